What follows belongs to an exercise in optimizing a design on an open flow for small area and a short achievable clock period; a production flow would make more cautious choices. Only simulation tests tie the RTL to the original design; equivalence was not proved. Runs are listed by start time; runs that overlapped did not see each other's results, and the first one shown may already differ from the original design. Not every run is shown, and edits may drop behaviour that the tests do not exercise.

`flow/design.v`:
```
module riscv_core
(
	input  wire        clk,
	input  wire        rst,
	output wire [31:0] ib_addr,
	input  wire [31:0] ib_data,
	output wire        ib_valid,
	input  wire        ib_ready,
	output wire [31:0] db_addr,
	output wire [ 3:0] db_lanes,
	input  wire [31:0] db_din,
	output wire [31:0] db_dout,
	output wire        db_wr,
	output wire        db_valid,
	input  wire        db_ready
);
localparam P1 = 20;
localparam P2 = 9;
reg  [31:1] pc;
reg  [31:0] fi0, fi1;
reg  [31:1] fa0, fa1;
reg         rp, wp;
reg  [ 1:0] cnt;
reg         skip;
wire        jmp;
wire [31:1] jmp_addr;
wire        hazard;
wire        ready = !hazard;
wire        f_full  = cnt[1];
wire        f_valid = cnt != 2'b00;
wire [31:0] f_instr = rp ? fi1 : fi0;
wire [31:1] f_addr  = rp ? fa1 : fa0;
assign ib_addr  = {pc, 1'b0};
assign ib_valid = !f_full;
wire [31:1] bp_jimm = {{12{ib_data[31]}}, ib_data[19:12], ib_data[20], ib_data[30:21]};
wire [31:1] bp_bimm = {{20{ib_data[31]}}, ib_data[7], ib_data[30:25], ib_data[11:8]};
wire        bp_jal  = ib_data[6:0] == 7'h6F;
wire        bp_br   = ib_data[6:0] == 7'h63 && ib_data[31];
wire [31:1] bp_next = pc + (bp_jal ? bp_jimm : bp_br ? bp_bimm : 31'd2);
wire        f_take  = ib_valid && ib_ready && !skip;
always @(posedge clk or posedge rst)
begin
	if (rst)
	begin
		pc   <= 31'd0;
		rp   <= 1'b0;
		wp   <= 1'b0;
		cnt  <= 2'd0;
		skip <= 1'b0;
	end
	else if (jmp)
	begin
		pc   <= jmp_addr;
		wp   <= rp;
		cnt  <= 2'd0;
		skip <= !f_full;
	end
	else
	begin
		if (ib_valid && ib_ready)
		begin
			skip <= 1'b0;
			if (!skip)
			begin
				pc <= bp_next;
				wp <= !wp;
				if (!ready || !f_valid)
					cnt <= cnt + 2'd1;
			end
		end
		if (f_valid && ready)
		begin
			rp <= !rp;
			if (!ib_ready || !ib_valid || skip)
				cnt <= cnt - 2'd1;
		end
	end
end
always @(posedge clk)
begin
	if (f_take && !jmp && !rst)
	begin
		if (wp) fa1 <= pc;
		else    fa0 <= pc;
	end
	if (f_take && !jmp)
	begin
		if (wp) fi1 <= ib_data;
		else    fi0 <= ib_data;
	end
end
reg         d_valid;
reg  [ 4:0] d_rd, d_rs1, d_rs2;
reg  [31:0] d_a, d_b, d_sd;
reg  [ 3:0] d_lanes;
reg         d_wr, d_isjal, d_isbr, d_mem, d_st;
reg  [31:1] d_jaddr, d_addr4;
reg         c_add, c_sub, c_and, c_or, c_xor, c_sll, c_srl;
reg         c_lt, c_ge, c_eq, c_ne, c_sgn, c_mul;
reg         c_div, c_rem, c_negq, c_negr;
reg         e_valid;
reg         w1_we;
reg  [ 4:0] w1_rd;
reg         w2_we;
reg  [ 4:0] w2_rd;
wire [31:0] w2_val;
wire [ 6:0] op  = f_instr[6:0];
wire [ 2:0] f3  = f_instr[14:12];
wire [ 4:0] rd  = f_instr[11:7];
wire [ 4:0] rs1 = f_instr[19:15];
wire [ 4:0] rs2 = f_instr[24:20];
wire [31:0] i_imm = {{20{f_instr[31]}}, f_instr[31:20]};
wire [31:0] s_imm = {{20{f_instr[31]}}, f_instr[31:25], f_instr[11:7]};
wire [31:0] u_imm = {f_instr[31:12], 12'h000};
wire [31:1] j_imm = {{12{f_instr[31]}}, f_instr[19:12], f_instr[20], f_instr[30:21]};
wire [31:1] b_imm = {{20{f_instr[31]}}, f_instr[7], f_instr[30:25], f_instr[11:8]};
reg  [31:0] rf [1:31];
always @(posedge clk)
	if (w2_we)
		rf[w2_rd] <= w2_val;
wire [31:0] rv1 = rs1 == 5'd0 ? 32'h0 : rf[rs1];
wire [31:0] rv2 = rs2 == 5'd0 ? 32'h0 : rf[rs2];
wire [31:0] fw1 = (w2_we && w2_rd == rs1) ? w2_val : rv1;
wire [31:0] fw2 = (w2_we && w2_rd == rs2) ? w2_val : rv2;
reg [4:0] alu_op;
always @*
begin
	casex ({f_instr[30], f_instr[25], f_instr[14:12], f_instr[6:0]})
		12'bxx_000_0010011: alu_op = 5'h00;
		12'bxx_xxx_0000011: alu_op = 5'h00;
		12'bxx_010_0010011: alu_op = 5'h0D;
		12'bxx_011_0010011: alu_op = 5'h0E;
		12'bxx_100_0010011: alu_op = 5'h04;
		12'bxx_110_0010011: alu_op = 5'h03;
		12'bxx_111_0010011: alu_op = 5'h02;
		12'bxx_001_0010011: alu_op = 5'h05;
		12'b0x_101_0010011: alu_op = 5'h06;
		12'b1x_101_0010011: alu_op = 5'h07;
		12'b00_000_0110011: alu_op = 5'h00;
		12'b10_000_0110011: alu_op = 5'h01;
		12'bx0_010_0110011: alu_op = 5'h0D;
		12'bx0_011_0110011: alu_op = 5'h0E;
		12'bx0_100_0110011: alu_op = 5'h04;
		12'bx0_110_0110011: alu_op = 5'h03;
		12'bx0_111_0110011: alu_op = 5'h02;
		12'bx0_001_0110011: alu_op = 5'h05;
		12'b00_101_0110011: alu_op = 5'h06;
		12'b10_101_0110011: alu_op = 5'h07;
		12'bxx_xxx_0110111: alu_op = 5'h08;
		12'bxx_xxx_0010111: alu_op = 5'h09;
		12'bxx_xxx_110x111: alu_op = 5'h0A;
		12'bxx_000_1100011: alu_op = 5'h0B;
		12'bxx_001_1100011: alu_op = 5'h0C;
		12'bxx_100_1100011: alu_op = 5'h0D;
		12'bxx_101_1100011: alu_op = 5'h0F;
		12'bxx_110_1100011: alu_op = 5'h0E;
		12'bxx_111_1100011: alu_op = 5'h10;
		12'b01_000_0110011: alu_op = 5'h18;
		12'b01_001_0110011: alu_op = 5'h19;
		12'b01_010_0110011: alu_op = 5'h1A;
		12'b01_011_0110011: alu_op = 5'h1B;
		12'b01_100_0110011: alu_op = 5'h1C;
		12'b01_101_0110011: alu_op = 5'h1D;
		12'b01_110_0110011: alu_op = 5'h1E;
		12'b01_111_0110011: alu_op = 5'h1F;
		12'bxx_xxx_0100011: alu_op = 5'h11;
		default:            alu_op = 5'h00;
	endcase
end
wire o_lui   = alu_op == 5'h08;
wire o_auipc = alu_op == 5'h09;
wire o_jal   = alu_op == 5'h0A;
wire o_mulh  = alu_op == 5'h19 || alu_op == 5'h1A || alu_op == 5'h1B;
wire o_saddr = alu_op == 5'h11;
wire o_div   = alu_op == 5'h1C || alu_op == 5'h1D || alu_op == 5'h1E || alu_op == 5'h1F;
wire o_sdiv  = alu_op == 5'h1C || alu_op == 5'h1E;
wire o_rem   = alu_op == 5'h1E || alu_op == 5'h1F;
wire        neg1 = o_sdiv && fw1[31];
wire        neg2 = o_sdiv && fw2[31];
wire [31:0] mag1 = neg1 ? -fw1 : fw1;
wire [31:0] mag2 = neg2 ? -fw2 : fw2;
wire [31:0] addr32 = {f_addr, 1'b0};
wire [31:0] opa =
	(o_lui || o_mulh)   ? 32'h0 :
	(o_auipc || o_jal)  ? addr32 :
	o_div               ? mag1 :
	fw1;
wire [31:0] opb =
	(o_lui || o_auipc)  ? u_imm :
	(o_jal || o_mulh)   ? 32'h0 :
	o_saddr             ? s_imm :
	o_div               ? mag2 :
	f_instr[5]          ? fw2 : i_imm;
wire        is_lw = {f3, op} == 10'b010_0000011;
wire        is_sb = {f3, op} == 10'b000_0100011;
wire        is_sh = {f3, op} == 10'b001_0100011;
wire        is_sw = {f3, op} == 10'b010_0100011;
wire [ 1:0] sa    = fw1[1:0] + s_imm[1:0];
wire [31:0] sdat  = is_sb ? {4{fw2[7:0]}} : is_sh ? {2{fw2[15:0]}} : fw2;
wire [31:0] sdrot =
	sa == 2'd0 ? sdat :
	sa == 2'd1 ? {sdat[23:0], sdat[31:24]} :
	sa == 2'd2 ? {sdat[15:0], sdat[31:16]} :
	             {sdat[ 7:0], sdat[31: 8]};
reg  [ 3:0] lanes;
always @*
begin
	if (is_sb)
		lanes = 4'b0001 << sa;
	else if (is_sh)
		lanes = sa == 2'd0 ? 4'b0011 : sa == 2'd1 ? 4'b0110 : sa == 2'd2 ? 4'b1100 : 4'b1000;
	else if (is_sw)
		lanes = sa == 2'd0 ? 4'b1111 : sa == 2'd1 ? 4'b1110 : sa == 2'd2 ? 4'b1100 : 4'b1000;
	else
		lanes = 4'b1111;
end
wire d_acc = f_valid && !jmp && !hazard;
always @(posedge clk or posedge rst)
begin
	if (rst)
		d_valid <= 1'b0;
	else
		d_valid <= d_acc;
end
always @(posedge clk)
begin
	d_rd    <= rd;
	d_rs1   <= rs1;
	d_rs2   <= rs2;
	d_a     <= opa;
	d_b     <= opb;
	d_sd    <= sdrot;
	d_lanes <= lanes;
	d_wr    <= rd != 5'd0 && op != 7'h63 && op != 7'h23 && op != 7'h0F;
	d_isjal <= op == 7'h6F;
	d_isbr  <= op == 7'h63;
	d_mem   <= is_lw || is_sb || is_sh || is_sw;
	d_st    <= is_sb || is_sh || is_sw;
	d_jaddr <= f_addr + (op == 7'h63 ? b_imm : j_imm);
	d_addr4 <= f_addr + 31'd2;
	c_add <= alu_op == 5'h00 || o_lui || o_auipc || o_jal || o_mulh || o_saddr;
	c_sub <= alu_op == 5'h01;
	c_and <= alu_op == 5'h02;
	c_or  <= alu_op == 5'h03;
	c_xor <= alu_op == 5'h04;
	c_sll <= alu_op == 5'h05;
	c_srl <= alu_op == 5'h06 || alu_op == 5'h07;
	c_lt  <= alu_op == 5'h0D || alu_op == 5'h0E;
	c_ge  <= alu_op == 5'h0F || alu_op == 5'h10;
	c_sgn <= alu_op == 5'h0D || alu_op == 5'h0F;
	c_eq  <= alu_op == 5'h0B;
	c_ne  <= alu_op == 5'h0C;
	c_mul <= alu_op == 5'h18;
	c_div <= o_div;
	c_rem <= o_rem;
	c_negq <= o_sdiv && (fw1[31] ^ fw2[31]) && fw2 != 32'h0;
	c_negr <= o_sdiv && fw1[31];
end
wire h_d = d_rd != 5'd0 && d_valid && (d_rd == rs1 || d_rd == rs2) && f_valid;
wire h_e = w1_rd != 5'd0 && e_valid &&
	(((w1_rd == rs1 || w1_rd == rs2) && f_valid) ||
	 ((w1_rd == d_rs1 || w1_rd == d_rs2) && d_valid));
assign hazard = h_d || h_e;
reg         q_jmp;
reg  [31:1] q_jaddr;
assign jmp      = q_jmp;
assign jmp_addr = q_jaddr;
wire        e_go = d_valid && !q_jmp;
wire        sub   = c_sub || c_lt || c_ge;
wire [32:0] sum   = {c_sgn & d_a[31], d_a} + ({c_sgn & d_b[31], d_b} ^ {33{sub}}) + {32'h0, sub};
wire        lt    = sum[32];
wire        eq    = d_a == d_b;
wire [31:0] prod  = d_a * d_b;
wire [31:0] res_e =
	({32{c_add | c_sub}} & sum[31:0]) |
	({32{c_and}} & (d_a & d_b)) |
	({32{c_or }} & (d_a | d_b)) |
	({32{c_xor}} & (d_a ^ d_b)) |
	({32{c_sll}} & (d_a << d_b[4:0])) |
	({32{c_srl}} & (d_a >> d_b[4:0])) |
	({32{c_mul}} & prod) |
	{31'h0, (c_lt & lt) | (c_ge & ~lt) | (c_eq & eq) | (c_ne & ~eq)};
wire        cond = res_e[0];
always @(posedge clk or posedge rst)
begin
	if (rst)
	begin
		q_jmp   <= 1'b0;
		w1_we   <= 1'b0;
		e_valid <= 1'b0;
	end
	else
	begin
		q_jmp   <= e_go && ((d_isjal && d_jaddr != f_addr) ||
		                    (d_isbr && (d_jaddr != f_addr || !cond)));
		w1_we   <= e_go && d_wr;
		e_valid <= e_go;
	end
end
always @(posedge clk)
begin
	q_jaddr <= (d_isbr && !cond) ? d_addr4 : d_jaddr;
	w1_rd   <= d_rd;
	w2_rd   <= w1_rd;
	w2_we   <= w1_we;    
end
reg         bus_valid;
reg  [31:0] bus_addr, bus_dout;
reg  [ 3:0] bus_lanes;
reg         bus_wr;
always @(posedge clk or posedge rst)
begin
	if (rst)
		bus_valid <= 1'b0;
	else if (!bus_valid)
		bus_valid <= d_valid && d_mem;
	else if (db_ready)
		bus_valid <= 1'b0;
end
always @(posedge clk)
begin
	if (!bus_valid)
	begin
		bus_addr  <= sum[31:0];
		bus_dout  <= d_sd;
		bus_lanes <= d_lanes;
		bus_wr    <= d_st;
	end
end
assign db_addr  = bus_addr;
assign db_dout  = bus_dout;
assign db_lanes = bus_lanes;
assign db_wr    = bus_wr;
assign db_valid = bus_valid;
reg  [31-P1:0] s1_r;
reg  [P1-1:0]  s1_a;
reg  [31:P1]   s1_q;
reg  [31:0]    s1_b;
reg            s1_div, s1_rem, s1_negq, s1_negr;
reg  [31-P2:0] s2_r;
reg  [P2-1:0]  s2_a;
reg  [31:P2]   s2_q;
reg  [31:0]    s2_b;
reg            s2_div, s2_rem, s2_negq, s2_negr;
wire [32:0] hz0, hz1, hz2;    
assign hz0[32] = 1'b1;
assign hz1[32] = 1'b1;
assign hz2[32] = 1'b1;
genvar k;
generate
	for (k = 31; k >= 0; k = k - 1)
	begin : hzg
		assign hz0[k] = hz0[k+1] & ~d_b[k];
		assign hz1[k] = hz1[k+1] & ~s1_b[k];
		assign hz2[k] = hz2[k+1] & ~s2_b[k];
	end
endgenerate
wire [31:0] qv;    
genvar i;
generate
	for (i = 31; i >= 0; i = i - 1)
	begin : row
		localparam W = 32 - i;
		wire [W-1:0] x;
		wire [W-1:0] b;
		wire         hz;
		wire [W-1:0] r;
		wire         q;
		if (i == 31)
		begin : s
			assign x = d_a[31];
			assign b = d_b[0];
			assign hz = hz0[32-i];
		end
		else if (i >= P1)
		begin : s
			assign x = {row[i+1].r, d_a[i]};
			assign b = d_b[W-1:0];
			assign hz = hz0[32-i];
		end
		else if (i == P1 - 1)
		begin : s
			assign x = {s1_r, s1_a[i]};
			assign b = s1_b[W-1:0];
			assign hz = hz1[32-i];
		end
		else if (i >= P2)
		begin : s
			assign x = {row[i+1].r, s1_a[i]};
			assign b = s1_b[W-1:0];
			assign hz = hz1[32-i];
		end
		else if (i == P2 - 1)
		begin : s
			assign x = {s2_r, s2_a[i]};
			assign b = s2_b[W-1:0];
			assign hz = hz2[32-i];
		end
		else
		begin : s
			assign x = {row[i+1].r, s2_a[i]};
			assign b = s2_b[W-1:0];
			assign hz = hz2[32-i];
		end
		wire [W:0] t = {1'b0, x} - {1'b0, b};
		assign q = hz & ~t[W];
		assign r = q ? t[W-1:0] : x;
		assign qv[i] = q;
	end
endgenerate
wire [31:0] res1 = {s1_r, s1_a};    
wire [31:0] res2 = {s2_r, s2_a};    
always @(posedge clk)
begin
	if (c_div)
	begin
		s1_r <= row[P1].r;
		s1_a <= d_a[P1-1:0];
	end
	else
		{s1_r, s1_a} <= res_e;
	s1_q    <= qv[31:P1];
	s1_b    <= d_b;
	s1_div  <= c_div;
	s1_rem  <= c_rem;
	s1_negq <= c_negq;
	s1_negr <= c_negr;
	if (s1_div)
	begin
		s2_r <= row[P2].r;
		s2_a <= s1_a[P2-1:0];
	end
	else
		{s2_r, s2_a} <= res1;
	s2_q    <= {s1_q, qv[P1-1:P2]};
	s2_b    <= s1_b;
	s2_div  <= s1_div;
	s2_rem  <= s1_rem;
	s2_negq <= s1_negq;
	s2_negr <= s1_negr;
end
wire [31:0] quo  = {s2_q, qv[P2-1:0]};
wire [31:0] rmd  = row[0].r;
wire [31:0] dres = s2_rem ? (s2_negr ? -rmd : rmd) : (s2_negq ? -quo : quo);
assign w2_val = s2_div ? dres : res2;
endmodule
```
`flow/run.sh`:
```
#!/bin/bash
# synth_recipe.tcl (not shown) runs the flow's synth.tcl, then flattens the netlist and writes it again
# the make line also repeats each setting of config.mk as NAME=value (left out here)
make -C /OpenROAD-flow-scripts/flow DESIGN_CONFIG=/design/flow/config.mk WORK_HOME=/design/flow/orfs CLKGATE_MAP_FILE= SYNTH_SCRIPT=/design/flow/synth_recipe.tcl finish
```
`flow/config.mk`:
```
export PLATFORM = sky130hd
export DESIGN_NAME = riscv_core
export DESIGN_NICKNAME = riscv_core
export VERILOG_FILES = /design/flow/design.v
export SDC_FILE = /design/flow/constraint.sdc
export NUM_CORES = 4
export LEC_CHECK = 0
export ABC_CLOCK_PERIOD_IN_PS = 25000
export CAP_MARGIN = 20
export CELL_PAD_IN_SITES_DETAIL_PLACEMENT = 1
export CELL_PAD_IN_SITES_GLOBAL_PLACEMENT = 2
export CORE_MARGIN = 2
export CORE_UTILIZATION = 30
export PLACE_DENSITY = 0.5
export SLEW_MARGIN = 20
```
`flow/constraint.sdc`:
```
create_clock -name core_clock -period 110.0 [get_ports {clk}]
set_input_delay 22.0000 -clock core_clock [delete_from_list [all_inputs] [get_ports {clk}]]
set_output_delay 22.0000 -clock core_clock [all_outputs]
set_load 0.01 [all_outputs]
```
==> qor.csv, run 1 <==
stage;metric;value;unit
clock_network;postCtsHoldBufs;0;
critical_path;critPathSlowestCell;o41ai_1;
flow_run;cap_violations;0;
global_routing;grt_usage;0.305;
critical_path;cp-start-kind;flop;
die;initial_core_util;0.301;
global_routing;overflow;0;
detailed_routing;drtIter0Drc;8916;
logic_synthesis;yosysWarnings;1;
global_routing;grt_max_degree;113;
critical_path;crit_path_max_incr_delay;0.66;ns
cells_and_area;syn_to_final_growth;12.3;%
clock_network;htreeDepth;4;
logic_synthesis;synth_area;130000;um2
critical_path;critPathRequiredTime;110.72;ns
hold_path;hold_path_class;reg -> reg;
logic_synthesis;ys_types;121;
sta;tightest_slew;1.35;ns
detailed_routing;detail_route.vias_per_cell;5.70;
detailed_routing;ant_nets;0;
logic_synthesis;synth_edf_count;1187;
clock_network;clk_pin_slew;0.06;ns
logic_synthesis;synth_top_area_frac;0.274;
clock_network;postCtsSetupBuffers;0;
detailed_routing;drt_wl_total;682000;um
sta;min_period;44.74;ns
logic_synthesis;synthTopCellsByArea;edfxtp_1 27%, nand2_1 9.0%, ha_1 8.0%, fa_1 6.8%, dfxtp_1 6.4%;
sta;fin_skew;0.0996;ns
sta;period_share;0.407;
global_routing;met2_usage;0.515;
cells_and_area;final_cells;21000;
die;num_rows;241;
clock_network;clkSinkCount;1640;
logic_synthesis;synthArstFlopShare;0.0250;
sta;slew_headroom;0.102;
placement;dp_cells;20600;
placement;place_hpwl;490000;um
critical_path;worstSetupPathType;reg -> reg;
sta;tns;0;ns
sta;hold_viol_final;0;
global_routing;antenna_found_initial;49;
die;die_area;438000;um2
placement;place_congestion;0.923;
cells_and_area;fin_nets;16500;
logic_synthesis;syn-num-nets;16500;
detailed_routing;routedWlPerCell;32.5;um
global_routing;grt.busiest_layer;met2;
global_routing;first_global_vias;125000;
logic_synthesis;ys_seq_area_frac;0.346;
logic_synthesis;post-synth-top-area-cell;edfxtp_1;
logic_synthesis;synthFlopType;edfxtp_1;
clock_network;cts_tree;done;
sta;finalSetupViolations;0;
detailed_routing;vias;120000;
cells_and_area;final_common_cell;nand2_1;
logic_synthesis;synthCells;15200;
status;outcome;finished clean;
global_routing;met3_usage;0.0343;
detailed_routing;route.detailed.drc;0;
die;die_h;662;um
critical_path;crit_fanout;27;
sta;finalMaxSlewViolations;0;
die;coreArea;431000;um2
critical_path;cpMostUsedCell;o21ai_0;
placement;portBuffers;137;
sta;fmax;22.4;MHz
die;num_io_pins;171;
critical_path;endpoint_kind;flop;
cells_and_area;layout_common_cells;3107 x nand2_1, 1187 x edfxtp_1, 1068 x nand3_1, 1025 x inv_1, 879 x nor2_1;
sta;rsz0062_at_grt;no;
critical_path;critical_path_arrival;45.45;ns
clock_network;ctsResizeCount;0;
logic_synthesis;avgSynthCellArea;8.54;um2
clock_network;cts_root_buf;clkbuf_16;
detailed_routing;first_pass_iters;6;
global_routing;grt_pass1_wl;957000;um
die;die_w;662;um
cells_and_area;layout-drive-gt1-share;0.0749;
clock_network;clk_latency;0.96;ns
clock_network;cts_inserted_buffers;203;
global_routing;grt_util_met1;0.397;
cells_and_area;top_register;rf;
cells_and_area;largest_reg_flops;992;
cells_and_area;fillers;49900;
logic_synthesis;ys_seq_elements;1640;
clock_network;clockBufferDepth;4;
[path summary, 6_finish.rpt]
kind                       slack (ns)      from  cells after the start       end
max                             65.27  s1_b[30]                    189  s2_r[12]
min                              0.33     c_rem                      0    s1_rem
max reg2reg                     65.27  s1_b[30]                    189  s2_r[12]
min reg2reg                      0.33     c_rem                      0    s1_rem
max in group asynchronous       87.81       rst                      3     q_jmp
min in group asynchronous       21.63       rst                      3        wp
[cells by family (layout without fill, tap and decap cells)]
family,Yosys count,after routing,synth area share
buf+inv,1908,1994,0.0556
fa+ha+maj,1274,1274,0.148
simple gates,6089,6089,0.206
xor+xnor,667,667,0.0450
mux,365,365,0.0299
compound gates,3258,3258,0.170
flops,1640,1640,0.346
other cells,1,24,0.0000289
[worst max-delay path: cells and delay by family, from the launching register on]
| kind | cells | cell delay (ns) |
|---|---|---|
| flops | 1 | 0.31 |
| compound gates | 134 | 29.15 |
| buf+inv | 12 | 3.24 |
| simple gates | 29 | 7.01 |
| mux | 4 | 1.36 |
| fa+ha+maj | 10 | 3.28 |
[final cells by class]
cell class / count / area [um2] / share of cell area
Multi-Input combinational cell: 11700 / 78500 / 0.538
Sequential cell: 1640 / 44900 / 0.308
Tap cell: 5710 / 7140 / 0.0490
Clock buffer: 266 / 5570 / 0.0382
Timing Repair Buffer: 566 / 4790 / 0.0329
Inverter: 1061 / 4030 / 0.0277
Clock inverter: 101 / 847 / 0.00581
Antenna cell: 23 / 57.6 / 0.000395
[through the flow]
stage	hold slack, ns	setup slack [ns]	utilization	instance area [um2]
after floorplan	0.310	73.94	-	130000
after CTS	0.322	64.89	0.338	146000
final	0.329	65.27	0.338	146000
after detailed placement	0.314	65.29	0.323	139000
after global placement	0.310	65.77	0.323	139000
after global routing	0.322	60.43	0.338	146000
[synthesized netlist by cell type, drive strengths merged (104+ instances only)]
master,n
ha,831
a31oi,129
mux2i,211
dfxtp,412
a311oi,361
a21oi,695
nand2,3110
o21ai,720
mux2,151
xor2,213
nor3,175
a21o,237
and3,195
edfxtp,1187
nand3,1073
nor2,921
o21a,126
clkbuf,611
o211ai,155
nand2b,104
fa,442
xnor2,454
inv,1042
buf,236
[layer usage]
layer,share of wire,up-vias
li1,-,53600
met1,0.44,62000
met2,0.47,3289
met3,0.047,894
met4,0.043,6
met5,0.000056,-
Power of run 1 is not shown: default switching activity piles up to over one toggle a cycle in this logic, so the estimate is an artifact.
==> inputs of run 2 (changes only) <==
==> flow/flow/run.sh (new file) <==
#!/bin/bash
# Standard synthesis and layout (standard.sh), with ORFS's repair_timing asked for
# extra setup margin and free to resize cells across footprints. The SDC is the design's.
set -euo pipefail
bash standard.sh SETUP_SLACK_MARGIN=75 MATCH_CELL_FOOTPRINT=0 finish > make.log 2>&1
==> flow/standard.sh (new file) <==
#!/bin/bash
# synth_recipe.tcl (not shown) runs the flow's synth.tcl, then flattens the netlist and writes it again
# the make line also repeats each setting of config.mk as NAME=value (left out here)
make -C /OpenROAD-flow-scripts/flow DESIGN_CONFIG=/design/flow/config.mk WORK_HOME=/design/flow/orfs CLKGATE_MAP_FILE= SYNTH_SCRIPT=/design/flow/synth_recipe.tcl "${@:-finish}"
removed: flow/run.sh
==> run 2 against run 1 <==
Worst hold slack worse by 0.0067 ns. Register-to-register slack better by 11 ns. Global-route usage is 0.31 points higher. Critical path type unchanged. Critical endpoint is now d_a[29]. Highest routed layer unchanged.
==> qor.csv, run 2 <==
stage;metric;value;unit;change
placement;place_congestion;0.935;;was 0.923
die;num_io_pins;171;;unchanged
logic_synthesis;synthFlopType;edfxtp_1;;unchanged
hold_path;hp-start;s1_q[28];;was c_rem
clock_network;htreeDepth;4;;unchanged
status;outcome;finished clean;;unchanged
die;initial_core_util;0.301;;unchanged
clock_network;clk_pin_slew;0.07;ns;was 0.06 ns
die;coreArea;431000;um2;unchanged
die;die_w;662;um;unchanged
critical_path;reg2reg_depth;113;;was 189
logic_synthesis;ys_types;121;;unchanged
critical_path;r2r_start;s2_b[0];;was s1_b[30]
critical_path;cpMostUsedCell;buf_4;;was o21ai_0
critical_path;r2r_end;d_a[29];;was s2_r[12]
die;num_rows;241;;unchanged
logic_synthesis;post-synth-top-area-cell;edfxtp_1;;unchanged
logic_synthesis;synth_edf_count;1187;;unchanged
sta;tightest_slew;1.43;ns;was 1.35 ns
cells_and_area;largest_reg_flops;992;;unchanged
sta;finalSetupViolations;0;;unchanged
logic_synthesis;ys_seq_elements;1640;;unchanged
global_routing;first_global_vias;125000;;about the same
cells_and_area;fillers;49600;;was 49900
detailed_routing;drt_wl_total;690000;um;was 682000 um
critical_path;path_buf_inv;16;;was 12
cells_and_area;final_common_cell;nand2_1;;unchanged
global_routing;antenna_found_initial;56;;was 49
critical_path;crit_path_max_incr_delay;0.75;ns;was 0.66 ns
critical_path;r2r_setup_slack;76.46;ns;was 65.27 ns
critical_path;critical_path_arrival;34.23;ns;was 45.45 ns
detailed_routing;routedWlPerCell;32.6;um;was 32.5 um
placement;place_hpwl;492000;um;was 490000 um
global_routing;overflow;0;;unchanged
logic_synthesis;synth_top_area_frac;0.274;;unchanged
sta;slew_headroom;0.0431;;was 0.102
logic_synthesis;yosysMostFrequentCell;nand2_1;;unchanged
clock_network;postCtsHoldBufs;0;;unchanged
detailed_routing;ant_nets;0;;unchanged
critical_path;critPathRequiredTime;110.69;ns;was 110.72 ns
placement;portBuffers;137;;unchanged
sta;period_share;0.305;;was 0.407
hold_path;hold_path_class;reg -> reg;;unchanged
sta;hold_viol_final;0;;unchanged
critical_path;endpoint_kind;flop;;unchanged
sta;tns;0;ns;unchanged
sta;hold_ws;0.322;ns;was 0.329 ns
sta;finalMaxSlewViolations;0;;unchanged
detailed_routing;detail_route.vias_per_cell;5.69;;was 5.70
cells_and_area;fin_nets;16600;;was 16500
die;die_area;438000;um2;unchanged
critical_path;critPathSlowestCell;a211oi_2;;was o41ai_1
critical_path;cp-start-kind;flop;;unchanged
cells_and_area;layout-drive-gt1-share;0.0938;;was 0.0749
global_routing;grt_pass1_wl;966000;um;was 957000 um
global_routing;grt_usage;0.308;;was 0.305
critical_path;crit_fanout;44;;was 27
clock_network;cts_inserted_buffers;206;;was 203
cells_and_area;layout_common_cells;3105 x nand2_1, 1187 x edfxtp_1, 1066 x nand3_1, 1025 x inv_1, 872 x nor2_1;;was 3107 x nand2_1, 1187 x edfxtp_1, 1068 x nand3_1, 1025 x inv_1, 879 x nor2_1
clock_network;clockBufferDepth;4;;unchanged
logic_synthesis;synthCells;15200;;unchanged
logic_synthesis;synthTopCellsByArea;edfxtp_1 27%, nand2_1 9.0%, ha_1 8.0%, fa_1 6.8%, dfxtp_1 6.4%;;unchanged
clock_network;cts_tree;done;;unchanged
logic_synthesis;ys_seq_area_frac;0.346;;unchanged
critical_path;crit_family;compound AO/OA/AOI/OAI gates;;unchanged
logic_synthesis;synth_area;130000;um2;unchanged
global_routing;grt_max_degree;99;;was 113
flow_run;cap_violations;0;;unchanged
cells_and_area;top_register;rf;;unchanged
critical_path;worstSetupPathType;reg -> reg;;unchanged
detailed_routing;drtIter0Drc;9279;;was 8916
hold_path;hold_depth;0;;unchanged
sta;fmax;29.8;MHz;was 22.4 MHz
sta;rsz0062_at_grt;no;;unchanged
detailed_routing;route.detailed.drc;0;;unchanged
clock_network;cts_root_buf;clkbuf_16;;unchanged
cells_and_area;syn_to_final_growth;14.1;%;was 12.3%
logic_synthesis;yosysWarnings;1;;unchanged
logic_synthesis;syn-num-nets;16500;;unchanged
sta;fin_skew;0.113;ns;was 0.0996 ns
sta;min_period;33.54;ns;was 44.74 ns
hold_path;hold_end;s2_q[28];;was s1_rem
die;die_h;662;um;unchanged
logic_synthesis;synthArstFlopShare;0.0250;;unchanged
detailed_routing;vias;120000;;about the same
logic_synthesis;avgSynthCellArea;8.54;um2;unchanged
logic_synthesis;synth_common_cells;3107 x nand2_1, 1187 x edfxtp_1, 1070 x nand3_1;;unchanged
detailed_routing;first_pass_iters;6;;unchanged
clock_network;clkSinkCount;1640;;unchanged
clock_network;clk_latency;0.94;ns;was 0.96 ns
==> run 2: cell counts after synthesis <==
No cell type changed its count.
==> run 2: metal layers <==
layer | vias to the layer above | share of wire | global-route usage
li1 | 53800 | - | -
met4 | 16 | 0.049 | 0.126
met5 | - | 0.00015 | 0
met1 | 62200 | 0.43 | 0.396
met3 | 972 | 0.052 | 0.0410
met2 | 3254 | 0.47 | 0.519
==> run 2: per-stage QoR <==
| step | cells | cell area [um2] | utilization | setup slack, ns |
|---|---|---|---|---|
| 5_1_grt | 21100 | 148000 | 0.344 | 74.92 |
| 6_report | 21100 | 148000 | 0.344 | 76.46 |
| 2_1_floorplan | 15200 | 130000 | - | 75.00 |
| 3_3_place_gp | 20600 | 139000 | 0.323 | 64.98 |
| 3_5_place_dp | 20600 | 139000 | 0.323 | 64.54 |
| 4_1_cts | 21100 | 147000 | 0.342 | 75.00 |
==> run 2: final cells by class <==
| class | instances | area (um2) | share of cell area |
|---|---|---|---|
| multi-input combinational | 11700 | 79400 | 0.536 |
| sequential | 1640 | 44900 | 0.303 |
| tap | 5710 | 7140 | 0.0482 |
| timing repair buffer | 682 | 5800 | 0.0392 |
| clock buffer | 270 | 5650 | 0.0382 |
| inverter | 1061 | 4040 | 0.0273 |
| clock inverter | 110 | 1150 | 0.00776 |
| antenna | 11 | 27.5 | 0.000186 |
==> run 2: kinds of logic (layout without fill, tap and decap cells) <==
| group | Yosys count | in the layout | synth area share |
|---|---|---|---|
| flip-flops | 1640 | 1640 | 0.346 |
| AO/OA/AOI/OAI | 3258 | 3258 | 0.170 |
| buffers and inverters | 1908 | 2123 | 0.0556 |
| AND/OR/NAND/NOR | 6089 | 6089 | 0.206 |
| other | 1 | 12 | 0.0000289 |
| XOR/XNOR | 667 | 667 | 0.0450 |
| adder cells (fa/ha/maj) | 1274 | 1274 | 0.148 |
| multiplexers | 365 | 365 | 0.0299 |
==> run 2: worst max-delay path by stage <==
stage / start / end / cells past startpoint
after floorplan: s1_b[1] / s2_r[21] / 195
final: s2_b[0] / d_a[29] / 113
after global routing: s1_b[25] / s2_r[5] / 195
after CTS: s1_b[28] / s2_r[5] / 194
after global placement: s1_b[30] / s2_r[10] / 190
after detailed placement: s1_b[30] / s2_r[10] / 191
==> run 2: repair_timing <==
| item | CTS | global route |
|---|---|---|
| pin swaps | 54 | 79 |
| gates cloned | 2 | 2 |
| setup buffers | 68 | 40 |
| setup endpoints to repair | 61 | 119 |
| resized for setup | 183 | 123 |
Power of run 2 is left out for the same reason.
==> inputs of run 3 (changes only) <==
--- a/flow/design.v
+++ b/flow/design.v
@@ -16,4 +16,2 @@
 );
-localparam P1 = 20;
-localparam P2 = 9;
 reg  [31:1] pc;
@@ -34,7 +32,15 @@
 assign ib_valid = !f_full;
-wire [31:1] bp_jimm = {{12{ib_data[31]}}, ib_data[19:12], ib_data[20], ib_data[30:21]};
-wire [31:1] bp_bimm = {{20{ib_data[31]}}, ib_data[7], ib_data[30:25], ib_data[11:8]};
+wire [19:1] bp_jlo  = {ib_data[19:12], ib_data[20], ib_data[30:21]};
+wire [11:1] bp_blo  = {ib_data[7], ib_data[30:25], ib_data[11:8]};
+wire [19:0] bp_sj   = {1'b0, pc[19:1]} + {1'b0, bp_jlo};
+wire [11:0] bp_sb   = {1'b0, pc[11:1]} + {1'b0, bp_blo};
+wire [31:20] pc_jp  = pc[31:20] + 12'd1;
+wire [31:20] pc_jm  = pc[31:20] - 12'd1;
+wire [31:12] pc_bm  = pc[31:12] - 20'd1;
+wire [31:1]  pc_p4  = pc + 31'd2;
+wire [31:20] bp_jhi = ib_data[31] ? (bp_sj[19] ? pc[31:20] : pc_jm) : (bp_sj[19] ? pc_jp : pc[31:20]);
+wire [31:12] bp_bhi = bp_sb[11] ? pc[31:12] : pc_bm;
 wire        bp_jal  = ib_data[6:0] == 7'h6F;
 wire        bp_br   = ib_data[6:0] == 7'h63 && ib_data[31];
-wire [31:1] bp_next = pc + (bp_jal ? bp_jimm : bp_br ? bp_bimm : 31'd2);
+wire [31:1] bp_next = bp_jal ? {bp_jhi, bp_sj[18:0]} : bp_br ? {bp_bhi, bp_sb[10:0]} : pc_p4;
 wire        f_take  = ib_valid && ib_ready && !skip;
@@ -80,3 +86,3 @@
 begin
-	if (f_take && !jmp && !rst)
+	if (f_take && !jmp)
 	begin
@@ -85,3 +91,3 @@
 	end
-	if (f_take && !jmp)
+	if (!f_full)
 	begin
@@ -120,6 +126,18 @@
 		rf[w2_rd] <= w2_val;
-wire [31:0] rv1 = rs1 == 5'd0 ? 32'h0 : rf[rs1];
-wire [31:0] rv2 = rs2 == 5'd0 ? 32'h0 : rf[rs2];
-wire [31:0] fw1 = (w2_we && w2_rd == rs1) ? w2_val : rv1;
-wire [31:0] fw2 = (w2_we && w2_rd == rs2) ? w2_val : rv2;
+wire        hit1 = w2_we && w2_rd == rs1;
+wire        hit2 = w2_we && w2_rd == rs2;
+wire [31:0] oh1  = 32'h1 << rs1;
+wire [31:0] oh2  = 32'h1 << rs2;
+reg  [31:0] fw1, fw2;
+integer n;
+always @*
+begin
+	fw1 = {32{hit1}} & w2_val;
+	fw2 = {32{hit2}} & w2_val;
+	for (n = 1; n < 32; n = n + 1)
+	begin
+		fw1 = fw1 | ({32{oh1[n] & !hit1}} & rf[n]);
+		fw2 = fw2 | ({32{oh2[n] & !hit2}} & rf[n]);
+	end
+end
 reg [4:0] alu_op;
@@ -334,78 +352,197 @@
 assign db_valid = bus_valid;
-reg  [31-P1:0] s1_r;
-reg  [P1-1:0]  s1_a;
-reg  [31:P1]   s1_q;
-reg  [31:0]    s1_b;
-reg            s1_div, s1_rem, s1_negq, s1_negr;
-reg  [31-P2:0] s2_r;
-reg  [P2-1:0]  s2_a;
-reg  [31:P2]   s2_q;
-reg  [31:0]    s2_b;
-reg            s2_div, s2_rem, s2_negq, s2_negr;
-wire [32:0] hz0, hz1, hz2;    
+reg  [13:0] s1_r;
+reg  [17:0] s1_a;
+reg  [31:18] s1_q;
+reg  [31:0] s1_b;
+reg  [33:0] s1_b3;
+reg         s1_div, s1_rem, s1_negq, s1_negr;
+reg  [23:0] s2_r;
+reg  [7:0] s2_a;
+reg  [31:8] s2_q;
+reg  [31:0] s2_b;
+reg  [33:0] s2_b3;
+reg         s2_div, s2_rem, s2_negq, s2_negr;
+wire [32:0] hz0;
 assign hz0[32] = 1'b1;
+genvar k0;
+generate for (k0 = 31; k0 >= 0; k0 = k0 - 1) begin : ghz0 assign hz0[k0] = hz0[k0+1] & ~d_b[k0]; end endgenerate
+wire [34:0] h30;
+assign h30[34] = 1'b1;
+generate for (k0 = 33; k0 >= 0; k0 = k0 - 1) begin : gh30 assign h30[k0] = h30[k0+1] & ~d_b3[k0]; end endgenerate
+wire [32:0] hz1;
 assign hz1[32] = 1'b1;
+genvar k1;
+generate for (k1 = 31; k1 >= 0; k1 = k1 - 1) begin : ghz1 assign hz1[k1] = hz1[k1+1] & ~s1_b[k1]; end endgenerate
+wire [34:0] h31;
+assign h31[34] = 1'b1;
+generate for (k1 = 33; k1 >= 0; k1 = k1 - 1) begin : gh31 assign h31[k1] = h31[k1+1] & ~s1_b3[k1]; end endgenerate
+wire [32:0] hz2;
 assign hz2[32] = 1'b1;
-genvar k;
-generate
-	for (k = 31; k >= 0; k = k - 1)
-	begin : hzg
-		assign hz0[k] = hz0[k+1] & ~d_b[k];
-		assign hz1[k] = hz1[k+1] & ~s1_b[k];
-		assign hz2[k] = hz2[k+1] & ~s2_b[k];
-	end
-endgenerate
-wire [31:0] qv;    
-genvar i;
-generate
-	for (i = 31; i >= 0; i = i - 1)
-	begin : row
-		localparam W = 32 - i;
-		wire [W-1:0] x;
-		wire [W-1:0] b;
-		wire         hz;
-		wire [W-1:0] r;
-		wire         q;
-		if (i == 31)
-		begin : s
-			assign x = d_a[31];
-			assign b = d_b[0];
-			assign hz = hz0[32-i];
-		end
-		else if (i >= P1)
-		begin : s
-			assign x = {row[i+1].r, d_a[i]};
-			assign b = d_b[W-1:0];
-			assign hz = hz0[32-i];
-		end
-		else if (i == P1 - 1)
-		begin : s
-			assign x = {s1_r, s1_a[i]};
-			assign b = s1_b[W-1:0];
-			assign hz = hz1[32-i];
-		end
-		else if (i >= P2)
-		begin : s
-			assign x = {row[i+1].r, s1_a[i]};
-			assign b = s1_b[W-1:0];
-			assign hz = hz1[32-i];
-		end
-		else if (i == P2 - 1)
-		begin : s
-			assign x = {s2_r, s2_a[i]};
-			assign b = s2_b[W-1:0];
-			assign hz = hz2[32-i];
-		end
-		else
-		begin : s
-			assign x = {row[i+1].r, s2_a[i]};
-			assign b = s2_b[W-1:0];
-			assign hz = hz2[32-i];
-		end
-		wire [W:0] t = {1'b0, x} - {1'b0, b};
-		assign q = hz & ~t[W];
-		assign r = q ? t[W-1:0] : x;
-		assign qv[i] = q;
-	end
-endgenerate
+genvar k2;
+generate for (k2 = 31; k2 >= 0; k2 = k2 - 1) begin : ghz2 assign hz2[k2] = hz2[k2+1] & ~s2_b[k2]; end endgenerate
+wire [34:0] h32;
+assign h32[34] = 1'b1;
+generate for (k2 = 33; k2 >= 0; k2 = k2 - 1) begin : gh32 assign h32[k2] = h32[k2+1] & ~s2_b3[k2]; end endgenerate
+wire [33:0] d_b3 = {2'b00, d_b} + {1'b0, d_b, 1'b0};    
+wire [31:0] qv;
+wire [0:0] x31 = d_a[31:31];
+wire [1:0] t1_31 = {1'b0, x31} - {1'b0, d_b[0:0]};
+wire g1_31 = hz0[1] & ~t1_31[1];
+wire [0:0] r31 = g1_31 ? t1_31[0:0] : x31;
+assign qv[31] = g1_31;
+wire [1:0] x30 = {r31, d_a[30:30]};
+wire [2:0] t1_30 = {1'b0, x30} - {1'b0, d_b[1:0]};
+wire g1_30 = hz0[2] & ~t1_30[2];
+wire [1:0] r30 = g1_30 ? t1_30[1:0] : x30;
+assign qv[30] = g1_30;
+wire [2:0] x29 = {r30, d_a[29:29]};
+wire [3:0] t1_29 = {1'b0, x29} - {1'b0, d_b[2:0]};
+wire g1_29 = hz0[3] & ~t1_29[3];
+wire [2:0] r29 = g1_29 ? t1_29[2:0] : x29;
+assign qv[29] = g1_29;
+wire [3:0] x28 = {r29, d_a[28:28]};
+wire [4:0] t1_28 = {1'b0, x28} - {1'b0, d_b[3:0]};
+wire g1_28 = hz0[4] & ~t1_28[4];
+wire [3:0] r28 = g1_28 ? t1_28[3:0] : x28;
+assign qv[28] = g1_28;
+wire [5:0] x26 = {r28, d_a[27:26]};
+wire [6:0] t1_26 = {1'b0, x26} - {1'b0, d_b[5:0]};
+wire g1_26 = hz0[6] & ~t1_26[6];
+wire [6:0] t2_26 = {1'b0, x26} - {1'b0, d_b[4:0], 1'b0};
+wire [6:0] t3_26 = {1'b0, x26} - {1'b0, d_b3[5:0]};
+wire g2_26 = hz0[5] & ~t2_26[6];
+wire g3_26 = h30[6] & ~t3_26[6];
+wire [5:0] r26 = g3_26 ? t3_26[5:0] : g2_26 ? t2_26[5:0] : g1_26 ? t1_26[5:0] : x26;
+assign qv[27] = g2_26;
+assign qv[26] = g3_26 | (g1_26 & ~g2_26);
+wire [7:0] x24 = {r26, d_a[25:24]};
+wire [8:0] t1_24 = {1'b0, x24} - {1'b0, d_b[7:0]};
+wire g1_24 = hz0[8] & ~t1_24[8];
+wire [8:0] t2_24 = {1'b0, x24} - {1'b0, d_b[6:0], 1'b0};
+wire [8:0] t3_24 = {1'b0, x24} - {1'b0, d_b3[7:0]};
+wire g2_24 = hz0[7] & ~t2_24[8];
+wire g3_24 = h30[8] & ~t3_24[8];
+wire [7:0] r24 = g3_24 ? t3_24[7:0] : g2_24 ? t2_24[7:0] : g1_24 ? t1_24[7:0] : x24;
+assign qv[25] = g2_24;
+assign qv[24] = g3_24 | (g1_24 & ~g2_24);
+wire [9:0] x22 = {r24, d_a[23:22]};
+wire [10:0] t1_22 = {1'b0, x22} - {1'b0, d_b[9:0]};
+wire g1_22 = hz0[10] & ~t1_22[10];
+wire [10:0] t2_22 = {1'b0, x22} - {1'b0, d_b[8:0], 1'b0};
+wire [10:0] t3_22 = {1'b0, x22} - {1'b0, d_b3[9:0]};
+wire g2_22 = hz0[9] & ~t2_22[10];
+wire g3_22 = h30[10] & ~t3_22[10];
+wire [9:0] r22 = g3_22 ? t3_22[9:0] : g2_22 ? t2_22[9:0] : g1_22 ? t1_22[9:0] : x22;
+assign qv[23] = g2_22;
+assign qv[22] = g3_22 | (g1_22 & ~g2_22);
+wire [11:0] x20 = {r22, d_a[21:20]};
+wire [12:0] t1_20 = {1'b0, x20} - {1'b0, d_b[11:0]};
+wire g1_20 = hz0[12] & ~t1_20[12];
+wire [12:0] t2_20 = {1'b0, x20} - {1'b0, d_b[10:0], 1'b0};
+wire [12:0] t3_20 = {1'b0, x20} - {1'b0, d_b3[11:0]};
+wire g2_20 = hz0[11] & ~t2_20[12];
+wire g3_20 = h30[12] & ~t3_20[12];
+wire [11:0] r20 = g3_20 ? t3_20[11:0] : g2_20 ? t2_20[11:0] : g1_20 ? t1_20[11:0] : x20;
+assign qv[21] = g2_20;
+assign qv[20] = g3_20 | (g1_20 & ~g2_20);
+wire [13:0] x18 = {r20, d_a[19:18]};
+wire [14:0] t1_18 = {1'b0, x18} - {1'b0, d_b[13:0]};
+wire g1_18 = hz0[14] & ~t1_18[14];
+wire [14:0] t2_18 = {1'b0, x18} - {1'b0, d_b[12:0], 1'b0};
+wire [14:0] t3_18 = {1'b0, x18} - {1'b0, d_b3[13:0]};
+wire g2_18 = hz0[13] & ~t2_18[14];
+wire g3_18 = h30[14] & ~t3_18[14];
+wire [13:0] r18 = g3_18 ? t3_18[13:0] : g2_18 ? t2_18[13:0] : g1_18 ? t1_18[13:0] : x18;
+assign qv[19] = g2_18;
+assign qv[18] = g3_18 | (g1_18 & ~g2_18);
+wire [15:0] x16 = {s1_r, s1_a[17:16]};
+wire [16:0] t1_16 = {1'b0, x16} - {1'b0, s1_b[15:0]};
+wire g1_16 = hz1[16] & ~t1_16[16];
+wire [16:0] t2_16 = {1'b0, x16} - {1'b0, s1_b[14:0], 1'b0};
+wire [16:0] t3_16 = {1'b0, x16} - {1'b0, s1_b3[15:0]};
+wire g2_16 = hz1[15] & ~t2_16[16];
+wire g3_16 = h31[16] & ~t3_16[16];
+wire [15:0] r16 = g3_16 ? t3_16[15:0] : g2_16 ? t2_16[15:0] : g1_16 ? t1_16[15:0] : x16;
+assign qv[17] = g2_16;
+assign qv[16] = g3_16 | (g1_16 & ~g2_16);
+wire [17:0] x14 = {r16, s1_a[15:14]};
+wire [18:0] t1_14 = {1'b0, x14} - {1'b0, s1_b[17:0]};
+wire g1_14 = hz1[18] & ~t1_14[18];
+wire [18:0] t2_14 = {1'b0, x14} - {1'b0, s1_b[16:0], 1'b0};
+wire [18:0] t3_14 = {1'b0, x14} - {1'b0, s1_b3[17:0]};
+wire g2_14 = hz1[17] & ~t2_14[18];
+wire g3_14 = h31[18] & ~t3_14[18];
+wire [17:0] r14 = g3_14 ? t3_14[17:0] : g2_14 ? t2_14[17:0] : g1_14 ? t1_14[17:0] : x14;
+assign qv[15] = g2_14;
+assign qv[14] = g3_14 | (g1_14 & ~g2_14);
+wire [19:0] x12 = {r14, s1_a[13:12]};
+wire [20:0] t1_12 = {1'b0, x12} - {1'b0, s1_b[19:0]};
+wire g1_12 = hz1[20] & ~t1_12[20];
+wire [20:0] t2_12 = {1'b0, x12} - {1'b0, s1_b[18:0], 1'b0};
+wire [20:0] t3_12 = {1'b0, x12} - {1'b0, s1_b3[19:0]};
+wire g2_12 = hz1[19] & ~t2_12[20];
+wire g3_12 = h31[20] & ~t3_12[20];
+wire [19:0] r12 = g3_12 ? t3_12[19:0] : g2_12 ? t2_12[19:0] : g1_12 ? t1_12[19:0] : x12;
+assign qv[13] = g2_12;
+assign qv[12] = g3_12 | (g1_12 & ~g2_12);
+wire [20:0] x11 = {r12, s1_a[11:11]};
+wire [21:0] t1_11 = {1'b0, x11} - {1'b0, s1_b[20:0]};
+wire g1_11 = hz1[21] & ~t1_11[21];
+wire [20:0] r11 = g1_11 ? t1_11[20:0] : x11;
+assign qv[11] = g1_11;
+wire [21:0] x10 = {r11, s1_a[10:10]};
+wire [22:0] t1_10 = {1'b0, x10} - {1'b0, s1_b[21:0]};
+wire g1_10 = hz1[22] & ~t1_10[22];
+wire [21:0] r10 = g1_10 ? t1_10[21:0] : x10;
+assign qv[10] = g1_10;
+wire [22:0] x9 = {r10, s1_a[9:9]};
+wire [23:0] t1_9 = {1'b0, x9} - {1'b0, s1_b[22:0]};
+wire g1_9 = hz1[23] & ~t1_9[23];
+wire [22:0] r9 = g1_9 ? t1_9[22:0] : x9;
+assign qv[9] = g1_9;
+wire [23:0] x8 = {r9, s1_a[8:8]};
+wire [24:0] t1_8 = {1'b0, x8} - {1'b0, s1_b[23:0]};
+wire g1_8 = hz1[24] & ~t1_8[24];
+wire [23:0] r8 = g1_8 ? t1_8[23:0] : x8;
+assign qv[8] = g1_8;
+wire [25:0] x6 = {s2_r, s2_a[7:6]};
+wire [26:0] t1_6 = {1'b0, x6} - {1'b0, s2_b[25:0]};
+wire g1_6 = hz2[26] & ~t1_6[26];
+wire [26:0] t2_6 = {1'b0, x6} - {1'b0, s2_b[24:0], 1'b0};
+wire [26:0] t3_6 = {1'b0, x6} - {1'b0, s2_b3[25:0]};
+wire g2_6 = hz2[25] & ~t2_6[26];
+wire g3_6 = h32[26] & ~t3_6[26];
+wire [25:0] r6 = g3_6 ? t3_6[25:0] : g2_6 ? t2_6[25:0] : g1_6 ? t1_6[25:0] : x6;
+assign qv[7] = g2_6;
+assign qv[6] = g3_6 | (g1_6 & ~g2_6);
+wire [27:0] x4 = {r6, s2_a[5:4]};
+wire [28:0] t1_4 = {1'b0, x4} - {1'b0, s2_b[27:0]};
+wire g1_4 = hz2[28] & ~t1_4[28];
+wire [28:0] t2_4 = {1'b0, x4} - {1'b0, s2_b[26:0], 1'b0};
+wire [28:0] t3_4 = {1'b0, x4} - {1'b0, s2_b3[27:0]};
+wire g2_4 = hz2[27] & ~t2_4[28];
+wire g3_4 = h32[28] & ~t3_4[28];
+wire [27:0] r4 = g3_4 ? t3_4[27:0] : g2_4 ? t2_4[27:0] : g1_4 ? t1_4[27:0] : x4;
+assign qv[5] = g2_4;
+assign qv[4] = g3_4 | (g1_4 & ~g2_4);
+wire [28:0] x3 = {r4, s2_a[3:3]};
+wire [29:0] t1_3 = {1'b0, x3} - {1'b0, s2_b[28:0]};
+wire g1_3 = hz2[29] & ~t1_3[29];
+wire [28:0] r3 = g1_3 ? t1_3[28:0] : x3;
+assign qv[3] = g1_3;
+wire [29:0] x2 = {r3, s2_a[2:2]};
+wire [30:0] t1_2 = {1'b0, x2} - {1'b0, s2_b[29:0]};
+wire g1_2 = hz2[30] & ~t1_2[30];
+wire [29:0] r2 = g1_2 ? t1_2[29:0] : x2;
+assign qv[2] = g1_2;
+wire [30:0] x1 = {r2, s2_a[1:1]};
+wire [31:0] t1_1 = {1'b0, x1} - {1'b0, s2_b[30:0]};
+wire g1_1 = hz2[31] & ~t1_1[31];
+wire [30:0] r1 = g1_1 ? t1_1[30:0] : x1;
+assign qv[1] = g1_1;
+wire [31:0] x0 = {r1, s2_a[0:0]};
+wire [32:0] t1_0 = {1'b0, x0} - {1'b0, s2_b[31:0]};
+wire g1_0 = hz2[32] & ~t1_0[32];
+wire [31:0] r0 = g1_0 ? t1_0[31:0] : x0;
+assign qv[0] = g1_0;
 wire [31:0] res1 = {s1_r, s1_a};    
@@ -416,4 +553,4 @@
 	begin
-		s1_r <= row[P1].r;
-		s1_a <= d_a[P1-1:0];
+		s1_r <= r18;
+		s1_a <= d_a[17:0];
 	end
@@ -421,6 +558,7 @@
 		{s1_r, s1_a} <= res_e;
-	s1_q    <= qv[31:P1];
+	s1_q    <= qv[31:18];
 	s1_b    <= d_b;
-	s1_div  <= c_div;
-	s1_rem  <= c_rem;
+	s1_b3   <= d_b3;
+	s1_div <= c_div;
+	s1_rem <= c_rem;
 	s1_negq <= c_negq;
@@ -429,4 +567,4 @@
 	begin
-		s2_r <= row[P2].r;
-		s2_a <= s1_a[P2-1:0];
+		s2_r <= r8;
+		s2_a <= s1_a[7:0];
 	end
@@ -434,6 +572,7 @@
 		{s2_r, s2_a} <= res1;
-	s2_q    <= {s1_q, qv[P1-1:P2]};
+	s2_q    <= {s1_q, qv[17:8]};
 	s2_b    <= s1_b;
-	s2_div  <= s1_div;
-	s2_rem  <= s1_rem;
+	s2_b3   <= s1_b3;
+	s2_div <= s1_div;
+	s2_rem <= s1_rem;
 	s2_negq <= s1_negq;
@@ -441,4 +580,4 @@
 end
-wire [31:0] quo  = {s2_q, qv[P2-1:0]};
-wire [31:0] rmd  = row[0].r;
+wire [31:0] quo  = {s2_q, qv[7:0]};
+wire [31:0] rmd  = r0;
 wire [31:0] dres = s2_rem ? (s2_negr ? -rmd : rmd) : (s2_negq ? -quo : quo);
--- a/flow/flow/run.sh
+++ b/flow/flow/run.sh
@@ -4,2 +4,2 @@
 set -euo pipefail
-bash standard.sh SETUP_SLACK_MARGIN=75 MATCH_CELL_FOOTPRINT=0 finish > make.log 2>&1
+bash standard.sh SETUP_SLACK_MARGIN=85 MATCH_CELL_FOOTPRINT=0 finish > make.log 2>&1
==> run 3 against run 2 <==
Global-route usage rose by 3.3 points. Utilization increased by 0.57 points. First-iteration DRC count grew 53%. Non-clock buffer count increased by 151. Final area is 6.6% higher. Final cell count up 1.2%. Worst hold slack worse by 0.025 ns. Wire length grew 18%. Sequential cell count rose by 69. Still clean. Count of clock-buffer cells in the layout fell by 4. Sequential share of layout area down 0.98 points. Synthesized cell count shrank 3.0%.
==> qor.csv, run 3 <==
stage;metric;value;unit;change
cells_and_area;fillers;51100;;was 49600
hold_path;hold_path_class;reg -> reg;;unchanged
detailed_routing;first_pass_iters;7;;was 6
global_routing;met3_usage;0.0571;;was 0.0410
sta;tightest_slew;1.32;ns;was 1.43 ns
sta;finalSetupViolations;0;;unchanged
clock_network;clkSinkCount;1709;;was 1640
logic_synthesis;synth_edf_count;1187;;unchanged
logic_synthesis;synth_top_family_by_area;compound AO/OA/AOI/OAI gates;;was simple AND/OR/NAND/NOR gates
logic_synthesis;ys_seq_elements;1709;;was 1640
global_routing;grt_max_degree;60;;was 99
die;num_io_pins;171;;unchanged
critical_path;worstSetupPathType;in -> reg;;was reg -> reg
logic_synthesis;yosysWarnings;1;;unchanged
critical_path;endpoint_kind;flop;;unchanged
logic_synthesis;avgSynthCellArea;9.22;um2;was 8.54 um2
detailed_routing;vias;130000;;was 120000
global_routing;met2_usage;0.542;;was 0.519
logic_synthesis;synthArstFlopShare;0.0240;;was 0.0250
clock_network;htreeDepth;4;;unchanged
global_routing;first_global_vias;131000;;was 125000
global_routing;grt.busiest_layer;met2;;unchanged
cells_and_area;largest_reg_flops;992;;unchanged
sta;hold_ws;0.297;ns;was 0.322 ns
critical_path;critPathRequiredTime;110.77;ns;was 110.69 ns
clock_network;cts_inserted_buffers;206;;unchanged
sta;rsz0062_at_grt;yes;;was no
clock_network;clk_pin_slew;0.06;ns;was 0.07 ns
die;die_h;677;um;was 662 um
sta;fin_skew;0.172;ns;was 0.113 ns
logic_synthesis;synthFlopType;edfxtp_1;;unchanged
logic_synthesis;ys_types;117;;was 121
sta;min_period;24.94;ns;was 33.54 ns
placement;place_hpwl;588000;um;was 492000 um
sta;period_share;0.227;;was 0.305
sta;slew_headroom;0.112;;was 0.0431
logic_synthesis;synth_xor_area_frac;0.0524;;was 0.0450
global_routing;grt_usage;0.341;;was 0.308
clock_network;cts_tree;done;;unchanged
detailed_routing;drt_wl_total;811000;um;was 690000 um
sta;fmax;40.1;MHz;was 29.8 MHz
detailed_routing;route.detailed.drc;0;;unchanged
logic_synthesis;yosysMostFrequentCell;nand2_1;;unchanged
detailed_routing;detail_route.vias_per_cell;6.06;;was 5.69
critical_path;critical_path_arrival;25.71;ns;was 34.23 ns
logic_synthesis;synth_top_area_frac;0.262;;was 0.274
detailed_routing;ant_nets;0;;unchanged
logic_synthesis;synthTopCellsByArea;edfxtp_1 26%, ha_1 9.5%, dfxtp_1 7.1%, fa_1 6.7%, nand2_1 3.7%;;was edfxtp_1 27%, nand2_1 9.0%, ha_1 8.0%, fa_1 6.8%, dfxtp_1 6.4%
cells_and_area;syn_to_final_growth;16.3;%;was 14.1%
sta;finalMaxSlewViolations;0;;unchanged
clock_network;cts_root_buf;clkbuf_16;;unchanged
cells_and_area;layout_common_cells;1331 x nand2_1, 1187 x edfxtp_1, 1160 x inv_1, 1060 x nor2_1, 1020 x ha_1;;was 3105 x nand2_1, 1187 x edfxtp_1, 1066 x nand3_1, 1025 x inv_1, 872 x nor2_1
die;die_area;458000;um2;was 438000 um2
detailed_routing;drtIter0Drc;14200;;was 9279
placement;portBuffers;137;;unchanged
logic_synthesis;ys_seq_area_frac;0.341;;was 0.346
die;die_w;677;um;was 662 um
detailed_routing;routedWlPerCell;37.9;um;was 32.6 um
logic_synthesis;post-synth-top-area-cell;edfxtp_1;;unchanged
logic_synthesis;synth_area;136000;um2;was 130000 um2
cells_and_area;final_util;0.349;;was 0.344
global_routing;antenna_found_initial;79;;was 56
cells_and_area;reg_top3;rf (992), s1_b3 (34), s2_b3 (34);;
global_routing;grt_pass1_wl;1100000;um;was 966000 um
die;initial_core_util;0.301;;about the same
die;num_rows;247;;was 241
status;outcome;finished clean;;unchanged
logic_synthesis;synth_common_cells;1337 x nand2_1, 1187 x edfxtp_1, 1172 x inv_1;;was 3107 x nand2_1, 1187 x edfxtp_1, 1070 x nand3_1
logic_synthesis;synth_fa_ha_area_frac;0.162;;was 0.148
clock_network;clk_latency;1.05;ns;was 0.94 ns
die;coreArea;452000;um2;was 431000 um2
critical_path;crit_fanout;7;;was 44
global_routing;overflow;0;;unchanged
clock_network;clockBufferDepth;4;;unchanged
placement;place_congestion;0.985;;was 0.935
cells_and_area;top_register;rf;;unchanged
logic_synthesis;syn-num-nets;16300;;was 16500
cells_and_area;fin_nets;16600;;about the same
logic_synthesis;synth-simple-area-share;0.142;;was 0.206
critical_path;cp-start-kind;input port;;was flop
cells_and_area;layout-drive-gt1-share;0.113;;was 0.0938
logic_synthesis;synthMuxAreaShare;0.0286;;was 0.0299
cells_and_area;final_common_cell;nand2_1;;unchanged
logic_synthesis;synth_compound_area_frac;0.222;;was 0.170
sta;hold_viol_final;0;;unchanged
logic_synthesis;synthCells;14700;;was 15200
global_routing;grt_util_met1;0.444;;was 0.396
sta;tns;0;ns;unchanged
flow_run;cap_violations;0;;unchanged
run 3: cell count changes after synthesis, moves of 149 or more:
| cell | before | now |
|---|---|---|
| a22oi_1 | 29 | 389 |
| a311oi_1 | 360 | 24 |
| a221oi_1 | 41 | 315 |
| ha_1 | 831 | 1027 |
| a22o_1 | 5 | 244 |
| a21oi_1 | 691 | 840 |
| nand3_1 | 1070 | 321 |
| nor3_1 | 173 | 334 |
| nand2_1 | 3107 | 1337 |
| nor2_1 | 921 | 1156 |
run 3: metal layers:
layer  wire (um)  share of wire
met1      343000           0.42
met2      364000           0.45
met3       56400          0.069
met4       47800          0.059
met5         331        0.00041
run 3: cell families (layout without fill, tap and decap cells):
kind of cell | Yosys count | after routing
AO/OA/AOI/OAI | 4319 | 4319
AND/OR/NAND/NOR | 4173 | 4175
buffers and inverters | 1878 | 2408
flip-flops | 1709 | 1709
adder cells (fa/ha/maj) | 1482 | 1482
XOR/XNOR | 813 | 813
multiplexers | 364 | 364
other | 1 | 139
run 3: worst max-delay path, cell delays in order:
cell	delay (ns)
buf_8	0.11
ha_4	0.20
a21o_1	0.18
a21o_1	0.19
a21o_1	0.20
a21oi_2	0.16
o21a_1	0.16
o21bai_1	0.08
a21o_1	0.19
a21oi_4	0.16
o21a_1	0.15
o21bai_2	0.07
a21o_1	0.18
a21o_1	0.20
a21oi_2	0.19
o21ai_2	0.10
a211oi_2	0.26
xnor2_1	0.17
a21oi_2	0.11
or2_4	0.33
mux2_4	0.30
run 3: timing repair:
| action | in CTS | in global routing |
|---|---|---|
| setup endpoints to repair | 886 | 244 |
| setup buffers | 52 | 60 |
| gates resized for setup | 201 | 236 |
| pin swaps | 47 | 74 |
| hold buffers | 0 | 0 |
| gates cloned | 4 | 2 |
run 3: layout make-up:
type,count,area [um2],area share
repair buffers,833,6980,0.0442
diodes,138,345,0.00219
inverters,1194,4520,0.0286
repair inverters,1,5.00,0.0000317
clock inverters,114,1500,0.00947
clock buffers,266,5570,0.0353
well taps,5976,7480,0.0474
multi-input cells,11200,85100,0.539
flip-flops and latches,1709,46400,0.294
run 3: metrics by stage:
stage                     setup slack, ns  area [um2]  std cells
final                               85.06      158000      21400
after global routing                84.85      158000      21400
after floorplan                     84.66      136000      14700
after detailed placement            76.79      148000      20700
after global placement              77.11      148000      20700
after CTS                           84.94      156000      21200
run 3: path summary, 6_finish.rpt:
| check | startpoint | to | slack [ns] | cells after the start |
|---|---|---|---|---|
| max in group asynchronous | rst | rp | 87.96 | 3 |
| worst max-delay path | ib_data[22] | pc[26] | 85.06 | 21 |
| min in group asynchronous | rst | pc[27] | 21.55 | 3 |
| worst min-delay path | s1_a[3] | s2_a[3] | 0.30 | 0 |
| worst max register to register | s2_b3[0] | d_sd[24] | 85.76 | 82 |
| worst min register to register | s1_a[3] | s2_a[3] | 0.30 | 0 |
Power of run 3 is left out for the same reason.
==> inputs of run 4 (changes only) <==
--- a/flow/design.v
+++ b/flow/design.v
@@ -356,9 +356,7 @@
 reg  [31:0] s1_b;
-reg  [33:0] s1_b3;
 reg         s1_div, s1_rem, s1_negq, s1_negr;
-reg  [23:0] s2_r;
-reg  [7:0] s2_a;
-reg  [31:8] s2_q;
+reg  [22:0] s2_r;
+reg  [8:0] s2_a;
+reg  [31:9] s2_q;
 reg  [31:0] s2_b;
-reg  [33:0] s2_b3;
 reg         s2_div, s2_rem, s2_negq, s2_negr;
@@ -368,5 +366,2 @@
 generate for (k0 = 31; k0 >= 0; k0 = k0 - 1) begin : ghz0 assign hz0[k0] = hz0[k0+1] & ~d_b[k0]; end endgenerate
-wire [34:0] h30;
-assign h30[34] = 1'b1;
-generate for (k0 = 33; k0 >= 0; k0 = k0 - 1) begin : gh30 assign h30[k0] = h30[k0+1] & ~d_b3[k0]; end endgenerate
 wire [32:0] hz1;
@@ -375,5 +370,2 @@
 generate for (k1 = 31; k1 >= 0; k1 = k1 - 1) begin : ghz1 assign hz1[k1] = hz1[k1+1] & ~s1_b[k1]; end endgenerate
-wire [34:0] h31;
-assign h31[34] = 1'b1;
-generate for (k1 = 33; k1 >= 0; k1 = k1 - 1) begin : gh31 assign h31[k1] = h31[k1+1] & ~s1_b3[k1]; end endgenerate
 wire [32:0] hz2;
@@ -382,5 +374,2 @@
 generate for (k2 = 31; k2 >= 0; k2 = k2 - 1) begin : ghz2 assign hz2[k2] = hz2[k2+1] & ~s2_b[k2]; end endgenerate
-wire [34:0] h32;
-assign h32[34] = 1'b1;
-generate for (k2 = 33; k2 >= 0; k2 = k2 - 1) begin : gh32 assign h32[k2] = h32[k2+1] & ~s2_b3[k2]; end endgenerate
 wire [33:0] d_b3 = {2'b00, d_b} + {1'b0, d_b, 1'b0};    
@@ -407,82 +396,82 @@
 assign qv[28] = g1_28;
-wire [5:0] x26 = {r28, d_a[27:26]};
+wire [4:0] x27 = {r28, d_a[27:27]};
+wire [5:0] t1_27 = {1'b0, x27} - {1'b0, d_b[4:0]};
+wire g1_27 = hz0[5] & ~t1_27[5];
+wire [4:0] r27 = g1_27 ? t1_27[4:0] : x27;
+assign qv[27] = g1_27;
+wire [5:0] x26 = {r27, d_a[26:26]};
 wire [6:0] t1_26 = {1'b0, x26} - {1'b0, d_b[5:0]};
 wire g1_26 = hz0[6] & ~t1_26[6];
-wire [6:0] t2_26 = {1'b0, x26} - {1'b0, d_b[4:0], 1'b0};
-wire [6:0] t3_26 = {1'b0, x26} - {1'b0, d_b3[5:0]};
-wire g2_26 = hz0[5] & ~t2_26[6];
-wire g3_26 = h30[6] & ~t3_26[6];
-wire [5:0] r26 = g3_26 ? t3_26[5:0] : g2_26 ? t2_26[5:0] : g1_26 ? t1_26[5:0] : x26;
-assign qv[27] = g2_26;
-assign qv[26] = g3_26 | (g1_26 & ~g2_26);
-wire [7:0] x24 = {r26, d_a[25:24]};
+wire [5:0] r26 = g1_26 ? t1_26[5:0] : x26;
+assign qv[26] = g1_26;
+wire [6:0] x25 = {r26, d_a[25:25]};
+wire [7:0] t1_25 = {1'b0, x25} - {1'b0, d_b[6:0]};
+wire g1_25 = hz0[7] & ~t1_25[7];
+wire [6:0] r25 = g1_25 ? t1_25[6:0] : x25;
+assign qv[25] = g1_25;
+wire [7:0] x24 = {r25, d_a[24:24]};
 wire [8:0] t1_24 = {1'b0, x24} - {1'b0, d_b[7:0]};
 wire g1_24 = hz0[8] & ~t1_24[8];
-wire [8:0] t2_24 = {1'b0, x24} - {1'b0, d_b[6:0], 1'b0};
-wire [8:0] t3_24 = {1'b0, x24} - {1'b0, d_b3[7:0]};
-wire g2_24 = hz0[7] & ~t2_24[8];
-wire g3_24 = h30[8] & ~t3_24[8];
-wire [7:0] r24 = g3_24 ? t3_24[7:0] : g2_24 ? t2_24[7:0] : g1_24 ? t1_24[7:0] : x24;
-assign qv[25] = g2_24;
-assign qv[24] = g3_24 | (g1_24 & ~g2_24);
-wire [9:0] x22 = {r24, d_a[23:22]};
+wire [7:0] r24 = g1_24 ? t1_24[7:0] : x24;
+assign qv[24] = g1_24;
+wire [8:0] x23 = {r24, d_a[23:23]};
+wire [9:0] t1_23 = {1'b0, x23} - {1'b0, d_b[8:0]};
+wire g1_23 = hz0[9] & ~t1_23[9];
+wire [8:0] r23 = g1_23 ? t1_23[8:0] : x23;
+assign qv[23] = g1_23;
+wire [9:0] x22 = {r23, d_a[22:22]};
 wire [10:0] t1_22 = {1'b0, x22} - {1'b0, d_b[9:0]};
 wire g1_22 = hz0[10] & ~t1_22[10];
-wire [10:0] t2_22 = {1'b0, x22} - {1'b0, d_b[8:0], 1'b0};
-wire [10:0] t3_22 = {1'b0, x22} - {1'b0, d_b3[9:0]};
-wire g2_22 = hz0[9] & ~t2_22[10];
-wire g3_22 = h30[10] & ~t3_22[10];
-wire [9:0] r22 = g3_22 ? t3_22[9:0] : g2_22 ? t2_22[9:0] : g1_22 ? t1_22[9:0] : x22;
-assign qv[23] = g2_22;
-assign qv[22] = g3_22 | (g1_22 & ~g2_22);
-wire [11:0] x20 = {r22, d_a[21:20]};
+wire [9:0] r22 = g1_22 ? t1_22[9:0] : x22;
+assign qv[22] = g1_22;
+wire [10:0] x21 = {r22, d_a[21:21]};
+wire [11:0] t1_21 = {1'b0, x21} - {1'b0, d_b[10:0]};
+wire g1_21 = hz0[11] & ~t1_21[11];
+wire [10:0] r21 = g1_21 ? t1_21[10:0] : x21;
+assign qv[21] = g1_21;
+wire [11:0] x20 = {r21, d_a[20:20]};
 wire [12:0] t1_20 = {1'b0, x20} - {1'b0, d_b[11:0]};
 wire g1_20 = hz0[12] & ~t1_20[12];
-wire [12:0] t2_20 = {1'b0, x20} - {1'b0, d_b[10:0], 1'b0};
-wire [12:0] t3_20 = {1'b0, x20} - {1'b0, d_b3[11:0]};
-wire g2_20 = hz0[11] & ~t2_20[12];
-wire g3_20 = h30[12] & ~t3_20[12];
-wire [11:0] r20 = g3_20 ? t3_20[11:0] : g2_20 ? t2_20[11:0] : g1_20 ? t1_20[11:0] : x20;
-assign qv[21] = g2_20;
-assign qv[20] = g3_20 | (g1_20 & ~g2_20);
-wire [13:0] x18 = {r20, d_a[19:18]};
+wire [11:0] r20 = g1_20 ? t1_20[11:0] : x20;
+assign qv[20] = g1_20;
+wire [12:0] x19 = {r20, d_a[19:19]};
+wire [13:0] t1_19 = {1'b0, x19} - {1'b0, d_b[12:0]};
+wire g1_19 = hz0[13] & ~t1_19[13];
+wire [12:0] r19 = g1_19 ? t1_19[12:0] : x19;
+assign qv[19] = g1_19;
+wire [13:0] x18 = {r19, d_a[18:18]};
 wire [14:0] t1_18 = {1'b0, x18} - {1'b0, d_b[13:0]};
 wire g1_18 = hz0[14] & ~t1_18[14];
-wire [14:0] t2_18 = {1'b0, x18} - {1'b0, d_b[12:0], 1'b0};
-wire [14:0] t3_18 = {1'b0, x18} - {1'b0, d_b3[13:0]};
-wire g2_18 = hz0[13] & ~t2_18[14];
-wire g3_18 = h30[14] & ~t3_18[14];
-wire [13:0] r18 = g3_18 ? t3_18[13:0] : g2_18 ? t2_18[13:0] : g1_18 ? t1_18[13:0] : x18;
-assign qv[19] = g2_18;
-assign qv[18] = g3_18 | (g1_18 & ~g2_18);
-wire [15:0] x16 = {s1_r, s1_a[17:16]};
+wire [13:0] r18 = g1_18 ? t1_18[13:0] : x18;
+assign qv[18] = g1_18;
+wire [14:0] x17 = {s1_r, s1_a[17:17]};
+wire [15:0] t1_17 = {1'b0, x17} - {1'b0, s1_b[14:0]};
+wire g1_17 = hz1[15] & ~t1_17[15];
+wire [14:0] r17 = g1_17 ? t1_17[14:0] : x17;
+assign qv[17] = g1_17;
+wire [15:0] x16 = {r17, s1_a[16:16]};
 wire [16:0] t1_16 = {1'b0, x16} - {1'b0, s1_b[15:0]};
 wire g1_16 = hz1[16] & ~t1_16[16];
-wire [16:0] t2_16 = {1'b0, x16} - {1'b0, s1_b[14:0], 1'b0};
-wire [16:0] t3_16 = {1'b0, x16} - {1'b0, s1_b3[15:0]};
-wire g2_16 = hz1[15] & ~t2_16[16];
-wire g3_16 = h31[16] & ~t3_16[16];
-wire [15:0] r16 = g3_16 ? t3_16[15:0] : g2_16 ? t2_16[15:0] : g1_16 ? t1_16[15:0] : x16;
-assign qv[17] = g2_16;
-assign qv[16] = g3_16 | (g1_16 & ~g2_16);
-wire [17:0] x14 = {r16, s1_a[15:14]};
+wire [15:0] r16 = g1_16 ? t1_16[15:0] : x16;
+assign qv[16] = g1_16;
+wire [16:0] x15 = {r16, s1_a[15:15]};
+wire [17:0] t1_15 = {1'b0, x15} - {1'b0, s1_b[16:0]};
+wire g1_15 = hz1[17] & ~t1_15[17];
+wire [16:0] r15 = g1_15 ? t1_15[16:0] : x15;
+assign qv[15] = g1_15;
+wire [17:0] x14 = {r15, s1_a[14:14]};
 wire [18:0] t1_14 = {1'b0, x14} - {1'b0, s1_b[17:0]};
 wire g1_14 = hz1[18] & ~t1_14[18];
-wire [18:0] t2_14 = {1'b0, x14} - {1'b0, s1_b[16:0], 1'b0};
-wire [18:0] t3_14 = {1'b0, x14} - {1'b0, s1_b3[17:0]};
-wire g2_14 = hz1[17] & ~t2_14[18];
-wire g3_14 = h31[18] & ~t3_14[18];
-wire [17:0] r14 = g3_14 ? t3_14[17:0] : g2_14 ? t2_14[17:0] : g1_14 ? t1_14[17:0] : x14;
-assign qv[15] = g2_14;
-assign qv[14] = g3_14 | (g1_14 & ~g2_14);
-wire [19:0] x12 = {r14, s1_a[13:12]};
+wire [17:0] r14 = g1_14 ? t1_14[17:0] : x14;
+assign qv[14] = g1_14;
+wire [18:0] x13 = {r14, s1_a[13:13]};
+wire [19:0] t1_13 = {1'b0, x13} - {1'b0, s1_b[18:0]};
+wire g1_13 = hz1[19] & ~t1_13[19];
+wire [18:0] r13 = g1_13 ? t1_13[18:0] : x13;
+assign qv[13] = g1_13;
+wire [19:0] x12 = {r13, s1_a[12:12]};
 wire [20:0] t1_12 = {1'b0, x12} - {1'b0, s1_b[19:0]};
 wire g1_12 = hz1[20] & ~t1_12[20];
-wire [20:0] t2_12 = {1'b0, x12} - {1'b0, s1_b[18:0], 1'b0};
-wire [20:0] t3_12 = {1'b0, x12} - {1'b0, s1_b3[19:0]};
-wire g2_12 = hz1[19] & ~t2_12[20];
-wire g3_12 = h31[20] & ~t3_12[20];
-wire [19:0] r12 = g3_12 ? t3_12[19:0] : g2_12 ? t2_12[19:0] : g1_12 ? t1_12[19:0] : x12;
-assign qv[13] = g2_12;
-assign qv[12] = g3_12 | (g1_12 & ~g2_12);
+wire [19:0] r12 = g1_12 ? t1_12[19:0] : x12;
+assign qv[12] = g1_12;
 wire [20:0] x11 = {r12, s1_a[11:11]};
@@ -502,27 +491,27 @@
 assign qv[9] = g1_9;
-wire [23:0] x8 = {r9, s1_a[8:8]};
-wire [24:0] t1_8 = {1'b0, x8} - {1'b0, s1_b[23:0]};
-wire g1_8 = hz1[24] & ~t1_8[24];
+wire [23:0] x8 = {s2_r, s2_a[8:8]};
+wire [24:0] t1_8 = {1'b0, x8} - {1'b0, s2_b[23:0]};
+wire g1_8 = hz2[24] & ~t1_8[24];
 wire [23:0] r8 = g1_8 ? t1_8[23:0] : x8;
 assign qv[8] = g1_8;
-wire [25:0] x6 = {s2_r, s2_a[7:6]};
+wire [24:0] x7 = {r8, s2_a[7:7]};
+wire [25:0] t1_7 = {1'b0, x7} - {1'b0, s2_b[24:0]};
+wire g1_7 = hz2[25] & ~t1_7[25];
+wire [24:0] r7 = g1_7 ? t1_7[24:0] : x7;
+assign qv[7] = g1_7;
+wire [25:0] x6 = {r7, s2_a[6:6]};
 wire [26:0] t1_6 = {1'b0, x6} - {1'b0, s2_b[25:0]};
 wire g1_6 = hz2[26] & ~t1_6[26];
-wire [26:0] t2_6 = {1'b0, x6} - {1'b0, s2_b[24:0], 1'b0};
-wire [26:0] t3_6 = {1'b0, x6} - {1'b0, s2_b3[25:0]};
-wire g2_6 = hz2[25] & ~t2_6[26];
-wire g3_6 = h32[26] & ~t3_6[26];
-wire [25:0] r6 = g3_6 ? t3_6[25:0] : g2_6 ? t2_6[25:0] : g1_6 ? t1_6[25:0] : x6;
-assign qv[7] = g2_6;
-assign qv[6] = g3_6 | (g1_6 & ~g2_6);
-wire [27:0] x4 = {r6, s2_a[5:4]};
+wire [25:0] r6 = g1_6 ? t1_6[25:0] : x6;
+assign qv[6] = g1_6;
+wire [26:0] x5 = {r6, s2_a[5:5]};
+wire [27:0] t1_5 = {1'b0, x5} - {1'b0, s2_b[26:0]};
+wire g1_5 = hz2[27] & ~t1_5[27];
+wire [26:0] r5 = g1_5 ? t1_5[26:0] : x5;
+assign qv[5] = g1_5;
+wire [27:0] x4 = {r5, s2_a[4:4]};
 wire [28:0] t1_4 = {1'b0, x4} - {1'b0, s2_b[27:0]};
 wire g1_4 = hz2[28] & ~t1_4[28];
-wire [28:0] t2_4 = {1'b0, x4} - {1'b0, s2_b[26:0], 1'b0};
-wire [28:0] t3_4 = {1'b0, x4} - {1'b0, s2_b3[27:0]};
-wire g2_4 = hz2[27] & ~t2_4[28];
-wire g3_4 = h32[28] & ~t3_4[28];
-wire [27:0] r4 = g3_4 ? t3_4[27:0] : g2_4 ? t2_4[27:0] : g1_4 ? t1_4[27:0] : x4;
-assign qv[5] = g2_4;
-assign qv[4] = g3_4 | (g1_4 & ~g2_4);
+wire [27:0] r4 = g1_4 ? t1_4[27:0] : x4;
+assign qv[4] = g1_4;
 wire [28:0] x3 = {r4, s2_a[3:3]};
@@ -560,3 +549,2 @@
 	s1_b    <= d_b;
-	s1_b3   <= d_b3;
 	s1_div <= c_div;
@@ -567,4 +555,4 @@
 	begin
-		s2_r <= r8;
-		s2_a <= s1_a[7:0];
+		s2_r <= r9;
+		s2_a <= s1_a[8:0];
 	end
@@ -572,5 +560,4 @@
 		{s2_r, s2_a} <= res1;
-	s2_q    <= {s1_q, qv[17:8]};
+	s2_q    <= {s1_q, qv[17:9]};
 	s2_b    <= s1_b;
-	s2_b3   <= s1_b3;
 	s2_div <= s1_div;
@@ -580,3 +567,3 @@
 end
-wire [31:0] quo  = {s2_q, qv[7:0]};
+wire [31:0] quo  = {s2_q, qv[8:0]};
 wire [31:0] rmd  = r0;
--- a/flow/flow/run.sh
+++ b/flow/flow/run.sh
@@ -4,2 +4,2 @@
 set -euo pipefail
-bash standard.sh SETUP_SLACK_MARGIN=85 MATCH_CELL_FOOTPRINT=0 finish > make.log 2>&1
+bash standard.sh SETUP_SLACK_MARGIN=80 MATCH_CELL_FOOTPRINT=0 finish > make.log 2>&1
==> run 4 against run 3 <==
Still clean. First-iteration DRC count decreased by 4.0%. Critical path depth increased by 83. Synthesized cell count decreased by 9.4%. Die area decreased by 7.5%. Synthesized area decreased by 7.6%. Fmax decreased by 14%. Largest cell class unchanged.
==> qor.csv, run 4 <==
stage;metric;value;unit;change
logic_synthesis;synth_common_cells;1192 x nand2_1, 1187 x edfxtp_1, 1087 x nor2_1;;was 1337 x nand2_1, 1187 x edfxtp_1, 1172 x inv_1
hold_path;hold_end;s2_a[0];;was s2_a[3]
clock_network;htreeDepth;4;;unchanged
clock_network;cts_inserted_buffers;197;;was 206
logic_synthesis;synth_edf_count;1187;;unchanged
sta;tns;0;ns;unchanged
sta;fmax;34.4;MHz;was 40.1 MHz
critical_path;critPathRequiredTime;110.79;ns;was 110.77 ns
global_routing;met3_usage;0.0568;;was 0.0571
sta;fin_skew;0.119;ns;was 0.172 ns
die;die_w;651;um;was 677 um
critical_path;reg2reg_depth;104;;was 82
hold_path;hold_depth;0;;unchanged
global_routing;grt_pass1_wl;1010000;um;was 1100000 um
logic_synthesis;synthFlopType;edfxtp_1;;unchanged
cells_and_area;syn_to_final_growth;16.7;%;was 16.3%
global_routing;antenna_found_initial;72;;was 79
sta;finalMaxSlewViolations;0;;unchanged
clock_network;clkSinkCount;1642;;was 1709
die;initial_core_util;0.301;;about the same
logic_synthesis;yosysWarnings;1;;unchanged
cells_and_area;top_register;rf;;unchanged
sta;rsz0062_at_grt;yes;;unchanged
detailed_routing;drtIter0Drc;13700;;was 14200
logic_synthesis;post-synth-top-area-cell;edfxtp_1;;unchanged
global_routing;grt.busiest_layer;met2;;unchanged
critical_path;worstSetupPathType;reg -> reg;;was in -> reg
clock_network;cts_tree;done;;unchanged
sta;hold_viol_final;0;;unchanged
critical_path;r2r_start;s2_b[15];;was s2_b3[0]
cells_and_area;largest_reg_flops;992;;unchanged
logic_synthesis;ys_seq_area_frac;0.358;;was 0.341
global_routing;met2_usage;0.537;;was 0.542
logic_synthesis;syn-num-nets;14700;;was 16300
cells_and_area;final_common_cell;edfxtp_1;;was nand2_1
die;die_area;424000;um2;was 458000 um2
global_routing;grt_usage;0.339;;was 0.341
critical_path;critical_path_arrival;29.82;ns;was 25.71 ns
logic_synthesis;avgSynthCellArea;9.41;um2;was 9.22 um2
critical_path;endpoint_kind;flop;;unchanged
detailed_routing;vias;118000;;was 130000
cells_and_area;fin_nets;15100;;was 16600
placement;place_hpwl;537000;um;was 588000 um
logic_synthesis;synth_area;126000;um2;was 136000 um2
clock_network;clk_pin_slew;0.06;ns;about the same
flow_run;cap_violations;0;;unchanged
global_routing;overflow;0;;unchanged
cells_and_area;layout_common_cells;1187 x edfxtp_1, 1183 x nand2_1, 1047 x inv_1, 970 x nor2_1, 835 x ha_1;;was 1331 x nand2_1, 1187 x edfxtp_1, 1160 x inv_1, 1060 x nor2_1, 1020 x ha_1
hold_path;hold_path_class;reg -> reg;;unchanged
critical_path;cpMostUsedCell;buf_4;;was a21o_1
sta;period_share;0.264;;was 0.227
detailed_routing;drt_wl_total;745000;um;was 811000 um
global_routing;grt_util_met1;0.441;;was 0.444
logic_synthesis;ys_seq_elements;1642;;was 1709
global_routing;first_global_vias;119000;;was 131000
placement;place_congestion;0.960;;was 0.985
global_routing;grt_max_degree;106;;was 60
clock_network;clockBufferDepth;4;;unchanged
logic_synthesis;ys_types;117;;unchanged
detailed_routing;first_pass_iters;10;;was 7
sta;min_period;29.04;ns;was 24.94 ns
hold_path;hp-start;s1_a[0];;was s1_a[3]
critical_path;crit_fanout;45;;was 7
critical_path;crit_path_max_incr_delay;0.61;ns;was 0.33 ns
status;outcome;finished clean;;unchanged
critical_path;critPathSlowestCell;or4_1;;was or2_4
sta;finalSetupViolations;0;;unchanged
logic_synthesis;synth_top_area_frac;0.284;;was 0.262
placement;portBuffers;137;;unchanged
die;num_rows;237;;was 247
logic_synthesis;synthArstFlopShare;0.0250;;was 0.0240
cells_and_area;final_util;0.352;;was 0.349
critical_path;r2r_end;d_b[30];;was d_sd[24]
detailed_routing;route.detailed.drc;0;;unchanged
cells_and_area;layout-drive-gt1-share;0.125;;was 0.113
detailed_routing;routedWlPerCell;38.3;um;was 37.9 um
clock_network;postCtsHoldBufs;0;;unchanged
die;die_h;651;um;was 677 um
clock_network;clk_latency;1.00;ns;was 1.05 ns
die;num_io_pins;171;;unchanged
logic_synthesis;yosysMostFrequentCell;nand2_1;;unchanged
logic_synthesis;synthCells;13300;;was 14700
clock_network;cts_root_buf;clkbuf_16;;unchanged
detailed_routing;ant_nets;0;;unchanged
detailed_routing;detail_route.vias_per_cell;6.09;;was 6.06
logic_synthesis;synthTopCellsByArea;edfxtp_1 28%, ha_1 8.4%, fa_1 7.1%, dfxtp_1 6.6%, a22oi_1 3.6%;;was edfxtp_1 26%, ha_1 9.5%, dfxtp_1 7.1%, fa_1 6.7%, nand2_1 3.7%
sta;tightest_slew;1.27;ns;was 1.32 ns
sta;slew_headroom;0.151;;was 0.112
critical_path;cp-start-kind;flop;;was input port
die;coreArea;417000;um2;was 452000 um2
critical_path;r2r_setup_slack;80.96;ns;was 85.76 ns
-- run 4: worst max-delay path: cells and delay by family, from the launching register on --
kind	cells	cell delay (ns)
xor gates and xnor gates	1	0.22
muxes	4	1.65
AOI/OAI and AO/OA	45	11.90
buffers and inverters	17	3.67
DFF	1	0.32
and+or+nand+nor	28	7.26
adders and majority gates	9	3.45
-- run 4: cells by family (layout without fill, tap and decap cells) --
kind of cell,Yosys count,in the layout,share of synthesized area
mux,388,388,0.0334
simple gates,3736,3741,0.138
fa+ha+maj,1284,1284,0.154
flops,1642,1642,0.358
compound gates,3871,3872,0.215
xor+xnor,695,695,0.0485
other cells,1,76,0.0000299
buf+inv,1732,2263,0.0525
-- run 4: how the worst max path moves through the flow --
stage / startpoint / to / slack (ns) / cells after the start
2_1_floorplan: s2_b[1] / d_b[25] / 80.28 / 132
3_3_place_gp: s2_b[1] / d_a[28] / 72.30 / 103
3_5_place_dp: s2_b[1] / d_a[28] / 72.07 / 103
4_1_cts: s2_b[15] / d_a[28] / 80.01 / 106
5_1_grt: s1_b[1] / s2_r[22] / 79.86 / 156
6_report: s2_b[15] / d_b[30] / 80.96 / 104
-- run 4: metal layers --
layer | wire, um | share of wire
met1 | 311000 | 0.42
met2 | 333000 | 0.45
met3 | 53700 | 0.072
met4 | 47600 | 0.064
met5 | 131 | 0.00018
-- run 4: what timing repair did --
action	in CTS	in global routing
buffers inserted	61	65
cloned	3	6
pin swaps	42	84
resized for setup	265	200
setup endpoints to repair	1134	728
-- run 4: stage by stage --
stage	setup WS [ns]	area, um2	hold WS, ns	instances
6_report	80.96	147000	0.328	19500
5_1_grt	79.86	147000	0.331	19400
4_1_cts	80.01	145000	0.330	19300
3_5_place_dp	72.07	137000	0.314	18900
3_3_place_gp	72.30	137000	0.315	18900
2_1_floorplan	80.28	126000	0.310	13300
-- run 4: cell type report --
| class | count | area, um2 |
|---|---|---|
| repair buffers | 822 | 7000 |
| well taps | 5497 | 6880 |
| multi-input cells | 9981 | 76800 |
| flip-flops and latches | 1642 | 45000 |
| clock inverters | 119 | 1350 |
| clock buffers | 239 | 5230 |
| diodes | 75 | 188 |
| fillers | 46800 | 270000 |
| inverters | 1083 | 4100 |
Power of run 4 is left out for the same reason.
==> inputs of run 5 (changes only) <==
--- a/flow/design.v
+++ b/flow/design.v
@@ -16,3 +16,3 @@
 );
-reg  [31:1] pc;
+reg  [31:1] pc;    
 reg  [31:0] fi0, fi1;
@@ -32,16 +32,52 @@
 assign ib_valid = !f_full;
-wire [19:1] bp_jlo  = {ib_data[19:12], ib_data[20], ib_data[30:21]};
-wire [11:1] bp_blo  = {ib_data[7], ib_data[30:25], ib_data[11:8]};
-wire [19:0] bp_sj   = {1'b0, pc[19:1]} + {1'b0, bp_jlo};
-wire [11:0] bp_sb   = {1'b0, pc[11:1]} + {1'b0, bp_blo};
-wire [31:20] pc_jp  = pc[31:20] + 12'd1;
-wire [31:20] pc_jm  = pc[31:20] - 12'd1;
-wire [31:12] pc_bm  = pc[31:12] - 20'd1;
-wire [31:1]  pc_p4  = pc + 31'd2;
-wire [31:20] bp_jhi = ib_data[31] ? (bp_sj[19] ? pc[31:20] : pc_jm) : (bp_sj[19] ? pc_jp : pc[31:20]);
-wire [31:12] bp_bhi = bp_sb[11] ? pc[31:12] : pc_bm;
+localparam NPB = 4;
+reg  [31:1]    ps0, ps1;
+reg  [NPB-1:0] pg, pp;
+wire [NPB:0]   pcc;
+assign pcc[0] = 1'b0;
+wire [31:1] bp_jimm = {{12{ib_data[31]}}, ib_data[19:12], ib_data[20], ib_data[30:21]};
+wire [31:1] bp_bimm = {{20{ib_data[31]}}, ib_data[7], ib_data[30:25], ib_data[11:8]};
 wire        bp_jal  = ib_data[6:0] == 7'h6F;
 wire        bp_br   = ib_data[6:0] == 7'h63 && ib_data[31];
-wire [31:1] bp_next = bp_jal ? {bp_jhi, bp_sj[18:0]} : bp_br ? {bp_bhi, bp_sb[10:0]} : pc_p4;
 wire        f_take  = ib_valid && ib_ready && !skip;
+wire [31:1] pn_base = jmp ? jmp_addr : pc;
+wire [31:1] pn_inc  = jmp ? 31'd0 : bp_jal ? bp_jimm : bp_br ? bp_bimm : 31'd2;
+wire        pn_load = jmp || f_take;
+wire [31:1] pn_s0, pn_s1;
+wire [NPB-1:0] pn_g, pn_p;
+genvar pb;
+generate
+	for (pb = 0; pb < NPB; pb = pb + 1)
+	begin : pcb
+		localparam LO = 1 + 8 * pb;
+		localparam HI = (8 * pb + 8 < 31) ? 8 * pb + 8 : 31;
+		localparam N  = HI - LO + 1;
+		wire [N:0] s0 = {1'b0, pn_base[HI:LO]} + {1'b0, pn_inc[HI:LO]};
+		wire [N:0] s1 = {1'b0, pn_base[HI:LO]} + {1'b0, pn_inc[HI:LO]} + {{N{1'b0}}, 1'b1};
+		assign pn_s0[HI:LO] = s0[N-1:0];
+		assign pn_s1[HI:LO] = s1[N-1:0];
+		assign pn_g[pb] = s0[N];
+		assign pn_p[pb] = s1[N];
+		assign pcc[pb+1] = pcc[pb] ? pp[pb] : pg[pb];
+		always @*
+			pc[HI:LO] = pcc[pb] ? ps1[HI:LO] : ps0[HI:LO];
+	end
+endgenerate
+always @(posedge clk or posedge rst)
+begin
+	if (rst)
+	begin
+		ps0 <= 31'd0;
+		ps1 <= 31'd0;
+		pg  <= {NPB{1'b0}};
+		pp  <= {NPB{1'b0}};
+	end
+	else if (pn_load)
+	begin
+		ps0 <= pn_s0;
+		ps1 <= pn_s1;
+		pg  <= pn_g;
+		pp  <= pn_p;
+	end
+end
 always @(posedge clk or posedge rst)
@@ -50,3 +86,2 @@
 	begin
-		pc   <= 31'd0;
 		rp   <= 1'b0;
@@ -58,3 +93,2 @@
 	begin
-		pc   <= jmp_addr;
 		wp   <= rp;
@@ -70,3 +104,2 @@
 			begin
-				pc <= bp_next;
 				wp <= !wp;
@@ -357,5 +390,5 @@
 reg         s1_div, s1_rem, s1_negq, s1_negr;
-reg  [22:0] s2_r;
-reg  [8:0] s2_a;
-reg  [31:9] s2_q;
+reg  [21:0] s2_r;
+reg  [9:0] s2_a;
+reg  [31:10] s2_q;
 reg  [31:0] s2_b;
@@ -486,8 +519,8 @@
 assign qv[10] = g1_10;
-wire [22:0] x9 = {r10, s1_a[9:9]};
-wire [23:0] t1_9 = {1'b0, x9} - {1'b0, s1_b[22:0]};
-wire g1_9 = hz1[23] & ~t1_9[23];
+wire [22:0] x9 = {s2_r, s2_a[9:9]};
+wire [23:0] t1_9 = {1'b0, x9} - {1'b0, s2_b[22:0]};
+wire g1_9 = hz2[23] & ~t1_9[23];
 wire [22:0] r9 = g1_9 ? t1_9[22:0] : x9;
 assign qv[9] = g1_9;
-wire [23:0] x8 = {s2_r, s2_a[8:8]};
+wire [23:0] x8 = {r9, s2_a[8:8]};
 wire [24:0] t1_8 = {1'b0, x8} - {1'b0, s2_b[23:0]};
@@ -555,4 +588,4 @@
 	begin
-		s2_r <= r9;
-		s2_a <= s1_a[8:0];
+		s2_r <= r10;
+		s2_a <= s1_a[9:0];
 	end
@@ -560,3 +593,3 @@
 		{s2_r, s2_a} <= res1;
-	s2_q    <= {s1_q, qv[17:9]};
+	s2_q    <= {s1_q, qv[17:10]};
 	s2_b    <= s1_b;
@@ -567,3 +600,3 @@
 end
-wire [31:0] quo  = {s2_q, qv[8:0]};
+wire [31:0] quo  = {s2_q, qv[9:0]};
 wire [31:0] rmd  = r0;
--- a/flow/flow/run.sh
+++ b/flow/flow/run.sh
@@ -4,2 +4,2 @@
 set -euo pipefail
-bash standard.sh SETUP_SLACK_MARGIN=80 MATCH_CELL_FOOTPRINT=0 finish > make.log 2>&1
+bash standard.sh SETUP_SLACK_MARGIN=85 MATCH_CELL_FOOTPRINT=0 finish > make.log 2>&1
--- a/flow/config.mk
+++ b/flow/config.mk
@@ -7,3 +7,3 @@
 export LEC_CHECK = 0
-export ABC_CLOCK_PERIOD_IN_PS = 25000
+export ABC_AREA = 1
 export CAP_MARGIN = 20
==> run 5 against run 4 <==
Still clean on timing, DRC and antenna. Clock skew up 0.062 ns. Synthesized cell count up 18%. Wire length down 8.0%. First-iteration DRC count down 20%. Critical path type is now reg -> out. Critical endpoint is now ib_addr[27].
==> qor.csv, run 5 <==
stage;metric;value;unit;change
status;outcome;finished clean;;unchanged
critical_path;worstSetupPathType;reg -> out;;was reg -> reg
placement;dpl-instance-area;137000;um2;about the same
logic_synthesis;ys_seq_elements;1669;;was 1642
global_routing;overflow;0;;unchanged
logic_synthesis;synth_top_family_by_area;simple AND/OR/NAND/NOR gates;;was compound AO/OA/AOI/OAI gates
hold_path;hp-start;s1_a[0];;unchanged
die;num_rows;239;;was 237
flow_run;cap_violations;0;;unchanged
clock_network;postCtsHoldBufs;0;;unchanged
die;die_area;432000;um2;was 424000 um2
logic_synthesis;ys_seq_area_frac;0.357;;was 0.358
detailed_routing;ant_nets;0;;unchanged
critical_path;r2r_start;d_b[17];;was s2_b[15]
logic_synthesis;synth_fa_ha_area_frac;0.151;;was 0.154
global_routing;antenna_found_initial;55;;was 72
critical_path;crit_family;buffers and inverters;;was compound AO/OA/AOI/OAI gates
global_routing;first_global_vias;123000;;was 119000
sta;tns;0;ns;unchanged
critical_path;critPathSlowestCell;dfrtp_2;;was or4_1
critical_path;crit_fanout;7;;was 45
hold_path;hold_end;s2_a[0];;unchanged
die;coreArea;424000;um2;was 417000 um2
critical_path;critPathRequiredTime;88.00;ns;was 110.79 ns
die;die_h;657;um;was 651 um
cells_and_area;final_common_cell;nand2_1;;was edfxtp_1
cells_and_area;layout_common_cells;3592 x nand2_1, 2287 x inv_1, 1187 x edfxtp_1, 778 x nor2_1, 758 x a21oi_1;;was 1187 x edfxtp_1, 1183 x nand2_1, 1047 x inv_1, 970 x nor2_1, 835 x ha_1
critical_path;r2r_end;s1_r[0];;was d_b[30]
critical_path;crit_path_max_incr_delay;0.45;ns;was 0.61 ns
die;num_io_pins;171;;unchanged
critical_path;critical_path_arrival;2.86;ns;was 29.82 ns
hold_path;hold_path_class;reg -> reg;;unchanged
placement;portBuffers;137;;unchanged
critical_path;r2r_setup_slack;85.97;ns;was 80.96 ns
die;initial_core_util;0.302;;was 0.301
detailed_routing;detail_route.vias_per_cell;5.40;;was 6.09
cells_and_area;largest_reg_flops;992;;unchanged
clock_network;clk_latency;1.02;ns;was 1.00 ns
critical_path;endpoint_kind;output port;;was flop
logic_synthesis;avgSynthCellArea;8.10;um2;was 9.41 um2
sta;final.setup.worst_slack;85.14;ns;was 80.96 ns
sta;hold_viol_final;0;;unchanged
logic_synthesis;synth_area;128000;um2;was 126000 um2
clock_network;cts_root_buf;clkbuf_16;;unchanged
logic_synthesis;synth_common_cells;3736 x nand2_1, 2335 x inv_1, 1187 x edfxtp_1;;was 1192 x nand2_1, 1187 x edfxtp_1, 1087 x nor2_1
placement;place_hpwl;499000;um;was 537000 um
critical_path;path_cells;or2_4 > nand2_8 > buf_4 > clkinvlp_4 > o21ai_4 > buf_6 > mux2_4 > clkbuf_2;;
detailed_routing;route.detailed.drc;0;;unchanged
sta;finalMaxSlewViolations;0;;unchanged
cells_and_area;fillers;49900;;was 46800
logic_synthesis;synth_compound_area_frac;0.152;;was 0.215
logic_synthesis;synth_xor_area_frac;0.0466;;was 0.0485
sta;min_period;24.86;ns;was 29.04 ns
sta;rsz0062_at_grt;yes;;unchanged
clock_network;htreeDepth;4;;unchanged
sta;finalSetupViolations;0;;unchanged
logic_synthesis;synthMuxAreaShare;0.00177;;was 0.0334
logic_synthesis;post-synth-top-area-cell;edfxtp_1;;unchanged
logic_synthesis;synthArstFlopShare;0.0413;;was 0.0250
clock_network;clkSinkCount;1669;;was 1642
logic_synthesis;synthFlopType;edfxtp_1;;unchanged
logic_synthesis;synthCells;15800;;was 13300
critical_path;reg2reg_depth;174;;was 104
detailed_routing;routedWlPerCell;30.8;um;was 38.3 um
detailed_routing;drtIter0Drc;11000;;was 13700
sta;fin_skew;0.181;ns;was 0.119 ns
logic_synthesis;synthTopCellsByArea;edfxtp_1 28%, nand2_1 11%, ha_1 8.2%, fa_1 7.0%, inv_1 6.9%;;was edfxtp_1 28%, ha_1 8.4%, fa_1 7.1%, dfxtp_1 6.6%, a22oi_1 3.6%
die;die_w;657;um;was 651 um
logic_synthesis;synth_top_area_frac;0.279;;was 0.284
clock_network;clk_pin_slew;0.06;ns;about the same
sta;tightest_slew;1.34;ns;was 1.27 ns
global_routing;grt_max_degree;67;;was 106
logic_synthesis;syn-num-nets;17100;;was 14700
detailed_routing;vias;120000;;was 118000
sta;fmax;40.2;MHz;was 34.4 MHz
cells_and_area;top_register;rf;;unchanged
clock_network;cts_inserted_buffers;203;;was 197
sta;slew_headroom;0.102;;was 0.151
placement;place_congestion;0.958;;was 0.960
sta;hold_ws;0.275;ns;was 0.328 ns
detailed_routing;drt_wl_total;686000;um;was 745000 um
clock_network;cts_tree;done;;unchanged
logic_synthesis;yosysMostFrequentCell;nand2_1;;unchanged
logic_synthesis;ys_types;104;;was 117
logic_synthesis;synth-simple-area-share;0.198;;was 0.138
logic_synthesis;yosysWarnings;1;;unchanged
critical_path;path_buf_inv;4;;was 17
hold_path;hold_depth;0;;unchanged
detailed_routing;first_pass_iters;6;;was 10
cells_and_area;final_area;152000;um2;was 147000 um2
cells_and_area;syn_to_final_growth;19.2;%;was 16.7%
critical_path;cp-start-kind;flop;;unchanged
cells_and_area;layout-drive-gt1-share;0.142;;was 0.125
sta;period_share;0.226;;was 0.264
global_routing;grt_usage;0.305;;was 0.339
global_routing;grt_pass1_wl;942000;um;was 1010000 um
clock_network;clockBufferDepth;4;;unchanged
logic_synthesis;synth_edf_count;1187;;unchanged
cells_and_area;fin_nets;17700;;was 15100
placement;dp_slack;77.57;ns;was 72.07 ns
-- run 5: cell count changes after synthesis, moves of 189 or more --
| cell | change |
|---|---|
| a21o_1 | -191 |
| a21oi_1 | +189 |
| a22oi_1 | -591 |
| inv_1 | +1278 |
| mux2i_1 | -190 |
| nand2_1 | +2544 |
| nand3_1 | +401 |
| nor2_1 | -235 |
| o21ai_0 | +251 |
| o22ai_1 | +260 |
| xnor2_1 | -263 |
| xor2_1 | +248 |
-- run 5: how the worst max path moves through the flow --
stage,startpoint,end,slack (ns),depth (start not counted)
6_report,pg[0],ib_addr[27],85.14,8
5_1_grt,d_b[24],s1_r[0],84.47,177
4_1_cts,pg[0],ib_addr[27],84.89,8
3_5_place_dp,d_b[17],s1_r[1],77.57,167
3_3_place_gp,d_b[17],s1_r[1],78.05,168
2_1_floorplan,ib_ready,fa0[10],85.06,4
-- run 5: stage by stage --
stage,instances,utilization
6_report,22300,0.360
5_1_grt,22200,0.359
4_1_cts,22000,0.347
3_5_place_dp,21400,0.324
3_3_place_gp,21400,0.324
2_1_floorplan,15800,-
-- run 5: layout make-up --
type,instances,area [um2],area share
Antenna cell,73,183,0.00120
Multi-Input combinational cell,11100,75200,0.493
Clock inverter,99,1010,0.00663
Tap cell,5663,7090,0.0465
Inverter,2422,9310,0.0610
Timing Repair inverter,6,48.8,0.000320
Timing Repair Buffer,919,8370,0.0549
Sequential cell,1669,45700,0.300
Clock buffer,272,5630,0.0369
-- run 5: cells by family after synthesis --
family,Yosys count
compound gates,3167
fa+ha+maj,1281
simple gates,5973
flops,1669
xor+xnor,680
buf+inv,3006
mux,22
other cells,1
-- run 5: repair_timing --
| action | in CTS | in global routing |
|---|---|---|
| setup endpoints to repair | 1168 | 849 |
| cloned | 24 | 21 |
| setup buffers | 123 | 217 |
| endpoints found under the hold margin | 0 | 0 |
| resized for setup | 501 | 710 |
| pin swaps | 96 | 314 |
-- run 5: metal layers --
metal	global-route usage	share of wire	wire length (um)
met5	0	0.000086	59
met1	0.421	0.45	309000
met4	0.112	0.041	28000
met2	0.488	0.45	308000
met3	0.0388	0.060	41200
Power of run 5 is left out for the same reason.
==> inputs of run 6 (changes only) <==
--- a/flow/design.v
+++ b/flow/design.v
@@ -136,3 +136,3 @@
 reg  [31:1] d_jaddr, d_addr4;
-reg         c_add, c_sub, c_and, c_or, c_xor, c_sll, c_srl;
+reg         c_add, c_sub, c_and, c_or, c_xor, c_srl;
 reg         c_lt, c_ge, c_eq, c_ne, c_sgn, c_mul;
@@ -233,2 +233,13 @@
 wire [31:0] addr32 = {f_addr, 1'b0};
+wire        o_sll = alu_op == 5'h05;
+wire        o_srl = alu_op == 5'h06 || alu_op == 5'h07;
+wire [31:0] rop2  = f_instr[5] ? fw2 : i_imm;
+wire [31:0] fw1r;
+genvar rv;
+generate
+	for (rv = 0; rv < 32; rv = rv + 1)
+	begin : rev1
+		assign fw1r[rv] = fw1[31-rv];
+	end
+endgenerate
 wire [31:0] opa =
@@ -237,2 +248,3 @@
 	o_div               ? mag1 :
+	o_srl               ? fw1r :
 	fw1;
@@ -243,3 +255,4 @@
 	o_div               ? mag2 :
-	f_instr[5]          ? fw2 : i_imm;
+	(o_sll || o_srl)    ? 32'h1 << rop2[4:0] :
+	rop2;
 wire        is_lw = {f3, op} == 10'b010_0000011;
@@ -296,4 +309,3 @@
 	c_xor <= alu_op == 5'h04;
-	c_sll <= alu_op == 5'h05;
-	c_srl <= alu_op == 5'h06 || alu_op == 5'h07;
+	c_srl <= o_srl;
 	c_lt  <= alu_op == 5'h0D || alu_op == 5'h0E;
@@ -303,3 +315,3 @@
 	c_ne  <= alu_op == 5'h0C;
-	c_mul <= alu_op == 5'h18;
+	c_mul <= alu_op == 5'h18 || o_sll;
 	c_div <= o_div;
@@ -324,2 +336,10 @@
 wire [31:0] prod  = d_a * d_b;
+wire [31:0] prod_r;
+genvar rp2;
+generate
+	for (rp2 = 0; rp2 < 32; rp2 = rp2 + 1)
+	begin : rev2
+		assign prod_r[rp2] = prod[31-rp2];
+	end
+endgenerate
 wire [31:0] res_e =
@@ -329,5 +349,4 @@
 	({32{c_xor}} & (d_a ^ d_b)) |
-	({32{c_sll}} & (d_a << d_b[4:0])) |
-	({32{c_srl}} & (d_a >> d_b[4:0])) |
 	({32{c_mul}} & prod) |
+	({32{c_srl}} & prod_r) |
 	{31'h0, (c_lt & lt) | (c_ge & ~lt) | (c_eq & eq) | (c_ne & ~eq)};
--- a/flow/flow/run.sh
+++ b/flow/flow/run.sh
@@ -4,2 +4,2 @@
 set -euo pipefail
-bash standard.sh SETUP_SLACK_MARGIN=85 MATCH_CELL_FOOTPRINT=0 finish > make.log 2>&1
+bash standard.sh SETUP_SLACK_MARGIN=86 MATCH_CELL_FOOTPRINT=0 finish > make.log 2>&1
--- a/flow/config.mk
+++ b/flow/config.mk
@@ -12,4 +12,4 @@
 export CORE_MARGIN = 2
-export CORE_UTILIZATION = 30
-export PLACE_DENSITY = 0.5
+export CORE_UTILIZATION = 45
+export PLACE_DENSITY = 0.6
 export SLEW_MARGIN = 20
==> run 6 against run 5 <==
First-iteration DRC count grew 22%. Die area shrank 34%. Register-to-register slack lost 0.10 ns. Critical path type unchanged.
==> qor.csv, run 6 <==
stage;metric;value;unit;change
status;outcome;finished clean;;unchanged
sta;fmax;40.3;MHz;was 40.2 MHz
detailed_routing;first_pass_iters;7;;was 6
critical_path;critPathRequiredTime;88.00;ns;about the same
sta;finalMaxSlewViolations;0;;unchanged
clock_network;cts_root_buf;clkbuf_16;;unchanged
flow_run;cap_violations;0;;unchanged
critical_path;crit_fanout;5;;was 7
die;initial_core_util;0.453;;was 0.302
logic_synthesis;synthMuxAreaShare;0.000692;;was 0.00177
critical_path;worstSetupPathType;reg -> out;;unchanged
critical_path;reg2reg_depth;178;;was 174
critical_path;cp-start-kind;flop;;unchanged
clock_network;cts_inserted_buffers;189;;was 203
detailed_routing;vias;124000;;was 120000
cells_and_area;fillers;32800;;was 49900
clock_network;htreeDepth;4;;unchanged
detailed_routing;routedWlPerCell;29.8;um;was 30.8 um
detailed_routing;drt_wl_total;603000;um;was 686000 um
cells_and_area;largest_reg_flops;992;;unchanged
logic_synthesis;synthCells;15600;;was 15800
die;die_area;286000;um2;was 432000 um2
cells_and_area;layout-drive-gt1-share;0.161;;was 0.142
critical_path;r2r_end;s1_r[4];;was s1_r[0]
logic_synthesis;ys_seq_area_frac;0.360;;was 0.357
placement;portBuffers;137;;unchanged
placement;place_congestion;0.982;;was 0.958
logic_synthesis;synthTopCellsByArea;edfxtp_1 28%, nand2_1 11%, ha_1 8.2%, inv_1 7.4%, fa_1 7.0%;;was edfxtp_1 28%, nand2_1 11%, ha_1 8.2%, fa_1 7.0%, inv_1 6.9%
logic_synthesis;avgSynthCellArea;8.09;um2;was 8.10 um2
critical_path;critical_path_arrival;2.79;ns;was 2.86 ns
sta;slew_headroom;0.104;;was 0.102
die;coreArea;280000;um2;was 424000 um2
logic_synthesis;synthFlopType;edfxtp_1;;unchanged
hold_path;hold_path_class;reg -> reg;;unchanged
placement;place_hpwl;411000;um;was 499000 um
global_routing;grt_max_degree;70;;was 67
logic_synthesis;ys_seq_elements;1668;;was 1669
global_routing;first_global_vias;125000;;was 123000
clock_network;clk_latency;0.92;ns;was 1.02 ns
logic_synthesis;synth_fa_ha_area_frac;0.153;;was 0.151
detailed_routing;detail_route.vias_per_cell;6.11;;was 5.40
logic_synthesis;ys_types;94;;was 104
logic_synthesis;yosysWarnings;1;;unchanged
clock_network;clk_pin_slew;0.07;ns;was 0.06 ns
critical_path;crit_end;ib_addr[28];;was ib_addr[27]
detailed_routing;drtIter0Drc;13400;;was 11000
detailed_routing;route.detailed.drc;0;;unchanged
sta;tightest_slew;1.34;ns;about the same
logic_synthesis;synth_compound_area_frac;0.145;;was 0.152
sta;finalSetupViolations;0;;unchanged
sta;min_period;24.79;ns;was 24.86 ns
cells_and_area;seq_area;45700;um2;about the same
critical_path;r2r_start;d_b[27];;was d_b[17]
logic_synthesis;synth_xor_area_frac;0.0488;;was 0.0466
logic_synthesis;synth_top_family_by_area;simple AND/OR/NAND/NOR gates;;unchanged
sta;fin_skew;0.0970;ns;was 0.181 ns
cells_and_area;top_register;rf;;unchanged
sta;period_share;0.225;;was 0.226
logic_synthesis;synth-simple-area-share;0.195;;was 0.198
cells_and_area;layout_common_cells;3472 x nand2_1, 2415 x inv_1, 1187 x edfxtp_1, 774 x buf_4, 713 x nor2_1;;was 3592 x nand2_1, 2287 x inv_1, 1187 x edfxtp_1, 778 x nor2_1, 758 x a21oi_1
critical_path;crit_start;pg[0];;unchanged
die;num_io_pins;171;;unchanged
die;num_rows;194;;was 239
global_routing;antenna_found_initial;31;;was 55
die;die_w;534;um;was 657 um
sta;tns;0;ns;unchanged
global_routing;grt_pass1_wl;847000;um;was 942000 um
logic_synthesis;post-synth-top-area-cell;edfxtp_1;;unchanged
logic_synthesis;synth_common_cells;3692 x nand2_1, 2497 x inv_1, 1187 x edfxtp_1;;was 3736 x nand2_1, 2335 x inv_1, 1187 x edfxtp_1
detailed_routing;ant_nets;0;;unchanged
logic_synthesis;synth_top_area_frac;0.282;;was 0.279
logic_synthesis;synth_edf_count;1187;;unchanged
sta;hold_viol_final;0;;unchanged
clock_network;clockBufferDepth;4;;unchanged
logic_synthesis;yosysMostFrequentCell;nand2_1;;unchanged
critical_path;endpoint_kind;output port;;unchanged
die;die_h;534;um;was 657 um
global_routing;overflow;0;;unchanged
logic_synthesis;syn-num-nets;17000;;was 17100
critical_path;r2r_setup_slack;85.87;ns;was 85.97 ns
cells_and_area;fin_nets;17700;;about the same
logic_synthesis;synthArstFlopShare;0.0414;;was 0.0413
global_routing;grt_usage;0.401;;was 0.305
clock_network;cts_tree;done;;unchanged
sta;rsz0062_at_grt;yes;;unchanged
cells_and_area;final_common_cell;nand2_1;;unchanged
logic_synthesis;synth_area;127000;um2;was 128000 um2
cells_and_area;syn_to_final_growth;19.4;%;was 19.2%
clock_network;clkSinkCount;1668;;was 1669
cells_and_area;multi_input_area;75000;um2;was 75200 um2
run 6: cell count changes in the layout (fill, tap and decap cells not counted), moves of 49 or more:
cell / delta
o22ai_1: -49
o21ai_0: -135
diode_2: -60
nor2_1: -65
inv_1: +128
buf_4: +107
a21oi_1: -107
nand2_1: -120
run 6: worst max-delay path, stage by stage (launching register included):
cell and delay, ns:
dfrtp_4 0.50, or2_4 0.27, nand2_8 0.09, clkinvlp_4 0.15
o21ai_2 0.17, buf_6 0.13, buf_6 0.11, mux2_4 0.32
buf_6 0.13
run 6: through the flow:
step                instance area [um2]  setup slack [ns]   util  hold WS (ns)  instances
floorplan                        127000             85.23      -         0.310      15600
global placement                 133000             79.36  0.477         0.317      19300
detailed placement               133000             78.70  0.477         0.314      19300
CTS                              145000             85.22  0.519         0.327      20000
global route                     151000             84.68  0.540         0.333      20200
finish                           151000             85.21  0.541         0.326      20200
run 6: how the worst min path moves through the flow:
stage / startpoint / end / cells after the start
2_1_floorplan: c_negq / s1_negq / 0
5_1_grt: c_rem / s1_rem / 0
3_3_place_gp: s1_a[0] / s2_a[0] / 0
6_report: s1_a[0] / s2_a[0] / 0
3_5_place_dp: s1_negr / s2_negr / 0
4_1_cts: s1_negr / s2_negr / 0
run 6: area by class of cell:
class                           instances  area share
Antenna cell                           13    0.000215
Clock inverter                        102     0.00773
Tap cell                             3724      0.0308
Clock buffer                          245      0.0340
Timing Repair Buffer                 1045      0.0623
Timing Repair inverter                  7    0.000389
Multi-Input combinational cell      10900       0.496
Sequential cell                      1668       0.302
Inverter                             2582      0.0662
run 6: logic make-up (layout without fill, tap and decap cells):
| kind of cell | after synthesis | after routing |
|---|---|---|
| buf+inv | 3141 | 3981 |
| fa+ha+maj | 1279 | 1279 |
| flops | 1668 | 1668 |
| other cells | 1 | 14 |
| compound gates | 2974 | 2976 |
| xor+xnor | 705 | 705 |
| mux | 8 | 8 |
| simple gates | 5871 | 5886 |
run 6: what timing repair did:
action | CTS | global route
setup buffers | 297 | 251
hold buffers | 0 | 0
gates cloned | 31 | 18
endpoints found under the hold margin | 0 | 0
pin swaps | 253 | 464
endpoints found under the setup margin | 1209 | 975
resized for setup | 893 | 840
run 6: per-layer routing:
layer  up-vias  GRT usage  part of all wire
met4        10      0.211             0.064
met1     61900      0.512              0.39
met2      6404      0.626              0.44
met3      1784      0.102              0.10
li1      53500          -                 -
met5         -          0           0.00010
Power of run 6 is left out for the same reason.
==> inputs of run 7 (changes only) <==
--- a/flow/config.mk
+++ b/flow/config.mk
@@ -8,3 +8,3 @@
 export ABC_AREA = 1
-export CAP_MARGIN = 20
+export CAP_MARGIN = 10
 export CELL_PAD_IN_SITES_DETAIL_PLACEMENT = 1
@@ -13,3 +13,5 @@
 export CORE_UTILIZATION = 45
+export CTS_BUF_LIST = sky130_fd_sc_hd__clkbuf_4 sky130_fd_sc_hd__clkbuf_8
+export CTS_CLUSTER_SIZE = 30
 export PLACE_DENSITY = 0.6
-export SLEW_MARGIN = 20
+export SLEW_MARGIN = 10
==> run 7 against run 6 <==
Now fails the layout checks on slew limit. Synthesized area is the same. Register-to-register slack lost 0.47 ns. First-iteration DRC count grew 2.8%. Global-route usage shrank 0.17 points. Via count grew 0.58%. Sequential share of layout area is essentially flat. Sequential cell count is the same. Non-clock buffer count grew 9. Synthesized cell count is the same. Clock skew grew 0.055 ns. Wire length grew 0.14%. Critical endpoint is now ib_addr[26].
==> qor.csv, run 7 <==
stage;metric;value;unit;change
status;outcome;finished with violations;;was finished clean
status;violatedChecks;slew limit;;
critical_path;r2r_start;d_b[27];;unchanged
sta;tns;0;ns;unchanged
cells_and_area;fillers;33100;;was 32800
sta;finalSetupViolations;0;;unchanged
logic_synthesis;synthFlopType;edfxtp_1;;unchanged
clock_network;cts_root_buf;clkbuf_8;;was clkbuf_16
clock_network;cts_tree;done;;unchanged
cells_and_area;layout_common_cells;3471 x nand2_1, 2417 x inv_1, 1187 x edfxtp_1, 781 x buf_4, 726 x nor2_1;;was 3472 x nand2_1, 2415 x inv_1, 1187 x edfxtp_1, 774 x buf_4, 713 x nor2_1
clock_network;clkSinkCount;1668;;unchanged
critical_path;critical_path_arrival;2.82;ns;was 2.79 ns
detailed_routing;drtIter0Drc;13800;;was 13400
logic_synthesis;avgSynthCellArea;8.09;um2;unchanged
logic_synthesis;yosysMostFrequentCell;nand2_1;;unchanged
sta;period_share;0.226;;was 0.225
die;num_io_pins;171;;unchanged
sta;slew_headroom;-0.00565;;was 0.104
critical_path;critPathRequiredTime;88.00;ns;about the same
flow_run;cap_violations;0;;unchanged
global_routing;grt_util_met1;0.508;;was 0.512
logic_synthesis;synth_top_area_frac;0.282;;unchanged
critical_path;cp-start-kind;flop;;unchanged
global_routing;grt_max_degree;70;;unchanged
placement;dp_slack;78.12;ns;was 78.70 ns
placement;dpl-instance-area;133000;um2;unchanged
placement;place_hpwl;411000;um;about the same
cells_and_area;layout-drive-gt1-share;0.171;;was 0.161
logic_synthesis;post-synth-top-area-cell;edfxtp_1;;unchanged
global_routing;met2_usage;0.619;;was 0.626
detailed_routing;detail_route.vias_per_cell;6.08;;was 6.11
cells_and_area;syn_to_final_growth;19.3;%;was 19.4%
sta;fin_skew;0.152;ns;was 0.0970 ns
die;die_h;534;um;unchanged
sta;min_period;24.82;ns;was 24.79 ns
clock_network;clockBufferDepth;4;;unchanged
global_routing;first_global_vias;126000;;was 125000
cells_and_area;fin_nets;17800;;was 17700
die;num_rows;194;;unchanged
sta;finalMaxSlewViolations;1;;was 0
die;die_area;286000;um2;unchanged
global_routing;overflow;0;;unchanged
logic_synthesis;synth_common_cells;3692 x nand2_1, 2497 x inv_1, 1187 x edfxtp_1;;unchanged
sta;final.setup.worst_slack;85.18;ns;was 85.21 ns
die;die_w;534;um;unchanged
cells_and_area;final_area;151000;um2;about the same
cells_and_area;largest_reg_flops;992;;unchanged
sta;rsz0062_at_grt;yes;;unchanged
hold_path;hp-start;s1_a[2];;was s1_a[0]
global_routing;grt.busiest_layer;met2;;unchanged
die;initial_core_util;0.453;;unchanged
sta;hold_viol_final;0;;unchanged
critical_path;crit_fanout;5;;unchanged
detailed_routing;routedWlPerCell;29.5;um;was 29.8 um
logic_synthesis;ys_seq_elements;1668;;unchanged
global_routing;grt_pass1_wl;843000;um;was 847000 um
logic_synthesis;yosysWarnings;1;;unchanged
clock_network;cts_inserted_buffers;300;;was 189
logic_synthesis;ys_seq_area_frac;0.360;;unchanged
cells_and_area;top_register;rf;;unchanged
die;coreArea;280000;um2;unchanged
critical_path;worstSetupPathType;reg -> out;;unchanged
clock_network;htreeDepth;5;;was 4
hold_path;hold_path_class;reg -> reg;;unchanged
sta;tightest_slew;1.51;ns;was 1.34 ns
detailed_routing;ant_nets;0;;unchanged
logic_synthesis;synthArstFlopShare;0.0414;;unchanged
critical_path;endpoint_kind;output port;;unchanged
cells_and_area;final_common_cell;nand2_1;;unchanged
logic_synthesis;syn-num-nets;17000;;unchanged
placement;place_congestion;0.982;;unchanged
logic_synthesis;synth_area;127000;um2;unchanged
logic_synthesis;synthCells;15600;;unchanged
placement;portBuffers;137;;unchanged
sta;fmax;40.3;MHz;about the same
clock_network;clk_pin_slew;0.06;ns;was 0.07 ns
logic_synthesis;synthTopCellsByArea;edfxtp_1 28%, nand2_1 11%, ha_1 8.2%, inv_1 7.4%, fa_1 7.0%;;unchanged
critical_path;crit_start;pg[0];;unchanged
global_routing;met3_usage;0.109;;was 0.102
detailed_routing;vias;124000;;about the same
global_routing;grt_usage;0.400;;was 0.401
clock_network;clk_latency;1.13;ns;was 0.92 ns
logic_synthesis;synth_edf_count;1187;;unchanged
detailed_routing;first_pass_iters;6;;was 7
global_routing;antenna_found_initial;51;;was 31
detailed_routing;drt_wl_total;604000;um;was 603000 um
detailed_routing;route.detailed.drc;0;;unchanged
clock_network;postCtsHoldBufs;0;;unchanged
logic_synthesis;ys_types;94;;unchanged
## run 7: cell counts after synthesis
No cell type changed its count.
## run 7: stage by stage
step                      hold slack (ns)  utilization  instances
after floorplan                     0.310            -      15600
after global placement              0.317        0.477      19300
after detailed placement            0.314        0.477      19300
after CTS                           0.288        0.517      20100
after global routing                0.304        0.540      20400
final                               0.289        0.540      20500
## run 7: cells by family (layout without fill, tap and decap cells)
group                      after synthesis  after routing  share of synthesized area
and+or+nand+nor                       5871           5885                      0.195
buffers and inverters                 3141           4183                     0.0966
AOI/OAI and AO/OA                     2974           2975                      0.145
DFF                                   1668           1668                      0.360
adders and majority gates             1279           1279                      0.153
xor gates and xnor gates               705            705                     0.0488
muxes                                    8              8                   0.000692
other                                    1             24                  0.0000296
## run 7: final timing paths
path	end	slack (ns)	depth (start not counted)
worst max-delay path	ib_addr[26]	85.18	10
worst min register to register	s2_a[2]	0.29	0
worst max register to register	s1_r[5]	85.40	178
max in group asynchronous	q_jmp	87.58	3
worst min-delay path	s2_a[2]	0.29	0
min in group asynchronous	ps0[13]	21.63	3
## run 7: routing by layer
layer,part of all wire,up-vias
li1,-,53900
met1,0.39,61900
met2,0.44,6635
met3,0.11,1880
met4,0.065,28
met5,0.00060,-
## run 7: critical path: stages, from the launching register on
cell,delay [ns]
dfrtp_2,0.44
or2_4,0.27
nand2_8,0.09
clkinvlp_4,0.14
nand2_2,0.11
o21ai_2,0.06
buf_6,0.13
buf_6,0.12
buf_4,0.14
o21ai_4,0.18
buf_6,0.15
## run 7: final cells by class
| class | instances | area (um2) | area share |
|---|---|---|---|
| Clock inverter | 124 | 1010 | 0.00669 |
| Sequential cell | 1668 | 45700 | 0.302 |
| Multi-Input combinational cell | 10900 | 74900 | 0.496 |
| Inverter | 2582 | 10000 | 0.0662 |
| Clock buffer | 417 | 5180 | 0.0343 |
| Timing Repair inverter | 6 | 48.8 | 0.000323 |
| Tap cell | 3724 | 4660 | 0.0309 |
| Timing Repair Buffer | 1054 | 9520 | 0.0631 |
| Antenna cell | 23 | 57.6 | 0.000381 |
## run 7: repair_timing
action / CTS / global route
pin swaps: 205 / 477
endpoints found under the setup margin: 1238 / 965
gates resized for setup: 833 / 905
gates cloned: 27 / 18
setup buffers: 286 / 270
Power of run 7 is left out for the same reason.
==> inputs of run 8 (changes only) <==
--- a/flow/design.v
+++ b/flow/design.v
@@ -34,5 +34,5 @@
 reg  [31:1]    ps0, ps1;
-reg  [NPB-1:0] pg, pp;
-wire [NPB:0]   pcc;
-assign pcc[0] = 1'b0;
+reg  [NPB-1:0] pcc;
+wire [NPB:0]   pn_c;
+assign pn_c[0] = 1'b0;
 wire [31:1] bp_jimm = {{12{ib_data[31]}}, ib_data[19:12], ib_data[20], ib_data[30:21]};
@@ -60,3 +60,3 @@
 		assign pn_p[pb] = s1[N];
-		assign pcc[pb+1] = pcc[pb] ? pp[pb] : pg[pb];
+		assign pn_c[pb+1] = pn_g[pb] | (pn_p[pb] & pn_c[pb]);
 		always @*
@@ -71,4 +71,3 @@
 		ps1 <= 31'd0;
-		pg  <= {NPB{1'b0}};
-		pp  <= {NPB{1'b0}};
+		pcc <= {NPB{1'b0}};
 	end
@@ -78,4 +77,3 @@
 		ps1 <= pn_s1;
-		pg  <= pn_g;
-		pp  <= pn_p;
+		pcc <= pn_c[NPB-1:0];
 	end
@@ -335,3 +333,27 @@
 wire        eq    = d_a == d_b;
-wire [31:0] prod  = d_a * d_b;
+reg  [31:0] prod;
+reg  [31:0] bpp [0:15];
+reg  [31:0] bneg;
+reg  [31:0] bsel;
+reg  [ 2:0] bdig;
+integer bi;
+always @*
+begin
+	bneg = 32'h0;
+	for (bi = 0; bi < 16; bi = bi + 1)
+	begin
+		bdig = {d_b[2*bi+1], d_b[2*bi], (bi == 0) ? 1'b0 : d_b[2*bi-1]};
+		case (bdig)
+			3'b001, 3'b010: bsel = d_a;
+			3'b011:         bsel = {d_a[30:0], 1'b0};
+			3'b100:         bsel = ~{d_a[30:0], 1'b0};
+			3'b101, 3'b110: bsel = ~d_a;
+			default:        bsel = 32'h0;
+		endcase
+		bpp[bi] = bsel << (2 * bi);
+		bneg[2*bi] = bdig[2] & ~(bdig[1] & bdig[0]);
+	end
+	prod = bpp[0] + bpp[1] + bpp[2] + bpp[3] + bpp[4] + bpp[5] + bpp[6] + bpp[7] +
+	       bpp[8] + bpp[9] + bpp[10] + bpp[11] + bpp[12] + bpp[13] + bpp[14] + bpp[15] + bneg;
+end
 wire [31:0] prod_r;
--- a/flow/flow/run.sh
+++ b/flow/flow/run.sh
@@ -4,2 +4,2 @@
 set -euo pipefail
-bash standard.sh SETUP_SLACK_MARGIN=86 MATCH_CELL_FOOTPRINT=0 finish > make.log 2>&1
+bash standard.sh SETUP_SLACK_MARGIN=85 MATCH_CELL_FOOTPRINT=0 finish > make.log 2>&1
==> flow/config.mk (replaced) <==
export PLATFORM = sky130hd
export DESIGN_NAME = riscv_core
export DESIGN_NICKNAME = riscv_core
export VERILOG_FILES = /design/flow/design.v
export SDC_FILE = /design/flow/constraint.sdc
export NUM_CORES = 4
export LEC_CHECK = 0
export ABC_AREA = 1
export CAP_MARGIN = 20
export CELL_PAD_IN_SITES_DETAIL_PLACEMENT = 1
export CELL_PAD_IN_SITES_GLOBAL_PLACEMENT = 2
export CORE_MARGIN = 2
export CORE_UTILIZATION = 30
export PLACE_DENSITY = 0.5
export SLEW_MARGIN = 20
==> run 8 against run 7 <==
The run now finishes clean. Worst hold slack got worse by 0.024 ns. Via count decreased by 5.9%. Fmax is essentially flat. Critical path depth down 8. Wire length increased by 9.1%. Highest routed layer unchanged. Die area is 45% higher. Critical path type unchanged. Count of clock-buffer cells in the layout decreased by 154. Synthesized cell count shrank 4.0%. Sequential share of layout area grew 1.3 points. Sequential cell count shrank 2. Clock skew up 0.0095 ns.
==> qor.csv, run 8 <==
stage;metric;value;unit;change
logic_synthesis;synthMuxAreaShare;0.000972;;was 0.000692
global_routing;grt_pass1_wl;908000;um;was 843000 um
logic_synthesis;syn-num-nets;16100;;was 17000
hold_path;hp-start;s1_q[27];;was s1_a[2]
logic_synthesis;synth_compound_area_frac;0.171;;was 0.145
logic_synthesis;synthFlopType;edfxtp_1;;unchanged
cells_and_area;syn_to_final_growth;18.3;%;was 19.3%
sta;finalSetupViolations;0;;unchanged
clock_network;cts_tree;done;;unchanged
cells_and_area;largest_reg_flops;992;;unchanged
placement;place_congestion;0.907;;was 0.982
detailed_routing;routedWlPerCell;31.3;um;was 29.5 um
global_routing;antenna_found_initial;40;;was 51
global_routing;grt_max_degree;68;;was 70
logic_synthesis;avgSynthCellArea;8.14;um2;was 8.09 um2
critical_path;path_cells;o21ai_1 > clkdlybuf4s50_1;;was or2_4 > nand2_8 > clkinvlp_4 > nand2_2 > o21ai_2 > buf_6 > buf_6 > buf_4 > o21ai_4 > buf_6
logic_synthesis;synth_edf_count;1187;;unchanged
placement;dpl-instance-area;131000;um2;was 133000 um2
logic_synthesis;ys_seq_area_frac;0.373;;was 0.360
clock_network;cts_inserted_buffers;205;;was 300
logic_synthesis;synth_top_area_frac;0.291;;was 0.282
logic_synthesis;post-synth-top-area-cell;edfxtp_1;;unchanged
critical_path;cp-start-kind;flop;;unchanged
logic_synthesis;ys_seq_elements;1666;;was 1668
critical_path;critical_path_arrival;2.84;ns;was 2.82 ns
logic_synthesis;synth_common_cells;3635 x nand2_1, 1694 x inv_1, 1187 x edfxtp_1;;was 3692 x nand2_1, 2497 x inv_1, 1187 x edfxtp_1
sta;min_period;24.84;ns;was 24.82 ns
die;num_io_pins;171;;unchanged
sta;fin_skew;0.161;ns;was 0.152 ns
detailed_routing;vias;117000;;was 124000
critical_path;r2r_setup_slack;86.39;ns;was 85.40 ns
sta;finalMaxSlewViolations;0;;was 1
cells_and_area;layout-drive-gt1-share;0.139;;was 0.171
logic_synthesis;synthTopCellsByArea;edfxtp_1 29%, nand2_1 11%, ha_1 8.2%, dfxtp_1 6.7%, inv_1 5.2%;;was edfxtp_1 28%, nand2_1 11%, ha_1 8.2%, inv_1 7.4%, fa_1 7.0%
critical_path;critPathRequiredTime;88.00;ns;about the same
cells_and_area;layout_common_cells;3521 x nand2_1, 1632 x inv_1, 1187 x edfxtp_1, 798 x nor2_1, 710 x ha_1;;was 3471 x nand2_1, 2417 x inv_1, 1187 x edfxtp_1, 781 x buf_4, 726 x nor2_1
logic_synthesis;synth_xor_area_frac;0.0474;;was 0.0488
die;num_rows;234;;was 194
logic_synthesis;yosysMostFrequentCell;nand2_1;;unchanged
die;initial_core_util;0.301;;was 0.453
cells_and_area;final_area;145000;um2;was 151000 um2
hold_path;hold_path_class;reg -> reg;;unchanged
die;die_h;642;um;was 534 um
clock_network;postCtsHoldBufs;0;;unchanged
sta;period_share;0.226;;about the same
clock_network;clockBufferDepth;4;;unchanged
detailed_routing;drt_wl_total;659000;um;was 604000 um
critical_path;reg2reg_depth;171;;was 178
logic_synthesis;ys_types;96;;was 94
status;outcome;finished clean;;was finished with violations
clock_network;clk_latency;1.00;ns;was 1.13 ns
logic_synthesis;synth_area;122000;um2;was 127000 um2
die;coreArea;406000;um2;was 280000 um2
critical_path;r2r_end;s1_r[7];;was s1_r[5]
sta;fmax;40.3;MHz;about the same
critical_path;crit_fanout;14;;was 5
critical_path;endpoint_kind;output port;;unchanged
global_routing;overflow;0;;unchanged
hold_path;hold_end;s2_q[27];;was s2_a[2]
detailed_routing;first_pass_iters;5;;was 6
global_routing;first_global_vias;118000;;was 126000
clock_network;cts_root_buf;clkbuf_16;;was clkbuf_8
clock_network;clk_pin_slew;0.06;ns;about the same
critical_path;worstSetupPathType;reg -> out;;unchanged
sta;hold_viol_final;0;;unchanged
logic_synthesis;synthArstFlopShare;0.0402;;was 0.0414
placement;portBuffers;137;;unchanged
clock_network;htreeDepth;4;;was 5
detailed_routing;drtIter0Drc;10400;;was 13800
die;die_area;413000;um2;was 286000 um2
cells_and_area;fin_nets;16500;;was 17800
detailed_routing;detail_route.vias_per_cell;5.56;;was 6.08
critical_path;critPathSlowestCell;o21ai_1;;was dfrtp_2
critical_path;r2r_start;d_b[15];;was d_b[27]
sta;tns;0;ns;unchanged
placement;place_hpwl;469000;um;was 411000 um
logic_synthesis;synth-simple-area-share;0.208;;was 0.195
detailed_routing;route.detailed.drc;0;;unchanged
hold_path;hold_depth;0;;unchanged
global_routing;grt_usage;0.305;;was 0.400
sta;tightest_slew;1.30;ns;was 1.51 ns
sta;rsz0062_at_grt;no;;was yes
logic_synthesis;yosysWarnings;2;;was 1
detailed_routing;ant_nets;0;;unchanged
die;die_w;642;um;was 534 um
sta;slew_headroom;0.131;;was -0.00565
clock_network;clkSinkCount;1666;;was 1668
flow_run;cap_violations;0;;unchanged
logic_synthesis;synth_fa_ha_area_frac;0.121;;was 0.153
logic_synthesis;synth_top_family_by_area;simple AND/OR/NAND/NOR gates;;unchanged
cells_and_area;top_register;rf;;unchanged
critical_path;crit_path_max_incr_delay;0.68;ns;was 0.44 ns
cells_and_area;final_common_cell;nand2_1;;unchanged
logic_synthesis;synthCells;15000;;was 15600
## run 8: cell count changes after synthesis, moves of 37 or more
cell       change
o22ai_1       +86
nor2_1        +78
nand3_1       -44
fa_1         -206
o2111ai_1     +77
ha_1          -37
inv_1        -803
a221oi_1     +157
nand2_1       -57
## run 8: cells by family (layout without fill, tap and decap cells)
family                   Yosys count  count (layout)
AND/OR/NAND/NOR                 5956            5971
adder cells (fa/ha/maj)         1036            1036
other                              1              20
buffers and inverters           2412            2961
multiplexers                      11              11
XOR/XNOR                         662             662
AO/OA/AOI/OAI                   3283            3283
flip-flops                      1666            1666
## run 8: through the flow
stage	hold WS, ns	utilization	std cells	setup WS [ns]
6_report	0.266	0.356	21000	85.16
3_5_place_dp	0.313	0.322	20400	77.93
4_1_cts	0.270	0.345	20900	84.85
3_3_place_gp	0.314	0.322	20300	78.27
2_1_floorplan	0.310	-	15000	84.91
5_1_grt	0.284	0.356	21000	84.68
## run 8: worst max path at each step
stage,from,endpoint,slack (ns),cells past startpoint
after floorplan,ib_data[5],pcc[3],84.91,27
after global placement,s2_b[1],d_b[4],78.27,152
after detailed placement,s2_b[1],d_b[4],77.93,153
after CTS,pcc[2],ib_addr[24],84.85,2
after global routing,d_b[15],s1_r[8],84.68,172
final,pcc[2],ib_addr[23],85.16,2
## run 8: worst max-delay path: cells and delay by family, from the launching register on
kind	cells	cell delay (ns)
DFF	1	0.57
buffers and inverters	1	0.67
AOI/OAI and AO/OA	1	0.68
## run 8: per-layer routing
layer	share of wire	GRT usage	up-vias
met5	0.000077	0	-
met4	0.049	0.125	8
met3	0.063	0.0434	985
met2	0.45	0.495	4056
met1	0.44	0.408	59300
li1	-	-	52700
## run 8: final cells by class
| cell class | count | area (um2) |
|---|---|---|
| inverters | 1799 | 7030 |
| flip-flops and latches | 1666 | 45700 |
| clock inverters | 112 | 1110 |
| repair inverters | 4 | 33.8 |
| clock buffers | 263 | 5610 |
| fillers | 47400 | 261000 |
| diodes | 19 | 47.5 |
| repair buffers | 783 | 7070 |
| well taps | 5428 | 6790 |
| multi-input cells | 11000 | 71300 |
## run 8: repair_timing
item                                    4_1_cts  5_1_grt
pin swaps                                    69      211
resized for setup                           436      718
setup buffers                               113      142
endpoints found under the setup margin     1178      894
cloned                                       15       22
Power of run 8 is left out for the same reason.
==> inputs of run 9 (changes only) <==
--- a/flow/config.mk
+++ b/flow/config.mk
@@ -12,4 +12,4 @@
 export CORE_MARGIN = 2
-export CORE_UTILIZATION = 30
-export PLACE_DENSITY = 0.5
+export CORE_UTILIZATION = 45
+export PLACE_DENSITY = 0.6
 export SLEW_MARGIN = 20
==> run 9 against run 8 <==
Largest cell class unchanged. Critical path depth unchanged. Wire length decreased by 12%. Non-clock buffer count decreased by 93. Critical path type unchanged. Sequential cell count stayed put. Count of clock-buffer cells in the layout is 26 lower. Fmax fell by 0.22%. First-iteration DRC count rose by 28%. Final area fell by 3.5%. Clock skew shrank 0.039 ns. Worst hold slack better by 0.034 ns. Global-route usage up 9.5 points. Sequential share of layout area up 1.1 points. Critical endpoint is now ib_addr[15].
==> qor.csv, run 9 <==
stage;metric;value;unit;change
status;outcome;finished clean;;unchanged
cells_and_area;largest_reg_flops;992;;unchanged
critical_path;endpoint_kind;output port;;unchanged
global_routing;grt_max_degree;68;;unchanged
detailed_routing;route.detailed.drc;0;;unchanged
detailed_routing;first_pass_iters;7;;was 5
clock_network;cts_inserted_buffers;188;;was 205
logic_synthesis;ys_seq_area_frac;0.373;;unchanged
logic_synthesis;synth_edf_count;1187;;unchanged
critical_path;cp-start-kind;flop;;unchanged
logic_synthesis;synth_common_cells;3635 x nand2_1, 1694 x inv_1, 1187 x edfxtp_1;;unchanged
placement;portBuffers;137;;unchanged
logic_synthesis;ys_seq_elements;1666;;unchanged
cells_and_area;fillers;32000;;was 47400
cells_and_area;final_common_cell;nand2_1;;unchanged
global_routing;grt_usage;0.400;;was 0.305
sta;hold_ws;0.299;ns;was 0.266 ns
clock_network;postCtsHoldBufs;0;;unchanged
logic_synthesis;synthCells;15000;;unchanged
critical_path;critical_path_arrival;2.89;ns;was 2.84 ns
logic_synthesis;synthArstFlopShare;0.0402;;unchanged
die;die_area;276000;um2;was 413000 um2
critical_path;crit_path_max_incr_delay;0.75;ns;was 0.68 ns
cells_and_area;top_register;rf;;unchanged
critical_path;path_cells;o21ai_0 > clkdlybuf4s50_1;;was o21ai_1 > clkdlybuf4s50_1
sta;period_share;0.226;;about the same
global_routing;grt_pass1_wl;819000;um;was 908000 um
logic_synthesis;synth_area;122000;um2;unchanged
logic_synthesis;synth_top_area_frac;0.291;;unchanged
clock_network;clkSinkCount;1666;;unchanged
logic_synthesis;synthMuxAreaShare;0.000972;;unchanged
clock_network;clk_pin_slew;0.06;ns;about the same
sta;min_period;24.89;ns;was 24.84 ns
cells_and_area;fin_nets;16400;;was 16500
detailed_routing;routedWlPerCell;30.4;um;was 31.3 um
global_routing;antenna_found_initial;33;;was 40
sta;finalSetupViolations;0;;unchanged
die;num_rows;191;;was 234
logic_synthesis;synth_fa_ha_area_frac;0.121;;unchanged
logic_synthesis;ys_types;96;;unchanged
clock_network;clk_latency;0.94;ns;was 1.00 ns
cells_and_area;layout-drive-gt1-share;0.120;;was 0.139
sta;final.setup.worst_slack;85.11;ns;was 85.16 ns
placement;place_congestion;1.00;;was 0.907
cells_and_area;layout_common_cells;3560 x nand2_1, 1637 x inv_1, 1187 x edfxtp_1, 829 x nor2_1, 734 x ha_1;;was 3521 x nand2_1, 1632 x inv_1, 1187 x edfxtp_1, 798 x nor2_1, 710 x ha_1
placement;place_hpwl;406000;um;was 469000 um
detailed_routing;drt_wl_total;579000;um;was 659000 um
logic_synthesis;synthTopCellsByArea;edfxtp_1 29%, nand2_1 11%, ha_1 8.2%, dfxtp_1 6.7%, inv_1 5.2%;;unchanged
global_routing;overflow;0;;unchanged
hold_path;hold_path_class;reg -> reg;;unchanged
global_routing;first_global_vias;121000;;was 118000
logic_synthesis;synth_top_family_by_area;simple AND/OR/NAND/NOR gates;;unchanged
sta;fin_skew;0.123;ns;was 0.161 ns
sta;tightest_slew;1.38;ns;was 1.30 ns
critical_path;critPathRequiredTime;88.00;ns;about the same
sta;tns;0;ns;unchanged
sta;fmax;40.2;MHz;was 40.3 MHz
clock_network;cts_root_buf;clkbuf_16;;unchanged
sta;slew_headroom;0.0788;;was 0.131
clock_network;cts_tree;done;;unchanged
critical_path;worstSetupPathType;reg -> out;;unchanged
sta;hold_viol_final;0;;unchanged
logic_synthesis;synth_xor_area_frac;0.0474;;unchanged
die;coreArea;271000;um2;was 406000 um2
logic_synthesis;yosysMostFrequentCell;nand2_1;;unchanged
logic_synthesis;avgSynthCellArea;8.14;um2;unchanged
detailed_routing;vias;120000;;was 117000
flow_run;cap_violations;0;;unchanged
die;die_h;525;um;was 642 um
placement;dp_slack;79.69;ns;was 77.93 ns
detailed_routing;ant_nets;0;;unchanged
clock_network;htreeDepth;4;;unchanged
critical_path;crit_fanout;14;;unchanged
critical_path;critPathSlowestCell;o21ai_0;;was o21ai_1
logic_synthesis;synth_compound_area_frac;0.171;;unchanged
clock_network;clockBufferDepth;4;;unchanged
logic_synthesis;synth-simple-area-share;0.208;;unchanged
die;die_w;525;um;was 642 um
detailed_routing;drtIter0Drc;13400;;was 10400
logic_synthesis;syn-num-nets;16100;;unchanged
cells_and_area;syn_to_final_growth;14.2;%;was 18.3%
cells_and_area;seq_area;45600;um2;was 45700 um2
logic_synthesis;post-synth-top-area-cell;edfxtp_1;;unchanged
detailed_routing;detail_route.vias_per_cell;6.31;;was 5.56
logic_synthesis;synthFlopType;edfxtp_1;;unchanged
critical_path;path_buf_inv;1;;unchanged
sta;rsz0062_at_grt;no;;unchanged
die;initial_core_util;0.452;;was 0.301
sta;finalMaxSlewViolations;0;;unchanged
logic_synthesis;yosysWarnings;2;;unchanged
critical_path;crit_family;compound AO/OA/AOI/OAI gates;;unchanged
cells_and_area;multi_input_area;70000;um2;was 71300 um2
die;num_io_pins;171;;unchanged
[run 9: through the flow]
step            util  cells  cell area, um2
2_1_floorplan      -  15000          122000
3_3_place_gp   0.473  18400          128000
3_5_place_dp   0.473  18400          128000
4_1_cts        0.503  18900          136000
5_1_grt        0.516  19000          140000
6_report       0.516  19100          140000
[run 9: path summary, 6_finish.rpt]
| check | from | to | slack, ns | cells past startpoint |
|---|---|---|---|---|
| max | pcc[1] | ib_addr[15] | 85.11 | 2 |
| min reg2reg | s1_negq | s2_negq | 0.30 | 0 |
| max reg2reg | s2_b[28] | d_a[21] | 86.15 | 138 |
| min in group asynchronous | rst | ps1[9] | 21.77 | 3 |
| min | s1_negq | s2_negq | 0.30 | 0 |
| max in group asynchronous | rst | rp | 87.53 | 3 |
[run 9: logic make-up (layout without fill, tap and decap cells)]
| group | count (synthesis) | after routing |
|---|---|---|
| other cells | 1 | 19 |
| compound gates | 3283 | 3283 |
| simple gates | 5956 | 5970 |
| fa+ha+maj | 1036 | 1036 |
| flops | 1666 | 1666 |
| xor+xnor | 662 | 662 |
| mux | 11 | 11 |
| buf+inv | 2412 | 2843 |
[run 9: worst reg2reg max path, delay by kind of cell (launching register included)]
family                     cells  cell delay [ns]
xor gates and xnor gates       2             0.33
AOI/OAI and AO/OA             31             6.66
DFF                            1             0.33
adders and majority gates     10             3.09
buffers and inverters         23             3.17
and+or+nand+nor               72            10.14
[run 9: area by class of cell]
class	count	share of cell area
timing repair buffer	690	0.0435
timing repair inverter	7	0.000305
clock buffer	237	0.0369
inverter	1799	0.0503
tap	3570	0.0320
multi-input combinational	11000	0.501
clock inverter	110	0.00831
antenna	18	0.000323
sequential	1666	0.327
[run 9: timing repair]
action                     4_1_cts  5_1_grt
gates cloned                    11       24
setup endpoints to repair     1162      920
pin swaps                       39      139
gates resized for setup        317      492
buffers inserted                90      127
[run 9: metal layers]
layer | part of all wire | global-route usage | wire (um) | vias to the layer above
met4 | 0.071 | 0.238 | 41400 | 16
met2 | 0.44 | 0.627 | 257000 | 6539
li1 | - | - | - | 52400
met1 | 0.38 | 0.499 | 220000 | 59500
met5 | 0.00025 | 0 | 147 | -
met3 | 0.11 | 0.0982 | 61300 | 1785
Power of run 9 is left out for the same reason.
==> inputs of run 10 (changes only) <==
--- a/flow/design.v
+++ b/flow/design.v
@@ -130,5 +130,4 @@
 reg  [ 4:0] d_rd, d_rs1, d_rs2;
-reg  [31:0] d_a, d_b, d_sd;
-reg  [ 3:0] d_lanes;
-reg         d_wr, d_isjal, d_isbr, d_mem, d_st;
+reg  [31:0] d_a, d_b;
+reg         d_wr, d_isjal, d_isbr, d_mem;
 reg  [31:1] d_jaddr, d_addr4;
@@ -293,4 +292,2 @@
 	d_b     <= opb;
-	d_sd    <= sdrot;
-	d_lanes <= lanes;
 	d_wr    <= rd != 5'd0 && op != 7'h63 && op != 7'h23 && op != 7'h0F;
@@ -299,3 +296,2 @@
 	d_mem   <= is_lw || is_sb || is_sh || is_sw;
-	d_st    <= is_sb || is_sh || is_sw;
 	d_jaddr <= f_addr + (op == 7'h63 ? b_imm : j_imm);
@@ -402,2 +398,3 @@
 reg         bus_wr;
+wire        bus_vn = bus_valid ? !db_ready : (d_valid && d_mem);
 always @(posedge clk or posedge rst)
@@ -406,6 +403,4 @@
 		bus_valid <= 1'b0;
-	else if (!bus_valid)
-		bus_valid <= d_valid && d_mem;
-	else if (db_ready)
-		bus_valid <= 1'b0;
+	else
+		bus_valid <= bus_vn;
 end
@@ -414,7 +409,8 @@
 	if (!bus_valid)
-	begin
 		bus_addr  <= sum[31:0];
-		bus_dout  <= d_sd;
-		bus_lanes <= d_lanes;
-		bus_wr    <= d_st;
+	if (!bus_vn)
+	begin
+		bus_dout  <= sdrot;
+		bus_lanes <= lanes;
+		bus_wr    <= is_sb || is_sh || is_sw;
 	end
@@ -643,3 +639,5 @@
 wire [31:0] rmd  = r0;
-wire [31:0] dres = s2_rem ? (s2_negr ? -rmd : rmd) : (s2_negq ? -quo : quo);
+wire [31:0] dsel = s2_rem ? rmd : quo;
+wire        dneg = s2_rem ? s2_negr : s2_negq;
+wire [31:0] dres = dneg ? -dsel : dsel;
 assign w2_val = s2_div ? dres : res2;
==> run 10 against run 9 <==
Now fails the layout checks on capacitance limit, slew limit. Fmax grew 0.17%. Synthesized area shrank 1.8%. Via count increased by 1.4%. Setup slack gained 0.042 ns. Synthesized cell count decreased by 2.1%. Count of clock-buffer cells in the layout decreased by 11. Global-route usage is 3.4 points higher. Utilization up 0.38 points. Wire length is 6.6% higher. Worst hold slack got worse by 0.029 ns. Final cell count decreased by 1.5%. Die area fell by 1.8%. Critical endpoint is now ib_addr[24].
==> qor.csv, run 10 <==
stage;metric;value;unit;change
global_routing;antenna_found_initial;56;;was 33
logic_synthesis;synthFlopType;edfxtp_1;;unchanged
logic_synthesis;syn-num-nets;15800;;was 16100
global_routing;grt_max_degree;68;;unchanged
detailed_routing;ant_nets;0;;unchanged
detailed_routing;first_pass_iters;7;;unchanged
logic_synthesis;synthArstFlopShare;0.0411;;was 0.0402
cells_and_area;seq_area;44900;um2;was 45600 um2
sta;min_period;24.85;ns;was 24.89 ns
sta;tns;0;ns;unchanged
placement;dp_slack;79.08;ns;was 79.69 ns
global_routing;first_global_vias;120000;;was 121000
logic_synthesis;yosysMostFrequentCell;nand2_1;;unchanged
detailed_routing;routedWlPerCell;32.9;um;was 30.4 um
cells_and_area;top_register;rf;;unchanged
critical_path;crit_end;ib_addr[24];;was ib_addr[15]
die;num_rows;189;;was 191
detailed_routing;route.detailed.drc;0;;unchanged
logic_synthesis;synthTopCellsByArea;edfxtp_1 30%, nand2_1 10%, ha_1 8.3%, dfxtp_1 6.3%, inv_1 5.7%;;was edfxtp_1 29%, nand2_1 11%, ha_1 8.2%, dfxtp_1 6.7%, inv_1 5.2%
cells_and_area;final_common_cell;nand2_1;;unchanged
critical_path;cp-start-kind;flop;;unchanged
clock_network;clk_latency;0.95;ns;was 0.94 ns
global_routing;grt_pass1_wl;855000;um;was 819000 um
logic_synthesis;synth_common_cells;3225 x nand2_1, 1834 x inv_1, 1187 x edfxtp_1;;was 3635 x nand2_1, 1694 x inv_1, 1187 x edfxtp_1
die;die_h;521;um;was 525 um
clock_network;cts_root_buf;clkbuf_16;;unchanged
critical_path;critical_path_arrival;2.85;ns;was 2.89 ns
flow_run;cap_violations;1;;was 0
detailed_routing;detail_route.vias_per_cell;6.49;;was 6.31
critical_path;crit_start;pcc[2];;was pcc[1]
logic_synthesis;ys_seq_area_frac;0.373;;about the same
logic_synthesis;ys_seq_elements;1629;;was 1666
global_routing;overflow;0;;unchanged
cells_and_area;layout_common_cells;3134 x nand2_1, 1800 x inv_1, 1187 x edfxtp_1, 828 x nor2_1, 743 x ha_1;;was 3560 x nand2_1, 1637 x inv_1, 1187 x edfxtp_1, 829 x nor2_1, 734 x ha_1
logic_synthesis;ys_types;88;;was 96
critical_path;critPathRequiredTime;88.00;ns;about the same
cells_and_area;largest_reg_flops;992;;unchanged
cells_and_area;syn_to_final_growth;14.9;%;was 14.2%
sta;rsz0062_at_grt;no;;unchanged
clock_network;htreeDepth;4;;unchanged
die;die_area;271000;um2;was 276000 um2
critical_path;r2r_end;s1_r[7];;was d_a[21]
critical_path;reg2reg_depth;169;;was 138
critical_path;r2r_setup_slack;85.58;ns;was 86.15 ns
sta;final.setup.worst_slack;85.15;ns;was 85.11 ns
clock_network;cts_tree;done;;unchanged
critical_path;crit_fanout;13;;was 14
cells_and_area;fillers;31400;;was 32000
logic_synthesis;synth_area;120000;um2;was 122000 um2
placement;place_congestion;1.02;;was 1.00
placement;dpl-instance-area;126000;um2;was 128000 um2
sta;period_share;0.226;;about the same
clock_network;clockBufferDepth;4;;unchanged
status;violatedChecks;capacitance limit, slew limit;;
hold_path;hold_path_class;reg -> reg;;unchanged
critical_path;endpoint_kind;output port;;unchanged
sta;hold_viol_final;0;;unchanged
die;num_io_pins;171;;unchanged
clock_network;clk_pin_slew;0.06;ns;about the same
die;initial_core_util;0.452;;about the same
cells_and_area;multi_input_area;68600;um2;was 70000 um2
detailed_routing;vias;122000;;was 120000
logic_synthesis;synthCells;14700;;was 15000
sta;slew_headroom;-0.0177;;was 0.0788
logic_synthesis;synth_top_area_frac;0.297;;was 0.291
critical_path;r2r_start;d_b[22];;was s2_b[28]
cells_and_area;fin_nets;16200;;was 16400
die;coreArea;265000;um2;was 271000 um2
sta;tightest_slew;1.49;ns;was 1.38 ns
detailed_routing;drtIter0Drc;16000;;was 13400
logic_synthesis;yosysWarnings;2;;unchanged
logic_synthesis;synth_edf_count;1187;;unchanged
sta;finalSetupViolations;0;;unchanged
logic_synthesis;avgSynthCellArea;8.16;um2;was 8.14 um2
cells_and_area;final_area;138000;um2;was 140000 um2
critical_path;worstSetupPathType;reg -> out;;unchanged
clock_network;cts_inserted_buffers;184;;was 188
sta;fmax;40.2;MHz;about the same
clock_network;clkSinkCount;1629;;was 1666
detailed_routing;drt_wl_total;617000;um;was 579000 um
logic_synthesis;post-synth-top-area-cell;edfxtp_1;;unchanged
placement;portBuffers;137;;unchanged
die;die_w;521;um;was 525 um
cells_and_area;layout-drive-gt1-share;0.120;;about the same
placement;place_hpwl;428000;um;was 406000 um
hold_path;hp-start;s1_q[25];;was s1_negq
status;outcome;finished with violations;;was finished clean
sta;fin_skew;0.144;ns;was 0.123 ns
global_routing;grt_usage;0.434;;was 0.400
sta;finalMaxSlewViolations;1;;was 0
run 10: critical path: stages (launching register included):
cell,delay [ns]
dfrtp_1,0.52
o21ai_0,0.76
clkdlybuf4s50_1,0.69
run 10: cell type report:
class / instances / area share
clock buffers: 226 / 0.0355
multi-input cells: 10600 / 0.497
well taps: 3533 / 0.0320
clock inverters: 105 / 0.00887
diodes: 42 / 0.000762
repair inverters: 7 / 0.000390
inverters: 1937 / 0.0543
repair buffers: 725 / 0.0454
flip-flops and latches: 1629 / 0.325
run 10: per-layer routing:
layer  wire (um)  share of wire  vias to the layer above  GRT usage
met3       71500           0.12                     2467      0.126
met5         236        0.00038                        -          0
met4       55500          0.090                       30      0.315
met2      260000           0.42                     7822      0.646
met1      230000           0.37                    59900      0.537
li1            -              -                    51700          -
run 10: per-stage QoR:
step / cells / hold slack, ns / util
after floorplan: 14700 / 0.310 / -
after global placement: 18100 / 0.313 / 0.476
after detailed placement: 18100 / 0.313 / 0.476
after CTS: 18500 / 0.301 / 0.505
after global routing: 18700 / 0.298 / 0.520
final: 18800 / 0.271 / 0.520
run 10: worst min-delay path by stage:
| stage | to | slack [ns] | cells past startpoint |
|---|---|---|---|
| after detailed placement | s2_q[25] | 0.31 | 0 |
| after global routing | s2_q[25] | 0.30 | 0 |
| after floorplan | s1_negq | 0.31 | 0 |
| final | s2_q[25] | 0.27 | 0 |
| after CTS | s2_b[27] | 0.30 | 0 |
| after global placement | s2_negq | 0.31 | 0 |
run 10: timing repair:
action                      CTS  global route
cloned                       16            23
setup endpoints to repair  1158           960
pin swaps                    54           160
buffers inserted             73           154
gates resized for setup     297           513
hold buffers                  0             0
run 10: cells by family after synthesis:
kind of cell,share of synthesized area
compound gates,0.181
xor+xnor,0.0480
fa+ha+maj,0.123
buf+inv,0.0824
flops,0.373
mux,0.000834
other cells,0.0000312
simple gates,0.191
Power of run 10 is left out for the same reason.
==> inputs of run 11 (changes only) <==
--- a/flow/config.mk
+++ b/flow/config.mk
@@ -12,4 +12,7 @@
 export CORE_MARGIN = 2
-export CORE_UTILIZATION = 45
-export PLACE_DENSITY = 0.6
+export CORE_UTILIZATION = 55
+export CTS_BUF_LIST = sky130_fd_sc_hd__clkbuf_8
+export CTS_CLUSTER_DIAMETER = 100
+export CTS_CLUSTER_SIZE = 40
+export PLACE_DENSITY = 0.68
 export SLEW_MARGIN = 20
==> run 11 against run 10 <==
The run now fails in global placement without I/O (3_1_place_gp_skip_io). Synthesized area is the same. Synthesized cell count unchanged.
==> qor.csv, run 11 <==
stage;metric;value;unit;change
logic_synthesis;synth_common_cells;3225 x nand2_1, 1834 x inv_1, 1187 x edfxtp_1;;unchanged
die;initial_core_util;0.553;;was 0.452
logic_synthesis;ys_seq_area_frac;0.373;;unchanged
logic_synthesis;ys_types;88;;unchanged
status;haltStage;global placement without I/O (3_1_place_gp_skip_io);;
logic_synthesis;avgSynthCellArea;8.16;um2;unchanged
logic_synthesis;synth_edf_count;1187;;unchanged
logic_synthesis;post-synth-top-area-cell;edfxtp_1;;unchanged
logic_synthesis;syn-num-nets;15800;;unchanged
logic_synthesis;synthTopCellsByArea;edfxtp_1 30%, nand2_1 10%, ha_1 8.3%, dfxtp_1 6.3%, inv_1 5.7%;;unchanged
logic_synthesis;synthFlopType;edfxtp_1;;unchanged
logic_synthesis;ys_seq_elements;1629;;unchanged
die;die_w;471;um;was 521 um
status;outcome;aborted with a tool error;;was finished with violations
logic_synthesis;synth_top_area_frac;0.297;;unchanged
die;die_h;471;um;was 521 um
status;error;[ERROR GPL-0301] Utilization 101.882 % exceeds 100%.;;
logic_synthesis;yosysWarnings;2;;unchanged
logic_synthesis;synthArstFlopShare;0.0411;;unchanged
logic_synthesis;yosysMostFrequentCell;nand2_1;;unchanged
logic_synthesis;synthCells;14700;;unchanged
die;num_rows;171;;was 189
logic_synthesis;synth_area;120000;um2;unchanged
## run 11: cell counts after synthesis
No cell type changed its count.
## run 11: kinds of logic after synthesis
kind of cell               after synthesis  share of synthesized area
and+or+nand+nor                       5423                      0.191
AOI/OAI and AO/OA                     3422                      0.181
buffers and inverters                 2539                     0.0824
DFF                                   1629                      0.373
adders and majority gates             1035                      0.123
xor gates and xnor gates               658                     0.0480
muxes                                    9                   0.000834
other                                    1                  0.0000312
==> inputs of run 12 (changes only) <==
==> flow/config.mk (replaced) <==
export PLATFORM = sky130hd
export DESIGN_NAME = riscv_core
export DESIGN_NICKNAME = riscv_core
export VERILOG_FILES = /design/flow/design.v
export SDC_FILE = /design/flow/constraint.sdc
export NUM_CORES = 4
export LEC_CHECK = 0
export ABC_AREA = 1
export CAP_MARGIN = 30
export CELL_PAD_IN_SITES_DETAIL_PLACEMENT = 1
export CELL_PAD_IN_SITES_GLOBAL_PLACEMENT = 2
export CORE_MARGIN = 2
export CORE_UTILIZATION = 45
export PLACE_DENSITY = 0.6
export SLEW_MARGIN = 30
==> run 12 against run 11 <==
Now clean on timing, DRC and antenna. Synthesized cell count unchanged. Synthesized area unchanged.
==> qor.csv, run 12 <==
stage;metric;value;unit;change
status;outcome;finished clean;;was aborted with a tool error
cells_and_area;fin_nets;16200;;
placement;place_congestion;1.02;;
clock_network;cts_inserted_buffers;184;;
die;die_area;271000;um2;
logic_synthesis;synth_edf_count;1187;;unchanged
clock_network;clockBufferDepth;4;;
sta;min_period;24.85;ns;
placement;dp_cells;18100;;
critical_path;cp-start-kind;flop;;
detailed_routing;routedWlPerCell;32.9;um;
die;coreArea;265000;um2;
die;num_io_pins;171;;
logic_synthesis;synth_area;120000;um2;unchanged
hold_path;hold_path_class;reg -> reg;;
cells_and_area;layout_common_cells;3139 x nand2_1, 1800 x inv_1, 1187 x edfxtp_1, 830 x nor2_1, 753 x ha_1;;
detailed_routing;first_pass_iters;8;;
logic_synthesis;yosysWarnings;2;;unchanged
logic_synthesis;synthTopCellsByArea;edfxtp_1 30%, nand2_1 10%, ha_1 8.3%, dfxtp_1 6.3%, inv_1 5.7%;;unchanged
cells_and_area;final_common_cell;nand2_1;;
sta;finalMaxSlewViolations;0;;
detailed_routing;drt_wl_total;618000;um;
logic_synthesis;syn-num-nets;15800;;unchanged
placement;portBuffers;137;;
critical_path;worstSetupPathType;reg -> out;;
critical_path;endpoint_kind;output port;;
global_routing;overflow;0;;
critical_path;crit_fanout;13;;
die;die_w;521;um;was 471 um
sta;tightest_slew;1.23;ns;
global_routing;grt_max_degree;68;;
logic_synthesis;synthFlopType;edfxtp_1;;unchanged
logic_synthesis;synthCells;14700;;unchanged
clock_network;clkSinkCount;1629;;
sta;fmax;40.2;MHz;
detailed_routing;route.detailed.drc;0;;
global_routing;first_global_vias;120000;;
cells_and_area;final_area;138000;um2;
logic_synthesis;ys_seq_area_frac;0.373;;unchanged
logic_synthesis;synthArstFlopShare;0.0411;;unchanged
sta;tns;0;ns;
sta;fin_skew;0.101;ns;
cells_and_area;layout-drive-gt1-share;0.119;;
placement;dpl-instance-area;126000;um2;
detailed_routing;detail_route.vias_per_cell;6.51;;
sta;period_share;0.226;;
global_routing;grt_usage;0.435;;
cells_and_area;largest_reg_flops;992;;
die;initial_core_util;0.452;;was 0.553
clock_network;clk_pin_slew;0.06;ns;
logic_synthesis;ys_seq_elements;1629;;unchanged
detailed_routing;drtIter0Drc;16300;;
logic_synthesis;post-synth-top-area-cell;edfxtp_1;;unchanged
logic_synthesis;ys_types;88;;unchanged
cells_and_area;syn_to_final_growth;14.8;%;
logic_synthesis;synth_common_cells;3225 x nand2_1, 1834 x inv_1, 1187 x edfxtp_1;;unchanged
global_routing;antenna_found_initial;52;;
clock_network;clk_latency;0.93;ns;
logic_synthesis;synth_top_area_frac;0.297;;unchanged
clock_network;cts_root_buf;clkbuf_16;;
global_routing;grt_pass1_wl;857000;um;
critical_path;critPathRequiredTime;88.00;ns;
critical_path;critical_path_arrival;2.85;ns;
sta;rsz0062_at_grt;no;;
sta;finalSetupViolations;0;;
logic_synthesis;yosysMostFrequentCell;nand2_1;;unchanged
clock_network;cts_tree;done;;
flow_run;cap_violations;0;;
cells_and_area;final_cells;18800;;
detailed_routing;ant_nets;0;;
sta;hold_viol_final;0;;
clock_network;htreeDepth;4;;
sta;slew_headroom;0.179;;
logic_synthesis;avgSynthCellArea;8.16;um2;unchanged
cells_and_area;top_register;rf;;
detailed_routing;vias;122000;;
placement;place_hpwl;428000;um;
die;num_rows;189;;was 171
die;die_h;521;um;was 471 um
clock_network;postCtsHoldBufs;0;;
==> run 12: cell counts after synthesis <==
Identical to the previous run, type by type.
==> run 12: repair_timing <==
item	4_1_cts	5_1_grt
endpoints found under the setup margin	1163	856
setup buffers	65	155
pin swaps	42	153
endpoints found under the hold margin	0	0
cloned	12	22
resized for setup	288	516
==> run 12: through the flow <==
stage,setup slack [ns],util,hold slack (ns)
final,85.15,0.520,0.287
after CTS,85.00,0.505,0.287
after detailed placement,79.25,0.477,0.313
after floorplan,85.01,-,0.310
after global routing,84.35,0.519,0.302
after global placement,79.80,0.476,0.313
==> run 12: final timing paths <==
path,cells past startpoint,end,start,slack (ns)
max reg2reg,168,s1_r[10],d_b[29],85.57
max in group asynchronous,3,rp,rst,87.76
max,2,ib_addr[22],pcc[2],85.15
min reg2reg,0,s2_q[25],s1_q[25],0.29
min,0,s2_q[25],s1_q[25],0.29
min in group asynchronous,3,ps1[24],rst,21.64
==> run 12: final cells by class <==
type                            instances  area (um2)
Antenna cell                           43         108
Tap cell                             3533        4420
Fill cell                           31300      127000
Timing Repair inverter                  7        51.3
Timing Repair Buffer                  719        6190
Clock buffer                          233        4920
Sequential cell                      1629       44900
Inverter                             1937        7490
Multi-Input combinational cell      10600       68700
Clock inverter                         96        1060
==> run 12: cell families (layout without fill, tap and decap cells) <==
group	count (synthesis)	count (layout)	synth area share
and+or+nand+nor	5423	5443	0.191
AOI/OAI and AO/OA	3422	3423	0.181
adders and majority gates	1035	1035	0.123
buffers and inverters	2539	2992	0.0824
xor gates and xnor gates	658	658	0.0480
other	1	44	0.0000312
DFF	1629	1629	0.373
muxes	9	9	0.000834
==> run 12: per-layer routing <==
layer  wire length [um]  GRT usage
met2             260000      0.648
met1             232000      0.539
met3              71900      0.129
met5                422    0.00193
met4              53700      0.304
==> run 12: worst max-delay path, stage by stage (launching register included) <==
cell and delay (ns):
dfrtp_1 0.52, o21ai_0 0.77, clkdlybuf4s50_1 0.69
Power of run 12 is left out for the same reason.
==> inputs of run 13 (changes only) <==
--- a/flow/config.mk
+++ b/flow/config.mk
@@ -12,4 +12,4 @@
 export CORE_MARGIN = 2
-export CORE_UTILIZATION = 45
-export PLACE_DENSITY = 0.6
+export CORE_UTILIZATION = 40
+export PLACE_DENSITY = 0.58
 export SLEW_MARGIN = 30
==> run 13 against run 12 <==
Still clean. Sequential cell count is the same. Clock skew up 0.070 ns. Global-route usage fell by 5.6 points. Synthesized area is the same. Fmax about the same. Via count fell by 3.4%. Final cell count increased by 2.4%. Final area grew 0.56%.
==> qor.csv, run 13 <==
stage;metric;value;unit;change
sta;period_share;0.226;;about the same
global_routing;grt_max_degree;68;;unchanged
logic_synthesis;synthCells;14700;;unchanged
clock_network;clk_pin_slew;0.06;ns;about the same
critical_path;r2r_end;s1_r[13];;was s1_r[10]
critical_path;critPathSlowestCell;o21ai_0;;unchanged
critical_path;cp-start-kind;flop;;unchanged
sta;finalSetupViolations;0;;unchanged
placement;place_congestion;1.00;;was 1.02
logic_synthesis;avgSynthCellArea;8.16;um2;unchanged
critical_path;critPathRequiredTime;88.00;ns;about the same
logic_synthesis;synthFlopType;edfxtp_1;;unchanged
detailed_routing;drtIter0Drc;13500;;was 16300
sta;min_period;24.88;ns;was 24.85 ns
sta;fmax;40.2;MHz;about the same
critical_path;crit_path_max_incr_delay;0.78;ns;was 0.77 ns
flow_run;cap_violations;0;;unchanged
sta;rsz0062_at_grt;yes;;was no
clock_network;clkSinkCount;1629;;unchanged
detailed_routing;vias;118000;;was 122000
logic_synthesis;synthTopCellsByArea;edfxtp_1 30%, nand2_1 10%, ha_1 8.3%, dfxtp_1 6.3%, inv_1 5.7%;;unchanged
clock_network;clk_latency;0.96;ns;was 0.93 ns
global_routing;met3_usage;0.0863;;was 0.129
detailed_routing;route.detailed.drc;0;;unchanged
placement;place_hpwl;435000;um;was 428000 um
cells_and_area;top_register;rf;;unchanged
critical_path;path_cells;o21ai_0 > clkdlybuf4s50_1;;unchanged
hold_path;hold_depth;0;;unchanged
hold_path;hold_end;s2_negr;;was s2_q[25]
clock_network;postCtsHoldBufs;0;;unchanged
critical_path;r2r_start;d_b[18];;was d_b[29]
logic_synthesis;ys_seq_area_frac;0.373;;unchanged
critical_path;crit_fanout;12;;was 13
sta;tns;0;ns;unchanged
global_routing;grt_util_met1;0.496;;was 0.539
cells_and_area;final_common_cell;nand2_1;;unchanged
global_routing;antenna_found_initial;51;;was 52
die;initial_core_util;0.401;;was 0.452
logic_synthesis;syn-num-nets;15800;;unchanged
cells_and_area;syn_to_final_growth;15.5;%;was 14.8%
critical_path;path_buf_inv;1;;unchanged
sta;tightest_slew;1.14;ns;was 1.23 ns
clock_network;cts_root_buf;clkbuf_16;;unchanged
sta;hold_viol_final;0;;unchanged
logic_synthesis;yosysWarnings;2;;unchanged
global_routing;met2_usage;0.575;;was 0.648
critical_path;worstSetupPathType;reg -> out;;unchanged
global_routing;first_global_vias;116000;;was 120000
logic_synthesis;yosysMostFrequentCell;nand2_1;;unchanged
cells_and_area;layout-drive-gt1-share;0.120;;was 0.119
detailed_routing;drt_wl_total;600000;um;was 618000 um
logic_synthesis;synth_common_cells;3225 x nand2_1, 1834 x inv_1, 1187 x edfxtp_1;;unchanged
clock_network;cts_inserted_buffers;189;;was 184
hold_path;hold_path_class;reg -> reg;;unchanged
detailed_routing;routedWlPerCell;31.3;um;was 32.9 um
clock_network;cts_tree;done;;unchanged
critical_path;reg2reg_depth;168;;unchanged
detailed_routing;ant_nets;0;;unchanged
detailed_routing;detail_route.vias_per_cell;6.14;;was 6.51
hold_path;hp-start;s1_negr;;was s1_q[25]
die;num_rows;201;;was 189
global_routing;overflow;0;;unchanged
global_routing;grt_usage;0.379;;was 0.435
critical_path;r2r_setup_slack;86.24;ns;was 85.57 ns
sta;slew_headroom;0.233;;was 0.179
die;coreArea;299000;um2;was 265000 um2
clock_network;htreeDepth;4;;unchanged
logic_synthesis;synth_edf_count;1187;;unchanged
clock_network;clockBufferDepth;4;;unchanged
logic_synthesis;post-synth-top-area-cell;edfxtp_1;;unchanged
logic_synthesis;synth_top_area_frac;0.297;;unchanged
global_routing;grt_pass1_wl;837000;um;was 857000 um
cells_and_area;largest_reg_flops;992;;unchanged
detailed_routing;first_pass_iters;8;;unchanged
sta;fin_skew;0.171;ns;was 0.101 ns
critical_path;critical_path_arrival;2.88;ns;was 2.85 ns
die;num_io_pins;171;;unchanged
logic_synthesis;synth_area;120000;um2;unchanged
status;outcome;finished clean;;unchanged
cells_and_area;fin_nets;16200;;about the same
logic_synthesis;ys_seq_elements;1629;;unchanged
die;die_w;552;um;was 521 um
die;die_h;552;um;was 521 um
die;die_area;305000;um2;was 271000 um2
placement;portBuffers;137;;unchanged
sta;finalMaxSlewViolations;0;;unchanged
global_routing;grt.busiest_layer;met2;;unchanged
logic_synthesis;synthArstFlopShare;0.0411;;unchanged
logic_synthesis;ys_types;88;;unchanged
critical_path;endpoint_kind;output port;;unchanged
cells_and_area;layout_common_cells;3123 x nand2_1, 1800 x inv_1, 1187 x edfxtp_1, 833 x nor2_1, 747 x ha_1;;was 3139 x nand2_1, 1800 x inv_1, 1187 x edfxtp_1, 830 x nor2_1, 753 x ha_1
critical_path;crit_family;compound AO/OA/AOI/OAI gates;;unchanged
[run 13: worst reg2reg max path: cells and delay by family, from the launching register on]
family | cells | cell delay [ns]
AND/OR/NAND/NOR | 69 | 8.03
AO/OA/AOI/OAI | 64 | 8.65
adder cells (fa/ha/maj) | 13 | 4.09
multiplexers | 2 | 0.64
buffers and inverters | 20 | 1.89
flip-flops | 1 | 0.43
[run 13: per-layer routing]
| metal | vias to the layer above | share of wire |
|---|---|---|
| li1 | 51700 | - |
| met3 | 1546 | 0.097 |
| met4 | 8 | 0.069 |
| met2 | 5948 | 0.43 |
| met1 | 58800 | 0.41 |
| met5 | - | 0.000093 |
[run 13: worst max path at each step]
stage                from      endpoint  depth (start not counted)
2_1_floorplan  ib_data[5]        pcc[3]                         22
3_3_place_gp     s2_b[18]  bus_dout[26]                        135
3_5_place_dp      s2_b[1]  bus_dout[26]                        140
4_1_cts        ib_data[1]        pcc[3]                         23
5_1_grt           d_b[17]      s1_r[13]                        172
6_report           pcc[3]   ib_addr[26]                          2
[run 13: cell families (layout without fill, tap and decap cells)]
logic type	count (synthesis)	after routing	synth area share
compound gates	3422	3422	0.181
xor+xnor	658	658	0.0480
fa+ha+maj	1035	1035	0.123
buf+inv	2539	3001	0.0824
flops	1629	1629	0.373
mux	9	9	0.000834
other cells	1	55	0.0000312
simple gates	5423	5444	0.191
[run 13: repair_timing]
| item | in CTS | in global routing |
|---|---|---|
| pin swaps | 61 | 165 |
| setup buffers | 76 | 135 |
| endpoints found under the setup margin | 1163 | 1049 |
| resized for setup | 365 | 502 |
| gates cloned | 16 | 17 |
[run 13: area by class of cell]
cell class | instances | area, um2
Timing Repair Buffer | 717 | 6110
Clock buffer | 247 | 5170
Inverter | 1937 | 7560
Tap cell | 3958 | 4950
Antenna cell | 54 | 135
Multi-Input combinational cell | 10600 | 68800
Sequential cell | 1629 | 44900
Timing Repair inverter | 6 | 47.5
Clock inverter | 94 | 978
Fill cell | 35200 | 161000
[run 13: per-stage QoR]
step / setup WS (ns) / cells / utilization / hold slack (ns) / cell area, um2
4_1_cts: 85.00 / 19000 / 0.452 / 0.297 / 135000
3_3_place_gp: 78.10 / 18600 / 0.424 / 0.316 / 127000
5_1_grt: 84.55 / 19200 / 0.463 / 0.303 / 139000
3_5_place_dp: 78.19 / 18600 / 0.424 / 0.313 / 127000
6_report: 85.12 / 19200 / 0.463 / 0.292 / 139000
2_1_floorplan: 85.01 / 14700 / - / 0.310 / 120000
Power of run 13 is left out for the same reason.

port drivers added, routing unchanged:
The flow's constraints put no driver on any port. The routed layouts listed below were extracted and timed again, unchanged, in two steps.
Step 1 (the two cells are an assumption about what drives the block):
set clk [get_ports {clk}]
set_driving_cell -lib_cell sky130_fd_sc_hd__clkbuf_16 $clk
set_driving_cell -lib_cell sky130_fd_sc_hd__buf_2 [delete_from_list [all_inputs] $clk]
Step 2 also shifts input and output timing later by t, the mid clock arrival at the registers, as if the neighbouring blocks saw the same clock.
a / b / c = ideal ports / drivers / drivers and shift; a / b = the first two.
run | t (ns) | setup slack, ns | clock arrival spread, ns | worst data-port slew with drivers (ns) | cell pins on the clock port's net
run 1 | 1.033 | 65.265 / 65.265 / 65.265 | 0.102 / 0.102 | 0.09 | 1
run 2 | 1.010 | 76.456 / 76.456 / 76.456 | 0.122 / 0.121 | 0.08 | 1
run 3 | 1.083 | 85.061 / 85.137 / 84.053 | 0.177 / 0.177 | 0.07 | 1
run 4 | 1.046 | 80.963 / 80.963 / 80.963 | 0.137 / 0.137 | 0.08 | 1
run 5 | 1.048 | 85.136 / 85.017 / 84.227 | 0.183 / 0.184 | 0.05 | 1
run 6 | 0.978 | 85.213 / 85.102 / 84.822 | 0.102 / 0.102 | 0.06 | 1
run 7 | 1.170 | 85.183 / 85.069 / 84.776 | 0.153 / 0.154 | 0.05 | 1
run 8 | 1.035 | 85.164 / 85.044 / 84.317 | 0.161 / 0.162 | 0.05 | 1
run 9 | 0.984 | 85.110 / 84.996 / 84.233 | 0.135 / 0.135 | 0.04 | 1
run 10 | 0.995 | 85.152 / 85.036 / 84.369 | 0.144 / 0.144 | 0.08 | 1
run 12 | 0.996 | 85.148 / 85.029 / 84.309 | 0.105 / 0.105 | 0.08 | 1
run 13 | 0.996 | 85.124 / 85.006 / 84.353 | 0.171 / 0.171 | 0.05 | 1
For run 3, which loses most, drivers alone change the setup slack by +0.076 ns; drivers and shift together by -1.008 ns.
